Context: an optimization exercise on an open-source flow, tuned for small area. The choices shown serve that exercise and are no tape-out recipe. Only simulation tests tie the RTL to the original design; equivalence was not proved. Runs are listed by start time; runs that overlapped did not see each other's results, and the first one shown may already differ from the original design. Not every run is shown, and edits may drop behaviour that the tests do not exercise.

==> design/flow/run.sh <==
#!/bin/bash
# synth_recipe.tcl (not shown) runs the flow's synth.tcl, then flattens the netlist and writes it again
# the make line also repeats each setting of config.mk as NAME=value (left out here)
make -C /OpenROAD-flow-scripts/flow DESIGN_CONFIG=/design/flow/config.mk WORK_HOME=/design/flow/orfs CLKGATE_MAP_FILE= SYNTH_SCRIPT=/design/flow/synth_recipe.tcl finish
==> design/flow/config.mk <==
export PLATFORM = sky130hd
export DESIGN_NAME = CC
export DESIGN_NICKNAME = CC
export VERILOG_FILES = /design/flow/design.v
export SDC_FILE = /design/flow/constraint.sdc
export NUM_CORES = 4
export LEC_CHECK = 0
export CAP_MARGIN = 20
export CORE_MARGIN = 2
export CORE_UTILIZATION = 40
export PLACE_DENSITY = 0.6
export SLEW_MARGIN = 20
==> design/flow/constraint.sdc <==
create_clock -name core_clock -period 50.0 [get_ports {clk}]
set_input_delay 10.0000 -clock core_clock [delete_from_list [all_inputs] [get_ports {clk}]]
set_output_delay 10.0000 -clock core_clock [all_outputs]
set_load 0.01 [all_outputs]
==> design/flow/design.v <==
module CC(
           clk,
           rst_n,
           in_valid,
           mode,
           xi,
           yi,
           out_valid,
           xo,
           yo
       );
input               clk, rst_n, in_valid;
input       [1:0]   mode;
input       [7:0]   xi, yi;
output reg          out_valid;
output reg  [7:0]   xo, yo;
localparam  DIV_LENGTH   = 8;
localparam  DATA_WIDTH   = 8;
localparam  DIV_IN   = 18;
parameter   MULTS_INPUT = 9;
parameter   MULTS_OUT = 17;
localparam R_SQR_BITS = 13;
localparam D_SQR_BITS = 24;
localparam ABS_RESULT_BITS = 17;
localparam CROSS_ADD_BITS = 18;
localparam AB_SQR_BITS = 13;
reg[2:0] currentState, nextState;
localparam IDLE                     = 3'd0;
localparam RD_DATA                  = 3'd1;
localparam OUT_FIRST_POINT          = 3'd2;
localparam MODE0                    = 3'd3;
localparam MODE1                    = 3'd4;
localparam MODE2                    = 3'd5;
wire state_IDLE                      = currentState == IDLE;
wire state_RD_DATA                   = currentState == RD_DATA;
wire state_OUTPUT_FIRST_POINT        = currentState == OUT_FIRST_POINT;
wire state_MODE0                     = currentState == MODE0;
wire state_MODE1                     = currentState == MODE1;
wire state_MODE2                     = currentState == MODE2;
reg signed[DATA_WIDTH-1:0] a1,a2,b1,b2,c1,c2,d1,d2;
reg signed[5:0] a1_m1,a2_m1,b1_m1,b2_m1,c1_m1,c2_m1,d1_m1,d2_m1;
reg signed[DATA_WIDTH-1:0] xul,xur,xdl,xdr;
reg signed[DATA_WIDTH-1:0] xr,xl,xr_ff;
reg signed[DATA_WIDTH-1:0] yu,yd;
reg signed[DATA_WIDTH-1:0] x_ff[0:3];
reg signed[DATA_WIDTH-1:0] y_ff[0:3];
reg signed[7:0] x_ptr,y_ptr;
reg rd_data_done_d;
reg[1:0] mode1_result;
reg[DATA_WIDTH*2-1:0] mode2_result;
reg[1:0] mode_ff;
localparam MODE0_DIV_IN0 = 16;
localparam MODE0_DIV_IN1 = 8;
localparam MODE0_DIV_LENGTH = 8;
localparam MODE0_MULT0_IN0 = 9;
localparam MODE0_MULT0_IN1 = 9;
localparam MODE0_MULT0_LENGTH = 17;
localparam MODE1_MULT0_IN0 = 9;
localparam MODE1_MULT0_IN1 = 9;
localparam MODE1_MULT0_LENGTH = 17;
reg signed[MODE0_MULT0_IN0-1:0]   mode0_mult0_in0;
reg signed[MODE0_MULT0_IN1-1:0]   mode0_mult0_in1;
wire signed[MODE0_MULT0_LENGTH-1:0] mode0_mult0_out;
reg signed[MODE1_MULT0_IN0-1:0]   mode1_mult0_in0;
reg signed[MODE1_MULT0_IN1-1:0]   mode1_mult0_in1;
wire signed[MODE1_MULT0_LENGTH-1:0] mode1_mult0_out;
reg xul_gt_xdl;
reg xur_gt_xdr;
reg signed[DATA_WIDTH:0] xul_xdl_sub;
reg signed[DATA_WIDTH:0] xdr_xur_sub;
reg signed[DATA_WIDTH:0] yu_sub_yd;
reg signed[DATA_WIDTH:0] xdl_sub_xul;
reg signed[DATA_WIDTH:0] xur_sub_xdr;
reg[AB_SQR_BITS-1:0] ab_sqr;
reg signed[AB_SQR_BITS-1:0] ab_sqr_ff;
reg signed[12:0]  d_sqr_first_term_ff;
reg [R_SQR_BITS-1:0] r_square;
reg [D_SQR_BITS-1:0] d_square;
reg [ABS_RESULT_BITS-1:0] abs_result;
reg signed[CROSS_ADD_BITS-1:0] cross_add;
reg [MODE0_DIV_IN0-1:0]   mode0_div0_in0;
reg [MODE0_DIV_IN1-1:0]   mode0_div0_in1;
wire [MODE0_DIV_LENGTH-1:0] mode0_div0_out;
wire read_done_f                = y_ptr == 3;
wire rendering_done_f           = y_ptr == yu & x_ptr == xur;
reg  right_bound_reach_d;
wire right_bound_reach_f        =  ~right_bound_reach_d && x_ptr == xr_ff;
always @(posedge clk or negedge rst_n)
begin
    if(~rst_n)
    begin
        right_bound_reach_d <= 0 ;
    end
    else
    begin
        right_bound_reach_d <= state_MODE0 ? right_bound_reach_f : 1'b0;
    end
end
always @(posedge clk or negedge rst_n)
begin
    if(~rst_n)
    begin
        currentState <= IDLE;
    end
    else
    begin
        currentState <= nextState;
    end
end
always @(*)
begin: NXT_STATE
    nextState = currentState;
    case (currentState)
        IDLE:
        begin
            nextState            = in_valid ? RD_DATA : IDLE;
        end
        RD_DATA :
        begin
            if(read_done_f)
            begin
                case(mode_ff)
                    'd0:
                    begin
                        nextState = (mode_ff == 0) ? OUT_FIRST_POINT: currentState;
                    end
                    'd1:
                    begin
                        nextState = (mode_ff == 1) ? MODE1: currentState;
                    end
                    'd2:
                    begin
                        nextState = (mode_ff == 2) ? MODE2: currentState;
                    end
                endcase
            end
        end
        OUT_FIRST_POINT:
        begin
            nextState = MODE0;
        end
        MODE0:
        begin
            if(rendering_done_f)
            begin
                nextState = IDLE;
            end
        end
        MODE1:
        begin
            nextState            = IDLE;
        end
        MODE2:
        begin
            nextState            = IDLE;
        end
    endcase
end
wire read_data = state_RD_DATA || state_IDLE;
always @(posedge clk)
begin
    if(read_data)
    begin
        if(in_valid)
        begin
            mode_ff <= mode;
            x_ff[y_ptr] <= xi;
            y_ff[y_ptr] <= yi;
        end
    end
end
always @(*)
begin
    xul = x_ff[0];
    xur = x_ff[1];
    xdl = x_ff[2];
    xdr = x_ff[3];
    yu = y_ff[0];
    yd = y_ff[2];
    a1 = x_ff[0];
    a2 = y_ff[0];
    b1 = x_ff[1];
    b2 = y_ff[1];
    c1 = x_ff[2];
    c2 = y_ff[2];
    d1 = x_ff[3];
    d2 = y_ff[3];
    a1_m1 = x_ff[0];
    a2_m1 = y_ff[0];
    b1_m1 = x_ff[1];
    b2_m1 = y_ff[1];
    c1_m1 = x_ff[2];
    c2_m1 = y_ff[2];
    d1_m1 = x_ff[3];
    d2_m1 = y_ff[3];
end
always @(posedge clk or negedge rst_n)
begin
    if(~rst_n)
    begin
        x_ptr <= 0;
        y_ptr <= 0;
        xr_ff <= 0;
    end
    else if(state_RD_DATA || state_IDLE)
    begin
        if(read_done_f)
        begin
            y_ptr <= 0;
        end
        else if(in_valid)
        begin
            y_ptr <= y_ptr + 1;
        end
        case(y_ptr)
            'd2:
                ab_sqr_ff           <= mode0_mult0_out - mode1_mult0_out;
            'd3:
                d_sqr_first_term_ff <= mode0_mult0_out - mode1_mult0_out;
        endcase
    end
    else
    begin
        case({state_OUTPUT_FIRST_POINT,state_MODE0})
            2'b10:
            begin
                x_ptr <= xdl + 1;
                y_ptr <= yd;
                xr_ff <= xdr;
            end
            2'b01:
            begin
                x_ptr <= ~right_bound_reach_d & right_bound_reach_f ? xl        : x_ptr + 1;
                y_ptr <= rendering_done_f ? 0 : (right_bound_reach_f ? y_ptr + 1 : y_ptr);
                xr_ff <= right_bound_reach_d ? xr        : xr_ff;
            end
            default:
            begin
                x_ptr <= x_ptr;
                y_ptr <= y_ptr;
            end
        endcase
    end
end
assign mode0_div0_out  = mode0_div0_in0 / mode0_div0_in1;
assign mode0_mult0_out = mode0_mult0_in0 * mode0_mult0_in1;
assign mode1_mult0_out = mode1_mult0_in0 * mode1_mult0_in1;
always @(*)
begin
    d_square     = 0;
    r_square     = 0;
    mode1_result = 0;
    cross_add    = 0;
    abs_result   = 0;
    mode2_result = 0;
    xl           = 0;
    xr           = 0;
    ab_sqr       = 0;
    mode0_div0_in0 = 0;
    mode0_div0_in1 = 1;
    mode0_mult0_in0 = 0;
    mode0_mult0_in1 = 0;
    mode1_mult0_in0 = 0;
    mode1_mult0_in1 = 0;
    xul_gt_xdl  = 0;
    xur_gt_xdr  = 0;
    yu_sub_yd   = 0;
    xul_xdl_sub = 0;
    xdr_xur_sub = 0;
    xdl_sub_xul    = 0;
    xur_sub_xdr    = 0;
    if(state_RD_DATA)
    begin
        case(y_ptr)
            'd2:
            begin
                mode0_mult0_in0 = a2_m1 - b2_m1;
                mode0_mult0_in1 = a2_m1 - b2_m1;
                mode1_mult0_in0 = a1_m1 - b1_m1;
                mode1_mult0_in1 = b1_m1 - a1_m1;
            end
            'd3:
            begin
                mode0_mult0_in0 = a2_m1 - b2_m1;
                mode0_mult0_in1 = c1_m1 - a1_m1;
                mode1_mult0_in0 = b1_m1 - a1_m1;
                mode1_mult0_in1 = a2_m1 - c2_m1;
            end
        endcase
    end
    else
    begin
        case({state_MODE0,state_MODE1,state_MODE2})
            3'b100:
            begin
                xul_gt_xdl  = (xul >= xdl);
                xur_gt_xdr  = (xur >= xdr);
                yu_sub_yd   = yu - yd;
                xul_xdl_sub = xul-xdl;
                xdr_xur_sub = xdr-xur;
                xdl_sub_xul    = xdl-xul;
                xur_sub_xdr    = xur-xdr;
                mode0_div0_in1 = yu_sub_yd;
                if(~right_bound_reach_d)
                begin
                    if(xul_gt_xdl == 1)
                    begin
                        mode0_mult0_in1 = xul_xdl_sub;
                        if(right_bound_reach_f)
                        begin
                            mode0_mult0_in0 = (y_ptr-yd)+1;
                            mode0_div0_in0 = $unsigned(mode0_mult0_out);
                            xl = xdl + $signed(mode0_div0_out);
                        end
                        else
                        begin
                            mode0_mult0_in0 = y_ptr-yd;
                            mode0_div0_in0 = $unsigned(mode0_mult0_out);
                            xl = xdl + $signed(mode0_div0_out);
                        end
                    end
                    else
                    begin
                        mode0_mult0_in1 = xdl_sub_xul;
                        if(right_bound_reach_f)
                        begin
                            mode0_mult0_in0 = (yu-y_ptr)-1 ;
                            mode0_div0_in0 = $unsigned(mode0_mult0_out);
                            xl = xul + $signed(mode0_div0_out);
                        end
                        else
                        begin
                            mode0_mult0_in0 = (yu-y_ptr);
                            mode0_div0_in0 = $unsigned(mode0_mult0_out);
                            xl = xul + $signed(mode0_div0_out);
                        end
                    end
                end
                else
                begin
                    if(xur_gt_xdr == 1)
                    begin
                        mode0_mult0_in1 = xur_sub_xdr;
                        if(right_bound_reach_f)
                        begin
                            mode0_mult0_in0 = (y_ptr-yd)+1;
                            mode0_div0_in0 = $unsigned(mode0_mult0_out);
                            xr = xdr + $signed(mode0_div0_out);
                        end
                        else
                        begin
                            mode0_mult0_in0 = (y_ptr-yd);
                            mode0_div0_in0 = $unsigned(mode0_mult0_out);
                            xr = xdr + $signed(mode0_div0_out);
                        end
                    end
                    else
                    begin
                        mode0_mult0_in1 = xdr_xur_sub;
                        if(right_bound_reach_f)
                        begin
                            mode0_mult0_in0 = (yu-y_ptr)-1;
                            mode0_div0_in0 = $unsigned(mode0_mult0_out);
                            xr = xur + $signed(mode0_div0_out);
                        end
                        else
                        begin
                            mode0_mult0_in0 = (yu-y_ptr);
                            mode0_div0_in0 = $unsigned(mode0_mult0_out);
                            xr = xur + $signed(mode0_div0_out);
                        end
                    end
                end
            end
            3'b010:
            begin
                mode0_mult0_in0 = d1_m1-c1_m1;
                mode0_mult0_in1 = d1_m1-c1_m1;
                mode1_mult0_in0 = c2_m1-d2_m1;
                mode1_mult0_in1 = d2_m1-c2_m1;
                d_square = (d_sqr_first_term_ff) * (d_sqr_first_term_ff);
                r_square = (mode0_mult0_out) - (mode1_mult0_out);
                ab_sqr = ab_sqr_ff;
                if (d_square > $unsigned(r_square) * $unsigned(ab_sqr))
                begin
                    mode1_result = 0;
                end
                else if(d_square < $unsigned(r_square) * $unsigned(ab_sqr))
                begin
                    mode1_result = 1;
                end
                else
                begin
                    mode1_result = 2;
                end
            end
            3'b001:
            begin
                mode0_mult0_in0 = c1-a1;
                mode0_mult0_in1 = d2-b2;
                mode1_mult0_in0 = c2-a2;
                mode1_mult0_in1 = b1-d1;
                cross_add =  (mode0_mult0_out) + (mode1_mult0_out);
                if( cross_add >= 0)
                begin
                    abs_result = cross_add;
                end
                else
                begin
                    abs_result = ~cross_add + 1;
                end
                mode2_result = abs_result/2;
            end
        endcase
    end
end
always @(posedge clk or negedge rst_n)
begin
    if(~rst_n)
    begin
        out_valid <= 0;
        xo        <= 0;
        yo        <= 0;
    end
    else if(state_IDLE || state_RD_DATA)
    begin
        out_valid <= 0;
        xo        <= 0;
        yo        <= 0;
    end
    else if(state_MODE0 || state_OUTPUT_FIRST_POINT)
    begin
        out_valid <= 1;
        case({state_OUTPUT_FIRST_POINT,state_MODE0})
            2'b10:
            begin
                xo <= xdl;
                yo <= yd;
            end
            2'b01:
            begin
                xo <= x_ptr;
                yo <= y_ptr;
            end
            default:
            begin
                xo <= xo;
                yo <= yo;
            end
        endcase
    end
    else if(state_MODE1 || state_MODE2)
    begin
        if(state_MODE1)
        begin
            out_valid <= 1;
            xo <= 0;
            yo <= mode1_result;
        end
        else
        begin
            out_valid <= 1;
            xo <= mode2_result[15:8];
            yo <= mode2_result[7:0];
        end
    end
    else
    begin
        out_valid <= 0;
        xo        <= 0;
        yo        <= 0;
    end
end
endmodule
==> reports/summary.txt, run 1 <==
status: no timing/DRC/antenna violations
share of flip-flops with an asynchronous set or reset: 0.328
routability-driven placement congestion ratio: 0.992
maximum clock frequency: 22.4 MHz
Synth top area share: 0.233
vias in the first global route: 28913
type of the worst min-delay path: flop to flop
DR iter-0 viols: 1917
starting density of the core: 0.403
ys flop type: sky130_fd_sc_hd__edfxtp_1
largest net degree at the start of global routing: 48
synthesized flop and latch total: 137
count of synthesis-stage warnings from yosys: 1
WS Path Type: flop to flop
fraction of layout cells with a size suffix above 1: 0.0364
share of the clock period used by the worst path after layout: 0.893
Slowest Stage Delay on Critical Path: 0.76 ns
fin area: 37800 um^2
Chip Width: 302 um
depth of the CTS H-tree: 4
DPL Wire Length: 84.0 mm
data arrival time of the critical path: 45.00 ns
gate count of the mapped netlist: 4176
count of clock tree sinks: 137
number of distinct library cell variants in the gate-level netlist after synthesis: 98
placed standard-cell area: 37200 um^2
I/O pin count: 38
clock root buffer: sky130_fd_sc_hd__clkbuf_16
Total Routing Usage GR: 0.226
total setup violations reported at the end of the flow: 0
Die Span Y: 302 um
biggest area contributors in the synthesized netlist: sky130_fd_sc_hd__fa_1 (23%), sky130_fd_sc_hd__ha_1 (17%), sky130_fd_sc_hd__edfxtp_1 (7.8%)
post-layout net count: 5070
port bufs: 37
count of standard-cell rows: 109
vias per std cell: 5.37
maximum fanout along the worst path: 28
initial antenna violation count: 1
clock transition at the registers of the reported paths: 0.08 ns
number of search-and-repair iterations in the first detailed-routing pass: 5
FF-to-FF setup slack: 5.36 ns
required time reported for the critical path endpoint: 50.35 ns
destination of the worst hold path: xr_ff[1]
relative slew slack: 0.232
setup skew after layout: 0.0328 ns
# DRC: 0
most used standard cell by instance count after synthesis: sky130_fd_sc_hd__inv_1
synthesized area per cell: 8.52 um^2
synth cell count leaders: sky130_fd_sc_hd__inv_1 (652), sky130_fd_sc_hd__ha_1 (495), sky130_fd_sc_hd__fa_1 (414)
area growth from synthesis to layout: 6.25%
number of cells traversed by the worst register-to-register path: 204
count of instances resized after the clock tree is built: 0
Critical Path Most Common Cell: sky130_fd_sc_hd__o21a_1
capturing point of the worst reg2reg path: x_ptr[7]
WL final: 101 mm
post-synthesis net count: 5106
number of stages on the worst hold path: 1
per-cell routed wire length: 19.0 um
number of max-cap violations: 0
number of vias in the routed layout: 28567
post-synth top area cell: sky130_fd_sc_hd__fa_1
time the final worst path needs with I/O delays and setup: 44.64 ns
buffer count from post-CTS setup fixing: 0
final slew viol count: 0
startpoint kind of the worst setup timing path: flop
TritonCTS buffer count: 17
count of hold-fix buffers inserted at cts: 0
Crit Reg-Reg Startpoint: x_ff[1][1]
crit path max-delay cell type: sky130_fd_sc_hd__a2111oi_1
post-place setup slack: 5.75 ns
insertion delay to the later sink of the worst-skew pair: 0.49 ns
core box area: 88200 um^2
number of synthesized flops with an enable pin: 92
clk buf depth: 2
RSZ-0062 raised after global routing: false
wire length of the first global-routing pass: 161 mm
Worst-Margin Slew: 1.14 ns
cell area after technology mapping: 35600 um^2
type of destination of the critical path: flop
hold violation count in the final report: 0
CTS tree: built
Setup TNS Final: 0 ns
source of the worst hold timing path: xr_ff[1]
Die Outline Area: 91300 um^2
post-route setup slack: 5.36 ns
remaining global-route overflow: 0
sequential fraction of the synthesis area: 0.109
number of nets with antenna violations after routing: 0
-- how the worst max path moves through the flow --
| stage | startpoint | end | cells past startpoint |
|---|---|---|---|
| 6_report | x_ff[1][1] | x_ptr[7] | 204 |
| 3_3_place_gp | x_ff[1][1] | x_ptr[7] | 204 |
| 4_1_cts | x_ff[1][1] | x_ptr[7] | 204 |
| 5_1_grt | x_ff[1][1] | x_ptr[7] | 203 |
| 3_5_place_dp | x_ff[1][1] | x_ptr[7] | 204 |
| 2_1_floorplan | x_ff[1][1] | x_ptr[7] | 214 |
-- cells by family after synthesis --
group / Yosys count / synth area share
other: 1 / 0.000105
AND/OR/NAND/NOR: 1141 / 0.154
flip-flops: 137 / 0.109
multiplexers: 71 / 0.0217
adder cells (fa/ha/maj): 909 / 0.407
XOR/XNOR: 287 / 0.0707
AO/OA/AOI/OAI: 847 / 0.153
buffers and inverters: 783 / 0.0835
-- layer usage --
layer | part of all wire | vias up | global-route usage
met3 | 0.051 | 155 | 0.0274
li1 | - | 13806 | -
met5 | 0.00015 | - | 0
met1 | 0.45 | 13841 | 0.300
met2 | 0.46 | 763 | 0.374
met4 | 0.041 | 2 | 0.0896
-- layout make-up --
class / instances / area [um^2]
tap: 1165 / 1460
sequential: 137 / 3890
antenna: 1 / 2.50
clock inverter: 15 / 178
inverter: 653 / 2450
timing repair buffer: 75 / 651
fill: 8831 / 50500
multi-input combinational: 3256 / 28700
clock buffer: 17 / 425
-- worst max-delay path: cells and delay by family, from the launching register on --
| family | cells | cell delay, ns |
|---|---|---|
| compound gates | 111 | 22.25 |
| simple gates | 46 | 9.70 |
| fa+ha+maj | 24 | 8.03 |
| mux | 7 | 2.14 |
| buf+inv | 13 | 1.46 |
| flops | 1 | 0.55 |
| xor+xnor | 3 | 0.38 |
-- state kept, by name (all words and copies together), names as in the netlist, 8 cells and up --
| name | cells |
|---|---|
| ab_sqr_ff | 13 |
| xr_ff | 8 |
| x_ff | 32 |
| x_ptr | 8 |
| y_ptr | 8 |
| yo | 8 |
| d_sqr_first_term_ff | 13 |
| y_ff | 32 |
| xo | 8 |
-- per-stage QoR --
step                std cells  hold slack, ns  utilization
floorplan                4176           0.501            -
global placement         5286           0.512        0.421
detailed placement       5286           0.525        0.421
CTS                      5318           0.540        0.428
global route             5318           0.570        0.428
finish                   5319           0.536        0.428
-- cell usage in the layout, fill, tap and decap left out, types with 40 or more instances in the layout --
master	Yosys	layout
sky130_fd_sc_hd__nor3_1	72	72
sky130_fd_sc_hd__and2_1	137	137
sky130_fd_sc_hd__nor2b_1	51	51
sky130_fd_sc_hd__nand2b_1	59	59
sky130_fd_sc_hd__mux2i_1	40	40
sky130_fd_sc_hd__inv_1	652	652
sky130_fd_sc_hd__a21o_1	88	88
sky130_fd_sc_hd__xor2_1	74	74
sky130_fd_sc_hd__nand3_1	41	41
sky130_fd_sc_hd__fa_1	414	414
sky130_fd_sc_hd__ha_1	495	493
sky130_fd_sc_hd__xnor2_1	213	213
sky130_fd_sc_hd__nand2_1	407	407
sky130_fd_sc_hd__o21ai_0	176	176
sky130_fd_sc_hd__nor2_1	241	240
sky130_fd_sc_hd__o21bai_1	50	50
sky130_fd_sc_hd__a21oi_1	245	245
sky130_fd_sc_hd__o21a_1	54	54
sky130_fd_sc_hd__dfrtp_1	45	45
sky130_fd_sc_hd__edfxtp_1	92	92
Power of run 1 is left out: the tool's default activity adds up to more than one toggle a clock period on the data nets, which glitch-free logic cannot reach.
==> inputs of run 2 (changes only) <==
==> design/flow/design.v (replaced) <==
module CC(
           clk,
           rst_n,
           in_valid,
           mode,
           xi,
           yi,
           out_valid,
           xo,
           yo
       );
input               clk, rst_n, in_valid;
input       [1:0]   mode;
input       [7:0]   xi, yi;
output              out_valid;
output      [7:0]   xo, yo;
localparam S_IDLE = 3'd0;
localparam S_CAP  = 3'd1;
localparam S_DIV  = 3'd2;
localparam S_RUN  = 3'd3;
localparam S_MUL  = 3'd4;
localparam S_LOAD = 3'd5;
localparam OP_H  = 3'd0;    
localparam OP_C  = 3'd1;    
localparam OP_R  = 3'd2;    
localparam OP_D  = 3'd3;    
localparam OP_S1 = 3'd4;    
localparam OP_S2 = 3'd5;    
reg [2:0] st;
reg [2:0] op;
reg [3:0] cnt;
reg       ph;
reg [1:0] md;
reg       valid;
reg       gneg;
reg       first;
reg [7:0] X, Y, YU, XL, XR, EL, ER, RL;
reg [8:0] DYm, QL, QR, RR;
reg signed [13:0] MA, MB, SA, SB;
reg signed [15:0] ACC;
assign out_valid = valid;
assign xo = X & {8{valid}};
assign yo = Y & {8{valid}};
wire m0 = md == 2'd0;
wire m1 = md == 2'd1;
wire m2 = md == 2'd2;
wire [1:0] pidx = (st == S_IDLE) ? 2'd0 : cnt[1:0];
wire cmode1 = (st == S_IDLE) ? (mode == 2'd1) : m1;
wire [7:0] xprev = (pidx == 2'd3) ? (cmode1 ? X : XR) : XL;
wire [7:0] yprev = (pidx == 2'd3) ? (cmode1 ? Y : ER) : YU;
wire [8:0] xsub = {xprev[7], xprev} - {xi[7], xi};
wire ycin = ~(pidx == 2'd2 && md == 2'd0);
wire [8:0] ysub = {yprev[7], yprev} + {~yi[7], ~yi} + {8'd0, ycin};
wire [8:0] dtL = {RL, QL[7]};
wire [9:0] duL = {1'b0, dtL} + {2'b11, ~DYm[7:0]};      
wire       dqL = ~duL[9];
wire [8:0] dtR = {RR[7:0], QR[7]};
wire [9:0] duR = {1'b0, dtR} + {2'b11, ~DYm[7:0]};
wire       dqR = ~duR[9];
wire [8:0] etL = EL + RL;
wire [9:0] euL = {1'b0, etL} + {2'b11, ~DYm[7:0]};
wire       ecL = ~euL[9];
wire [7:0] enL = ecL ? euL[7:0] : etL[7:0];
wire [7:0] xnL = XL + QL[7:0] + {7'd0, ecL};
wire [8:0] etR = ER + RR[7:0];
wire [9:0] euR = {1'b0, etR} + {2'b11, ~DYm[7:0]};
wire       ecR = ~euR[9];
wire [7:0] enR = ecR ? euR[7:0] : etR[7:0];
wire [7:0] xnR = XR + QR[7:0] + {7'd0, ecR};
wire row_end  = X == XR;
wire last_row = Y == YU;
wire [3:0] nsteps = (op == OP_D) ? 4'd13 : (op[2] ? 4'd8 : 4'd6);
wire last = cnt == nsteps;
wire mbit = ph ? SB[0] : SA[0];
wire addB = (op == OP_H) || (op == OP_R);
wire mneg = (ph ? ~addB : 1'b0) ^ last ^ gneg;
wire signed [15:0] mc = ph ? MB : MA;
wire signed [15:0] pp = mbit ? (mneg ? -mc : mc) : 16'sd0;
wire signed [15:0] asum = ACC + pp;
wire [13:0] res14 = {ACC[6:0], SA[13:7]};
wire d_zero = (asum == 16'sd0) && (SA[13:1] == 13'd0);
always @(posedge clk or negedge rst_n) begin
    if (!rst_n) begin
        st    <= S_IDLE;
        valid <= 1'b0;
        cnt   <= 4'd0;
    end else begin
        case (st)
            S_IDLE: begin
                valid <= 1'b0;
                if (in_valid) begin
                    st  <= S_CAP;
                    cnt <= 4'd1;
                end
            end
            S_CAP: begin
                cnt <= cnt + 4'd1;
                if (cnt[1:0] == 2'd3) begin
                    cnt <= 4'd0;
                    st  <= m0 ? S_DIV : S_MUL;
                end
            end
            S_DIV: begin
                cnt <= cnt + 4'd1;
                if (cnt == 4'd7) begin
                    st    <= S_RUN;
                    valid <= 1'b1;
                end
            end
            S_RUN: begin
                if (row_end && last_row) begin
                    st    <= S_IDLE;
                    valid <= 1'b0;
                end
            end
            S_MUL: begin
                if (ph) begin
                    cnt <= cnt + 4'd1;
                    if (last) begin
                        cnt <= 4'd0;
                        if (op == OP_D || op == OP_S2) begin
                            st    <= S_IDLE;
                            valid <= 1'b1;
                        end else
                            st <= S_LOAD;
                    end
                end
            end
            S_LOAD: st <= S_MUL;
            default: st <= S_IDLE;
        endcase
    end
end
always @(posedge clk) begin
    if ((st == S_IDLE && in_valid) || st == S_CAP) begin
        case (pidx)
            2'd0: begin
                md <= mode;
                XL <= xi;
                YU <= yi;
                ph <= 1'b0;
                gneg <= 1'b0;
                op <= (mode == 2'd1) ? OP_H : OP_S1;
            end
            2'd1: begin
                XR <= xi;
                ER <= yi;
                MA <= {{5{xsub[8]}}, xsub};
                SA <= {{5{xsub[8]}}, xsub};
                MB <= {{5{ysub[8]}}, ysub};
                SB <= {{5{ysub[8]}}, ysub};
            end
            2'd2: begin
                X  <= xi;
                Y  <= yi;
                XL <= xi;
                QL <= xsub;
                DYm <= ysub;
                if (m2) begin
                    MA <= {{5{xsub[8]}}, xsub};
                    MB <= {{5{ysub[8]}}, ysub};
                end
            end
            2'd3: begin
                XR <= xi;
                QR <= xsub;
                RR <= ysub;
                RL <= QL[8] ? DYm[7:0] : 8'd0;
                ACC <= 16'sd0;
                if (m2) begin
                    SA <= {{5{ysub[8]}}, ysub};
                    SB <= {{5{xsub[8]}}, xsub};
                end
            end
        endcase
        if (pidx == 2'd3 && m0)
            RR <= xsub[8] ? {1'b0, DYm[7:0]} : 9'd0;
    end
    if (st == S_DIV) begin
        RL <= dqL ? duL[7:0] : dtL[7:0];
        QL <= {QL[8], QL[6:0], dqL};
        RR <= {1'b0, dqR ? duR[7:0] : dtR[7:0]};
        QR <= {QR[8], QR[6:0], dqR};
        EL <= 8'd0;
        ER <= 8'd0;
        first <= 1'b1;
    end
    if (st == S_RUN) begin
        if (row_end) begin
            X  <= XL;
            Y  <= Y + 8'd1;
            XR <= xnR;
            ER <= enR;
            first <= 1'b1;
        end else begin
            X <= X + 8'd1;
            if (first) begin
                XL <= xnL;
                EL <= enL;
                first <= 1'b0;
            end
        end
    end
    if (st == S_MUL) begin
        if (ph) begin
            ACC <= asum >>> 1;
            SA  <= {asum[0], SA[13:1]};
            SB  <= SB >>> 1;
        end else begin
            ACC <= asum;
        end
        ph <= ~ph;
    end
    if (st == S_LOAD) begin
        ACC <= 16'sd0;
        case (op)
            OP_H: begin
                {X, Y} <= {{2{res14[13]}}, res14};
                SA <= {{5{DYm[8]}}, DYm};
                SB <= {{5{QL[8]}}, QL};
                op <= OP_C;
            end
            OP_C: begin
                {XL, XR} <= {{2{res14[13]}}, res14};
                MA <= {{5{QR[8]}}, QR};
                SA <= {{5{QR[8]}}, QR};
                MB <= {{5{RR[8]}}, RR};
                SB <= {{5{RR[8]}}, RR};
                op <= OP_R;
            end
            OP_R: begin
                MA <= res14;
                MB <= {XL[5:0], XR};
                SA <= {X[5:0], Y};
                SB <= {XL[5:0], XR};
                op <= OP_D;
            end
            default: begin
                gneg <= ACC[15];
                SA <= {{5{RR[8]}}, RR};
                SB <= {{5{QR[8]}}, QR};
                op <= OP_S2;
            end
        endcase
    end
    if (st == S_MUL && ph && last && op == OP_D) begin
        X <= 8'd0;
        Y <= {6'd0, d_zero, ~asum[15] & ~d_zero};
    end
    if (st == S_MUL && ph && last && op == OP_S2) begin
        X <= asum[8:1];
        Y <= {asum[0], SA[13:7]};
    end
end
endmodule
==> reports/summary.txt, run 2 <==
number of nets with antenna violations after routing: 0 (unchanged)
insertion delay to the later sink of the worst-skew pair: 0.47 ns (-0.02 ns)
time the final worst path needs with I/O delays and setup: 14.18 ns (-30.46 ns)
fin area: 16500 um^2 (-56%)
post-place setup slack: 35.39 ns (+29.64 ns)
core box area: 37400 um^2 (-58%)
number of vias in the routed layout: 15155 (-47%)
post-synth top area cell: sky130_fd_sc_hd__dfxtp_1
type of destination of the critical path: flop
clk buf depth: 2 (unchanged)
Slowest Stage Delay on Critical Path: 0.53 ns (-0.23 ns)
filler cell count in the final layout: 3700 (-58%)
share of the clock period used by the worst path after layout: 0.284 (-0.609)
I/O pin count: 38 (unchanged)
clock root buffer: sky130_fd_sc_hd__clkbuf_16
fraction of layout cells with a size suffix above 1: 0.0456 (+0.00926)
gate count of the mapped netlist: 1895 (-55%)
biggest area contributors in the synthesized netlist: sky130_fd_sc_hd__dfxtp_1 (16%), sky130_fd_sc_hd__edfxtp_1 (12%), sky130_fd_sc_hd__ha_1 (8.3%)
register name with the most flops: ACC
Chip Width: 198 um (-34%)
most used standard cell by instance count after synthesis: sky130_fd_sc_hd__a21oi_1
sequential fraction of the synthesis area: 0.290 (+0.181)
DPL Wire Length: 43.1 mm (-49%)
relative slew slack: 0.190 (-0.0419)
type of the worst min-delay path: flop to flop
post-route setup slack: 35.82 ns (+30.46 ns)
count of hold-fix buffers inserted at cts: 0 (unchanged)
count of instances resized after the clock tree is built: 0 (unchanged)
vias per std cell: 6.33 (+18%)
setup skew after layout: 0.0166 ns (-0.0162 ns)
crit path max-delay cell type: sky130_fd_sc_hd__o21ai_0
Die Outline Area: 39300 um^2 (-57%)
total setup violations reported at the end of the flow: 0 (unchanged)
post-synthesis net count: 2030 (-60%)
port bufs: 37 (unchanged)
maximum fanout along the worst path: 18 (-36%)
cells along the critical path: clkdlybuf4s50_1 > nand2b_1 > o21ai_2 > buf_4 > mux2i_1 > nand2_1 > o21ai_0 > fa_1 > fa_1 > nor2b_1 > o21ai_0 > a21boi_1 > o21ai_0 > a221o_1 > and2_1 > o21ai_0 > o211ai_1
most frequent cells in the layout: sky130_fd_sc_hd__a21oi_1 (196), sky130_fd_sc_hd__nand2_1 (176), sky130_fd_sc_hd__nor2_1 (166)
CTS tree: built
startpoint kind of the worst setup timing path: input port
area occupied by multi-input gates: 10000 um^2 (-65%)
Core Util, Final: 0.441 (+0.0129)
count of clock tree sinks: 188 (+37%)
initial antenna violation count: 0 (-1)
required time reported for the critical path endpoint: 50.18 ns (-0.17 ns)
depth of the CTS H-tree: 4 (unchanged)
number of max-cap violations: 0 (unchanged)
wire length of the first global-routing pass: 87.9 mm (-45%)
Setup TNS Final: 0 ns (unchanged)
number of synthesized flops with an enable pin: 58 (-37%)
post-layout net count: 2007 (-60%)
DR iter-0 viols: 1900 (-0.89%)
number of cells traversed by the worst register-to-register path: 17 (-92%)
hold violation count in the final report: 0 (unchanged)
Synth top area share: 0.162 (-0.0713)
number of stages on the worst hold path: 2 (+1)
WS Path Type: input port to flop
worst setup path startpoint: mode[1]
number of distinct library cell variants in the gate-level netlist after synthesis: 81 (-17%)
data arrival time of the critical path: 14.36 ns (-30.64 ns)
WL final: 58.4 mm (-42%)
Total Routing Usage GR: 0.298 (+0.0724)
area growth from synthesis to layout: 9.24%
placed standard-cell area: 15900 um^2 (-57%)
synthesized flop and latch total: 188 (+37%)
RSZ-0062 raised after global routing: false
Die Span Y: 198 um (-34%)
Crit Reg-Reg Startpoint: st[0]
cell area after technology mapping: 15100 um^2 (-58%)
area taken by flip-flops and latches: 4380 um^2 (+13%)
largest net degree at the start of global routing: 47 (-2.1%)
final slew viol count: 0 (unchanged)
remaining global-route overflow: 0 (unchanged)
status: no timing/DRC/antenna violations
starting density of the core: 0.404 (+0.000735)
count of synthesis-stage warnings from yosys: 1 (unchanged)
number of search-and-repair iterations in the first detailed-routing pass: 9 (+4)
buffer count from post-CTS setup fixing: 0 (unchanged)
synth cell count leaders: sky130_fd_sc_hd__a21oi_1 (196), sky130_fd_sc_hd__nand2_1 (176), sky130_fd_sc_hd__nor2_1 (167)
vias in the first global route: 14088 (-51%)
TritonCTS buffer count: 17 (unchanged)
source of the worst hold timing path: ACC[7]
per-cell routed wire length: 24.4 um (+29%)
maximum clock frequency: 70.5 MHz (+210%)
number of inserted diodes: 0 (-1)
# DRC: 0 (unchanged)
clock transition at the registers of the reported paths: 0.08 ns (about the same)
number of flip-flops in the largest register: 16
synthesized area per cell: 7.97 um^2 (-6.4%)
share of flip-flops with an asynchronous set or reset: 0.0426 (-0.286)
Critical Path Most Common Cell: sky130_fd_sc_hd__o21ai_0
Worst-Margin Slew: 1.21 ns (+0.0630 ns)
routability-driven placement congestion ratio: 1.03 (+3.9%)
most common library cell in the layout ignoring fill and taps: sky130_fd_sc_hd__a21oi_1
FF-to-FF setup slack: 44.13 ns (+38.77 ns)
count of standard-cell rows: 71 (-35%)
ys flop type: sky130_fd_sc_hd__dfxtp_1
run 2: stage by stage:
| step | hold WS [ns] | cells |
|---|---|---|
| detailed placement | 0.452 | 2363 |
| floorplan | 0.436 | 1895 |
| global placement | 0.447 | 2363 |
| CTS | 0.462 | 2395 |
| global route | 0.497 | 2396 |
| finish | 0.462 | 2396 |
run 2: worst paths after layout:
check                          to
max                        SB[13]
min                        ACC[7]
max reg2reg                SB[13]
min reg2reg                ACC[7]
max in group asynchronous   valid
min in group asynchronous   st[1]
run 2: layout make-up:
type	instances	share of cell area
repair buffers	62	0.0337
inverters	87	0.0198
flip-flops and latches	188	0.266
clock inverters	15	0.00918
multi-input cells	1516	0.607
clock buffers	17	0.0258
well taps	511	0.0388
run 2: critical path: cells and delay by family:
family,cells,cell delay (ns)
muxes,1,0.14
AOI/OAI and AO/OA,8,1.95
adders and majority gates,2,0.90
and+or+nand+nor,4,0.61
buffers and inverters,2,0.74
run 2: kinds of logic after synthesis:
family / synth area share
compound gates: 0.267
xor+xnor: 0.0568
fa+ha+maj: 0.101
buf+inv: 0.0481
flops: 0.290
mux: 0.0497
simple gates: 0.187
run 2: routing by layer:
metal	GRT usage	wire, um	vias up
met5	0.0128	62	-
met4	0.0872	1800	2
met3	0.0705	6280	143
met2	0.459	25400	814
li1	-	-	6916
met1	0.413	24900	7280
Power of run 2 is not shown: the default activity estimate is doubtful for this run.
==> inputs of run 3 (changes only) <==
==> design/flow/design.v (replaced) <==
module CC(
           clk,
           rst_n,
           in_valid,
           mode,
           xi,
           yi,
           out_valid,
           xo,
           yo
       );
input               clk, rst_n, in_valid;
input       [1:0]   mode;
input       [7:0]   xi, yi;
output              out_valid;
output      [7:0]   xo, yo;
localparam S_IDLE = 3'd0;
localparam S_CAP  = 3'd1;
localparam S_DIV  = 3'd2;
localparam S_RUN  = 3'd3;
localparam S_MUL  = 3'd4;
localparam S_LD   = 3'd5;
localparam OP_C  = 3'd0;    
localparam OP_H  = 3'd1;    
localparam OP_R0 = 3'd2;    
localparam OP_R  = 3'd3;    
localparam OP_D  = 3'd4;    
localparam OP_S1 = 3'd5;    
localparam OP_S2 = 3'd6;    
reg [2:0] st;
reg [2:0] op;
reg [3:0] cnt;
reg       ph;
reg [1:0] md;
reg       valid;
reg       gneg;
reg       first;
reg [7:0] X, Y, YU;
reg [8:0] DY;
reg [7:0] AX, AR, AE, BX, BR, BE;
reg [8:0] AQ, BQ;
reg signed [13:0] MA, MB, SA, SB;
reg signed [15:0] ACC;
assign out_valid = valid;
assign xo = X & {8{valid}};
assign yo = Y & {8{valid}};
wire m0 = md == 2'd0;
wire m1 = md == 2'd1;
wire m2 = md == 2'd2;
wire cap = (st == S_IDLE && in_valid) || st == S_CAP;
wire [1:0] pidx = (st == S_IDLE) ? 2'd0 : cnt[1:0];
wire p3 = pidx == 2'd3;
wire [7:0] xprev = p3 ? (m1 ? X : BX) : AX;
wire [7:0] yprev = p3 ? (m1 ? Y : BE) : YU;
wire [8:0] xsub = {xprev[7], xprev} + {~xi[7], ~xi} + 9'd1;
wire ycin = ~(pidx == 2'd2 && m0);
wire [8:0] ysub = {yprev[7], yprev} + {~yi[7], ~yi} + {8'd0, ycin};
wire div    = st == S_DIV;
wire render = st == S_RUN;
wire [8:0] et = AE + AR + {7'd0, div & AQ[7]};
wire [9:0] eu = {1'b0, et} + {2'b11, ~DY[7:0]};       
wire       ec = ~eu[9];
wire [7:0] rem_new = ec ? eu[7:0] : et[7:0];
wire div_final = div && cnt[2:0] == 3'd7;
wire [8:0] fQ = div ? {AQ[8], AQ[6:0], ec} : AQ;
wire [7:0] fR = div ? rem_new : AR;
wire [7:0] fE = div_final ? 8'd0 : rem_new;
wire [7:0] fX = AX + (AQ[7:0] & {8{render}}) + {7'd0, render & ec};
wire row_end  = ~first && X == AX;
wire last_row = Y == YU;
wire swap = div_final || (render && (first || row_end));
wire [3:0] nlast = (op == OP_D) ? 4'd13 : (op[2] ? 4'd8 : 4'd7);
wire last = cnt == nlast;
wire mbit = ph ? SB[0] : SA[0];
reg  psign;
always @(*) begin
    case (op)
        OP_C, OP_D: psign = ph;
        OP_H, OP_R: psign = 1'b0;
        default:    psign = ~ph ^ gneg;
    endcase
end
wire mneg = psign ^ last;
wire signed [15:0] mc = ph ? MB : MA;
wire [15:0] ppx = (mc ^ {16{mneg}}) & {16{mbit}};
wire signed [15:0] asum = ACC + ppx + {15'd0, mbit & mneg};
wire [15:0] res = {ACC[7:0], SA[13:6]};
wire d_zero = (ACC == 16'd0) && (SA == 14'd0);
always @(posedge clk or negedge rst_n) begin
    if (!rst_n) begin
        st    <= S_IDLE;
        valid <= 1'b0;
    end else begin
        case (st)
            S_IDLE: begin
                valid <= 1'b0;
                if (in_valid) st <= S_CAP;
            end
            S_CAP:
                if (p3) st <= m0 ? S_DIV : S_MUL;
            S_DIV:
                if (cnt == 4'd15) begin
                    st    <= S_RUN;
                    valid <= 1'b1;
                end
            S_RUN:
                if (row_end && last_row) begin
                    st    <= S_IDLE;
                    valid <= 1'b0;
                end
            S_MUL:
                if (ph && last) st <= S_LD;
            S_LD:
                if (op == OP_D || op == OP_S2) begin
                    st    <= S_IDLE;
                    valid <= 1'b1;
                end else if (op != OP_H)
                    st <= S_MUL;
            default: st <= S_IDLE;
        endcase
    end
end
always @(posedge clk) begin
    if (st == S_IDLE)
        cnt <= 4'd1;
    else if (st == S_CAP && p3)
        cnt <= 4'd0;
    else if (st == S_LD)
        cnt <= 4'd0;
    else if (st != S_MUL || ph)
        cnt <= cnt + 4'd1;
    if (st == S_DIV && cnt == 4'd15)
        first <= 1'b1;
    else if (render)
        first <= row_end;
    if (cap) begin
        case (pidx)
            2'd0: begin
                md   <= mode;
                AX   <= xi;
                YU   <= yi;
                ph   <= 1'b0;
                gneg <= 1'b0;
            end
            2'd1: begin
                BX <= xi;
                BE <= yi;
                MA <= {{5{xsub[8]}}, xsub};
                MB <= {{5{ysub[8]}}, ysub};
            end
            2'd2: begin
                X  <= xi;
                Y  <= yi;
                AX <= xi;
                AQ <= xsub;
                DY <= ysub;
            end
            2'd3: begin
                BX <= xi;
                BQ <= xsub;
                AR <= AQ[8] ? DY[7:0] : 8'd0;
                AE <= AQ[8] ? DY[7:0] : 8'd0;
                BE <= xsub[8] ? DY[7:0] : 8'd0;
                BR <= m0 ? (xsub[8] ? DY[7:0] : 8'd0) : ysub[7:0];
                SA <= {{5{DY[8]}}, DY};
                SB <= {{5{AQ[8]}}, AQ};
                ACC <= 16'sd0;
                op  <= m1 ? OP_C : OP_S1;
                if (m2) begin
                    MA <= {{5{xsub[8]}}, xsub};
                    MB <= {{5{ysub[8]}}, ysub};
                end
            end
        endcase
    end
    if (swap) begin
        AX <= BX; AQ <= BQ; AR <= BR; AE <= BE;
        BX <= fX; BQ <= fQ; BR <= fR; BE <= fE;
    end else if (div) begin
        AQ <= fQ; AR <= fR; AE <= fE;
    end
    if (render) begin
        if (row_end) begin
            X <= BX;
            Y <= Y + 8'd1;
        end else
            X <= X + 8'd1;
    end
    if (st == S_MUL) begin
        if (ph) begin
            ACC <= asum >>> 1;
            SA  <= {asum[0], SA[13:1]};
            SB  <= SB >>> 1;
        end else
            ACC <= asum;
        ph <= ~ph;
    end
    if (st == S_LD) begin
        ACC <= 16'sd0;
        case (op)
            OP_C: begin
                {YU, DY[7:0]} <= res;
                SA <= MA;
                SB <= MB;
                op <= OP_H;
            end
            OP_H: begin
                {X, Y} <= res;
                MA <= {{5{BQ[8]}}, BQ};
                MB <= {{6{BR[7]}}, BR};
                op <= OP_R0;
            end
            OP_R0: begin
                SA <= MA;
                SB <= MB;
                op <= OP_R;
            end
            OP_R: begin
                MA <= res[13:0];
                MB <= {YU[5:0], DY[7:0]};
                SB <= {YU[5:0], DY[7:0]};
                SA <= {X[5:0], Y};
                op <= OP_D;
            end
            OP_D: begin
                X <= 8'd0;
                Y <= {6'd0, d_zero, ~ACC[15] & ~d_zero};
            end
            OP_S1: begin
                gneg <= ACC[15];
                SA <= {{5{DY[8]}}, DY};
                SB <= {{5{AQ[8]}}, AQ};
                op <= OP_S2;
            end
            default:
                {X, Y} <= res;
        endcase
    end
end
endmodule
==> reports/summary.txt, run 3 <==
time the final worst path needs with I/O delays and setup: 12.44 ns (-1.74 ns)
depth of the CTS H-tree: 4 (unchanged)
filler cell count in the final layout: 3271 (-12%)
sequential fraction of the synthesis area: 0.336 (+0.0459)
biggest area contributors in the synthesized netlist: sky130_fd_sc_hd__dfxtp_1 (17%), sky130_fd_sc_hd__edfxtp_1 (16%), sky130_fd_sc_hd__nand2_1 (6.4%)
number of nets with antenna violations after routing: 0 (unchanged)
share of the clock period used by the worst path after layout: 0.249 (-0.0349)
DR iter-0 viols: 1494 (-21%)
most used standard cell by instance count after synthesis: sky130_fd_sc_hd__nand2_1
data arrival time of the critical path: 12.75 ns (-1.61 ns)
synthesized flop and latch total: 187 (-0.53%)
fraction of layout cells with a size suffix above 1: 0.0482 (+0.00260)
count of clock tree sinks: 187 (-0.53%)
most common library cell in the layout ignoring fill and taps: sky130_fd_sc_hd__nand2_1
number of synthesized flops with an enable pin: 70 (+21%)
relative slew slack: 0.337 (+0.147)
startpoint kind of the worst setup timing path: input port
Total Routing Usage GR: 0.273 (-0.0257)
I/O pin count: 38 (unchanged)
cell area after technology mapping: 13300 um^2 (-12%)
hold violation count in the final report: 0 (unchanged)
remaining global-route overflow: 0 (unchanged)
final slew viol count: 0 (unchanged)
wire length of the first global-routing pass: 70.7 mm (-20%)
largest net degree at the start of global routing: 55 (+17%)
number of search-and-repair iterations in the first detailed-routing pass: 6 (-3)
share of flip-flops with an asynchronous set or reset: 0.0214 (-0.0212)
count of standard-cell rows: 66 (-7.0%)
most frequent cells in the layout: sky130_fd_sc_hd__nand2_1 (225), sky130_fd_sc_hd__a21oi_1 (163), sky130_fd_sc_hd__nor2_1 (159)
port bufs: 37 (unchanged)
WS Path Type: input port to flop
count of instances resized after the clock tree is built: 0 (unchanged)
CTS tree: built
count of hold-fix buffers inserted at cts: 0 (unchanged)
post-synthesis net count: 1772 (-13%)
Synth top area share: 0.170 (+0.00864)
area occupied by multi-input gates: 8140 um^2 (-19%)
synth cell count leaders: sky130_fd_sc_hd__nand2_1 (226), sky130_fd_sc_hd__a21oi_1 (163), sky130_fd_sc_hd__nor2_1 (161)
number of max-cap violations: 0 (unchanged)
vias in the first global route: 11920 (-15%)
count of synthesis-stage warnings from yosys: 1 (unchanged)
routability-driven placement congestion ratio: 0.924 (-10%)
# DRC: 0 (unchanged)
Die Span Y: 186 um (-6.1%)
type of the worst min-delay path: flop to flop
clock transition at the registers of the reported paths: 0.08 ns (about the same)
maximum clock frequency: 80.4 MHz (+14%)
synthesized area per cell: 7.87 um^2 (-1.2%)
type of destination of the critical path: flop
Die Outline Area: 34700 um^2 (-12%)
area taken by flip-flops and latches: 4460 um^2 (+1.8%)
insertion delay to the later sink of the worst-skew pair: 0.47 ns (about the same)
maximum fanout along the worst path: 6 (-12)
Worst-Margin Slew: 0.992 ns (-0.214 ns)
number of flip-flops in the largest register: 16 (unchanged)
WL final: 46.8 mm (-20%)
RSZ-0062 raised after global routing: false
starting density of the core: 0.407 (+0.00329)
area growth from synthesis to layout: 9.54%
clk buf depth: 2 (unchanged)
total setup violations reported at the end of the flow: 0 (unchanged)
post-layout net count: 1731 (-14%)
initial antenna violation count: 0 (unchanged)
Chip Width: 186 um (-6.1%)
ys flop type: sky130_fd_sc_hd__dfxtp_1
Setup TNS Final: 0 ns (unchanged)
buffer count from post-CTS setup fixing: 0 (unchanged)
number of vias in the routed layout: 12675 (-16%)
setup skew after layout: 0.0173 ns (+0.000740 ns)
core box area: 32600 um^2 (-13%)
gate count of the mapped netlist: 1687 (-11%)
number of distinct library cell variants in the gate-level netlist after synthesis: 74 (-8.6%)
register name with the most flops: ACC
per-cell routed wire length: 22.3 um (-8.7%)
clock root buffer: sky130_fd_sc_hd__clkbuf_16
TritonCTS buffer count: 17 (unchanged)
required time reported for the critical path endpoint: 50.31 ns (+0.13 ns)
status: no timing/DRC/antenna violations
vias per std cell: 6.03 (-4.7%)
post-synth top area cell: sky130_fd_sc_hd__dfxtp_1
DPL Wire Length: 34.4 mm (-20%)
## run 3: cell count changes after synthesis, moves of 15 or more
cell / delta
sky130_fd_sc_hd__o21ai_1: +70
sky130_fd_sc_hd__o21ai_0: -69
sky130_fd_sc_hd__nand2_1: +50
sky130_fd_sc_hd__ha_1: -46
sky130_fd_sc_hd__a22oi_1: -36
sky130_fd_sc_hd__inv_1: -36
sky130_fd_sc_hd__a21oi_1: -33
sky130_fd_sc_hd__o21a_1: +25
sky130_fd_sc_hd__nor2b_1: +24
sky130_fd_sc_hd__o221ai_1: -18
sky130_fd_sc_hd__xnor2_1: -18
sky130_fd_sc_hd__nand3_1: -17
sky130_fd_sc_hd__mux2i_1: -16
sky130_fd_sc_hd__a311o_1: +15
## run 3: final timing paths
check | slack, ns | start | cells past startpoint | to
max | 37.56 | yi[0] | 11 | MB[10]
max reg2reg | 43.93 | st[2] | 26 | BX[6]
min in group asynchronous | 9.74 | rst_n | 1 | st[0]
max in group asynchronous | 40.09 | rst_n | 1 | st[1]
min | 0.50 | SB[13] | 2 | SB[13]
min reg2reg | 0.50 | SB[13] | 2 | SB[13]
## run 3: area by class of cell
type / count / area share
multi-input cells: 1325 / 0.560
flip-flops and latches: 187 / 0.307
repair buffers: 63 / 0.0389
well taps: 442 / 0.0380
clock buffers: 17 / 0.0292
clock inverters: 15 / 0.0136
inverters: 52 / 0.0136
diodes: 1 / 0.000172
## run 3: cells by family (layout without fill, tap and decap cells)
| group | after synthesis | in the layout | share of synthesized area |
|---|---|---|---|
| other | 0 | 1 | 0 |
| muxes | 54 | 54 | 0.0411 |
| DFF | 187 | 187 | 0.336 |
| AOI/OAI and AO/OA | 522 | 522 | 0.243 |
| xor gates and xnor gates | 78 | 78 | 0.0525 |
| buffers and inverters | 175 | 147 | 0.0519 |
| and+or+nand+nor | 607 | 607 | 0.210 |
| adders and majority gates | 64 | 64 | 0.0660 |
## run 3: worst max-delay path, stage by stage
cell and delay, ns:
sky130_fd_sc_hd__clkdlybuf4s50_1 0.51, sky130_fd_sc_hd__fa_1 0.50, sky130_fd_sc_hd__fa_1 0.45, sky130_fd_sc_hd__nor2b_1 0.13, sky130_fd_sc_hd__o21a_1 0.15, sky130_fd_sc_hd__o21ai_1 0.09
sky130_fd_sc_hd__a21oi_1 0.21, sky130_fd_sc_hd__o22ai_1 0.16, sky130_fd_sc_hd__nor2_1 0.31, sky130_fd_sc_hd__or3_1 0.16, sky130_fd_sc_hd__o21ai_0 0.07
## run 3: stage by stage
stage	utilization	setup slack, ns	hold slack, ns	instances	cell area [um^2]
after floorplan	-	37.98	0.454	1687	13300
after global placement	0.427	37.17	0.478	2069	13900
after detailed placement	0.427	37.16	0.487	2069	13900
after CTS	0.446	37.61	0.505	2101	14500
after global routing	0.446	37.35	0.550	2101	14500
final	0.446	37.56	0.497	2102	14500
## run 3: layer usage
metal | vias to the layer above | part of all wire | track usage
li1 | 5926 | - | -
met1 | 5996 | 0.41 | 0.357
met2 | 639 | 0.46 | 0.432
met3 | 114 | 0.089 | 0.0574
met4 | 0 | 0.041 | 0.125
met5 | - | 0 | 0
Power of run 3 is not shown: the default activity estimate is doubtful for this run.
==> inputs of run 4 (changes only) <==
==> design/flow/design.v (replaced) <==
module CC(
           clk,
           rst_n,
           in_valid,
           mode,
           xi,
           yi,
           out_valid,
           xo,
           yo
       );
input               clk, rst_n, in_valid;
input       [1:0]   mode;
input       [7:0]   xi, yi;
output              out_valid;
output      [7:0]   xo, yo;
localparam S_IDLE = 3'd0;
localparam S_CAP  = 3'd1;
localparam S_DIV  = 3'd2;
localparam S_RUN  = 3'd3;
localparam S_MUL  = 3'd4;
localparam S_OUT  = 3'd5;
reg [2:0] st;
reg [1:0] op;
reg [3:0] cnt;
reg [1:0] md;
reg       valid;
reg       gneg;
reg       first;
reg       ph;
reg [7:0] X, Y, YU;
reg [7:0] AX, AR, AE, BX, BR;
reg [8:0] BE;    
reg [13:0] AQ, BQ, DY;
reg [13:0] T1;
reg [15:0] ACC;
assign out_valid = valid;
assign xo = X & {8{valid}};
assign yo = Y & {8{valid}};
wire m0 = md == 2'd0;
wire m1 = md == 2'd1;
wire cap = (st == S_IDLE && in_valid) || st == S_CAP;
wire [1:0] pidx = (st == S_IDLE) ? 2'd0 : cnt[1:0];
wire p1 = cap && pidx == 2'd1;
wire p2 = cap && pidx == 2'd2;
wire p3 = cap && pidx == 2'd3;
wire [7:0] xprev = p3 ? (m1 ? X : BX) : AX;
wire [7:0] yprev = p3 ? (m1 ? Y : BE[7:0]) : YU;
wire [8:0] xsub = {xprev[7], xprev} + {~xi[7], ~xi} + 9'd1;
wire ycin = ~(pidx == 2'd2 && m0);
wire [8:0] ysub = {yprev[7], yprev} + {~yi[7], ~yi} + {8'd0, ycin};
wire [13:0] xsub14 = {{5{xsub[8]}}, xsub};
wire [13:0] ysub14 = {{5{ysub[8]}}, ysub};
wire div    = st == S_DIV;
wire render = st == S_RUN;
wire [8:0] et = AE + AR + {7'd0, div & AQ[7]};
wire [9:0] eu = {1'b0, et} + {2'b11, ~DY[7:0]};       
wire       ec = ~eu[9];
wire [7:0] rem_new = ec ? eu[7:0] : et[7:0];
wire div_final = div && cnt[2:0] == 3'd7;
wire [8:0] fQ = div ? {AQ[8], AQ[6:0], ec} : AQ[8:0];
wire [7:0] fR = div ? rem_new : AR;
wire [7:0] fE = div_final ? 8'd0 : rem_new;
wire [7:0] fX = AX + (AQ[7:0] & {8{render}}) + {7'd0, render & ec};
wire row_end  = ~first && X == AX;
wire last_row = Y == YU;
wire swap = div_final || (render && (first || row_end));
wire mul  = st == S_MUL;
wire smallop = m1 && op != 2'd3;
wire mstep = ~(smallop && cnt > 4'd6);
wire sh    = mul && (ph || !mstep);           
wire last  = sh && cnt == 4'd13;
wire sstep = cnt == (smallop ? 4'd6 : 4'd13);   
wire o0 = op == 2'd0, o1 = op == 2'd1, o2 = op == 2'd2, o3 = op == 2'd3;
reg        bitA, bitB;
reg [13:0] PA, PB;
always @(*) begin
    if (!m1) begin
        bitA = DY[0];  bitB = AQ[0];
        PA = BQ;  PB = {{5{BE[8]}}, BE};
    end else begin
        case (op)
            2'd0: begin bitA = T1[0]; bitB = BX[0]; end
            2'd1: begin bitA = DY[0]; bitB = AQ[0]; end
            2'd2: begin bitA = BQ[0]; bitB = BR[0]; end
            default: begin bitA = T1[0]; bitB = DY[0]; end
        endcase
        case (op)
            2'd0, 2'd1: begin PA = {{6{AR[7]}}, AR}; PB = {{6{AE[7]}}, AE}; end
            2'd2:       begin PA = {{6{AX[7]}}, AX}; PB = {{6{BE[7]}}, BE[7:0]}; end
            default:    begin PA = BQ;               PB = AQ;               end
        endcase
    end
end
wire neg  = (ph ? (m1 ? op[0] : gneg) : (m1 ? 1'b0 : ~gneg)) ^ sstep;
wire mbit = mstep & (ph ? bitB : bitA);
wire [13:0] PM = ph ? PB : PA;
wire [15:0] pp = ({{2{PM[13]}}, PM} ^ {16{neg}}) & {16{mbit}};
wire [15:0] accin = ACC & {16{cnt != 4'd0 || ph}};
wire [15:0] asum = accin + pp + {15'd0, mbit & neg};
wire drop = asum[0];
wire d_zero = (ACC == 16'd0) && (T1 == 14'd0);
always @(posedge clk or negedge rst_n) begin
    if (!rst_n) begin
        st    <= S_IDLE;
        valid <= 1'b0;
    end else begin
        case (st)
            S_IDLE: begin
                valid <= 1'b0;
                if (in_valid) st <= S_CAP;
            end
            S_CAP:
                if (pidx == 2'd3) st <= m0 ? S_DIV : S_MUL;
            S_DIV:
                if (cnt == 4'd15) begin
                    st    <= S_RUN;
                    valid <= 1'b1;
                end
            S_RUN:
                if (row_end && last_row) begin
                    st    <= S_IDLE;
                    valid <= 1'b0;
                end
            S_MUL:
                if (last && (m1 ? o3 : o1)) st <= S_OUT;
            S_OUT: begin
                st    <= S_IDLE;
                valid <= 1'b1;
            end
            default: st <= S_IDLE;
        endcase
    end
end
always @(posedge clk) begin
    if (st == S_IDLE)
        cnt <= 4'd1;
    else if (st == S_CAP && pidx == 2'd3)
        cnt <= 4'd0;
    else if (last)
        cnt <= 4'd0;
    else if (!mul || sh)
        cnt <= cnt + 4'd1;
    ph <= mul && mstep && !ph;
    if (cap)
        op <= 2'd0;
    else if (last)
        op <= op + 2'd1;
    if (div && cnt == 4'd15)
        first <= 1'b1;
    else if (render)
        first <= row_end;
    if (last && o0)
        gneg <= asum[15];
    else if (cap)
        gneg <= 1'b0;
    if (cap && pidx == 2'd0) begin
        md <= mode;
        YU <= yi;
    end
    if (cap && (pidx == 2'd0 || pidx == 2'd2))
        AX <= xi;
    else if (p3 && m1)
        AX <= xsub[7:0];                        
    else if (swap)
        AX <= BX;
    if (p1) begin
        AR <= xsub[7:0];                        
        AE <= ysub[7:0];                        
        T1 <= xsub14;                           
        BE[7:0] <= yi;
    end
    if (p1 || (p3 && !m1))
        BX <= (p1 && m1) ? ysub[7:0] : xi;      
    else if (swap)
        BX <= fX;
    else if (sh && m1 && o0)
        BX <= {BX[7], BX[7:1]};
    if (p2) begin
        X  <= xi;
        Y  <= yi;
        DY <= ysub14;
    end
    if (p2)
        AQ <= xsub14;
    else if (swap)
        AQ[8:0] <= BQ[8:0];
    else if (div)
        AQ[8:0] <= fQ;
    else if (sh && (m1 ? o1 : 1'b1))
        AQ <= {m1 ? drop : AQ[0], AQ[13:1]};
    if (p3)
        BQ <= xsub14;
    else if (swap)
        BQ[8:0] <= fQ;
    else if (sh && m1 && o2)
        BQ <= {drop, BQ[13:1]};
    if (sh && (m1 ? (o1 || o3) : 1'b1))
        DY <= {(m1 || o1) ? drop : DY[0], DY[13:1]};
    if (p3) begin
        if (m0) begin
            AR <= AQ[8] ? DY[7:0] : 8'd0;
            AE <= AQ[8] ? DY[7:0] : 8'd0;
        end
        BR <= m0 ? (xsub[8] ? DY[7:0] : 8'd0) : ysub[7:0];
        BE <= m0 ? {1'b0, xsub[8] ? DY[7:0] : 8'd0} : ysub;
    end else if (swap) begin
        AR <= BR; AE <= BE[7:0];
        BR <= fR; BE[7:0] <= fE;
    end else if (div) begin
        AR <= fR; AE <= fE;
    end else if (sh && m1 && o2)
        BR <= {BR[7], BR[7:1]};
    if (sh && m1 && (o0 || o3))
        T1 <= {drop, T1[13:1]};
    if (sh)
        ACC <= {asum[15], asum[15:1]};
    else if (mul)
        ACC <= asum;
    if (render) begin
        if (row_end) begin
            X <= BX;
            Y <= Y + 8'd1;
        end else
            X <= X + 8'd1;
    end
    if (st == S_OUT) begin
        X <= m1 ? 8'd0 : {ACC[2:0], DY[13:9]};
        Y <= m1 ? {6'd0, d_zero, ~ACC[15] & ~d_zero} : DY[8:1];
    end
end
endmodule
==> reports/summary.txt, run 4 <==
CTS tree: built
grt met1 use: 0.393 (+0.0361)
filler cell count in the final layout: 2957 (-9.6%)
number of flip-flops in the largest register: 16 (unchanged)
vias in the first global route: 10745 (-9.9%)
remaining global-route overflow: 0 (unchanged)
Synth top area share: 0.306 (+0.136)
number of search-and-repair iterations in the first detailed-routing pass: 6 (unchanged)
WL final: 44.3 mm (-5.3%)
count of clock tree sinks: 160 (-14%)
type of the worst min-delay path: flop to flop
count of standard-cell rows: 63 (-4.5%)
DR iter-0 viols: 1649 (+10%)
time the final worst path needs with I/O delays and setup: 12.82 ns (+0.387 ns)
number of nets with antenna violations after routing: 0 (unchanged)
most used routing layer: met2
insertion delay to the later sink of the worst-skew pair: 0.45 ns (-0.02 ns)
most frequent cells in the layout: sky130_fd_sc_hd__nand2_1 (174), sky130_fd_sc_hd__nor2_1 (148), sky130_fd_sc_hd__edfxtp_1 (124)
total setup violations reported at the end of the flow: 0 (unchanged)
Total Routing Usage GR: 0.281 (+0.00891)
most common library cell in the layout ignoring fill and taps: sky130_fd_sc_hd__nand2_1
Die Outline Area: 31800 um^2 (-8.1%)
share of the clock period used by the worst path after layout: 0.256 (+0.00775)
sequential fraction of the synthesis area: 0.367 (+0.0305)
per-cell routed wire length: 24.4 um (+9.4%)
cell area after technology mapping: 12200 um^2 (-8.3%)
number of vias in the routed layout: 11709 (-7.6%)
count of instances resized after the clock tree is built: 0 (unchanged)
relative slew slack: 0.216 (-0.121)
total buffers and inverters traversed by the critical path: 2 (+1)
synth cell count leaders: sky130_fd_sc_hd__nand2_1 (174), sky130_fd_sc_hd__nor2_1 (149), sky130_fd_sc_hd__edfxtp_1 (124)
largest net degree at the start of global routing: 46 (-16%)
Worst-Margin Slew: 1.16 ns (+0.173 ns)
dominant delay contributor by cell family on the critical path: compound AO/OA/AOI/OAI gates
required time reported for the critical path endpoint: 50.35 ns (+0.04 ns)
buffer count from post-CTS setup fixing: 0 (unchanged)
Chip Width: 178 um (-4.2%)
wire length of the first global-routing pass: 66.7 mm (-5.7%)
crit path max-delay cell type: sky130_fd_sc_hd__a21boi_1
port bufs: 37 (unchanged)
WS Path Type: input port to flop
data arrival time of the critical path: 13.17 ns (+0.42 ns)
number of inserted diodes: 0 (-1)
final slew viol count: 0 (unchanged)
initial antenna violation count: 1 (+1)
count of hold-fix buffers inserted at cts: 0 (unchanged)
hold violation count in the final report: 0 (unchanged)
startpoint kind of the worst setup timing path: input port
depth of the CTS H-tree: 4 (unchanged)
routability-driven placement congestion ratio: 0.989 (+7.0%)
share of flip-flops with an asynchronous set or reset: 0.0250 (+0.00361)
number of max-cap violations: 0 (unchanged)
Core Util, Final: 0.452 (+0.00655)
core box area: 29800 um^2 (-8.7%)
Setup TNS Final: 0 ns (unchanged)
met2 Usage GRT: 0.417 (-0.0156)
number of distinct library cell variants in the gate-level netlist after synthesis: 76 (+2.7%)
Slowest Stage Delay on Critical Path: 0.60 ns (+0.09 ns)
starting density of the core: 0.409 (+0.00148)
register name with the most flops: ACC
# DRC: 0 (unchanged)
post-synth top area cell: sky130_fd_sc_hd__edfxtp_1
post-synthesis net count: 1507 (-15%)
most used standard cell by instance count after synthesis: sky130_fd_sc_hd__nand2_1
RSZ-0062 raised after global routing: false
cells along the critical path: clkdlybuf4s50_1 > ha_1 > inv_2 > fa_1 > a21o_1 > a21oi_1 > nor2b_1 > o31ai_1 > a21boi_1 > mux2_2 > o21ai_1 > o211ai_1
synthesized area per cell: 8.60 um^2 (+9.3%)
maximum clock frequency: 78.0 MHz (-3.0%)
clock transition at the registers of the reported paths: 0.07 ns (about the same)
gate count of the mapped netlist: 1415 (-16%)
TritonCTS buffer count: 17 (unchanged)
setup skew after layout: 0.0181 ns (+0.000805 ns)
I/O pin count: 38 (unchanged)
count of synthesis-stage warnings from yosys: 1 (unchanged)
synthesized flop and latch total: 160 (-14%)
maximum fanout along the worst path: 5 (-1)
ys flop type: sky130_fd_sc_hd__edfxtp_1
post-layout net count: 1508 (-13%)
number of synthesized flops with an enable pin: 124 (+77%)
DPL Wire Length: 33.0 mm (-4.1%)
area growth from synthesis to layout: 10.7%
biggest area contributors in the synthesized netlist: sky130_fd_sc_hd__edfxtp_1 (31%), sky130_fd_sc_hd__ha_1 (6.3%), sky130_fd_sc_hd__nand2_1 (5.4%)
type of destination of the critical path: flop
GRT met3 Usage: 0.0543 (-0.00309)
clock root buffer: sky130_fd_sc_hd__clkbuf_16
clk buf depth: 2 (unchanged)
status: no timing/DRC/antenna violations
Die Span Y: 178 um (-4.2%)
vias per std cell: 6.44 (+6.8%)
fraction of layout cells with a size suffix above 1: 0.0623 (+0.0141)
[run 4: layout make-up]
| type | instances | area [um^2] | share of cell area |
|---|---|---|---|
| sequential | 160 | 4460 | 0.331 |
| multi-input combinational | 1123 | 7220 | 0.536 |
| tap | 390 | 488 | 0.0362 |
| timing repair buffer | 60 | 543 | 0.0403 |
| clock buffer | 18 | 429 | 0.0318 |
| inverter | 54 | 203 | 0.0150 |
| clock inverter | 14 | 130 | 0.00965 |
[run 4: metrics by stage]
step	hold slack [ns]	setup slack, ns	cell area, um^2	instances
floorplan	0.465	37.73	12200	1415
global placement	0.507	36.84	12900	1787
detailed placement	0.506	36.80	12900	1787
CTS	0.524	37.25	13500	1819
global route	0.551	36.99	13500	1819
finish	0.531	37.18	13500	1819
[run 4: kinds of logic after synthesis]
kind of cell,synth area share
compound gates,0.236
buf+inv,0.0414
mux,0.0296
flops,0.367
xor+xnor,0.0594
fa+ha+maj,0.0791
simple gates,0.187
[run 4: final timing paths]
kind | from | end | slack [ns] | cells past startpoint
setup reg to reg | st[2] | BX[6] | 43.93 | 27
max in group asynchronous | rst_n | st[1] | 40.01 | 1
hold / removal | BR[2] | AR[2] | 0.53 | 2
min in group asynchronous | rst_n | st[2] | 9.79 | 1
setup / recovery | xi[0] | AR[6] | 37.18 | 12
hold reg to reg | BR[2] | AR[2] | 0.53 | 2
[run 4: layer usage]
metal,wire length [um],share of wire,vias up
li1,-,-,5217
met1,18800,0.42,5636
met2,19000,0.43,744
met3,4380,0.099,112
met4,2170,0.049,0
met5,0,0,-
[run 4: worst register-to-register path, stage by stage (launching register included)]
cell,delay [ns]
sky130_fd_sc_hd__dfrtp_1,0.50
sky130_fd_sc_hd__nand2b_1,0.25
sky130_fd_sc_hd__nor2_2,0.19
sky130_fd_sc_hd__nand2_1,0.13
sky130_fd_sc_hd__fa_1,0.46
sky130_fd_sc_hd__fa_1,0.42
sky130_fd_sc_hd__nor2b_1,0.15
sky130_fd_sc_hd__o21ai_1,0.10
sky130_fd_sc_hd__a21oi_1,0.21
sky130_fd_sc_hd__a211oi_1,0.09
sky130_fd_sc_hd__xnor2_1,0.22
sky130_fd_sc_hd__ha_1,0.31
sky130_fd_sc_hd__a21oi_1,0.18
sky130_fd_sc_hd__o21ai_1,0.10
sky130_fd_sc_hd__or3_1,0.31
sky130_fd_sc_hd__a211oi_1,0.32
sky130_fd_sc_hd__o32ai_2,0.14
sky130_fd_sc_hd__buf_4,0.22
sky130_fd_sc_hd__nand2_1,0.12
sky130_fd_sc_hd__fa_1,0.21
sky130_fd_sc_hd__fa_1,0.22
sky130_fd_sc_hd__inv_1,0.05
sky130_fd_sc_hd__a21oi_1,0.13
sky130_fd_sc_hd__o21bai_1,0.11
sky130_fd_sc_hd__a21o_1,0.19
sky130_fd_sc_hd__a21oi_1,0.17
sky130_fd_sc_hd__xor2_1,0.18
sky130_fd_sc_hd__o221ai_1,0.13
Power of run 4 is not shown: the default activity estimate is doubtful for this run.
==> inputs of run 5 (changes only) <==
--- a/design/flow/config.mk
+++ b/design/flow/config.mk
@@ -8,5 +8,6 @@
 export CAP_MARGIN = 20
 export CORE_MARGIN = 2
 export CORE_UTILIZATION = 40
+export CTS_BUF_LIST = sky130_fd_sc_hd__clkbuf_8
 export PLACE_DENSITY = 0.6
 export SLEW_MARGIN = 20
==> reports/summary.txt, run 5 <==
status: no timing/DRC/antenna violations
TritonCTS buffer count: 17 (unchanged)
relative slew slack: 0.249 (+0.0325)
capturing point of the worst reg2reg path: BX[6]
vias per std cell: 6.39 (-0.67%)
share of the clock period used by the worst path after layout: 0.256 (-0.000670)
RSZ-0062 raised after global routing: false
starting density of the core: 0.409 (unchanged)
count of hold-fix buffers inserted at cts: 0 (unchanged)
cell area after technology mapping: 12200 um^2 (unchanged)
vias in the first global route: 10763 (+0.17%)
Synth top area share: 0.306 (unchanged)
type of destination of the critical path: flop
wire length of the first global-routing pass: 66.5 mm (-0.21%)
biggest area contributors in the synthesized netlist: sky130_fd_sc_hd__edfxtp_1 (31%), sky130_fd_sc_hd__ha_1 (6.3%), sky130_fd_sc_hd__nand2_1 (5.4%)
number of max-cap violations: 0 (unchanged)
count of standard-cell rows: 63 (unchanged)
count of synthesis-stage warnings from yosys: 1 (unchanged)
placed standard-cell area: 12900 um^2 (unchanged)
gate count of the mapped netlist: 1415 (unchanged)
fin area: 13300 um^2 (-1.4%)
Setup TNS Final: 0 ns (unchanged)
synth cell count leaders: sky130_fd_sc_hd__nand2_1 (174), sky130_fd_sc_hd__nor2_1 (149), sky130_fd_sc_hd__edfxtp_1 (124)
ys flop type: sky130_fd_sc_hd__edfxtp_1
WS Path Type: input port to flop
most frequent cells in the layout: sky130_fd_sc_hd__nand2_1 (174), sky130_fd_sc_hd__nor2_1 (148), sky130_fd_sc_hd__edfxtp_1 (124)
Chip Width: 178 um (unchanged)
buffer count from post-CTS setup fixing: 0 (unchanged)
DR iter-0 viols: 1500 (-9.0%)
insertion delay to the later sink of the worst-skew pair: 0.50 ns (+0.05 ns)
data arrival time of the critical path: 13.18 ns (about the same)
Post-Route Hold Slack: 0.532 ns (+0.000916 ns)
final slew viol count: 0 (unchanged)
hold violation count in the final report: 0 (unchanged)
post-synthesis net count: 1507 (unchanged)
I/O pin count: 38 (unchanged)
Die Span Y: 178 um (unchanged)
most used routing layer: met2
clock transition at the registers of the reported paths: 0.10 ns (+0.03 ns)
post-layout net count: 1509 (+0.066%)
register name with the most flops: ACC
required time reported for the critical path endpoint: 50.39 ns (+0.04 ns)
count of instances resized after the clock tree is built: 0 (unchanged)
most used standard cell by instance count after synthesis: sky130_fd_sc_hd__nand2_1
DPL Wire Length: 33.0 mm (unchanged)
grt met1 use: 0.392 (-0.000936)
startpoint kind of the worst setup timing path: input port
area growth from synthesis to layout: 9.21%
depth of the CTS H-tree: 4 (unchanged)
port bufs: 37 (unchanged)
time the final worst path needs with I/O delays and setup: 12.79 ns (-0.0335 ns)
sequential fraction of the synthesis area: 0.367 (unchanged)
share of flip-flops with an asynchronous set or reset: 0.0250 (unchanged)
setup skew after layout: 0.0221 ns (+0.00401 ns)
post-synth top area cell: sky130_fd_sc_hd__edfxtp_1
worst setup path startpoint: xi[0]
maximum clock frequency: 78.2 MHz (+0.26%)
met2 Usage GRT: 0.416 (-0.000483)
number of synthesized flops with an enable pin: 124 (unchanged)
initial antenna violation count: 0 (-1)
WL final: 44.3 mm (-0.18%)
number of distinct library cell variants in the gate-level netlist after synthesis: 76 (unchanged)
number of vias in the routed layout: 11637 (-0.61%)
Crit Reg-Reg Startpoint: st[2]
Layout Cells excl Fill: 1820 (+0.055%)
CTS tree: built
total setup violations reported at the end of the flow: 0 (unchanged)
largest net degree at the start of global routing: 46 (unchanged)
FF-to-FF setup slack: 43.89 ns (-0.04 ns)
Die Outline Area: 31800 um^2 (unchanged)
synthesized area per cell: 8.60 um^2 (unchanged)
GRT met3 Usage: 0.0531 (-0.00128)
maximum fanout along the worst path: 5 (unchanged)
count of clock tree sinks: 160 (unchanged)
remaining global-route overflow: 0 (unchanged)
Worst setup endpoint: AR[6]
synthesized flop and latch total: 160 (unchanged)
core box area: 29800 um^2 (unchanged)
number of nets with antenna violations after routing: 0 (unchanged)
number of cells traversed by the worst register-to-register path: 27 (unchanged)
number of flip-flops in the largest register: 16 (unchanged)
number of search-and-repair iterations in the first detailed-routing pass: 6 (unchanged)
type of the worst min-delay path: flop to flop
most common library cell in the layout ignoring fill and taps: sky130_fd_sc_hd__nand2_1
clock root buffer: sky130_fd_sc_hd__clkbuf_8
number of inserted diodes: 0 (unchanged)
Total Routing Usage GR: 0.281 (-0.000455)
# DRC: 0 (unchanged)
clk buf depth: 2 (unchanged)
routability-driven placement congestion ratio: 0.989 (unchanged)
Placed Instances: 1787 (unchanged)
Worst-Margin Slew: 1.13 ns (-0.0380 ns)
per-cell routed wire length: 24.3 um (-0.24%)
fraction of layout cells with a size suffix above 1: 0.0629 (+0.000656)
[run 5: cell counts after synthesis]
Identical to the previous run, type by type.
[run 5: worst min-delay path by stage]
stage | start | end | slack [ns] | cells after the start
floorplan | BR[7] | AR[7] | 0.46 | 2
global placement | first | first | 0.51 | 1
detailed placement | BR[2] | AR[2] | 0.51 | 2
CTS | BR[2] | AR[2] | 0.53 | 2
global route | first | first | 0.56 | 1
finish | BR[2] | AR[2] | 0.53 | 2
[run 5: area by class of cell]
type                    instances  area, um^2
fillers                      2978       16500
multi-input cells            1123        7220
flip-flops and latches        160        4460
repair buffers                 61         548
well taps                     390         488
clock buffers                  17         234
inverters                      54         203
clock inverters                15         134
[run 5: critical path: stages]
cell                              delay [ns]
sky130_fd_sc_hd__clkdlybuf4s50_1        0.55
sky130_fd_sc_hd__ha_1                   0.19
sky130_fd_sc_hd__inv_2                  0.05
sky130_fd_sc_hd__fa_1                   0.39
sky130_fd_sc_hd__a21o_1                 0.18
sky130_fd_sc_hd__a21oi_1                0.29
sky130_fd_sc_hd__nor2b_1                0.10
sky130_fd_sc_hd__o31ai_1                0.35
sky130_fd_sc_hd__a21boi_1               0.61
sky130_fd_sc_hd__mux2_2                 0.28
sky130_fd_sc_hd__o21ai_1                0.06
sky130_fd_sc_hd__o211ai_1               0.11
[run 5: cell families after synthesis]
kind of cell / Yosys count / synth area share
AND/OR/NAND/NOR: 502 / 0.187
flip-flops: 160 / 0.367
buffers and inverters: 132 / 0.0414
AO/OA/AOI/OAI: 437 / 0.236
XOR/XNOR: 80 / 0.0594
adder cells (fa/ha/maj): 71 / 0.0791
multiplexers: 33 / 0.0296
[run 5: metrics by stage]
step            util  setup slack [ns]
3_5_place_dp   0.434             36.80
2_1_floorplan      -             37.73
3_3_place_gp   0.434             36.84
4_1_cts        0.446             37.30
5_1_grt        0.446             37.04
6_report       0.446             37.21
[run 5: routing by layer]
layer | part of all wire | vias up
li1 | - | 5219
met1 | 0.43 | 5628
met2 | 0.43 | 678
met3 | 0.095 | 112
met4 | 0.050 | 0
met5 | 0 | -
Power of run 5 is not shown: the default activity estimate is doubtful for this run.
==> inputs of run 6 (changes only) <==
==> design/flow/design.v (replaced) <==
module CC(
           clk,
           rst_n,
           in_valid,
           mode,
           xi,
           yi,
           out_valid,
           xo,
           yo
       );
input               clk, rst_n, in_valid;
input       [1:0]   mode;
input       [7:0]   xi, yi;
output              out_valid;
output      [7:0]   xo, yo;
localparam S_IDLE = 3'd0;
localparam S_CAP  = 3'd1;
localparam S_DIV  = 3'd2;
localparam S_RUN  = 3'd3;
localparam S_MUL  = 3'd4;
localparam S_OUT  = 3'd5;
reg [2:0] st;
reg [1:0] op;
reg [4:0] cnt;
reg [1:0] md;
reg       valid;
reg       gneg;
reg       first;
reg       ph;
reg [7:0] X, Y, YU;
reg [7:0] AX, AR, AE, BX, BR;
reg [8:0] BE;           
reg [13:0] AQ, BQ, DY;
reg [13:0] T1;
reg [15:0] ACC;
assign out_valid = valid;
assign xo = X;
assign yo = Y & {8{valid}};
wire m0 = md == 2'd0;
wire m1 = md == 2'd1;
wire cap = (st == S_IDLE && in_valid) || st == S_CAP;
wire [1:0] pidx = (st == S_IDLE) ? 2'd0 : cnt[1:0];
wire p0 = cap && pidx == 2'd0;
wire p1 = cap && pidx == 2'd1;
wire p2 = cap && pidx == 2'd2;
wire p3 = cap && pidx == 2'd3;
wire lastm = p3 && !m1;
wire [7:0] xprev = lastm ? BX : AX;
wire [7:0] yprev = lastm ? BE[7:0] : YU;
wire [8:0] xsub = {xprev[7], xprev} + {~xi[7], ~xi} + 9'd1;
wire ycin = ~(pidx == 2'd2 && m0);
wire [8:0] ysub = {yprev[7], yprev} + {~yi[7], ~yi} + {8'd0, ycin};
wire [13:0] xsub14 = {{5{xsub[8]}}, xsub};
wire [13:0] ysub14 = {{5{ysub[8]}}, ysub};
wire div    = st == S_DIV;
wire render = st == S_RUN;
wire dinit  = div && cnt[4:1] == 4'd0;            
wire dlast  = div && cnt[4:1] == 4'd8;            
wire [7:0] initv = DY[7:0] & {8{AQ[8]}};          
wire [8:0] et = AE + AR + {7'd0, div & AQ[7]};
wire [9:0] eu = {1'b0, et} + {2'b11, ~DY[7:0]};   
wire       ec = ~eu[9];
wire [7:0] rem_new = ec ? eu[7:0] : et[7:0];
wire [8:0] fQ = (div && !dinit) ? {AQ[8], AQ[6:0], ec} : AQ[8:0];
wire [7:0] fR = render ? AR : (dinit ? initv : rem_new);
wire [7:0] fE = dinit ? initv : (dlast ? 8'd0 : rem_new);
wire [7:0] fX = AX + (AQ[7:0] & {8{render}}) + {7'd0, render & ec};
wire row_end  = ~first && X == AX;
wire last_row = Y == YU;
wire swap = div || (render && (first || row_end));
wire div_end = div && cnt == 5'd17;
wire mul  = st == S_MUL;
wire o0 = op == 2'd0, o1 = op == 2'd1, o2 = op == 2'd2, o3 = op == 2'd3;
wire smallop = m1 && !o3;
wire mstep = ~(smallop && cnt > 5'd6);
wire sh    = mul && (ph || !mstep);               
wire last  = sh && cnt == 5'd13;
wire sstep = cnt == (smallop ? 5'd6 : 5'd13);     
reg        bitA, bitB;
reg [13:0] PA, PB;
always @(*) begin
    if (!m1) begin
        bitA = DY[0];  bitB = AQ[0];
        PA = BQ;  PB = {{5{BE[8]}}, BE};
    end else begin
        case (op)
            2'd0: begin bitA = T1[0]; bitB = BX[0]; end
            2'd1: begin bitA = DY[0]; bitB = AQ[0]; end
            2'd2: begin bitA = BQ[0]; bitB = BR[0]; end
            default: begin bitA = T1[0]; bitB = DY[0]; end
        endcase
        case (op)
            2'd0, 2'd1: begin PA = {{6{AR[7]}}, AR}; PB = {{6{AE[7]}}, AE}; end
            2'd2:       begin PA = {{6{AX[7]}}, AX}; PB = {{6{BE[7]}}, BE[7:0]}; end
            default:    begin PA = BQ;               PB = AQ;               end
        endcase
    end
end
wire neg  = (ph ? (m1 ? op[0] : gneg) : (m1 ? 1'b0 : ~gneg)) ^ sstep;
wire mbit = mstep & (ph ? bitB : bitA);
wire [13:0] PM = ph ? PB : PA;
wire [15:0] pp = ({{2{PM[13]}}, PM} ^ {16{neg}}) & {16{mbit}};
wire [15:0] accin = ACC & {16{cnt != 5'd0 || ph}};
wire [15:0] asum = accin + pp + {15'd0, mbit & neg};
wire drop = asum[0];
wire d_zero = (ACC == 16'd0) && (T1 == 14'd0);
always @(posedge clk or negedge rst_n) begin
    if (!rst_n)
        X <= 8'd0;
    else if (st == S_OUT)
        X <= m1 ? 8'd0 : {ACC[2:0], DY[13:9]};
    else if (div_end || (render && row_end && !last_row))
        X <= BX;
    else if (render && !row_end)
        X <= X + 8'd1;
    else
        X <= 8'd0;
end
always @(posedge clk or negedge rst_n) begin
    if (!rst_n) begin
        st    <= S_IDLE;
        valid <= 1'b0;
    end else begin
        case (st)
            S_IDLE: begin
                valid <= 1'b0;
                if (in_valid) st <= S_CAP;
            end
            S_CAP:
                if (pidx == 2'd3) st <= m0 ? S_DIV : S_MUL;
            S_DIV:
                if (div_end) begin
                    st    <= S_RUN;
                    valid <= 1'b1;
                end
            S_RUN:
                if (row_end && last_row) begin
                    st    <= S_IDLE;
                    valid <= 1'b0;
                end
            S_MUL:
                if (last && (m1 ? o3 : o1)) st <= S_OUT;
            S_OUT: begin
                st    <= S_IDLE;
                valid <= 1'b1;
            end
            default: st <= S_IDLE;
        endcase
    end
end
always @(posedge clk) begin
    if (st == S_IDLE)
        cnt <= 5'd1;
    else if (p3 || last)
        cnt <= 5'd0;
    else if (!mul || sh)
        cnt <= cnt + 5'd1;
    ph <= mul && mstep && !ph;
    if (cap)
        op <= 2'd0;
    else if (last)
        op <= op + 2'd1;
    if (div_end)
        first <= 1'b1;
    else if (render)
        first <= row_end;
    if (last && o0)
        gneg <= asum[15];
    else if (cap)
        gneg <= 1'b0;
    if (p0)
        md <= mode;
    if (p0 || (p2 && m1))
        YU <= yi;                                 
    if (p2)
        Y <= yi;
    if (p0 || p2)
        AX <= xi;                                 
    else if (p3 && m1)
        AX <= xsub[7:0];                          
    else if (swap)
        AX <= BX;
    if (p1) begin
        AR <= xsub[7:0];                          
        AE <= ysub[7:0];                          
    end else if (swap) begin
        AR <= BR;
        AE <= BE[7:0];
    end
    if (p2)
        AQ <= xsub14;                             
    else if (swap)
        AQ[8:0] <= BQ[8:0];
    else if (sh && (m1 ? o1 : 1'b1))
        AQ <= {m1 ? drop : AQ[0], AQ[13:1]};
    if (p1 || (p3 && !m1))
        BX <= (p1 && m1) ? ysub[7:0] : xi;        
    else if (swap)
        BX <= fX;
    else if (sh && m1 && o0)
        BX <= {BX[7], BX[7:1]};
    if (p3)
        BQ <= xsub14;                             
    else if (swap)
        BQ[8:0] <= fQ;
    else if (sh && m1 && o2)
        BQ <= {drop, BQ[13:1]};
    if (p3)
        BR <= ysub[7:0];                          
    else if (swap)
        BR <= fR;
    else if (sh && m1 && o2)
        BR <= {BR[7], BR[7:1]};
    if (p1)
        BE[7:0] <= yi;                            
    else if (p3)
        BE <= ysub;                               
    else if (swap)
        BE[7:0] <= fE;
    if (p2)
        DY <= ysub14;                             
    else if (sh && (m1 ? (o1 || o3) : 1'b1))
        DY <= {(m1 || o1) ? drop : DY[0], DY[13:1]};
    if (p1)
        T1 <= xsub14;                             
    else if (sh && m1 && (o0 || o3))
        T1 <= {drop, T1[13:1]};
    ACC <= sh ? {asum[15], asum[15:1]} : asum;
    if (st == S_OUT)
        Y <= m1 ? {6'd0, d_zero, ~ACC[15] & ~d_zero} : DY[8:1];
    if (render && row_end)
        Y <= Y + 8'd1;
end
endmodule
--- a/design/flow/config.mk
+++ b/design/flow/config.mk
@@ -8,6 +8,5 @@
 export CAP_MARGIN = 20
 export CORE_MARGIN = 2
 export CORE_UTILIZATION = 40
-export CTS_BUF_LIST = sky130_fd_sc_hd__clkbuf_8
 export PLACE_DENSITY = 0.6
 export SLEW_MARGIN = 20
==> reports/summary.txt, run 6 <==
number of max-cap violations: 0 (unchanged)
biggest area contributors in the synthesized netlist: sky130_fd_sc_hd__edfxtp_1 (32%), sky130_fd_sc_hd__ha_1 (6.5%), sky130_fd_sc_hd__dfxtp_1 (4.3%)
number of distinct library cell variants in the gate-level netlist after synthesis: 74 (-2.6%)
DPL Wire Length: 29.0 mm (-12%)
number of cells traversed by the worst register-to-register path: 29 (+7.4%)
area occupied by multi-input gates: 6590 um^2 (-8.8%)
initial antenna violation count: 0 (unchanged)
wire length of the first global-routing pass: 59.3 mm (-11%)
Total Routing Usage GR: 0.258 (-0.0228)
vias in the first global route: 9573 (-11%)
WL final: 39.1 mm (-12%)
insertion delay to the later sink of the worst-skew pair: 0.45 ns (-0.05 ns)
number of synthesized flops with an enable pin: 124 (unchanged)
cell area after technology mapping: 11600 um^2 (-4.6%)
required time reported for the critical path endpoint: 50.18 ns (-0.21 ns)
I/O pin count: 38 (unchanged)
hold violation count in the final report: 0 (unchanged)
share of the clock period used by the worst path after layout: 0.255 (-0.00111)
Synth top area share: 0.321 (+0.0149)
time the final worst path needs with I/O delays and setup: 12.74 ns (-0.0555 ns)
data arrival time of the critical path: 12.92 ns (-0.26 ns)
register name with the most flops: ACC
share of flip-flops with an asynchronous set or reset: 0.0745 (+0.0495)
count of instances resized after the clock tree is built: 0 (unchanged)
per-cell routed wire length: 23.4 um (-3.9%)
gate count of the mapped netlist: 1268 (-10%)
maximum clock frequency: 78.5 MHz (+0.44%)
WS Path Type: input port to flop
clock transition at the registers of the reported paths: 0.07 ns (-0.03 ns)
clk buf depth: 2 (unchanged)
number of vias in the routed layout: 10254 (-12%)
depth of the CTS H-tree: 4 (unchanged)
setup skew after layout: 0.0149 ns (-0.00724 ns)
filler cell count in the final layout: 2728 (-8.4%)
core box area: 28600 um^2 (-3.9%)
number of flip-flops in the largest register: 16 (unchanged)
worst setup path startpoint: yi[0]
number of nets with antenna violations after routing: 0 (unchanged)
startpoint kind of the worst setup timing path: input port
most frequent cells in the layout: sky130_fd_sc_hd__edfxtp_1 (124), sky130_fd_sc_hd__nor2_1 (123), sky130_fd_sc_hd__nand2_1 (117)
post-synthesis net count: 1359 (-9.8%)
number of search-and-repair iterations in the first detailed-routing pass: 6 (unchanged)
count of clock tree sinks: 161 (+0.63%)
post-synth top area cell: sky130_fd_sc_hd__edfxtp_1
synth cell count leaders: sky130_fd_sc_hd__edfxtp_1 (124), sky130_fd_sc_hd__nor2_1 (124), sky130_fd_sc_hd__nand2_1 (117)
synthesized flop and latch total: 161 (+0.63%)
count of standard-cell rows: 62 (-1.6%)
most common library cell in the layout ignoring fill and taps: sky130_fd_sc_hd__edfxtp_1
TritonCTS buffer count: 17 (unchanged)
final slew viol count: 0 (unchanged)
area taken by flip-flops and latches: 4520 um^2 (+1.3%)
synthesized area per cell: 9.15 um^2 (+6.4%)
post-layout net count: 1365 (-9.5%)
Crit Reg-Reg Startpoint: AX[5]
ys flop type: sky130_fd_sc_hd__edfxtp_1
capturing point of the worst reg2reg path: BX[6]
RSZ-0062 raised after global routing: false
Chip Width: 174 um (-2.3%)
starting density of the core: 0.405 (-0.00304)
buffer count from post-CTS setup fixing: 0 (unchanged)
Die Outline Area: 30400 um^2 (-4.5%)
count of hold-fix buffers inserted at cts: 0 (unchanged)
count of synthesis-stage warnings from yosys: 1 (unchanged)
# DRC: 0 (unchanged)
FF-to-FF setup slack: 42.73 ns (-1.16 ns)
relative slew slack: 0.287 (+0.0383)
vias per std cell: 6.14 (-4.0%)
clock root buffer: sky130_fd_sc_hd__clkbuf_16
total setup violations reported at the end of the flow: 0 (unchanged)
fraction of layout cells with a size suffix above 1: 0.0738 (+0.0109)
Worst setup endpoint: BX[6]
remaining global-route overflow: 0 (unchanged)
CTS tree: built
Die Span Y: 174 um (-2.3%)
sequential fraction of the synthesis area: 0.390 (+0.0230)
number of inserted diodes: 0 (unchanged)
DR iter-0 viols: 1371 (-8.6%)
maximum fanout along the worst path: 4 (-1)
port bufs: 37 (unchanged)
type of destination of the critical path: flop
type of the worst min-delay path: flop to flop
Worst-Margin Slew: 1.07 ns (-0.0614 ns)
Setup TNS Final: 0 ns (unchanged)
area growth from synthesis to layout: 11.4%
routability-driven placement congestion ratio: 0.927 (-6.2%)
status: no timing/DRC/antenna violations
largest net degree at the start of global routing: 39 (-15%)
## run 6: cell types whose count changed after synthesis, moves of 12 or more
cell                       change
sky130_fd_sc_hd__a211oi_1     +12
sky130_fd_sc_hd__a21oi_1      -49
sky130_fd_sc_hd__a22oi_1      +15
sky130_fd_sc_hd__a31oi_1      -18
sky130_fd_sc_hd__inv_1        +25
sky130_fd_sc_hd__mux2_2       +17
sky130_fd_sc_hd__nand2_1      -57
sky130_fd_sc_hd__nand3_1      -23
sky130_fd_sc_hd__nor2_1       -25
sky130_fd_sc_hd__o211ai_1     -26
sky130_fd_sc_hd__o21ai_0      +37
sky130_fd_sc_hd__o21ai_1      -37
## run 6: worst min path at each step
stage          cells past startpoint  slack (ns)  endpoint   start
6_report                           1        0.53      X[0]   DY[9]
5_1_grt                            2        0.57     T1[1]   T1[2]
4_1_cts                            1        0.54      X[3]  DY[12]
3_5_place_dp                       1        0.52      X[3]  DY[12]
3_3_place_gp                       1        0.52      X[1]  DY[10]
2_1_floorplan                      1        0.48      X[6]  ACC[1]
## run 6: layout make-up
type	count	area share
Sequential cell	161	0.350
Inverter	71	0.0206
Timing Repair Buffer	53	0.0379
Clock inverter	15	0.0124
Clock buffer	17	0.0329
Tap cell	384	0.0372
Multi-Input combinational cell	970	0.509
## run 6: cells by family after synthesis
kind of cell / share of synthesized area
AO/OA/AOI/OAI: 0.209
XOR/XNOR: 0.0634
adder cells (fa/ha/maj): 0.0819
buffers and inverters: 0.0452
flip-flops: 0.390
multiplexers: 0.0389
AND/OR/NAND/NOR: 0.172
## run 6: layer usage
metal / wire, um / vias up / share of wire / track usage
met4: 1480 / 0 / 0.038 / 0.108
met3: 4480 / 89 / 0.11 / 0.0566
li1: - / 4652 / - / -
met2: 16600 / 611 / 0.42 / 0.377
met1: 16500 / 4902 / 0.42 / 0.368
met5: 0 / - / 0 / 0
## run 6: stage by stage
step / utilization / instance area [um^2] / instances / worst slack (ns) / hold WS, ns
floorplan: - / 11600 / 1268 / 37.65 / 0.478
global placement: 0.431 / 12300 / 1639 / 36.89 / 0.518
detailed placement: 0.431 / 12300 / 1639 / 36.85 / 0.520
CTS: 0.452 / 12900 / 1671 / 37.30 / 0.536
global route: 0.452 / 12900 / 1671 / 37.03 / 0.568
finish: 0.452 / 12900 / 1671 / 37.26 / 0.530
## run 6: critical path, cell delays in order
cell and delay [ns]:
sky130_fd_sc_hd__clkdlybuf4s50_1 0.49, sky130_fd_sc_hd__inv_1 0.10, sky130_fd_sc_hd__fa_1 0.47, sky130_fd_sc_hd__fa_1 0.41, sky130_fd_sc_hd__a21o_1 0.17, sky130_fd_sc_hd__a21oi_1 0.24
sky130_fd_sc_hd__o21bai_1 0.10, sky130_fd_sc_hd__a21oi_1 0.20, sky130_fd_sc_hd__xor2_1 0.33, sky130_fd_sc_hd__nor3_1 0.10, sky130_fd_sc_hd__a211oi_1 0.19, sky130_fd_sc_hd__o31ai_1 0.10
Power of run 6 is not shown: the default activity estimate is doubtful for this run.
==> inputs of run 7 (changes only) <==
--- a/design/flow/design.v
+++ b/design/flow/design.v
@@ -77,32 +77,23 @@
 wire sh    = mul && (ph || !mstep);               
 wire last  = sh && cnt == 5'd13;
 wire sstep = cnt == (smallop ? 5'd6 : 5'd13);     
-reg        bitA, bitB;
-reg [13:0] PA, PB;
-always @(*) begin
-    if (!m1) begin
-        bitA = DY[0];  bitB = AQ[0];
-        PA = BQ;  PB = {{5{BE[8]}}, BE};
-    end else begin
-        case (op)
-            2'd0: begin bitA = T1[0]; bitB = BX[0]; end
-            2'd1: begin bitA = DY[0]; bitB = AQ[0]; end
-            2'd2: begin bitA = BQ[0]; bitB = BR[0]; end
-            default: begin bitA = T1[0]; bitB = DY[0]; end
-        endcase
-        case (op)
-            2'd0, 2'd1: begin PA = {{6{AR[7]}}, AR}; PB = {{6{AE[7]}}, AE}; end
-            2'd2:       begin PA = {{6{AX[7]}}, AX}; PB = {{6{BE[7]}}, BE[7:0]}; end
-            default:    begin PA = BQ;               PB = AQ;               end
-        endcase
-    end
-end
+wire oab = o0 || o1;
+wire sA_T1 = m1 && (o0 || o3), sA_DY = !m1 || o1, sA_BQ = m1 && o2;
+wire sB_BX = m1 && o0, sB_AQ = !m1 || o1, sB_BR = m1 && o2, sB_DY = m1 && o3;
+wire bitA = (sA_T1 & T1[0]) | (sA_DY & DY[0]) | (sA_BQ & BQ[0]);
+wire bitB = (sB_BX & BX[0]) | (sB_AQ & AQ[0]) | (sB_BR & BR[0]) | (sB_DY & DY[0]);
+wire mbit = mstep & (ph ? bitB : bitA);
+wire g0 = mbit & ~ph, g1 = mbit & ph;
+wire pAR = g0 & m1 & oab, pAX = g0 & m1 & o2, pBQ = g0 & (!m1 || o3);
+wire pAE = g1 & m1 & oab, pBE = g1 & (!m1 || o2), pAQ = g1 & m1 & o3;
+wire [15:0] PM = ({16{pAR}} & {{8{AR[7]}}, AR}) | ({16{pAX}} & {{8{AX[7]}}, AX})
+               | ({16{pBQ}} & {{2{BQ[13]}}, BQ}) | ({16{pAE}} & {{8{AE[7]}}, AE})
+               | ({16{pBE}} & {{7{BE[8]}}, BE}) | ({16{pAQ}} & {{2{AQ[13]}}, AQ});
 wire neg  = (ph ? (m1 ? op[0] : gneg) : (m1 ? 1'b0 : ~gneg)) ^ sstep;
-wire mbit = mstep & (ph ? bitB : bitA);
-wire [13:0] PM = ph ? PB : PA;
-wire [15:0] pp = ({{2{PM[13]}}, PM} ^ {16{neg}}) & {16{mbit}};
+wire mneg = mbit & neg;
+wire [15:0] pp = PM ^ {16{mneg}};
 wire [15:0] accin = ACC & {16{cnt != 5'd0 || ph}};
-wire [15:0] asum = accin + pp + {15'd0, mbit & neg};
+wire [15:0] asum = accin + pp + {15'd0, mneg};
 wire drop = asum[0];
 wire d_zero = (ACC == 16'd0) && (T1 == 14'd0);
 always @(posedge clk or negedge rst_n) begin
@@ -149,87 +140,57 @@
         endcase
     end
 end
+wire idle    = st == S_IDLE;
+wire cnt_clr = p3 || last;
+wire cnt_inc = !idle && !cnt_clr && (!mul || sh);
+wire cnt_hld = !idle && !cnt_clr && !cnt_inc;
+wire op_inc  = !cap && last;
+wire fst_set = div_end;
+wire fst_upd = !div_end && render;
+wire gn_set  = last && o0;
+wire gn_clr  = !gn_set && cap;
+wire yu_ld   = p0 || (p2 && m1);
+wire out     = st == S_OUT;
+wire y_inc   = render && row_end;
+wire ax_xi   = p0 || p2;
+wire ax_sub  = p3 && m1;
+wire ax_sw   = swap;
+wire aq_sh   = sh && (m1 ? o1 : 1'b1);
+wire bx_ld   = p1 || (p3 && !m1);
+wire bx_sh   = sh && m1 && o0;
+wire bq_sh   = sh && m1 && o2;
+wire dy_sh   = sh && (m1 ? (o1 || o3) : 1'b1);
+wire t1_sh   = sh && m1 && (o0 || o3);
+wire [7:0] bx_in = (p1 && m1) ? ysub[7:0] : xi;
 always @(posedge clk) begin
-    if (st == S_IDLE)
-        cnt <= 5'd1;
-    else if (p3 || last)
-        cnt <= 5'd0;
-    else if (!mul || sh)
-        cnt <= cnt + 5'd1;
-    ph <= mul && mstep && !ph;
-    if (cap)
-        op <= 2'd0;
-    else if (last)
-        op <= op + 2'd1;
-    if (div_end)
-        first <= 1'b1;
-    else if (render)
-        first <= row_end;
-    if (last && o0)
-        gneg <= asum[15];
-    else if (cap)
-        gneg <= 1'b0;
-    if (p0)
-        md <= mode;
-    if (p0 || (p2 && m1))
-        YU <= yi;                                 
-    if (p2)
-        Y <= yi;
-    if (p0 || p2)
-        AX <= xi;                                 
-    else if (p3 && m1)
-        AX <= xsub[7:0];                          
-    else if (swap)
-        AX <= BX;
-    if (p1) begin
-        AR <= xsub[7:0];                          
-        AE <= ysub[7:0];                          
-    end else if (swap) begin
-        AR <= BR;
-        AE <= BE[7:0];
-    end
-    if (p2)
-        AQ <= xsub14;                             
-    else if (swap)
-        AQ[8:0] <= BQ[8:0];
-    else if (sh && (m1 ? o1 : 1'b1))
-        AQ <= {m1 ? drop : AQ[0], AQ[13:1]};
-    if (p1 || (p3 && !m1))
-        BX <= (p1 && m1) ? ysub[7:0] : xi;        
-    else if (swap)
-        BX <= fX;
-    else if (sh && m1 && o0)
-        BX <= {BX[7], BX[7:1]};
-    if (p3)
-        BQ <= xsub14;                             
-    else if (swap)
-        BQ[8:0] <= fQ;
-    else if (sh && m1 && o2)
-        BQ <= {drop, BQ[13:1]};
-    if (p3)
-        BR <= ysub[7:0];                          
-    else if (swap)
-        BR <= fR;
-    else if (sh && m1 && o2)
-        BR <= {BR[7], BR[7:1]};
-    if (p1)
-        BE[7:0] <= yi;                            
-    else if (p3)
-        BE <= ysub;                               
-    else if (swap)
-        BE[7:0] <= fE;
-    if (p2)
-        DY <= ysub14;                             
-    else if (sh && (m1 ? (o1 || o3) : 1'b1))
-        DY <= {(m1 || o1) ? drop : DY[0], DY[13:1]};
-    if (p1)
-        T1 <= xsub14;                             
-    else if (sh && m1 && (o0 || o3))
-        T1 <= {drop, T1[13:1]};
+    cnt   <= ({5{idle}} & (5'd1)) | ({5{cnt_inc}} & (cnt + 5'd1)) | ({5{cnt_hld}} & (cnt));
+    ph    <= mul && mstep && !ph;
+    op    <= ({2{op_inc}} & (op + 2'd1)) | ({2{!cap && !last}} & (op));
+    first <= fst_set | (fst_upd & row_end) | (!fst_set && !fst_upd && first);
+    gneg  <= (gn_set & asum[15]) | (!gn_set && !gn_clr && gneg);
+    md    <= ({2{p0}} & (mode)) | ({2{!p0}} & (md));
+    YU    <= ({8{yu_ld}} & (yi)) | ({8{!yu_ld}} & (YU));
+    Y     <= ({8{p2}} & (yi)) | ({8{y_inc}} & (Y + 8'd1))
+           | ({8{out}} & (m1 ? {6'd0, d_zero, ~ACC[15] & ~d_zero} : DY[8:1]))
+           | ({8{!p2 && !y_inc && !out}} & (Y));
+    AX <= ({8{ax_xi}} & (xi)) | ({8{ax_sub}} & (xsub[7:0])) | ({8{ax_sw}} & (BX))
+        | ({8{!ax_xi && !ax_sub && !ax_sw}} & (AX));
+    AR <= ({8{p1}} & (xsub[7:0])) | ({8{swap}} & (BR)) | ({8{!p1 && !swap}} & (AR));
+    AE <= ({8{p1}} & (ysub[7:0])) | ({8{swap}} & (BE[7:0])) | ({8{!p1 && !swap}} & (AE));
+    AQ <= ({14{p2}} & (xsub14)) | ({14{swap}} & ({AQ[13:9], BQ[8:0]}))
+        | ({14{aq_sh}} & ({m1 ? drop : AQ[0], AQ[13:1]}))
+        | ({14{!p2 && !swap && !aq_sh}} & (AQ));
+    BX <= ({8{bx_ld}} & (bx_in)) | ({8{swap}} & (fX)) | ({8{bx_sh}} & ({BX[7], BX[7:1]}))
+        | ({8{!bx_ld && !swap && !bx_sh}} & (BX));
+    BQ <= ({14{p3}} & (xsub14)) | ({14{swap}} & ({BQ[13:9], fQ}))
+        | ({14{bq_sh}} & ({drop, BQ[13:1]})) | ({14{!p3 && !swap && !bq_sh}} & (BQ));
+    BR <= ({8{p3}} & (ysub[7:0])) | ({8{swap}} & (fR)) | ({8{bq_sh}} & ({BR[7], BR[7:1]}))
+        | ({8{!p3 && !swap && !bq_sh}} & (BR));
+    BE <= ({9{p1}} & ({BE[8], yi})) | ({9{p3}} & (ysub)) | ({9{swap}} & ({BE[8], fE}))
+        | ({9{!p1 && !p3 && !swap}} & (BE));
+    DY <= ({14{p2}} & (ysub14)) | ({14{dy_sh}} & ({(m1 || o1) ? drop : DY[0], DY[13:1]}))
+        | ({14{!p2 && !dy_sh}} & (DY));
+    T1 <= ({14{p1}} & (xsub14)) | ({14{t1_sh}} & ({drop, T1[13:1]})) | ({14{!p1 && !t1_sh}} & (T1));
     ACC <= sh ? {asum[15], asum[15:1]} : asum;
-    if (st == S_OUT)
-        Y <= m1 ? {6'd0, d_zero, ~ACC[15] & ~d_zero} : DY[8:1];
-    if (render && row_end)
-        Y <= Y + 8'd1;
 end
 endmodule
--- a/design/flow/config.mk
+++ b/design/flow/config.mk
@@ -8,5 +8,6 @@
 export CAP_MARGIN = 20
 export CORE_MARGIN = 2
 export CORE_UTILIZATION = 40
+export CTS_BUF_LIST = sky130_fd_sc_hd__clkbuf_8
 export PLACE_DENSITY = 0.6
 export SLEW_MARGIN = 20
==> reports/summary.txt, run 7 <==
routability-driven placement congestion ratio: 0.955 (+3.0%)
Synth top area share: 0.257 (-0.0637)
wire length of the first global-routing pass: 57.7 mm (-2.7%)
most frequent cells in the layout: sky130_fd_sc_hd__dfxtp_1 (139), sky130_fd_sc_hd__nand2_1 (107), sky130_fd_sc_hd__nor2_1 (99)
number of inserted diodes: 0 (unchanged)
sequential fraction of the synthesis area: 0.313 (-0.0773)
core box area: 26700 um^2 (-6.6%)
largest net degree at the start of global routing: 52 (+33%)
fin area: 11900 um^2 (-7.7%)
total setup violations reported at the end of the flow: 0 (unchanged)
hold violation count in the final report: 0 (unchanged)
fraction of layout cells with a size suffix above 1: 0.0724 (-0.00140)
most common library cell in the layout ignoring fill and taps: sky130_fd_sc_hd__dfxtp_1
Post-Route Hold Slack: 0.501 ns (-0.0288 ns)
clock root buffer: sky130_fd_sc_hd__clkbuf_8
count of clock tree sinks: 161 (unchanged)
per-cell routed wire length: 22.9 um (-2.3%)
synth cell count leaders: sky130_fd_sc_hd__dfxtp_1 (139), sky130_fd_sc_hd__nand2_1 (107), sky130_fd_sc_hd__nor2_1 (101)
CTS tree: built
count of instances resized after the clock tree is built: 0 (unchanged)
placed standard-cell area: 11600 um^2 (-6.4%)
Die Outline Area: 28400 um^2 (-6.6%)
Setup TNS Final: 0 ns (unchanged)
area taken by flip-flops and latches: 3380 um^2 (-25%)
ys flop type: sky130_fd_sc_hd__dfxtp_1
share of the clock period used by the worst path after layout: 0.253 (-0.00176)
required time reported for the critical path endpoint: 50.39 ns (+0.21 ns)
Worst-Margin Slew: 1.14 ns (+0.0749 ns)
Die Span Y: 169 um (-3.3%)
WS Path Type: input port to flop
count of synthesis-stage warnings from yosys: 1 (unchanged)
number of synthesized flops with an enable pin: 10 (-92%)
area occupied by multi-input gates: 6990 um^2 (+6.1%)
vias in the first global route: 9703 (+1.4%)
Critical Path Most Common Cell: sky130_fd_sc_hd__o21ai_0
Core Util, Final: 0.447 (-0.00511)
dominant delay contributor by cell family on the critical path: compound AO/OA/AOI/OAI gates
startpoint kind of the worst setup timing path: input port
RSZ-0062 raised after global routing: false
synthesized area per cell: 8.50 um^2 (-7.1%)
buffer count from post-CTS setup fixing: 0 (unchanged)
initial antenna violation count: 0 (unchanged)
status: no timing/DRC/antenna violations
setup skew after layout: 0.0181 ns (+0.00326 ns)
post-layout net count: 1375 (+0.73%)
Chip Width: 169 um (-3.3%)
cell area after technology mapping: 10800 um^2 (-6.7%)
data arrival time of the critical path: 13.04 ns (+0.12 ns)
number of nets with antenna violations after routing: 0 (unchanged)
number of vias in the routed layout: 10450 (+1.9%)
gate count of the mapped netlist: 1273 (+0.39%)
time the final worst path needs with I/O delays and setup: 12.65 ns (-0.0878 ns)
maximum fanout along the worst path: 6 (+2)
Total Routing Usage GR: 0.263 (+0.00436)
Slowest Stage Delay on Critical Path: 0.63 ns (+0.14 ns)
total buffers and inverters traversed by the critical path: 1 (-1)
# DRC: 0 (unchanged)
most used standard cell by instance count after synthesis: sky130_fd_sc_hd__dfxtp_1
type of destination of the critical path: flop
number of search-and-repair iterations in the first detailed-routing pass: 7 (+1)
post-synthesis net count: 1363 (+0.29%)
share of flip-flops with an asynchronous set or reset: 0.0745 (unchanged)
biggest area contributors in the synthesized netlist: sky130_fd_sc_hd__dfxtp_1 (26%), sky130_fd_sc_hd__ha_1 (6.9%), sky130_fd_sc_hd__a221o_1 (5.5%)
filler cell count in the final layout: 2692 (-1.3%)
maximum clock frequency: 79.1 MHz (+0.69%)
I/O pin count: 38 (unchanged)
register name with the most flops: ACC
type of the worst min-delay path: flop to flop
depth of the CTS H-tree: 4 (unchanged)
synthesized flop and latch total: 161 (unchanged)
count of hold-fix buffers inserted at cts: 0 (unchanged)
cells along the critical path: clkdlybuf4s50_1 > ha_1 > fa_1 > nor2b_1 > o21ai_0 > a21boi_0 > o21a_1 > o21ai_0 > a31oi_1 > nor2_1 > a221o_1
clock transition at the registers of the reported paths: 0.10 ns (+0.03 ns)
number of max-cap violations: 0 (unchanged)
final slew viol count: 0 (unchanged)
relative slew slack: 0.237 (-0.0501)
post-synth top area cell: sky130_fd_sc_hd__dfxtp_1
insertion delay to the later sink of the worst-skew pair: 0.50 ns (+0.05 ns)
clk buf depth: 2 (unchanged)
FF-to-FF setup slack: 43.48 ns (+0.75 ns)
vias per std cell: 6.38 (+3.9%)
DPL Wire Length: 27.9 mm (-3.9%)
WL final: 37.5 mm (-4.1%)
starting density of the core: 0.405 (-0.000443)
TritonCTS buffer count: 17 (unchanged)
port bufs: 37 (unchanged)
DR iter-0 viols: 1376 (+0.36%)
remaining global-route overflow: 0 (unchanged)
area growth from synthesis to layout: 10.3%
number of flip-flops in the largest register: 16 (unchanged)
crit path max-delay cell type: sky130_fd_sc_hd__a31oi_1
count of standard-cell rows: 60 (-3.2%)
number of distinct library cell variants in the gate-level netlist after synthesis: 76 (+2.7%)
## run 7: cell families after synthesis
logic type               share of synthesized area
AO/OA/AOI/OAI                                0.272
XOR/XNOR                                    0.0663
adder cells (fa/ha/maj)                     0.0860
buffers and inverters                       0.0457
flip-flops                                   0.313
multiplexers                                0.0333
AND/OR/NAND/NOR                              0.184
## run 7: worst register-to-register path, cell delays in order, from the launching register on
cell and delay (ns):
sky130_fd_sc_hd__dfrtp_1 0.50, sky130_fd_sc_hd__nand2b_1 0.27, sky130_fd_sc_hd__nor2_1 0.47, sky130_fd_sc_hd__nand2_1 0.14, sky130_fd_sc_hd__fa_1 0.45, sky130_fd_sc_hd__inv_1 0.10
sky130_fd_sc_hd__fa_1 0.20, sky130_fd_sc_hd__a21o_1 0.12, sky130_fd_sc_hd__a21oi_1 0.09, sky130_fd_sc_hd__o21bai_1 0.19, sky130_fd_sc_hd__a21oi_1 0.11, sky130_fd_sc_hd__xnor2_1 0.26
sky130_fd_sc_hd__ha_1 0.26, sky130_fd_sc_hd__nor2_1 0.05, sky130_fd_sc_hd__nor2_1 0.22, sky130_fd_sc_hd__nand3_1 0.35, sky130_fd_sc_hd__nand2_1 0.26, sky130_fd_sc_hd__nand2_1 0.17
sky130_fd_sc_hd__fa_1 0.43, sky130_fd_sc_hd__fa_1 0.42, sky130_fd_sc_hd__nor2b_1 0.12, sky130_fd_sc_hd__o21ai_0 0.09, sky130_fd_sc_hd__nand2b_1 0.12, sky130_fd_sc_hd__a21o_1 0.13
sky130_fd_sc_hd__a21oi_1 0.07, sky130_fd_sc_hd__xnor2_1 0.14, sky130_fd_sc_hd__a222oi_1 0.47, sky130_fd_sc_hd__o21ai_0 0.15
## run 7: area by class of cell
class / instances / share of cell area
clock buffers: 17 / 0.0196
multi-input cells: 983 / 0.585
inverters: 65 / 0.0204
clock inverters: 15 / 0.0121
repair buffers: 57 / 0.0436
flip-flops and latches: 161 / 0.283
well taps: 341 / 0.0357
## run 7: path summary, 6_finish.rpt
path	cells past startpoint	to	startpoint
worst min-delay path	2	gneg	gneg
worst max register to register	27	BX[6]	st[2]
min in group asynchronous	1	X[3]	rst_n
max in group asynchronous	1	st[0]	rst_n
worst max-delay path	11	BQ[10]	xi[0]
worst min register to register	2	gneg	gneg
## run 7: layer usage
metal | part of all wire | wire length [um] | global-route usage | vias up
met4 | 0.030 | 1110 | 0.0926 | 0
met2 | 0.44 | 16500 | 0.405 | 491
met5 | 0 | 0 | 0 | -
met3 | 0.082 | 3080 | 0.0496 | 64
met1 | 0.45 | 16800 | 0.367 | 5058
li1 | - | - | - | 4837
## run 7: stage by stage
| step | cells | worst slack, ns |
|---|---|---|
| detailed placement | 1607 | 36.85 |
| global placement | 1607 | 36.89 |
| finish | 1639 | 37.35 |
| floorplan | 1273 | 37.80 |
| CTS | 1639 | 37.38 |
| global route | 1639 | 37.18 |
Power of run 7 is not shown: the default activity estimate is doubtful for this run.
==> inputs of run 8 (changes only) <==
--- a/design/flow/config.mk
+++ b/design/flow/config.mk
@@ -9,5 +9,6 @@
 export CORE_MARGIN = 2
 export CORE_UTILIZATION = 40
 export CTS_BUF_LIST = sky130_fd_sc_hd__clkbuf_8
+export GPL_TIMING_DRIVEN = 0
 export PLACE_DENSITY = 0.6
 export SLEW_MARGIN = 20
==> reports/summary.txt, run 8 <==
clk buf depth: 2 (unchanged)
dominant combinational cell family by area after synthesis: compound AO/OA/AOI/OAI gates
count of hold-fix buffers inserted at cts: 0 (unchanged)
maximum fanout along the worst path: 6 (unchanged)
DR iter-0 viols: 1661 (+21%)
wire length of the first global-routing pass: 60.5 mm (+4.9%)
port bufs: 37 (unchanged)
share of the clock period used by the worst path after layout: 0.261 (+0.00818)
count of instances resized after the clock tree is built: 0 (unchanged)
XOR/XNOR Fraction of Synth Area: 0.0663 (unchanged)
CTS tree: built
type of the worst min-delay path: flop to flop
synthesized area per cell: 8.50 um^2 (unchanged)
fraction of layout cells with a size suffix above 1: 0.0544 (-0.0180)
maximum clock frequency: 76.6 MHz (-3.1%)
required time reported for the critical path endpoint: 50.39 ns (about the same)
Die Outline Area: 28400 um^2 (unchanged)
total setup violations reported at the end of the flow: 0 (unchanged)
mux cell area share after synthesis: 0.0333 (unchanged)
Die Span Y: 169 um (unchanged)
count of standard-cell rows: 60 (unchanged)
sequential fraction of the synthesis area: 0.313 (unchanged)
Setup TNS Final: 0 ns (unchanged)
number of synthesized flops with an enable pin: 10 (unchanged)
Crit Reg-Reg Startpoint: st[1]
source of the worst hold timing path: BE[8]
synthesized flop and latch total: 161 (unchanged)
per-cell routed wire length: 23.5 um (+3.0%)
remaining global-route overflow: 0 (unchanged)
synth cell count leaders: sky130_fd_sc_hd__dfxtp_1 (139), sky130_fd_sc_hd__nand2_1 (107), sky130_fd_sc_hd__nor2_1 (101)
most common library cell in the layout ignoring fill and taps: sky130_fd_sc_hd__dfxtp_1
number of flip-flops in the largest register: 16 (unchanged)
# DRC: 0 (unchanged)
Total Routing Usage GR: 0.279 (+0.0166)
status: no timing/DRC/antenna violations
gate count of the mapped netlist: 1273 (unchanged)
RSZ-0062 raised after global routing: false
number of nets with antenna violations after routing: 0 (unchanged)
clock root buffer: sky130_fd_sc_hd__clkbuf_8
simple-gate portion of the synthesized area: 0.184 (unchanged)
number of search-and-repair iterations in the first detailed-routing pass: 9 (+2)
number of distinct library cell variants in the gate-level netlist after synthesis: 76 (unchanged)
WS Path Type: input port to flop
post-layout net count: 1419 (+3.2%)
insertion delay to the later sink of the worst-skew pair: 0.51 ns (about the same)
startpoint kind of the worst setup timing path: input port
number of vias in the routed layout: 10720 (+2.6%)
ys flop type: sky130_fd_sc_hd__dfxtp_1
filler cell count in the final layout: 2704 (+0.45%)
Synth Area in Compound Gates: 0.272 (unchanged)
hold violation count in the final report: 0 (unchanged)
setup skew after layout: 0.0299 ns (+0.0118 ns)
count of clock tree sinks: 161 (unchanged)
depth of the CTS H-tree: 4 (unchanged)
biggest area contributors in the synthesized netlist: sky130_fd_sc_hd__dfxtp_1 (26%), sky130_fd_sc_hd__ha_1 (6.9%), sky130_fd_sc_hd__a221o_1 (5.5%)
initial antenna violation count: 0 (unchanged)
worst setup path startpoint: yi[0]
vias per std cell: 6.37 (about the same)
routability-driven placement congestion ratio: 0.934 (-2.2%)
number of inserted diodes: 0 (unchanged)
Worst-Margin Slew: 1.17 ns (+0.0258 ns)
most used standard cell by instance count after synthesis: sky130_fd_sc_hd__dfxtp_1
core box area: 26700 um^2 (unchanged)
area growth from synthesis to layout: 11.1%
vias in the first global route: 10041 (+3.5%)
Synth top area share: 0.257 (unchanged)
DPL Wire Length: 30.9 mm (+11%)
cell area after technology mapping: 10800 um^2 (unchanged)
most frequent cells in the layout: sky130_fd_sc_hd__dfxtp_1 (139), sky130_fd_sc_hd__nand2_1 (107), sky130_fd_sc_hd__nor2_1 (101)
number of max-cap violations: 0 (unchanged)
final slew viol count: 0 (unchanged)
post-synthesis net count: 1363 (unchanged)
I/O pin count: 38 (unchanged)
largest net degree at the start of global routing: 19 (-63%)
WL final: 39.6 mm (+5.8%)
time the final worst path needs with I/O delays and setup: 13.06 ns (+0.409 ns)
starting density of the core: 0.405 (unchanged)
register name with the most flops: ACC
TritonCTS buffer count: 17 (unchanged)
post-synth top area cell: sky130_fd_sc_hd__dfxtp_1
relative slew slack: 0.217 (-0.0204)
Chip Width: 169 um (unchanged)
buffer count from post-CTS setup fixing: 0 (unchanged)
type of destination of the critical path: flop
clock transition at the registers of the reported paths: 0.12 ns (+0.02 ns)
data arrival time of the critical path: 13.45 ns (+0.41 ns)
share of flip-flops with an asynchronous set or reset: 0.0745 (unchanged)
adder-cell share of the synthesized area: 0.0860 (unchanged)
count of synthesis-stage warnings from yosys: 1 (unchanged)
[run 8: cell types whose count changed in the layout (fill, tap and decap cells not counted), sizes merged]
cell      before  now
inv           76   72
clkbuf        17   72
buf           20    9
clkinvlp       1    0
clkinv         3    8
[run 8: worst paths after layout]
kind	end	slack, ns	cells after the start
min in group asynchronous	X[5]	9.86	1
worst min-delay path	BE[8]	0.51	2
worst max-delay path	DY[8]	36.94	11
worst max register to register	BX[6]	43.75	26
worst min register to register	BE[8]	0.51	2
max in group asynchronous	X[3]	39.74	1
[run 8: area by class of cell]
class	instances	area, um^2	share of cell area
multi-input combinational	983	6950	0.578
sequential	161	3380	0.281
tap	341	427	0.0355
timing repair buffer	37	370	0.0308
buffer	64	250	0.0208
inverter	65	244	0.0203
clock buffer	17	234	0.0194
clock inverter	15	169	0.0140
[run 8: stage by stage]
step | utilization | worst slack (ns) | area [um^2] | cells | hold WS [ns]
final | 0.450 | 36.94 | 12000 | 1683 | 0.510
after detailed placement | 0.435 | 36.51 | 11600 | 1651 | 0.492
after global routing | 0.450 | 36.72 | 12000 | 1683 | 0.544
after floorplan | - | 37.80 | 10800 | 1273 | 0.439
after global placement | 0.435 | 36.54 | 11600 | 1651 | 0.488
after CTS | 0.450 | 37.02 | 12000 | 1683 | 0.511
[run 8: worst max-delay path, stage by stage]
cell and delay [ns]:
sky130_fd_sc_hd__clkdlybuf4s50_1 0.51, sky130_fd_sc_hd__fa_1 0.50, sky130_fd_sc_hd__fa_1 0.47, sky130_fd_sc_hd__nor2b_1 0.14, sky130_fd_sc_hd__o21ai_0 0.13, sky130_fd_sc_hd__a21boi_0 0.31
sky130_fd_sc_hd__o21a_1 0.17, sky130_fd_sc_hd__o21ai_0 0.07, sky130_fd_sc_hd__a31oi_1 0.60, sky130_fd_sc_hd__nor2_1 0.23, sky130_fd_sc_hd__a221o_1 0.32
[run 8: kinds of logic after synthesis]
logic type	count (synthesis)
buf+inv	129
compound gates	394
flops	161
mux	34
fa+ha+maj	69
simple gates	404
xor+xnor	82
[run 8: routing by layer]
| metal | track usage | vias up | wire length, um |
|---|---|---|---|
| met2 | 0.425 | 514 | 17000 |
| met3 | 0.0505 | 96 | 3250 |
| met1 | 0.393 | 5180 | 17900 |
| met4 | 0.107 | 0 | 1520 |
| li1 | - | 4930 | - |
| met5 | 0 | - | 0 |
Power of run 8 is not shown: the default activity estimate is doubtful for this run.
==> inputs of run 9 (changes only) <==
--- a/design/flow/design.v
+++ b/design/flow/design.v
@@ -32,8 +32,7 @@
 reg [7:0] AX, AR, AE, BX, BR;
 reg [8:0] BE;           
 reg [13:0] AQ, BQ, DY;
-reg [13:0] T1;
-reg [15:0] ACC;
+wire [15:0] ACC = {YU, Y};
 assign out_valid = valid;
 assign xo = X;
 assign yo = Y & {8{valid}};
@@ -46,8 +45,8 @@
 wire p2 = cap && pidx == 2'd2;
 wire p3 = cap && pidx == 2'd3;
 wire lastm = p3 && !m1;
-wire [7:0] xprev = lastm ? BX : AX;
-wire [7:0] yprev = lastm ? BE[7:0] : YU;
+wire [7:0] xprev = ({8{lastm}} & BX) | ({8{~lastm}} & AX);
+wire [7:0] yprev = ({8{lastm}} & BE[7:0]) | ({8{~lastm}} & YU);
 wire [8:0] xsub = {xprev[7], xprev} + {~xi[7], ~xi} + 9'd1;
 wire ycin = ~(pidx == 2'd2 && m0);
 wire [8:0] ysub = {yprev[7], yprev} + {~yi[7], ~yi} + {8'd0, ycin};
@@ -61,10 +60,13 @@
 wire [8:0] et = AE + AR + {7'd0, div & AQ[7]};
 wire [9:0] eu = {1'b0, et} + {2'b11, ~DY[7:0]};   
 wire       ec = ~eu[9];
-wire [7:0] rem_new = ec ? eu[7:0] : et[7:0];
-wire [8:0] fQ = (div && !dinit) ? {AQ[8], AQ[6:0], ec} : AQ[8:0];
-wire [7:0] fR = render ? AR : (dinit ? initv : rem_new);
-wire [7:0] fE = dinit ? initv : (dlast ? 8'd0 : rem_new);
+wire [7:0] rem_new = ({8{ec}} & eu[7:0]) | ({8{~ec}} & et[7:0]);
+wire qsh = div && !dinit;
+wire [8:0] fQ = ({9{qsh}} & {AQ[8], AQ[6:0], ec}) | ({9{~qsh}} & AQ[8:0]);
+wire r_new = !render && !dinit;
+wire e_new = !dinit && !dlast;
+wire [7:0] fR = ({8{render}} & AR) | ({8{dinit}} & initv) | ({8{r_new}} & rem_new);
+wire [7:0] fE = ({8{dinit}} & initv) | ({8{e_new}} & rem_new);
 wire [7:0] fX = AX + (AQ[7:0] & {8{render}}) + {7'd0, render & ec};
 wire row_end  = ~first && X == AX;
 wire last_row = Y == YU;
@@ -78,10 +80,11 @@
 wire last  = sh && cnt == 5'd13;
 wire sstep = cnt == (smallop ? 5'd6 : 5'd13);     
 wire oab = o0 || o1;
-wire sA_T1 = m1 && (o0 || o3), sA_DY = !m1 || o1, sA_BQ = m1 && o2;
-wire sB_BX = m1 && o0, sB_AQ = !m1 || o1, sB_BR = m1 && o2, sB_DY = m1 && o3;
-wire bitA = (sA_T1 & T1[0]) | (sA_DY & DY[0]) | (sA_BQ & BQ[0]);
-wire bitB = (sB_BX & BX[0]) | (sB_AQ & AQ[0]) | (sB_BR & BR[0]) | (sB_DY & DY[0]);
+wire [2:0] bi = cnt[2:0];
+wire sA_AR = m1 && o0, sA_DY = !m1 || o1, sA_AX = m1 && o2, sA_BX = m1 && o3;
+wire sB_AE = m1 && o0, sB_AQ = !m1 || o1, sB_BE = m1 && o2, sB_DY = m1 && o3;
+wire bitA = (sA_AR & AR[bi]) | (sA_DY & DY[0]) | (sA_AX & AX[bi]) | (sA_BX & BX[0]);
+wire bitB = (sB_AE & AE[bi]) | (sB_AQ & AQ[0]) | (sB_BE & BE[bi]) | (sB_DY & DY[0]);
 wire mbit = mstep & (ph ? bitB : bitA);
 wire g0 = mbit & ~ph, g1 = mbit & ph;
 wire pAR = g0 & m1 & oab, pAX = g0 & m1 & o2, pBQ = g0 & (!m1 || o3);
@@ -95,18 +98,16 @@
 wire [15:0] accin = ACC & {16{cnt != 5'd0 || ph}};
 wire [15:0] asum = accin + pp + {15'd0, mneg};
 wire drop = asum[0];
-wire d_zero = (ACC == 16'd0) && (T1 == 14'd0);
+wire [15:0] acc_nx = ({16{sh}} & {asum[15], asum[15:1]}) | ({16{~sh}} & asum);
+wire d_zero = (ACC == 16'd0) && ({BR[5:0], BX} == 14'd0);
+wire x_res = st == S_OUT && !m1;
+wire x_bx  = div_end || (render && row_end && !last_row);
+wire x_inc = render && !row_end;
 always @(posedge clk or negedge rst_n) begin
     if (!rst_n)
         X <= 8'd0;
-    else if (st == S_OUT)
-        X <= m1 ? 8'd0 : {ACC[2:0], DY[13:9]};
-    else if (div_end || (render && row_end && !last_row))
-        X <= BX;
-    else if (render && !row_end)
-        X <= X + 8'd1;
     else
-        X <= 8'd0;
+        X <= ({8{x_res}} & {ACC[2:0], DY[13:9]}) | ({8{x_bx}} & BX) | ({8{x_inc}} & (X + 8'd1));
 end
 always @(posedge clk or negedge rst_n) begin
     if (!rst_n) begin
@@ -156,12 +157,10 @@
 wire ax_sub  = p3 && m1;
 wire ax_sw   = swap;
 wire aq_sh   = sh && (m1 ? o1 : 1'b1);
-wire bx_ld   = p1 || (p3 && !m1);
-wire bx_sh   = sh && m1 && o0;
+wire bx_ld   = p1 || p3;
+wire ch_sh   = sh && m1 && (o0 || o3);
 wire bq_sh   = sh && m1 && o2;
 wire dy_sh   = sh && (m1 ? (o1 || o3) : 1'b1);
-wire t1_sh   = sh && m1 && (o0 || o3);
-wire [7:0] bx_in = (p1 && m1) ? ysub[7:0] : xi;
 always @(posedge clk) begin
     cnt   <= ({5{idle}} & (5'd1)) | ({5{cnt_inc}} & (cnt + 5'd1)) | ({5{cnt_hld}} & (cnt));
     ph    <= mul && mstep && !ph;
@@ -169,10 +168,10 @@
     first <= fst_set | (fst_upd & row_end) | (!fst_set && !fst_upd && first);
     gneg  <= (gn_set & asum[15]) | (!gn_set && !gn_clr && gneg);
     md    <= ({2{p0}} & (mode)) | ({2{!p0}} & (md));
-    YU    <= ({8{yu_ld}} & (yi)) | ({8{!yu_ld}} & (YU));
-    Y     <= ({8{p2}} & (yi)) | ({8{y_inc}} & (Y + 8'd1))
-           | ({8{out}} & (m1 ? {6'd0, d_zero, ~ACC[15] & ~d_zero} : DY[8:1]))
-           | ({8{!p2 && !y_inc && !out}} & (Y));
+    YU    <= ({8{yu_ld}} & (yi)) | ({8{mul}} & (acc_nx[15:8])) | ({8{!yu_ld && !mul}} & (YU));
+    Y     <= ({8{p2}} & (yi)) | ({8{y_inc}} & (Y + 8'd1)) | ({8{mul}} & (acc_nx[7:0]))
+           | ({8{out & m1}} & ({6'd0, d_zero, ~ACC[15] & ~d_zero})) | ({8{out & ~m1}} & (DY[8:1]))
+           | ({8{!p2 && !y_inc && !out && !mul}} & (Y));
     AX <= ({8{ax_xi}} & (xi)) | ({8{ax_sub}} & (xsub[7:0])) | ({8{ax_sw}} & (BX))
         | ({8{!ax_xi && !ax_sub && !ax_sw}} & (AX));
     AR <= ({8{p1}} & (xsub[7:0])) | ({8{swap}} & (BR)) | ({8{!p1 && !swap}} & (AR));
@@ -180,17 +179,15 @@
     AQ <= ({14{p2}} & (xsub14)) | ({14{swap}} & ({AQ[13:9], BQ[8:0]}))
         | ({14{aq_sh}} & ({m1 ? drop : AQ[0], AQ[13:1]}))
         | ({14{!p2 && !swap && !aq_sh}} & (AQ));
-    BX <= ({8{bx_ld}} & (bx_in)) | ({8{swap}} & (fX)) | ({8{bx_sh}} & ({BX[7], BX[7:1]}))
-        | ({8{!bx_ld && !swap && !bx_sh}} & (BX));
+    BX <= ({8{bx_ld}} & (xi)) | ({8{swap}} & (fX)) | ({8{ch_sh}} & ({BR[0], BX[7:1]}))
+        | ({8{!bx_ld && !swap && !ch_sh}} & (BX));
     BQ <= ({14{p3}} & (xsub14)) | ({14{swap}} & ({BQ[13:9], fQ}))
         | ({14{bq_sh}} & ({drop, BQ[13:1]})) | ({14{!p3 && !swap && !bq_sh}} & (BQ));
-    BR <= ({8{p3}} & (ysub[7:0])) | ({8{swap}} & (fR)) | ({8{bq_sh}} & ({BR[7], BR[7:1]}))
-        | ({8{!p3 && !swap && !bq_sh}} & (BR));
+    BR <= ({8{swap}} & (fR)) | ({8{ch_sh}} & ({BR[7:6], drop, BR[5:1]}))
+        | ({8{!swap && !ch_sh}} & (BR));
     BE <= ({9{p1}} & ({BE[8], yi})) | ({9{p3}} & (ysub)) | ({9{swap}} & ({BE[8], fE}))
         | ({9{!p1 && !p3 && !swap}} & (BE));
     DY <= ({14{p2}} & (ysub14)) | ({14{dy_sh}} & ({(m1 || o1) ? drop : DY[0], DY[13:1]}))
         | ({14{!p2 && !dy_sh}} & (DY));
-    T1 <= ({14{p1}} & (xsub14)) | ({14{t1_sh}} & ({drop, T1[13:1]})) | ({14{!p1 && !t1_sh}} & (T1));
-    ACC <= sh ? {asum[15], asum[15:1]} : asum;
 end
 endmodule
--- a/design/flow/config.mk
+++ b/design/flow/config.mk
@@ -9,6 +9,5 @@
 export CORE_MARGIN = 2
 export CORE_UTILIZATION = 40
 export CTS_BUF_LIST = sky130_fd_sc_hd__clkbuf_8
-export GPL_TIMING_DRIVEN = 0
 export PLACE_DENSITY = 0.6
 export SLEW_MARGIN = 20
==> reports/summary.txt, run 9 <==
final slew viol count: 0 (unchanged)
post-synth top area cell: sky130_fd_sc_hd__dfxtp_1
type of destination of the critical path: flop
WS Path Type: input port to flop
port bufs: 37 (unchanged)
CTS tree: built
most used standard cell by instance count after synthesis: sky130_fd_sc_hd__dfxtp_1
I/O pin count: 38 (unchanged)
Chip Width: 161 um (-4.3%)
WL final: 36.1 mm (-8.8%)
most common library cell in the layout ignoring fill and taps: sky130_fd_sc_hd__dfxtp_1
number of stages on the worst hold path: 2 (unchanged)
number of nets with antenna violations after routing: 0 (unchanged)
source of the worst hold timing path: BE[8]
data arrival time of the critical path: 13.07 ns (-0.38 ns)
count of standard-cell rows: 57 (-5.0%)
depth of the CTS H-tree: 4 (unchanged)
count of synthesis-stage warnings from yosys: 1 (unchanged)
maximum clock frequency: 78.6 MHz (+2.6%)
status: no timing/DRC/antenna violations
gate count of the mapped netlist: 1183 (-7.1%)
core box area: 24300 um^2 (-9.0%)
cell area after technology mapping: 9900 um^2 (-8.6%)
most used routing layer: met2
Die Outline Area: 26000 um^2 (-8.4%)
met2 Usage GRT: 0.416 (-0.00883)
destination of the worst hold path: BE[8]
# DRC: 0 (unchanged)
ys flop type: sky130_fd_sc_hd__dfxtp_1
most frequent cells in the layout: sky130_fd_sc_hd__dfxtp_1 (117), sky130_fd_sc_hd__nor2_1 (107), sky130_fd_sc_hd__o21ai_0 (97)
DPL Wire Length: 27.2 mm (-12%)
type of the worst min-delay path: flop to flop
count of instances resized after the clock tree is built: 0 (unchanged)
per-cell routed wire length: 23.5 um (about the same)
maximum fanout along the worst path: 6 (unchanged)
required time reported for the critical path endpoint: 50.35 ns (-0.04 ns)
count of clock tree sinks: 131 (-19%)
initial antenna violation count: 0 (unchanged)
post-route setup slack: 37.28 ns (+0.336 ns)
GRT met3 Usage: 0.0542 (+0.00368)
remaining global-route overflow: 0 (unchanged)
vias per std cell: 6.41 (+0.62%)
grt met1 use: 0.384 (-0.00873)
Worst-Margin Slew: 1.29 ns (+0.119 ns)
count of hold-fix buffers inserted at cts: 0 (unchanged)
wire length of the first global-routing pass: 55.1 mm (-8.9%)
vias in the first global route: 9088 (-9.5%)
Total Routing Usage GR: 0.276 (-0.00319)
clock transition at the registers of the reported paths: 0.09 ns (-0.03 ns)
insertion delay to the later sink of the worst-skew pair: 0.46 ns (-0.05 ns)
FF-to-FF setup slack: 43.38 ns (-0.37 ns)
routability-driven placement congestion ratio: 0.979 (+4.9%)
post-layout net count: 1289 (-9.2%)
largest net degree at the start of global routing: 54 (+35)
setup skew after layout: 0.0124 ns (-0.0175 ns)
filler cell count in the final layout: 2422 (-10%)
DR iter-0 viols: 1572 (-5.4%)
post-place setup slack: 36.87 ns (+0.359 ns)
hold violation count in the final report: 0 (unchanged)
share of the clock period used by the worst path after layout: 0.254 (-0.00673)
Crit Reg-Reg Startpoint: cnt[0]
share of flip-flops with an asynchronous set or reset: 0.0916 (+0.0171)
capturing point of the worst reg2reg path: YU[6]
starting density of the core: 0.407 (+0.00195)
synthesized flop and latch total: 131 (-19%)
area growth from synthesis to layout: 11.0%
number of synthesized flops with an enable pin: 2 (-8)
number of distinct library cell variants in the gate-level netlist after synthesis: 78 (+2.6%)
buffer count from post-CTS setup fixing: 0 (unchanged)
biggest registers after layout: AQ (14), BQ (14), DY (14)
number of inserted diodes: 0 (unchanged)
fraction of layout cells with a size suffix above 1: 0.0694 (+0.0150)
relative slew slack: 0.137 (-0.0799)
sequential fraction of the synthesis area: 0.273 (-0.0395)
TritonCTS buffer count: 17 (unchanged)
Setup TNS Final: 0 ns (unchanged)
startpoint kind of the worst setup timing path: input port
clk buf depth: 2 (unchanged)
number of cells traversed by the worst register-to-register path: 20 (-23%)
post-synthesis net count: 1274 (-6.5%)
clock root buffer: sky130_fd_sc_hd__clkbuf_8
synthesized area per cell: 8.37 um^2 (-1.6%)
number of search-and-repair iterations in the first detailed-routing pass: 9 (unchanged)
biggest area contributors in the synthesized netlist: sky130_fd_sc_hd__dfxtp_1 (24%), sky130_fd_sc_hd__ha_1 (7.7%), sky130_fd_sc_hd__o21ai_0 (4.9%)
time the final worst path needs with I/O delays and setup: 12.72 ns (-0.336 ns)
Die Span Y: 161 um (-4.3%)
synth cell count leaders: sky130_fd_sc_hd__dfxtp_1 (117), sky130_fd_sc_hd__nor2_1 (107), sky130_fd_sc_hd__o21ai_0 (97)
RSZ-0062 raised after global routing: false
number of max-cap violations: 0 (unchanged)
total setup violations reported at the end of the flow: 0 (unchanged)
number of vias in the routed layout: 9838 (-8.2%)
worst setup path startpoint: yi[0]
Synth top area share: 0.237 (-0.0204)
==> run 9: layout make-up <==
| cell class | instances | area [um^2] | share of cell area |
|---|---|---|---|
| multi-input cells | 934 | 6750 | 0.614 |
| clock buffers | 18 | 248 | 0.0225 |
| inverters | 61 | 229 | 0.0208 |
| clock inverters | 14 | 163 | 0.0148 |
| repair buffers | 53 | 490 | 0.0446 |
| flip-flops and latches | 131 | 2700 | 0.246 |
| well taps | 324 | 405 | 0.0369 |
==> run 9: cell families (layout without fill, tap and decap cells) <==
| logic type | after synthesis | count (layout) | synth area share |
|---|---|---|---|
| XOR/XNOR | 82 | 82 | 0.0733 |
| adder cells (fa/ha/maj) | 70 | 70 | 0.0953 |
| AND/OR/NAND/NOR | 360 | 360 | 0.174 |
| AO/OA/AOI/OAI | 375 | 375 | 0.278 |
| buffers and inverters | 118 | 146 | 0.0464 |
| flip-flops | 131 | 131 | 0.273 |
| multiplexers | 47 | 47 | 0.0598 |
==> run 9: worst max-delay path, cell delays in order <==
cell and delay (ns):
sky130_fd_sc_hd__clkdlybuf4s50_1 0.58, sky130_fd_sc_hd__fa_1 0.53, sky130_fd_sc_hd__fa_1 0.44, sky130_fd_sc_hd__nor2b_1 0.12, sky130_fd_sc_hd__o21ai_0 0.09, sky130_fd_sc_hd__nand2b_1 0.11
sky130_fd_sc_hd__a21o_1 0.12, sky130_fd_sc_hd__a21o_1 0.14, sky130_fd_sc_hd__nand2_1 0.06, sky130_fd_sc_hd__a31oi_1 0.39, sky130_fd_sc_hd__nor2_1 0.19, sky130_fd_sc_hd__a221o_1 0.30
==> run 9: worst max path at each step <==
stage,depth (start not counted),endpoint
3_3_place_gp,12,DY[10]
5_1_grt,8,YU[0]
4_1_cts,12,DY[9]
2_1_floorplan,11,BE[6]
3_5_place_dp,12,DY[9]
6_report,12,DY[9]
==> run 9: metal layers <==
layer / vias to the layer above / part of all wire
met4: 0 / 0.039
met5: - / 0
met1: 4723 / 0.44
met3: 94 / 0.091
met2: 537 / 0.43
li1: 4484 / -
==> run 9: through the flow <==
| step | utilization | cells | area (um^2) | hold slack (ns) |
|---|---|---|---|---|
| after floorplan | - | 1183 | 9900 | 0.425 |
| after global placement | 0.435 | 1503 | 10600 | 0.447 |
| after detailed placement | 0.435 | 1503 | 10600 | 0.460 |
| after CTS | 0.452 | 1535 | 11000 | 0.479 |
| after global routing | 0.452 | 1535 | 11000 | 0.502 |
| final | 0.452 | 1535 | 11000 | 0.478 |
Power of run 9 is not shown: the default activity estimate is doubtful for this run.
==> inputs of run 10 (changes only) <==
--- a/design/flow/design.v
+++ b/design/flow/design.v
@@ -36,6 +36,24 @@
 assign out_valid = valid;
 assign xo = X;
 assign yo = Y & {8{valid}};
+function [16:0] rca;
+    input [15:0] a, b;
+    input        cin;
+    integer k;
+    reg c;
+    begin
+        c = cin;
+        for (k = 0; k < 16; k = k + 1) begin
+            rca[k] = a[k] ^ b[k] ^ c;
+            c = (a[k] & b[k]) | (c & (a[k] ^ b[k]));
+        end
+        rca[16] = c;
+    end
+endfunction
+wire [16:0] xinc = rca({8'd0, X}, 16'd0, 1'b1);
+wire [16:0] yinc = rca({8'd0, Y}, 16'd0, 1'b1);
+wire [16:0] cinc = rca({11'd0, cnt}, 16'd0, 1'b1);
+wire [16:0] oinc = rca({14'd0, op}, 16'd0, 1'b1);
 wire m0 = md == 2'd0;
 wire m1 = md == 2'd1;
 wire cap = (st == S_IDLE && in_valid) || st == S_CAP;
@@ -47,9 +65,11 @@
 wire lastm = p3 && !m1;
 wire [7:0] xprev = ({8{lastm}} & BX) | ({8{~lastm}} & AX);
 wire [7:0] yprev = ({8{lastm}} & BE[7:0]) | ({8{~lastm}} & YU);
-wire [8:0] xsub = {xprev[7], xprev} + {~xi[7], ~xi} + 9'd1;
+wire [16:0] xsub_w = rca({{8{xprev[7]}}, xprev}, {{8{~xi[7]}}, ~xi}, 1'b1);
+wire [8:0] xsub = xsub_w[8:0];
 wire ycin = ~(pidx == 2'd2 && m0);
-wire [8:0] ysub = {yprev[7], yprev} + {~yi[7], ~yi} + {8'd0, ycin};
+wire [16:0] ysub_w = rca({{8{yprev[7]}}, yprev}, {{8{~yi[7]}}, ~yi}, ycin);
+wire [8:0] ysub = ysub_w[8:0];
 wire [13:0] xsub14 = {{5{xsub[8]}}, xsub};
 wire [13:0] ysub14 = {{5{ysub[8]}}, ysub};
 wire div    = st == S_DIV;
@@ -57,8 +77,10 @@
 wire dinit  = div && cnt[4:1] == 4'd0;            
 wire dlast  = div && cnt[4:1] == 4'd8;            
 wire [7:0] initv = DY[7:0] & {8{AQ[8]}};          
-wire [8:0] et = AE + AR + {7'd0, div & AQ[7]};
-wire [9:0] eu = {1'b0, et} + {2'b11, ~DY[7:0]};   
+wire [16:0] et_w = rca({8'd0, AE}, {8'd0, AR}, div & AQ[7]);
+wire [8:0] et = et_w[8:0];
+wire [16:0] eu_w = rca({7'd0, et}, {8'hff, ~DY[7:0]}, 1'b0);   
+wire [9:0] eu = eu_w[9:0];
 wire       ec = ~eu[9];
 wire [7:0] rem_new = ({8{ec}} & eu[7:0]) | ({8{~ec}} & et[7:0]);
 wire qsh = div && !dinit;
@@ -67,7 +89,8 @@
 wire e_new = !dinit && !dlast;
 wire [7:0] fR = ({8{render}} & AR) | ({8{dinit}} & initv) | ({8{r_new}} & rem_new);
 wire [7:0] fE = ({8{dinit}} & initv) | ({8{e_new}} & rem_new);
-wire [7:0] fX = AX + (AQ[7:0] & {8{render}}) + {7'd0, render & ec};
+wire [16:0] fX_w = rca({8'd0, AX}, {8'd0, AQ[7:0] & {8{render}}}, render & ec);
+wire [7:0] fX = fX_w[7:0];
 wire row_end  = ~first && X == AX;
 wire last_row = Y == YU;
 wire swap = div || (render && (first || row_end));
@@ -96,7 +119,8 @@
 wire mneg = mbit & neg;
 wire [15:0] pp = PM ^ {16{mneg}};
 wire [15:0] accin = ACC & {16{cnt != 5'd0 || ph}};
-wire [15:0] asum = accin + pp + {15'd0, mneg};
+wire [16:0] asum_w = rca(accin, pp, mneg);
+wire [15:0] asum = asum_w[15:0];
 wire drop = asum[0];
 wire [15:0] acc_nx = ({16{sh}} & {asum[15], asum[15:1]}) | ({16{~sh}} & asum);
 wire d_zero = (ACC == 16'd0) && ({BR[5:0], BX} == 14'd0);
@@ -107,7 +131,7 @@
     if (!rst_n)
         X <= 8'd0;
     else
-        X <= ({8{x_res}} & {ACC[2:0], DY[13:9]}) | ({8{x_bx}} & BX) | ({8{x_inc}} & (X + 8'd1));
+        X <= ({8{x_res}} & {ACC[2:0], DY[13:9]}) | ({8{x_bx}} & BX) | ({8{x_inc}} & xinc[7:0]);
 end
 always @(posedge clk or negedge rst_n) begin
     if (!rst_n) begin
@@ -162,14 +186,14 @@
 wire bq_sh   = sh && m1 && o2;
 wire dy_sh   = sh && (m1 ? (o1 || o3) : 1'b1);
 always @(posedge clk) begin
-    cnt   <= ({5{idle}} & (5'd1)) | ({5{cnt_inc}} & (cnt + 5'd1)) | ({5{cnt_hld}} & (cnt));
+    cnt   <= ({5{idle}} & (5'd1)) | ({5{cnt_inc}} & (cinc[4:0])) | ({5{cnt_hld}} & (cnt));
     ph    <= mul && mstep && !ph;
-    op    <= ({2{op_inc}} & (op + 2'd1)) | ({2{!cap && !last}} & (op));
+    op    <= ({2{op_inc}} & (oinc[1:0])) | ({2{!cap && !last}} & (op));
     first <= fst_set | (fst_upd & row_end) | (!fst_set && !fst_upd && first);
     gneg  <= (gn_set & asum[15]) | (!gn_set && !gn_clr && gneg);
     md    <= ({2{p0}} & (mode)) | ({2{!p0}} & (md));
     YU    <= ({8{yu_ld}} & (yi)) | ({8{mul}} & (acc_nx[15:8])) | ({8{!yu_ld && !mul}} & (YU));
-    Y     <= ({8{p2}} & (yi)) | ({8{y_inc}} & (Y + 8'd1)) | ({8{mul}} & (acc_nx[7:0]))
+    Y     <= ({8{p2}} & (yi)) | ({8{y_inc}} & (yinc[7:0])) | ({8{mul}} & (acc_nx[7:0]))
            | ({8{out & m1}} & ({6'd0, d_zero, ~ACC[15] & ~d_zero})) | ({8{out & ~m1}} & (DY[8:1]))
            | ({8{!p2 && !y_inc && !out && !mul}} & (Y));
     AX <= ({8{ax_xi}} & (xi)) | ({8{ax_sub}} & (xsub[7:0])) | ({8{ax_sw}} & (BX))
==> reports/summary.txt, run 10 <==
Post-Route Hold Slack: 0.489 ns (+0.0118 ns)
starting density of the core: 0.404 (-0.00305)
final slew viol count: 0 (unchanged)
number of search-and-repair iterations in the first detailed-routing pass: 8 (-1)
# DRC: 0 (unchanged)
most used standard cell by instance count after synthesis: sky130_fd_sc_hd__nand2_1
most frequent cells in the layout: sky130_fd_sc_hd__nand2_1 (125), sky130_fd_sc_hd__dfxtp_1 (117), sky130_fd_sc_hd__inv_1 (65)
clk buf depth: 2 (unchanged)
Critical Path Most Common Cell: sky130_fd_sc_hd__fa_1
Chip Width: 155 um (-4.2%)
time the final worst path needs with I/O delays and setup: 13.90 ns (+1.18 ns)
insertion delay to the later sink of the worst-skew pair: 0.47 ns (about the same)
wire length of the first global-routing pass: 51.8 mm (-6.0%)
ys flop type: sky130_fd_sc_hd__dfxtp_1
share of flip-flops with an asynchronous set or reset: 0.0916 (unchanged)
number of synthesized flops with an enable pin: 2 (unchanged)
remaining global-route overflow: 0 (unchanged)
Core Util, Final: 0.454 (+0.00272)
number of distinct library cell variants in the gate-level netlist after synthesis: 71 (-9.0%)
count of instances resized after the clock tree is built: 0 (unchanged)
area taken by flip-flops and latches: 2700 um^2 (unchanged)
synth cell count leaders: sky130_fd_sc_hd__nand2_1 (125), sky130_fd_sc_hd__dfxtp_1 (117), sky130_fd_sc_hd__inv_1 (64)
TritonCTS buffer count: 17 (unchanged)
synthesized area per cell: 9.01 um^2 (+7.7%)
type of destination of the critical path: flop
post-layout net count: 1116 (-13%)
hold violation count in the final report: 0 (unchanged)
area growth from synthesis to layout: 12.5%
Die Outline Area: 23900 um^2 (-8.2%)
status: no timing/DRC/antenna violations
startpoint kind of the worst setup timing path: input port
post-synthesis net count: 1102 (-14%)
maximum clock frequency: 71.9 MHz (-8.5%)
vias in the first global route: 8213 (-9.6%)
count of synthesis-stage warnings from yosys: 1 (unchanged)
area occupied by multi-input gates: 5910 um^2 (-12%)
total setup violations reported at the end of the flow: 0 (unchanged)
number of nets with antenna violations after routing: 0 (unchanged)
post-synth top area cell: sky130_fd_sc_hd__dfxtp_1
depth of the CTS H-tree: 4 (unchanged)
core box area: 22400 um^2 (-7.8%)
DPL Wire Length: 25.8 mm (-5.2%)
Synth top area share: 0.258 (+0.0218)
routability-driven placement congestion ratio: 1.01 (+2.7%)
synthesized flop and latch total: 131 (unchanged)
WL final: 34.0 mm (-6.0%)
clock root buffer: sky130_fd_sc_hd__clkbuf_8
number of vias in the routed layout: 8625 (-12%)
type of the worst min-delay path: flop to flop
crit path max-delay cell type: sky130_fd_sc_hd__clkdlybuf4s50_1
filler cell count in the final layout: 2198 (-9.2%)
most common library cell in the layout ignoring fill and taps: sky130_fd_sc_hd__nand2_1
Total Routing Usage GR: 0.288 (+0.0119)
biggest area contributors in the synthesized netlist: sky130_fd_sc_hd__dfxtp_1 (26%), sky130_fd_sc_hd__fa_1 (11%), sky130_fd_sc_hd__a221o_1 (6.5%)
cell area after technology mapping: 9060 um^2 (-8.4%)
maximum fanout along the worst path: 6 (unchanged)
biggest registers after layout: AQ (14), BQ (14), DY (14)
largest net degree at the start of global routing: 47 (-13%)
count of hold-fix buffers inserted at cts: 0 (unchanged)
Die Span Y: 155 um (-4.2%)
I/O pin count: 38 (unchanged)
cells along the critical path: clkdlybuf4s50_1 > fa_1 > fa_1 > fa_1 > fa_1 > fa_1 > fa_1 > inv_1 > fa_1 > fa_1 > nor2_1 > a31oi_1 > o311ai_2
count of clock tree sinks: 131 (unchanged)
Worst-Margin Slew: 1.10 ns (-0.185 ns)
setup skew after layout: 0.0143 ns (+0.00184 ns)
number of max-cap violations: 0 (unchanged)
per-cell routed wire length: 25.8 um (+9.5%)
FF-to-FF setup slack: 40.50 ns (-2.88 ns)
relative slew slack: 0.264 (+0.127)
vias per std cell: 6.54 (+2.1%)
WS Path Type: input port to flop
count of standard-cell rows: 55 (-3.5%)
number of inserted diodes: 0 (unchanged)
share of the clock period used by the worst path after layout: 0.278 (+0.0237)
Slowest Stage Delay on Critical Path: 0.51 ns (-0.07 ns)
data arrival time of the critical path: 14.24 ns (+1.17 ns)
gate count of the mapped netlist: 1006 (-15%)
DR iter-0 viols: 1221 (-22%)
CTS tree: built
port bufs: 37 (unchanged)
required time reported for the critical path endpoint: 50.34 ns (about the same)
fraction of layout cells with a size suffix above 1: 0.0707 (+0.00130)
RSZ-0062 raised after global routing: false
sequential fraction of the synthesis area: 0.298 (+0.0252)
post-route setup slack: 36.10 ns (-1.18 ns)
initial antenna violation count: 0 (unchanged)
Setup TNS Final: 0 ns (unchanged)
buffer count from post-CTS setup fixing: 0 (unchanged)
clock transition at the registers of the reported paths: 0.08 ns (about the same)
post-place setup slack: 35.63 ns (-1.24 ns)
==> run 10: cell count changes after synthesis, sizes merged, moves of 20 or more <==
| cell | before | now |
|---|---|---|
| nor2 | 108 | 62 |
| xnor2 | 36 | 9 |
| fa | 9 | 51 |
| a21oi | 52 | 31 |
| nand2 | 96 | 125 |
| ha | 61 | 24 |
| a22oi | 21 | 44 |
| o21ai | 98 | 37 |
| xor2 | 46 | 26 |
==> run 10: worst max-delay path, delay by kind of cell <==
kind / cells / cell delay [ns]
AND/OR/NAND/NOR: 1 / 0.15
AO/OA/AOI/OAI: 2 / 0.37
buffers and inverters: 2 / 0.59
adder cells (fa/ha/maj): 8 / 3.12
==> run 10: worst paths after layout <==
| kind | startpoint | to | cells past startpoint |
|---|---|---|---|
| setup / recovery | yi[0] | DY[13] | 13 |
| hold / removal | AE[6] | AE[6] | 2 |
| setup reg to reg | ph | YU[6] | 27 |
| hold reg to reg | AE[6] | AE[6] | 2 |
| max in group asynchronous | rst_n | st[2] | 1 |
| min in group asynchronous | rst_n | st[0] | 1 |
==> run 10: logic make-up (layout without fill, tap and decap cells) <==
kind of cell	Yosys count	after routing	share of synthesized area
AO/OA/AOI/OAI	299	299	0.265
AND/OR/NAND/NOR	299	299	0.155
flip-flops	131	131	0.298
buffers and inverters	124	151	0.0525
adder cells (fa/ha/maj)	75	75	0.146
multiplexers	43	43	0.0490
XOR/XNOR	35	35	0.0347
==> run 10: final cells by class <==
| class | count | area share |
|---|---|---|
| multi-input combinational | 751 | 0.580 |
| sequential | 131 | 0.265 |
| timing repair buffer | 55 | 0.0493 |
| tap | 285 | 0.0350 |
| clock buffer | 22 | 0.0297 |
| inverter | 64 | 0.0236 |
| clock inverter | 10 | 0.0173 |
==> run 10: through the flow <==
stage	instance area (um^2)	instances
finish	10200	1318
global route	10200	1318
CTS	10200	1316
detailed placement	9700	1284
global placement	9700	1284
floorplan	9060	1006
==> run 10: per-layer routing <==
layer | vias to the layer above | GRT usage | share of wire
met4 | 0 | 0.126 | 0.040
met5 | - | 0 | 0
li1 | 3798 | - | -
met3 | 80 | 0.0569 | 0.094
met2 | 509 | 0.446 | 0.44
met1 | 4238 | 0.391 | 0.42
Power of run 10 is not shown: the default activity estimate is doubtful for this run.
==> inputs of run 11 (changes only) <==
--- a/design/flow/config.mk
+++ b/design/flow/config.mk
@@ -9,5 +9,7 @@
 export CORE_MARGIN = 2
 export CORE_UTILIZATION = 40
 export CTS_BUF_LIST = sky130_fd_sc_hd__clkbuf_8
+export CTS_CLUSTER_DIAMETER = 100
+export CTS_CLUSTER_SIZE = 30
 export PLACE_DENSITY = 0.6
 export SLEW_MARGIN = 20
==> reports/summary.txt, run 11 <==
port bufs: 37 (unchanged)
per-cell routed wire length: 25.8 um (unchanged)
ys flop type: sky130_fd_sc_hd__dfxtp_1
largest net degree at the start of global routing: 47 (unchanged)
initial antenna violation count: 0 (unchanged)
DPL Wire Length: 25.8 mm (unchanged)
share of flip-flops with an asynchronous set or reset: 0.0916 (unchanged)
Total Routing Usage GR: 0.288 (unchanged)
WL final: 34.0 mm (unchanged)
hold violation count in the final report: 0 (unchanged)
number of nets with antenna violations after routing: 0 (unchanged)
starting density of the core: 0.404 (unchanged)
biggest registers after layout: AQ (14), BQ (14), DY (14)
count of clock tree sinks: 131 (unchanged)
gate count of the mapped netlist: 1006 (unchanged)
cell area after technology mapping: 9060 um^2 (unchanged)
count of synthesis-stage warnings from yosys: 1 (unchanged)
Die Outline Area: 23900 um^2 (unchanged)
data arrival time of the critical path: 14.24 ns (about the same)
core box area: 22400 um^2 (unchanged)
Layout Cells excl Fill: 1318 (unchanged)
area growth from synthesis to layout: 12.5% (unchanged)
type of the worst min-delay path: flop to flop
share of the clock period used by the worst path after layout: 0.278 (unchanged)
total setup violations reported at the end of the flow: 0 (unchanged)
final slew viol count: 0 (unchanged)
depth of the CTS H-tree: 4 (unchanged)
status: no timing/DRC/antenna violations
synth cell count leaders: sky130_fd_sc_hd__nand2_1 (125), sky130_fd_sc_hd__dfxtp_1 (117), sky130_fd_sc_hd__inv_1 (64)
Chip Width: 155 um (unchanged)
Die Span Y: 155 um (unchanged)
Worst-Margin Slew: 1.10 ns (unchanged)
RSZ-0062 raised after global routing: false
Setup TNS Final: 0 ns (unchanged)
# DRC: 0 (unchanged)
time the final worst path needs with I/O delays and setup: 13.90 ns (unchanged)
relative slew slack: 0.264 (unchanged)
Synth top area share: 0.258 (unchanged)
number of distinct library cell variants in the gate-level netlist after synthesis: 71 (unchanged)
number of inserted diodes: 0 (unchanged)
maximum clock frequency: 71.9 MHz (unchanged)
fin area: 10200 um^2 (unchanged)
most frequent cells in the layout: sky130_fd_sc_hd__nand2_1 (125), sky130_fd_sc_hd__dfxtp_1 (117), sky130_fd_sc_hd__inv_1 (65)
number of max-cap violations: 0 (unchanged)
crit path max-delay cell type: sky130_fd_sc_hd__clkdlybuf4s50_1
clock transition at the registers of the reported paths: 0.08 ns (about the same)
post-synth top area cell: sky130_fd_sc_hd__dfxtp_1
biggest area contributors in the synthesized netlist: sky130_fd_sc_hd__dfxtp_1 (26%), sky130_fd_sc_hd__fa_1 (11%), sky130_fd_sc_hd__a221o_1 (6.5%)
insertion delay to the later sink of the worst-skew pair: 0.47 ns (about the same)
most used standard cell by instance count after synthesis: sky130_fd_sc_hd__nand2_1
synthesized flop and latch total: 131 (unchanged)
remaining global-route overflow: 0 (unchanged)
buffer count from post-CTS setup fixing: 0 (unchanged)
placed standard-cell area: 9700 um^2 (unchanged)
most common library cell in the layout ignoring fill and taps: sky130_fd_sc_hd__nand2_1
Placed Instances: 1284 (unchanged)
cells along the critical path: clkdlybuf4s50_1 > fa_1 > fa_1 > fa_1 > fa_1 > fa_1 > fa_1 > inv_1 > fa_1 > fa_1 > nor2_1 > a31oi_1 > o311ai_2
type of destination of the critical path: flop
required time reported for the critical path endpoint: 50.34 ns (about the same)
TritonCTS buffer count: 17 (unchanged)
maximum fanout along the worst path: 6 (unchanged)
WS Path Type: input port to flop
CTS tree: built
total buffers and inverters traversed by the critical path: 2 (unchanged)
startpoint kind of the worst setup timing path: input port
post-synthesis net count: 1102 (unchanged)
number of search-and-repair iterations in the first detailed-routing pass: 8 (unchanged)
number of synthesized flops with an enable pin: 2 (unchanged)
routability-driven placement congestion ratio: 1.01 (unchanged)
vias per std cell: 6.54 (unchanged)
count of hold-fix buffers inserted at cts: 0 (unchanged)
sequential fraction of the synthesis area: 0.298 (unchanged)
post-layout net count: 1116 (unchanged)
filler cell count in the final layout: 2198 (unchanged)
clock root buffer: sky130_fd_sc_hd__clkbuf_8
vias in the first global route: 8213 (unchanged)
wire length of the first global-routing pass: 51.8 mm (unchanged)
setup skew after layout: 0.0143 ns (unchanged)
Critical Path Most Common Cell: sky130_fd_sc_hd__fa_1
count of standard-cell rows: 55 (unchanged)
fraction of layout cells with a size suffix above 1: 0.0707 (unchanged)
clk buf depth: 2 (unchanged)
number of vias in the routed layout: 8625 (unchanged)
dominant delay contributor by cell family on the critical path: adder cells
Slowest Stage Delay on Critical Path: 0.51 ns (about the same)
synthesized area per cell: 9.01 um^2 (unchanged)
count of instances resized after the clock tree is built: 0 (unchanged)
I/O pin count: 38 (unchanged)
Core Util, Final: 0.454 (unchanged)
DR iter-0 viols: 1221 (unchanged)
==> run 11: final cells by class <==
class / count / area, um^2 / share of cell area
Timing Repair Buffer: 55 / 503 / 0.0493
Multi-Input combinational cell: 751 / 5910 / 0.580
Sequential cell: 131 / 2700 / 0.265
Tap cell: 285 / 357 / 0.0350
Clock inverter: 10 / 176 / 0.0173
Inverter: 64 / 240 / 0.0236
Clock buffer: 22 / 303 / 0.0297
==> run 11: stage by stage <==
step | worst slack [ns] | hold WS [ns]
finish | 36.10 | 0.489
floorplan | 36.37 | 0.426
global placement | 35.67 | 0.454
CTS | 36.08 | 0.480
detailed placement | 35.63 | 0.462
global route | 35.88 | 0.506
==> run 11: worst paths after layout <==
check / startpoint / endpoint / slack [ns] / depth (start not counted)
hold / removal: AE[6] / AE[6] / 0.49 / 2
max in group asynchronous: rst_n / st[2] / 39.77 / 1
hold reg to reg: AE[6] / AE[6] / 0.49 / 2
setup / recovery: yi[0] / DY[13] / 36.10 / 13
min in group asynchronous: rst_n / st[0] / 9.87 / 1
setup reg to reg: ph / YU[6] / 40.50 / 27
==> run 11: cells by family (layout without fill, tap and decap cells) <==
| family | count (synthesis) | count (layout) | share of synthesized area |
|---|---|---|---|
| AOI/OAI and AO/OA | 299 | 299 | 0.265 |
| xor gates and xnor gates | 35 | 35 | 0.0347 |
| adders and majority gates | 75 | 75 | 0.146 |
| buffers and inverters | 124 | 151 | 0.0525 |
| DFF | 131 | 131 | 0.298 |
| muxes | 43 | 43 | 0.0490 |
| and+or+nand+nor | 299 | 299 | 0.155 |
==> run 11: per-layer routing <==
metal	vias to the layer above	routed length [um]	part of all wire	global-route usage
met3	80	3210	0.094	0.0569
met1	4238	14400	0.42	0.391
li1	3798	-	-	-
met5	-	0	0	0
met2	509	15000	0.44	0.446
met4	0	1370	0.040	0.126
==> run 11: worst min-delay path: cells and delay by family, from the launching register on <==
kind | cells | cell delay, ns
DFF | 1 | 0.34
and+or+nand+nor | 2 | 0.10
Power of run 11 is not shown: the default activity estimate is doubtful for this run.
==> inputs of run 12 (changes only) <==
==> design/flow/flow/run.sh (new file) <==
#!/bin/bash
cp standard.sh standard.sh.txt
export CTS_ARGS="-sink_clustering_enable -repair_clock_nets -dont_use_dummy_load -buf_list sky130_fd_sc_hd__clkbuf_8"
bash standard.sh > standard.log 2>&1
==> design/flow/standard.sh (new file) <==
#!/bin/bash
# synth_recipe.tcl (not shown) runs the flow's synth.tcl, then flattens the netlist and writes it again
# the make line also repeats each setting of config.mk as NAME=value (left out here)
make -C /OpenROAD-flow-scripts/flow DESIGN_CONFIG=/design/flow/config.mk WORK_HOME=/design/flow/orfs CLKGATE_MAP_FILE= SYNTH_SCRIPT=/design/flow/synth_recipe.tcl "${@:-finish}"
--- a/design/flow/config.mk
+++ b/design/flow/config.mk
@@ -9,7 +9,5 @@
 export CORE_MARGIN = 2
 export CORE_UTILIZATION = 40
 export CTS_BUF_LIST = sky130_fd_sc_hd__clkbuf_8
-export CTS_CLUSTER_DIAMETER = 100
-export CTS_CLUSTER_SIZE = 30
 export PLACE_DENSITY = 0.6
 export SLEW_MARGIN = 20
removed: design/flow/run.sh
==> reports/summary.txt, run 12 <==
relative slew slack: 0.285 (+0.0211)
number of stages on the worst hold path: 2 (unchanged)
required time reported for the critical path endpoint: 50.33 ns (about the same)
RSZ-0062 raised after global routing: false
Die Span Y: 155 um (unchanged)
vias in the first global route: 8165 (-0.58%)
buffer count from post-CTS setup fixing: 0 (unchanged)
type of destination of the critical path: flop
largest net degree at the start of global routing: 47 (unchanged)
vias per std cell: 6.60 (+0.83%)
final slew viol count: 0 (unchanged)
Crit Reg-Reg Startpoint: st[0]
number of cells traversed by the worst register-to-register path: 26 (-3.7%)
wire length of the first global-routing pass: 51.5 mm (-0.69%)
FF-to-FF setup slack: 40.55 ns (+0.05 ns)
dominant delay contributor by cell family on the critical path: adder cells
filler cell count in the final layout: 2223 (+1.1%)
DR iter-0 viols: 1062 (-13%)
Slowest Stage Delay on Critical Path: 0.51 ns (about the same)
most frequent cells in the layout: sky130_fd_sc_hd__nand2_1 (125), sky130_fd_sc_hd__dfxtp_1 (117), sky130_fd_sc_hd__inv_1 (64)
source of the worst hold timing path: BE[8]
DPL Wire Length: 25.8 mm (unchanged)
WS Path Type: input port to flop
Layout Cells excl Fill: 1303 (-1.1%)
number of synthesized flops with an enable pin: 2 (unchanged)
I/O pin count: 38 (unchanged)
area growth from synthesis to layout: 9.80%
synth cell count leaders: sky130_fd_sc_hd__nand2_1 (125), sky130_fd_sc_hd__dfxtp_1 (117), sky130_fd_sc_hd__inv_1 (64)
count of clock tree sinks: 131 (unchanged)
starting density of the core: 0.404 (unchanged)
crit path max-delay cell type: sky130_fd_sc_hd__clkdlybuf4s50_1
synthesized area per cell: 9.01 um^2 (unchanged)
destination of the worst hold path: BE[8]
initial antenna violation count: 0 (unchanged)
Total Routing Usage GR: 0.287 (-0.00126)
WL final: 33.8 mm (-0.48%)
cell area after technology mapping: 9060 um^2 (unchanged)
Placed Instances: 1284 (unchanged)
cells along the critical path: clkdlybuf4s50_1 > fa_1 > fa_1 > fa_1 > fa_1 > fa_1 > fa_1 > inv_1 > fa_1 > fa_1 > nor2_1 > a31oi_1 > o311ai_2
remaining global-route overflow: 0 (unchanged)
data arrival time of the critical path: 14.26 ns (+0.02 ns)
count of instances resized after the clock tree is built: 0 (unchanged)
fraction of layout cells with a size suffix above 1: 0.0580 (-0.0127)
post-synth top area cell: sky130_fd_sc_hd__dfxtp_1
ys flop type: sky130_fd_sc_hd__dfxtp_1
total setup violations reported at the end of the flow: 0 (unchanged)
maximum fanout along the worst path: 6 (unchanged)
CTS tree: built
per-cell routed wire length: 26.0 um (+0.67%)
area taken by flip-flops and latches: 2700 um^2 (unchanged)
Critical Path Most Common Cell: sky130_fd_sc_hd__fa_1
Die Outline Area: 23900 um^2 (unchanged)
insertion delay to the later sink of the worst-skew pair: 0.47 ns (about the same)
startpoint kind of the worst setup timing path: input port
share of flip-flops with an asynchronous set or reset: 0.0916 (unchanged)
Post-Route Hold Slack: 0.485 ns (-0.00485 ns)
capturing point of the worst reg2reg path: BX[7]
core box area: 22400 um^2 (unchanged)
most used standard cell by instance count after synthesis: sky130_fd_sc_hd__nand2_1
number of distinct library cell variants in the gate-level netlist after synthesis: 71 (unchanged)
clk buf depth: 2 (unchanged)
number of max-cap violations: 0 (unchanged)
Chip Width: 155 um (unchanged)
maximum clock frequency: 71.8 MHz (-0.13%)
area occupied by multi-input gates: 5910 um^2 (unchanged)
# DRC: 0 (unchanged)
count of synthesis-stage warnings from yosys: 1 (unchanged)
depth of the CTS H-tree: 4 (unchanged)
type of the worst min-delay path: flop to flop
TritonCTS buffer count: 17 (unchanged)
number of nets with antenna violations after routing: 0 (unchanged)
biggest registers after layout: AQ (14), BQ (14), DY (14)
setup skew after layout: 0.0191 ns (+0.00477 ns)
clock root buffer: sky130_fd_sc_hd__clkbuf_8
number of search-and-repair iterations in the first detailed-routing pass: 9 (+1)
Synth top area share: 0.258 (unchanged)
count of standard-cell rows: 55 (unchanged)
port bufs: 37 (unchanged)
sequential fraction of the synthesis area: 0.298 (unchanged)
post-route setup slack: 36.08 ns (-0.0181 ns)
count of hold-fix buffers inserted at cts: 0 (unchanged)
Setup TNS Final: 0 ns (unchanged)
post-layout net count: 1116 (unchanged)
biggest area contributors in the synthesized netlist: sky130_fd_sc_hd__dfxtp_1 (26%), sky130_fd_sc_hd__fa_1 (11%), sky130_fd_sc_hd__a221o_1 (6.5%)
hold violation count in the final report: 0 (unchanged)
time the final worst path needs with I/O delays and setup: 13.92 ns (+0.0181 ns)
Worst-Margin Slew: 1.07 ns (-0.0315 ns)
post-synthesis net count: 1102 (unchanged)
number of inserted diodes: 0 (unchanged)
routability-driven placement congestion ratio: 1.01 (unchanged)
total buffers and inverters traversed by the critical path: 2 (unchanged)
number of vias in the routed layout: 8598 (-0.31%)
post-place setup slack: 35.63 ns (unchanged)
gate count of the mapped netlist: 1006 (unchanged)
share of the clock period used by the worst path after layout: 0.278 (+0.000362)
synthesized flop and latch total: 131 (unchanged)
status: no timing/DRC/antenna violations
clock transition at the registers of the reported paths: 0.07 ns (about the same)
most common library cell in the layout ignoring fill and taps: sky130_fd_sc_hd__nand2_1
[run 12: cell types whose count changed in the layout (fill, tap and decap cells not counted), sizes merged]
cell and delta:
clkinvlp -1, inv -1, clkinv -3, bufinv -5
clkbuf -5
[run 12: how the worst max path moves through the flow]
stage | from | slack [ns] | depth (start not counted) | to
floorplan | yi[0] | 36.37 | 10 | BE[7]
global placement | yi[0] | 35.67 | 13 | DY[13]
detailed placement | yi[0] | 35.63 | 13 | DY[13]
CTS | yi[0] | 36.07 | 13 | DY[13]
global route | yi[0] | 35.88 | 13 | DY[13]
finish | yi[0] | 36.08 | 13 | DY[13]
[run 12: routing by layer]
layer / track usage / routed length (um) / up-vias / share of wire
met4: 0.133 / 1390 / 0 / 0.041
li1: - / - / 3787 / -
met5: 0 / 0 / - / 0
met2: 0.441 / 15000 / 459 / 0.44
met1: 0.389 / 14300 / 4274 / 0.42
met3: 0.0563 / 3090 / 78 / 0.091
[run 12: cell type report]
type                            count  area share
Inverter                           64      0.0241
Multi-Input combinational cell    751       0.594
Tap cell                          285      0.0358
Sequential cell                   131       0.272
Timing Repair Buffer               55      0.0505
Clock buffer                       17      0.0235
[run 12: worst min-delay path, delay by kind of cell, from the launching register on]
family,cells,cell delay [ns]
flip-flops,1,0.32
AND/OR/NAND/NOR,1,0.05
AO/OA/AOI/OAI,1,0.06
[run 12: per-stage QoR]
stage	cell area (um^2)	util
after floorplan	9060	-
after global placement	9700	0.432
after detailed placement	9700	0.432
after CTS	9930	0.443
after global routing	9950	0.444
final	9950	0.444
[run 12: logic make-up (layout without fill, tap and decap cells)]
family / Yosys count / in the layout / share of synthesized area
simple gates: 299 / 299 / 0.155
xor+xnor: 35 / 35 / 0.0347
flops: 131 / 131 / 0.298
mux: 43 / 43 / 0.0490
buf+inv: 124 / 136 / 0.0525
fa+ha+maj: 75 / 75 / 0.146
compound gates: 299 / 299 / 0.265
Power of run 12 is not shown: the default activity estimate is doubtful for this run.
==> inputs of run 13 (changes only) <==
--- a/design/flow/design.v
+++ b/design/flow/design.v
@@ -65,11 +65,9 @@
 wire lastm = p3 && !m1;
 wire [7:0] xprev = ({8{lastm}} & BX) | ({8{~lastm}} & AX);
 wire [7:0] yprev = ({8{lastm}} & BE[7:0]) | ({8{~lastm}} & YU);
-wire [16:0] xsub_w = rca({{8{xprev[7]}}, xprev}, {{8{~xi[7]}}, ~xi}, 1'b1);
-wire [8:0] xsub = xsub_w[8:0];
+wire [8:0] xsub;
 wire ycin = ~(pidx == 2'd2 && m0);
-wire [16:0] ysub_w = rca({{8{yprev[7]}}, yprev}, {{8{~yi[7]}}, ~yi}, ycin);
-wire [8:0] ysub = ysub_w[8:0];
+wire [8:0] ysub;
 wire [13:0] xsub14 = {{5{xsub[8]}}, xsub};
 wire [13:0] ysub14 = {{5{ysub[8]}}, ysub};
 wire div    = st == S_DIV;
@@ -77,8 +75,11 @@
 wire dinit  = div && cnt[4:1] == 4'd0;            
 wire dlast  = div && cnt[4:1] == 4'd8;            
 wire [7:0] initv = DY[7:0] & {8{AQ[8]}};          
-wire [16:0] et_w = rca({8'd0, AE}, {8'd0, AR}, div & AQ[7]);
+wire [8:0] etA = ({9{cap}} & {yprev[7], yprev}) | ({9{~cap}} & {1'b0, AE});
+wire [8:0] etB = ({9{cap}} & {~yi[7], ~yi}) | ({9{~cap}} & {1'b0, AR});
+wire [16:0] et_w = rca({{7{etA[8]}}, etA}, {{7{etB[8]}}, etB}, (div & AQ[7]) | (cap & ycin));
 wire [8:0] et = et_w[8:0];
+assign ysub = et;
 wire [16:0] eu_w = rca({7'd0, et}, {8'hff, ~DY[7:0]}, 1'b0);   
 wire [9:0] eu = eu_w[9:0];
 wire       ec = ~eu[9];
@@ -89,8 +90,10 @@
 wire e_new = !dinit && !dlast;
 wire [7:0] fR = ({8{render}} & AR) | ({8{dinit}} & initv) | ({8{r_new}} & rem_new);
 wire [7:0] fE = ({8{dinit}} & initv) | ({8{e_new}} & rem_new);
-wire [16:0] fX_w = rca({8'd0, AX}, {8'd0, AQ[7:0] & {8{render}}}, render & ec);
+wire [7:0] fXb = ({8{render}} & AQ[7:0]) | ({8{cap}} & ~xi);
+wire [16:0] fX_w = rca({{8{xprev[7]}}, xprev}, {{8{fXb[7]}}, fXb}, (render & ec) | cap);
 wire [7:0] fX = fX_w[7:0];
+assign xsub = fX_w[8:0];
 wire row_end  = ~first && X == AX;
 wire last_row = Y == YU;
 wire swap = div || (render && (first || row_end));
==> design/flow/run.sh (new file) <==
#!/bin/bash
# synth_recipe.tcl (not shown) runs the flow's synth.tcl, then flattens the netlist and writes it again
# the make line also repeats each setting of config.mk as NAME=value (left out here)
make -C /OpenROAD-flow-scripts/flow DESIGN_CONFIG=/design/flow/config.mk WORK_HOME=/design/flow/orfs CLKGATE_MAP_FILE= SYNTH_SCRIPT=/design/flow/synth_recipe.tcl finish
removed: design/flow/flow/run.sh
removed: design/flow/standard.sh
==> reports/summary.txt, run 13 <==
core box area: 21800 um^2 (-2.7%)
biggest area contributors in the synthesized netlist: sky130_fd_sc_hd__dfxtp_1 (26%), sky130_fd_sc_hd__fa_1 (8.3%), sky130_fd_sc_hd__nand2_1 (7.2%)
vias per std cell: 6.57 (-0.40%)
simple-gate portion of the synthesized area: 0.179 (+0.0243)
Crit Reg-Reg Startpoint: cnt[1]
ys flop type: sky130_fd_sc_hd__dfxtp_1
most frequent cells in the layout: sky130_fd_sc_hd__nand2_1 (170), sky130_fd_sc_hd__dfxtp_1 (117), sky130_fd_sc_hd__o21ai_0 (70)
clk buf depth: 2 (unchanged)
DPL Wire Length: 25.4 mm (-1.2%)
depth of the CTS H-tree: 4 (unchanged)
clock transition at the registers of the reported paths: 0.08 ns (about the same)
capturing point of the worst reg2reg path: AQ[7]
synthesized area per cell: 8.60 um^2 (-4.5%)
count of standard-cell rows: 54 (-1.8%)
share of the clock period used by the worst path after layout: 0.394 (+0.115)
FF-to-FF setup slack: 38.71 ns (-1.84 ns)
destination of the worst hold path: gneg
post-synth top area cell: sky130_fd_sc_hd__dfxtp_1
count of clock tree sinks: 131 (unchanged)
post-layout net count: 1130 (+1.3%)
Post-Route Hold Slack: 0.489 ns (+0.00446 ns)
sequential fraction of the synthesis area: 0.304 (+0.00532)
count of instances resized after the clock tree is built: 0 (unchanged)
Layout Cells excl Fill: 1342 (+3.0%)
WL final: 34.6 mm (+2.3%)
count of synthesis-stage warnings from yosys: 1 (unchanged)
met3 wirelength from detailed routing: 3.92 mm (+27%)
starting density of the core: 0.408 (+0.00402)
XOR/XNOR Fraction of Synth Area: 0.0344 (-0.000225)
filler cell count in the final layout: 2148 (-3.4%)
source of the worst hold timing path: gneg
type of destination of the critical path: flop
most common library cell in the layout ignoring fill and taps: sky130_fd_sc_hd__nand2_1
mux cell area share after synthesis: 0.0516 (+0.00256)
per-cell routed wire length: 25.8 um (-0.72%)
clock root buffer: sky130_fd_sc_hd__clkbuf_8
post-synthesis net count: 1116 (+1.3%)
TritonCTS buffer count: 17 (unchanged)
number of synthesized flops with an enable pin: 2 (unchanged)
biggest registers after layout: AQ (14), BQ (14), DY (14)
insertion delay to the later sink of the worst-skew pair: 0.48 ns (about the same)
Die Span Y: 153 um (-0.86%)
final slew viol count: 0 (unchanged)
# DRC: 0 (unchanged)
gate count of the mapped netlist: 1035 (+2.9%)
share of flip-flops with an asynchronous set or reset: 0.0916 (unchanged)
Placed Instances: 1310 (+2.0%)
metal2 WL: 14.7 mm (-2.0%)
number of stages on the worst hold path: 2 (unchanged)
number of distinct library cell variants in the gate-level netlist after synthesis: 71 (unchanged)
Total Routing Usage GR: 0.291 (+0.00407)
wire length of the first global-routing pass: 51.8 mm (+0.59%)
data arrival time of the critical path: 20.11 ns (+5.85 ns)
count of hold-fix buffers inserted at cts: 0 (unchanged)
area growth from synthesis to layout: 11.4%
hold violation count in the final report: 0 (unchanged)
number of search-and-repair iterations in the first detailed-routing pass: 13 (+4)
port bufs: 37 (unchanged)
maximum fanout along the worst path: 48 (+42)
Worst-Margin Slew: 1.17 ns (+0.105 ns)
type of the worst min-delay path: flop to flop
required time reported for the critical path endpoint: 50.41 ns (+0.08 ns)
setup skew after layout: 0.0211 ns (+0.00209 ns)
Core Util, Final: 0.455 (+0.0110)
relative slew slack: 0.212 (-0.0737)
adder-cell share of the synthesized area: 0.116 (-0.0303)
CTS tree: built
Synth Area in Compound Gates: 0.267 (+0.00191)
WS Path Type: input port to flop
largest net degree at the start of global routing: 49 (+4.3%)
time the final worst path needs with I/O delays and setup: 19.70 ns (+5.77 ns)
total setup violations reported at the end of the flow: 0 (unchanged)
most used standard cell by instance count after synthesis: sky130_fd_sc_hd__nand2_1
status: no timing/DRC/antenna violations
number of max-cap violations: 0 (unchanged)
Die Outline Area: 23500 um^2 (-1.7%)
routability-driven placement congestion ratio: 0.995 (-1.0%)
Synth top area share: 0.263 (+0.00461)
Setup TNS Final: 0 ns (unchanged)
synthesized flop and latch total: 131 (unchanged)
number of cells traversed by the worst register-to-register path: 30 (+15%)
maximum clock frequency: 50.8 MHz (-29%)
dominant combinational cell family by area after synthesis: compound AO/OA/AOI/OAI gates
number of inserted diodes: 0 (unchanged)
buffer count from post-CTS setup fixing: 0 (unchanged)
Chip Width: 153 um (-0.86%)
fraction of layout cells with a size suffix above 1: 0.0744 (+0.0164)
cell area after technology mapping: 8900 um^2 (-1.8%)
number of nets with antenna violations after routing: 0 (unchanged)
vias in the first global route: 8182 (+0.21%)
startpoint kind of the worst setup timing path: input port
remaining global-route overflow: 0 (unchanged)
DR iter-0 viols: 1552 (+46%)
RSZ-0062 raised after global routing: false
highest metal layer with signal wires: met5
initial antenna violation count: 0 (unchanged)
I/O pin count: 38 (unchanged)
synth cell count leaders: sky130_fd_sc_hd__nand2_1 (170), sky130_fd_sc_hd__dfxtp_1 (117), sky130_fd_sc_hd__o21ai_0 (71)
number of vias in the routed layout: 8820 (+2.6%)
total routed wire length on the met1 layer: 14.1 mm (-1.2%)
-- run 13: cell count changes after synthesis, sizes merged, moves of 8 or more --
cell    change
o21ai      +39
a221oi      -8
nor2       -11
inv        -19
o211ai      -8
buf         +8
nand2      +47
mux2i       -9
mux2        +9
a221o       -9
fa         -14
-- run 13: worst max-delay path by stage --
stage                     startpoint  endpoint  slack, ns  cells after the start
after floorplan             in_valid     AQ[7]      30.85                     29
after global placement      in_valid     AQ[7]      29.98                     28
after detailed placement    in_valid     AQ[7]      29.89                     28
after CTS                   in_valid     AQ[7]      30.34                     28
after global routing        in_valid     AQ[7]      29.66                     28
final                       in_valid     AQ[7]      30.30                     28
-- run 13: cell families (layout without fill, tap and decap cells) --
kind of cell,after synthesis,in the layout
simple gates,344,344
fa+ha+maj,60,60
xor+xnor,35,35
compound gates,315,315
buf+inv,107,134
flops,131,131
mux,43,43
-- run 13: layer usage --
metal	global-route usage	vias up
met5	0.0166	-
met4	0.128	2
met3	0.0819	115
met2	0.422	579
met1	0.401	4222
li1	-	3902
-- run 13: worst max-delay path: stages --
cell and delay (ns):
sky130_fd_sc_hd__clkdlybuf4s50_1 0.48, sky130_fd_sc_hd__o21ai_4 0.14, sky130_fd_sc_hd__buf_4 0.41, sky130_fd_sc_hd__o21ai_0 0.22
sky130_fd_sc_hd__fa_1 0.49, sky130_fd_sc_hd__fa_1 0.46, sky130_fd_sc_hd__fa_1 0.46, sky130_fd_sc_hd__fa_1 0.46
sky130_fd_sc_hd__fa_1 0.47, sky130_fd_sc_hd__fa_1 0.47, sky130_fd_sc_hd__fa_1 0.56, sky130_fd_sc_hd__inv_1 0.11
sky130_fd_sc_hd__fa_1 0.20, sky130_fd_sc_hd__fa_1 0.20, sky130_fd_sc_hd__nand2b_1 0.07, sky130_fd_sc_hd__mux2i_2 0.75
sky130_fd_sc_hd__o21ai_0 0.26, sky130_fd_sc_hd__fa_1 0.49, sky130_fd_sc_hd__fa_1 0.46, sky130_fd_sc_hd__fa_1 0.46
sky130_fd_sc_hd__fa_1 0.46, sky130_fd_sc_hd__fa_1 0.46, sky130_fd_sc_hd__fa_1 0.43, sky130_fd_sc_hd__inv_1 0.08
sky130_fd_sc_hd__fa_1 0.23, sky130_fd_sc_hd__fa_1 0.48, sky130_fd_sc_hd__o21ai_0 0.19, sky130_fd_sc_hd__a221o_1 0.14
-- run 13: cell type report --
type | instances | area [um^2] | area share
Timing Repair Buffer | 57 | 520 | 0.0525
Multi-Input combinational cell | 797 | 5810 | 0.586
Sequential cell | 131 | 2700 | 0.272
Inverter | 45 | 169 | 0.0170
Clock buffer | 17 | 234 | 0.0236
Tap cell | 280 | 350 | 0.0353
Clock inverter | 15 | 133 | 0.0134
-- run 13: stage by stage --
step	setup WS, ns	instance area [um^2]
global route	29.66	9920
finish	30.30	9920
CTS	30.34	9920
detailed placement	29.89	9550
global placement	29.98	9550
floorplan	30.85	8900
Power of run 13 is not shown: the default activity estimate is doubtful for this run.
==> inputs of run 14 (changes only) <==
--- a/design/flow/design.v
+++ b/design/flow/design.v
@@ -51,7 +51,6 @@
     end
 endfunction
 wire [16:0] xinc = rca({8'd0, X}, 16'd0, 1'b1);
-wire [16:0] yinc = rca({8'd0, Y}, 16'd0, 1'b1);
 wire [16:0] cinc = rca({11'd0, cnt}, 16'd0, 1'b1);
 wire [16:0] oinc = rca({14'd0, op}, 16'd0, 1'b1);
 wire m0 = md == 2'd0;
@@ -111,7 +110,7 @@
 wire sB_AE = m1 && o0, sB_AQ = !m1 || o1, sB_BE = m1 && o2, sB_DY = m1 && o3;
 wire bitA = (sA_AR & AR[bi]) | (sA_DY & DY[0]) | (sA_AX & AX[bi]) | (sA_BX & BX[0]);
 wire bitB = (sB_AE & AE[bi]) | (sB_AQ & AQ[0]) | (sB_BE & BE[bi]) | (sB_DY & DY[0]);
-wire mbit = mstep & (ph ? bitB : bitA);
+wire mbit = mul & mstep & (ph ? bitB : bitA);
 wire g0 = mbit & ~ph, g1 = mbit & ph;
 wire pAR = g0 & m1 & oab, pAX = g0 & m1 & o2, pBQ = g0 & (!m1 || o3);
 wire pAE = g1 & m1 & oab, pBE = g1 & (!m1 || o2), pAQ = g1 & m1 & o3;
@@ -121,8 +120,8 @@
 wire neg  = (ph ? (m1 ? op[0] : gneg) : (m1 ? 1'b0 : ~gneg)) ^ sstep;
 wire mneg = mbit & neg;
 wire [15:0] pp = PM ^ {16{mneg}};
-wire [15:0] accin = ACC & {16{cnt != 5'd0 || ph}};
-wire [16:0] asum_w = rca(accin, pp, mneg);
+wire [15:0] accin = ACC & {16{cnt != 5'd0 || ph || !mul}};
+wire [16:0] asum_w = rca(accin, pp, mneg | render);
 wire [15:0] asum = asum_w[15:0];
 wire drop = asum[0];
 wire [15:0] acc_nx = ({16{sh}} & {asum[15], asum[15:1]}) | ({16{~sh}} & asum);
@@ -196,7 +195,7 @@
     gneg  <= (gn_set & asum[15]) | (!gn_set && !gn_clr && gneg);
     md    <= ({2{p0}} & (mode)) | ({2{!p0}} & (md));
     YU    <= ({8{yu_ld}} & (yi)) | ({8{mul}} & (acc_nx[15:8])) | ({8{!yu_ld && !mul}} & (YU));
-    Y     <= ({8{p2}} & (yi)) | ({8{y_inc}} & (yinc[7:0])) | ({8{mul}} & (acc_nx[7:0]))
+    Y     <= ({8{p2}} & (yi)) | ({8{y_inc}} & (asum[7:0])) | ({8{mul}} & (acc_nx[7:0]))
            | ({8{out & m1}} & ({6'd0, d_zero, ~ACC[15] & ~d_zero})) | ({8{out & ~m1}} & (DY[8:1]))
            | ({8{!p2 && !y_inc && !out && !mul}} & (Y));
     AX <= ({8{ax_xi}} & (xi)) | ({8{ax_sub}} & (xsub[7:0])) | ({8{ax_sw}} & (BX))
==> design/flow/flow/run.sh (new file) <==
#!/bin/bash
export CTS_ARGS="-sink_clustering_enable -repair_clock_nets -dont_use_dummy_load -buf_list sky130_fd_sc_hd__clkbuf_8"
export BUFFER_PORTS_ARGS="-buffer_cell sky130_fd_sc_hd__buf_1"
bash standard.sh > standard.log 2>&1
==> design/flow/standard.sh (new file) <==
#!/bin/bash
# synth_recipe.tcl (not shown) runs the flow's synth.tcl, then flattens the netlist and writes it again
# the make line also repeats each setting of config.mk as NAME=value (left out here)
make -C /OpenROAD-flow-scripts/flow DESIGN_CONFIG=/design/flow/config.mk WORK_HOME=/design/flow/orfs CLKGATE_MAP_FILE= SYNTH_SCRIPT=/design/flow/synth_recipe.tcl "${@:-finish}"
==> design/flow/config.mk (replaced) <==
export PLATFORM = sky130hd
export DESIGN_NAME = CC
export DESIGN_NICKNAME = CC
export VERILOG_FILES = /design/flow/design.v
export SDC_FILE = /design/flow/constraint.sdc
export NUM_CORES = 4
export LEC_CHECK = 0
export CAP_MARGIN = 0
export CORE_MARGIN = 2
export CORE_UTILIZATION = 40
export CTS_BUF_LIST = sky130_fd_sc_hd__clkbuf_8
export PLACE_DENSITY = 0.6
export SLEW_MARGIN = 0
removed: design/flow/run.sh
==> reports/summary.txt, run 14 <==
maximum fanout along the worst path: 46 (-4.2%)
Setup TNS Final: 0 ns (unchanged)
Total Routing Usage GR: 0.283 (-0.00749)
hold violation count in the final report: 0 (unchanged)
# DRC: 0 (unchanged)
number of distinct library cell variants in the gate-level netlist after synthesis: 65 (-8.5%)
Die Outline Area: 23300 um^2 (-0.61%)
count of clock tree sinks: 131 (unchanged)
post-synthesis net count: 1103 (-1.2%)
Chip Width: 153 um (-0.30%)
time the final worst path needs with I/O delays and setup: 19.18 ns (-0.519 ns)
TritonCTS buffer count: 17 (unchanged)
post-layout net count: 1122 (-0.71%)
most common library cell in the layout ignoring fill and taps: sky130_fd_sc_hd__nand2_1
number of vias in the routed layout: 8711 (-1.2%)
total buffers and inverters traversed by the critical path: 4 (unchanged)
synthesized area per cell: 8.61 um^2 (about the same)
WS Path Type: input port to flop
count of synthesis-stage warnings from yosys: 1 (unchanged)
DR iter-0 viols: 1451 (-6.5%)
Slowest Stage Delay on Critical Path: 0.54 ns (-0.21 ns)
largest net degree at the start of global routing: 57 (+16%)
status: no timing/DRC/antenna violations
number of inserted diodes: 0 (unchanged)
startpoint kind of the worst setup timing path: input port
count of hold-fix buffers inserted at cts: 0 (unchanged)
post-synth top area cell: sky130_fd_sc_hd__dfxtp_1
initial antenna violation count: 2 (+2)
insertion delay to the later sink of the worst-skew pair: 0.46 ns (-0.02 ns)
biggest registers after layout: AQ (14), BQ (14), DY (14)
number of nets with antenna violations after routing: 0 (unchanged)
vias per std cell: 6.57 (about the same)
ys flop type: sky130_fd_sc_hd__dfxtp_1
most used standard cell by instance count after synthesis: sky130_fd_sc_hd__nand2_1
type of destination of the critical path: flop
buffer count from post-CTS setup fixing: 0 (unchanged)
Worst-Margin Slew: 1.20 ns (+0.0256 ns)
total setup violations reported at the end of the flow: 0 (unchanged)
WL final: 33.7 mm (-2.7%)
remaining global-route overflow: 0 (unchanged)
clock root buffer: sky130_fd_sc_hd__clkbuf_8
dominant delay contributor by cell family on the critical path: adder cells
wire length of the first global-routing pass: 50.6 mm (-2.3%)
count of standard-cell rows: 54 (unchanged)
biggest area contributors in the synthesized netlist: sky130_fd_sc_hd__dfxtp_1 (26%), sky130_fd_sc_hd__fa_1 (8.6%), sky130_fd_sc_hd__a221o_1 (7.4%)
depth of the CTS H-tree: 4 (unchanged)
starting density of the core: 0.407 (-0.00126)
Die Span Y: 153 um (-0.30%)
routability-driven placement congestion ratio: 0.968 (-2.7%)
share of flip-flops with an asynchronous set or reset: 0.0916 (unchanged)
Synth top area share: 0.265 (+0.00164)
I/O pin count: 38 (unchanged)
sequential fraction of the synthesis area: 0.305 (+0.00189)
share of the clock period used by the worst path after layout: 0.384 (-0.0104)
most frequent cells in the layout: sky130_fd_sc_hd__nand2_1 (167), sky130_fd_sc_hd__dfxtp_1 (117), sky130_fd_sc_hd__o21ai_0 (69)
clk buf depth: 2 (unchanged)
vias in the first global route: 8010 (-2.1%)
count of instances resized after the clock tree is built: 0 (unchanged)
synth cell count leaders: sky130_fd_sc_hd__nand2_1 (167), sky130_fd_sc_hd__dfxtp_1 (117), sky130_fd_sc_hd__o21ai_0 (69)
fraction of layout cells with a size suffix above 1: 0.0660 (-0.00836)
core box area: 21800 um^2 (-0.31%)
gate count of the mapped netlist: 1028 (-0.68%)
number of synthesized flops with an enable pin: 2 (unchanged)
cell area after technology mapping: 8850 um^2 (-0.62%)
synthesized flop and latch total: 131 (unchanged)
port bufs: 37 (unchanged)
setup skew after layout: 0.0265 ns (+0.00532 ns)
relative slew slack: 0.194 (-0.0172)
RSZ-0062 raised after global routing: false
clock transition at the registers of the reported paths: 0.07 ns (about the same)
crit path max-delay cell type: sky130_fd_sc_hd__fa_1
area growth from synthesis to layout: 7.75%
DPL Wire Length: 24.9 mm (-2.3%)
Critical Path Most Common Cell: sky130_fd_sc_hd__fa_1
data arrival time of the critical path: 19.56 ns (-0.55 ns)
type of the worst min-delay path: flop to flop
CTS tree: built
per-cell routed wire length: 25.4 um (-1.5%)
number of max-cap violations: 0 (unchanged)
required time reported for the critical path endpoint: 50.39 ns (-0.02 ns)
number of search-and-repair iterations in the first detailed-routing pass: 8 (-5)
maximum clock frequency: 52.1 MHz (+2.7%)
final slew viol count: 0 (unchanged)
-- run 14: final cells by class --
| class | instances | area [um^2] |
|---|---|---|
| Clock buffer | 17 | 234 |
| Fill cell | 2226 | 12200 |
| Inverter | 41 | 154 |
| Multi-Input combinational cell | 796 | 5780 |
| Sequential cell | 131 | 2700 |
| Tap cell | 280 | 350 |
| Timing Repair Buffer | 60 | 312 |
-- run 14: path summary, 6_finish.rpt --
check	start	slack, ns	to	cells past startpoint
worst max-delay path	in_valid	30.82	AQ[7]	29
worst min-delay path	BE[8]	0.48	BE[8]	2
worst max register to register	st[0]	38.90	AQ[7]	31
worst min register to register	BE[8]	0.48	BE[8]	2
max in group asynchronous	rst_n	39.75	st[2]	1
min in group asynchronous	rst_n	9.65	X[1]	1
-- run 14: per-stage QoR --
stage               hold slack (ns)  cell area (um^2)  cells   util  setup slack (ns)
detailed placement            0.456              9300   1308  0.427             30.47
finish                        0.482              9530   1325  0.438             30.82
floorplan                     0.425              8850   1028      -             31.28
global route                  0.496              9530   1325  0.438             30.38
CTS                           0.478              9530   1325  0.438             30.87
global placement              0.447              9300   1308  0.427             30.53
-- run 14: worst reg2reg max path: cells and delay by family, from the launching register on --
kind	cells	cell delay, ns
AOI/OAI and AO/OA	4	0.70
buffers and inverters	4	0.73
muxes	2	0.71
DFF	1	0.72
and+or+nand+nor	4	0.99
adders and majority gates	17	7.18
-- run 14: logic make-up after synthesis --
kind of cell	count (synthesis)	share of synthesized area
AO/OA/AOI/OAI	310	0.264
XOR/XNOR	29	0.0287
adder cells (fa/ha/maj)	54	0.109
buffers and inverters	101	0.0448
flip-flops	131	0.305
multiplexers	48	0.0622
AND/OR/NAND/NOR	355	0.186
-- run 14: routing by layer --
layer / track usage / part of all wire / wire length, um
met4: 0.116 / 0.044 / 1460
met1: 0.398 / 0.42 / 14100
met2: 0.413 / 0.43 / 14400
met3: 0.0739 / 0.11 / 3690
met5: 0 / 0 / 0
Power of run 14 is not shown: the default activity estimate is doubtful for this run.
==> inputs of run 15 (changes only) <==
==> design/flow/config.mk (replaced) <==
export PLATFORM = sky130hd
export DESIGN_NAME = CC
export DESIGN_NICKNAME = CC
export VERILOG_FILES = /design/flow/design.v
export SDC_FILE = /design/flow/constraint.sdc
export NUM_CORES = 4
export LEC_CHECK = 0
export CAP_MARGIN = 20
export CORE_MARGIN = 2
export CORE_UTILIZATION = 40
export CTS_BUF_LIST = sky130_fd_sc_hd__clkbuf_8
export PLACE_DENSITY = 0.6
export SLEW_MARGIN = 20
==> reports/summary.txt, run 15 <==
post-synth top area cell: sky130_fd_sc_hd__dfxtp_1
post-synthesis net count: 1103 (unchanged)
post-place setup slack: 30.47 ns (unchanged)
Worst-Margin Slew: 1.08 ns (-0.115 ns)
fraction of layout cells with a size suffix above 1: 0.0679 (+0.00185)
maximum clock frequency: 52.1 MHz (about the same)
crit path max-delay cell type: sky130_fd_sc_hd__fa_1
remaining global-route overflow: 0 (unchanged)
per-cell routed wire length: 25.4 um (about the same)
time the final worst path needs with I/O delays and setup: 19.18 ns (+0.000200 ns)
count of clock tree sinks: 131 (unchanged)
cell area after technology mapping: 8850 um^2 (unchanged)
TritonCTS buffer count: 17 (unchanged)
synthesized area per cell: 8.61 um^2 (unchanged)
Slowest Stage Delay on Critical Path: 0.54 ns (about the same)
maximum fanout along the worst path: 46 (unchanged)
number of vias in the routed layout: 8716 (+0.057%)
sequential fraction of the synthesis area: 0.305 (unchanged)
vias in the first global route: 8010 (unchanged)
Die Span Y: 153 um (unchanged)
RSZ-0062 raised after global routing: false
starting density of the core: 0.407 (unchanged)
synth cell count leaders: sky130_fd_sc_hd__nand2_1 (167), sky130_fd_sc_hd__dfxtp_1 (117), sky130_fd_sc_hd__o21ai_0 (69)
DPL Wire Length: 24.9 mm (unchanged)
Layout Cells excl Fill: 1327 (+0.15%)
routability-driven placement congestion ratio: 0.968 (unchanged)
number of synthesized flops with an enable pin: 2 (unchanged)
synthesized flop and latch total: 131 (unchanged)
area growth from synthesis to layout: 7.89%
startpoint kind of the worst setup timing path: input port
Total Routing Usage GR: 0.283 (unchanged)
required time reported for the critical path endpoint: 50.39 ns (about the same)
total setup violations reported at the end of the flow: 0 (unchanged)
most used standard cell by instance count after synthesis: sky130_fd_sc_hd__nand2_1
wire length of the first global-routing pass: 50.6 mm (unchanged)
share of the clock period used by the worst path after layout: 0.384 (about the same)
count of standard-cell rows: 54 (unchanged)
WL final: 33.7 mm (+0.13%)
ys flop type: sky130_fd_sc_hd__dfxtp_1
clk buf depth: 2 (unchanged)
setup skew after layout: 0.0288 ns (+0.00239 ns)
Synth top area share: 0.265 (unchanged)
count of synthesis-stage warnings from yosys: 1 (unchanged)
number of distinct library cell variants in the gate-level netlist after synthesis: 65 (unchanged)
vias per std cell: 6.57 (about the same)
most frequent cells in the layout: sky130_fd_sc_hd__nand2_1 (167), sky130_fd_sc_hd__dfxtp_1 (117), sky130_fd_sc_hd__o21ai_0 (69)
Critical Path Most Common Cell: sky130_fd_sc_hd__fa_1
WS Path Type: input port to flop
port bufs: 37 (unchanged)
dominant delay contributor by cell family on the critical path: adder cells
share of flip-flops with an asynchronous set or reset: 0.0916 (unchanged)
Die Outline Area: 23300 um^2 (unchanged)
gate count of the mapped netlist: 1028 (unchanged)
DR iter-0 viols: 1422 (-2.0%)
status: no timing/DRC/antenna violations
type of the worst min-delay path: flop to flop
initial antenna violation count: 2 (unchanged)
Placed Instances: 1308 (unchanged)
biggest registers after layout: AQ (14), BQ (14), DY (14)
hold violation count in the final report: 0 (unchanged)
WP depth: 29 (unchanged)
biggest area contributors in the synthesized netlist: sky130_fd_sc_hd__dfxtp_1 (26%), sky130_fd_sc_hd__fa_1 (8.6%), sky130_fd_sc_hd__a221o_1 (7.4%)
data arrival time of the critical path: 19.56 ns (about the same)
clock transition at the registers of the reported paths: 0.06 ns (about the same)
total buffers and inverters traversed by the critical path: 4 (unchanged)
final slew viol count: 0 (unchanged)
type of destination of the critical path: flop
filler cell count in the final layout: 2226 (unchanged)
number of search-and-repair iterations in the first detailed-routing pass: 9 (+1)
count of instances resized after the clock tree is built: 0 (unchanged)
buffer count from post-CTS setup fixing: 0 (unchanged)
relative slew slack: 0.272 (+0.0773)
core box area: 21800 um^2 (unchanged)
most common library cell in the layout ignoring fill and taps: sky130_fd_sc_hd__nand2_1
# DRC: 0 (unchanged)
number of max-cap violations: 0 (unchanged)
CTS tree: built
post-route setup slack: 30.82 ns (-0.000200 ns)
depth of the CTS H-tree: 4 (unchanged)
largest net degree at the start of global routing: 57 (unchanged)
I/O pin count: 38 (unchanged)
insertion delay to the later sink of the worst-skew pair: 0.46 ns (about the same)
Chip Width: 153 um (unchanged)
post-layout net count: 1123 (+0.089%)
number of stages on the worst hold path: 2 (unchanged)
number of cells traversed by the worst register-to-register path: 31 (unchanged)
count of hold-fix buffers inserted at cts: 0 (unchanged)
clock root buffer: sky130_fd_sc_hd__clkbuf_8
number of nets with antenna violations after routing: 0 (unchanged)
Setup TNS Final: 0 ns (unchanged)
## run 15: cell type report
type                       count  area, um^2  area share
antenna                        1        2.50    0.000262
clock buffer                  17         234      0.0245
inverter                      41         154      0.0161
multi-input combinational    796        5790       0.606
sequential                   131        2700       0.283
tap                          280         350      0.0367
timing repair buffer          61         317      0.0332
## run 15: metrics by stage
step	hold WS, ns	cell area [um^2]	util
after floorplan	0.425	8850	-
after global placement	0.447	9300	0.427
after detailed placement	0.456	9300	0.427
after CTS	0.478	9530	0.438
after global routing	0.496	9540	0.439
final	0.490	9550	0.439
## run 15: worst reg2reg max path: cells and delay by family, from the launching register on
kind,cells,cell delay [ns]
AOI/OAI and AO/OA,4,0.68
adders and majority gates,17,7.18
buffers and inverters,4,0.73
DFF,1,0.73
muxes,2,0.72
and+or+nand+nor,4,1.00
## run 15: kinds of logic (layout without fill, tap and decap cells)
family | count (synthesis) | in the layout | synth area share
compound gates | 310 | 310 | 0.264
other cells | 0 | 1 | 0
simple gates | 355 | 355 | 0.186
flops | 131 | 131 | 0.305
fa+ha+maj | 54 | 54 | 0.109
buf+inv | 101 | 119 | 0.0448
xor+xnor | 29 | 29 | 0.0287
mux | 48 | 48 | 0.0622
## run 15: worst paths after layout
kind / from / end / slack [ns]
setup / recovery: in_valid / AQ[7] / 30.82
hold / removal: BE[8] / BE[8] / 0.49
setup reg to reg: st[0] / AQ[7] / 38.88
hold reg to reg: BE[8] / BE[8] / 0.49
max in group asynchronous: rst_n / st[2] / 39.75
min in group asynchronous: rst_n / X[1] / 9.65
## run 15: layer usage
layer,vias to the layer above,track usage,part of all wire
li1,3882,-,-
met1,4208,0.398,0.42
met2,556,0.413,0.43
met3,70,0.0739,0.11
met4,0,0.116,0.039
met5,-,0,0
Power of run 15 is not shown: the default activity estimate is doubtful for this run.
==> inputs of run 16 (changes only) <==
--- a/design/flow/design.v
+++ b/design/flow/design.v
@@ -31,7 +31,7 @@
 reg [7:0] X, Y, YU;
 reg [7:0] AX, AR, AE, BX, BR;
 reg [8:0] BE;           
-reg [13:0] AQ, BQ, DY;
+reg [12:0] AQ, BQ, DY;
 wire [15:0] ACC = {YU, Y};
 assign out_valid = valid;
 assign xo = X;
@@ -67,8 +67,8 @@
 wire [8:0] xsub;
 wire ycin = ~(pidx == 2'd2 && m0);
 wire [8:0] ysub;
-wire [13:0] xsub14 = {{5{xsub[8]}}, xsub};
-wire [13:0] ysub14 = {{5{ysub[8]}}, ysub};
+wire [12:0] xsub13 = {{4{xsub[8]}}, xsub};
+wire [12:0] ysub13 = {{4{ysub[8]}}, ysub};
 wire div    = st == S_DIV;
 wire render = st == S_RUN;
 wire dinit  = div && cnt[4:1] == 4'd0;            
@@ -102,8 +102,8 @@
 wire smallop = m1 && !o3;
 wire mstep = ~(smallop && cnt > 5'd6);
 wire sh    = mul && (ph || !mstep);               
-wire last  = sh && cnt == 5'd13;
-wire sstep = cnt == (smallop ? 5'd6 : 5'd13);     
+wire last  = sh && cnt == 5'd12;
+wire sstep = cnt == (smallop ? 5'd6 : 5'd12) && !(m1 && o3 && !ph);
 wire oab = o0 || o1;
 wire [2:0] bi = cnt[2:0];
 wire sA_AR = m1 && o0, sA_DY = !m1 || o1, sA_AX = m1 && o2, sA_BX = m1 && o3;
@@ -115,8 +115,8 @@
 wire pAR = g0 & m1 & oab, pAX = g0 & m1 & o2, pBQ = g0 & (!m1 || o3);
 wire pAE = g1 & m1 & oab, pBE = g1 & (!m1 || o2), pAQ = g1 & m1 & o3;
 wire [15:0] PM = ({16{pAR}} & {{8{AR[7]}}, AR}) | ({16{pAX}} & {{8{AX[7]}}, AX})
-               | ({16{pBQ}} & {{2{BQ[13]}}, BQ}) | ({16{pAE}} & {{8{AE[7]}}, AE})
-               | ({16{pBE}} & {{7{BE[8]}}, BE}) | ({16{pAQ}} & {{2{AQ[13]}}, AQ});
+               | ({16{pBQ}} & {{3{BQ[12] & !m1}}, BQ}) | ({16{pAE}} & {{8{AE[7]}}, AE})
+               | ({16{pBE}} & {{7{BE[8]}}, BE}) | ({16{pAQ}} & {{3{AQ[12]}}, AQ});
 wire neg  = (ph ? (m1 ? op[0] : gneg) : (m1 ? 1'b0 : ~gneg)) ^ sstep;
 wire mneg = mbit & neg;
 wire [15:0] pp = PM ^ {16{mneg}};
@@ -125,7 +125,7 @@
 wire [15:0] asum = asum_w[15:0];
 wire drop = asum[0];
 wire [15:0] acc_nx = ({16{sh}} & {asum[15], asum[15:1]}) | ({16{~sh}} & asum);
-wire d_zero = (ACC == 16'd0) && ({BR[5:0], BX} == 14'd0);
+wire d_zero = (ACC == 16'd0) && ({BR[4:0], BX} == 13'd0);
 wire x_res = st == S_OUT && !m1;
 wire x_bx  = div_end || (render && row_end && !last_row);
 wire x_inc = render && !row_end;
@@ -133,7 +133,7 @@
     if (!rst_n)
         X <= 8'd0;
     else
-        X <= ({8{x_res}} & {ACC[2:0], DY[13:9]}) | ({8{x_bx}} & BX) | ({8{x_inc}} & xinc[7:0]);
+        X <= ({8{x_res}} & {ACC[3:0], DY[12:9]}) | ({8{x_bx}} & BX) | ({8{x_inc}} & xinc[7:0]);
 end
 always @(posedge clk or negedge rst_n) begin
     if (!rst_n) begin
@@ -202,18 +202,18 @@
         | ({8{!ax_xi && !ax_sub && !ax_sw}} & (AX));
     AR <= ({8{p1}} & (xsub[7:0])) | ({8{swap}} & (BR)) | ({8{!p1 && !swap}} & (AR));
     AE <= ({8{p1}} & (ysub[7:0])) | ({8{swap}} & (BE[7:0])) | ({8{!p1 && !swap}} & (AE));
-    AQ <= ({14{p2}} & (xsub14)) | ({14{swap}} & ({AQ[13:9], BQ[8:0]}))
-        | ({14{aq_sh}} & ({m1 ? drop : AQ[0], AQ[13:1]}))
-        | ({14{!p2 && !swap && !aq_sh}} & (AQ));
+    AQ <= ({13{p2}} & (xsub13)) | ({13{swap}} & ({AQ[12:9], BQ[8:0]}))
+        | ({13{aq_sh}} & ({m1 ? drop : AQ[0], AQ[12:1]}))
+        | ({13{!p2 && !swap && !aq_sh}} & (AQ));
     BX <= ({8{bx_ld}} & (xi)) | ({8{swap}} & (fX)) | ({8{ch_sh}} & ({BR[0], BX[7:1]}))
         | ({8{!bx_ld && !swap && !ch_sh}} & (BX));
-    BQ <= ({14{p3}} & (xsub14)) | ({14{swap}} & ({BQ[13:9], fQ}))
-        | ({14{bq_sh}} & ({drop, BQ[13:1]})) | ({14{!p3 && !swap && !bq_sh}} & (BQ));
-    BR <= ({8{swap}} & (fR)) | ({8{ch_sh}} & ({BR[7:6], drop, BR[5:1]}))
+    BQ <= ({13{p3}} & (xsub13)) | ({13{swap}} & ({BQ[12:9], fQ}))
+        | ({13{bq_sh}} & ({drop, BQ[12:1]})) | ({13{!p3 && !swap && !bq_sh}} & (BQ));
+    BR <= ({8{swap}} & (fR)) | ({8{ch_sh}} & ({BR[7:5], drop, BR[4:1]}))
         | ({8{!swap && !ch_sh}} & (BR));
     BE <= ({9{p1}} & ({BE[8], yi})) | ({9{p3}} & (ysub)) | ({9{swap}} & ({BE[8], fE}))
         | ({9{!p1 && !p3 && !swap}} & (BE));
-    DY <= ({14{p2}} & (ysub14)) | ({14{dy_sh}} & ({(m1 || o1) ? drop : DY[0], DY[13:1]}))
-        | ({14{!p2 && !dy_sh}} & (DY));
+    DY <= ({13{p2}} & (ysub13)) | ({13{dy_sh}} & ({(m1 || o1) ? drop : DY[0], DY[12:1]}))
+        | ({13{!p2 && !dy_sh}} & (DY));
 end
 endmodule
==> design/flow/flow/run.sh (replaced) <==
#!/bin/bash
export CTS_ARGS="-sink_clustering_enable -repair_clock_nets -dont_use_dummy_load -buf_list sky130_fd_sc_hd__clkbuf_8 -sink_clustering_size 24 -sink_clustering_max_diameter 80 -sink_clustering_levels 1"
export BUFFER_PORTS_ARGS="-buffer_cell sky130_fd_sc_hd__buf_1"
bash standard.sh > standard.log 2>&1
==> reports/summary.txt, run 16 <==
most used standard cell by instance count after synthesis: sky130_fd_sc_hd__nand2_1
remaining global-route overflow: 0 (unchanged)
crit path max-delay cell type: sky130_fd_sc_hd__fa_1
hold violation count in the final report: 0 (unchanged)
type of destination of the critical path: flop
RSZ-0062 raised after global routing: false
Die Outline Area: 22800 um^2 (-2.3%)
number of synthesized flops with an enable pin: 2 (unchanged)
area occupied by multi-input gates: 5640 um^2 (-2.6%)
number of nets with antenna violations after routing: 0 (unchanged)
number of vias in the routed layout: 8502 (-2.5%)
maximum clock frequency: 53.2 MHz (+2.1%)
relative slew slack: 0.221 (-0.0502)
vias per std cell: 6.66 (+1.4%)
final slew viol count: 0 (unchanged)
routability-driven placement congestion ratio: 0.940 (-2.9%)
time the final worst path needs with I/O delays and setup: 18.78 ns (-0.393 ns)
synth cell count leaders: sky130_fd_sc_hd__nand2_1 (144), sky130_fd_sc_hd__dfxtp_1 (114), sky130_fd_sc_hd__nor2_1 (65)
maximum fanout along the worst path: 48 (+4.3%)
WL final: 33.6 mm (-0.42%)
post-synthesis net count: 1061 (-3.8%)
Slowest Stage Delay on Critical Path: 0.55 ns (about the same)
wire length of the first global-routing pass: 50.4 mm (-0.45%)
fraction of layout cells with a size suffix above 1: 0.0739 (+0.00597)
vias in the first global route: 8057 (+0.59%)
number of search-and-repair iterations in the first detailed-routing pass: 10 (+1)
Total Routing Usage GR: 0.301 (+0.0177)
cell area after technology mapping: 8640 um^2 (-2.3%)
biggest area contributors in the synthesized netlist: sky130_fd_sc_hd__dfxtp_1 (26%), sky130_fd_sc_hd__fa_1 (8.8%), sky130_fd_sc_hd__nand2_1 (6.3%)
count of clock tree sinks: 128 (-2.3%)
share of the clock period used by the worst path after layout: 0.376 (-0.00786)
startpoint kind of the worst setup timing path: input port
clock root buffer: sky130_fd_sc_hd__clkbuf_8
Setup TNS Final: 0 ns (unchanged)
type of the worst min-delay path: flop to flop
TritonCTS buffer count: 17 (unchanged)
initial antenna violation count: 1 (-1)
buffer count from post-CTS setup fixing: 0 (unchanged)
number of inserted diodes: 0 (-1)
Worst-Margin Slew: 1.17 ns (+0.0837 ns)
most common library cell in the layout ignoring fill and taps: sky130_fd_sc_hd__nand2_1
count of hold-fix buffers inserted at cts: 0 (unchanged)
most frequent cells in the layout: sky130_fd_sc_hd__nand2_1 (144), sky130_fd_sc_hd__dfxtp_1 (114), sky130_fd_sc_hd__nor2_1 (64)
post-layout net count: 1079 (-3.9%)
setup skew after layout: 0.0290 ns (+0.000141 ns)
data arrival time of the critical path: 19.18 ns (-0.38 ns)
post-synth top area cell: sky130_fd_sc_hd__dfxtp_1
sequential fraction of the synthesis area: 0.306 (about the same)
number of distinct library cell variants in the gate-level netlist after synthesis: 72 (+11%)
depth of the CTS H-tree: 4 (unchanged)
synthesized flop and latch total: 128 (-2.3%)
count of standard-cell rows: 53 (-1.9%)
core box area: 21100 um^2 (-3.1%)
required time reported for the critical path endpoint: 50.39 ns (about the same)
CTS tree: built
synthesized area per cell: 8.77 um^2 (+1.8%)
biggest registers after layout: AQ (13), BQ (13), DY (13)
count of synthesis-stage warnings from yosys: 1 (unchanged)
I/O pin count: 38 (unchanged)
Critical Path Most Common Cell: sky130_fd_sc_hd__fa_1
DPL Wire Length: 24.3 mm (-2.4%)
share of flip-flops with an asynchronous set or reset: 0.0938 (+0.00215)
port bufs: 37 (unchanged)
clock transition at the registers of the reported paths: 0.07 ns (about the same)
# DRC: 0 (unchanged)
largest net degree at the start of global routing: 53 (-7.0%)
clk buf depth: 2 (unchanged)
total setup violations reported at the end of the flow: 0 (unchanged)
Synth top area share: 0.264 (-0.000664)
Chip Width: 151 um (-1.1%)
status: no timing/DRC/antenna violations
number of max-cap violations: 0 (unchanged)
insertion delay to the later sink of the worst-skew pair: 0.47 ns (about the same)
count of instances resized after the clock tree is built: 0 (unchanged)
Die Span Y: 151 um (-1.1%)
WS Path Type: input port to flop
per-cell routed wire length: 26.3 um (+3.5%)
starting density of the core: 0.410 (+0.00316)
DR iter-0 viols: 1387 (-2.5%)
gate count of the mapped netlist: 986 (-4.1%)
ys flop type: sky130_fd_sc_hd__dfxtp_1
filler cell count in the final layout: 2171 (-2.5%)
area growth from synthesis to layout: 7.87% (about the same)
area taken by flip-flops and latches: 2640 um^2 (-2.2%)
[run 16: cell count changes after synthesis, sizes merged, moves of 9 or more]
cell    delta
nand2     -23
nand3      -9
a221o     -18
buf        +9
a222oi    +14
[run 16: cell families after synthesis]
logic type	share of synthesized area
and+or+nand+nor	0.165
AOI/OAI and AO/OA	0.269
buffers and inverters	0.0470
xor gates and xnor gates	0.0371
adders and majority gates	0.111
muxes	0.0643
DFF	0.306
[run 16: layer usage]
metal | share of wire | track usage
met2 | 0.43 | 0.450
met5 | 0.00048 | 0
met4 | 0.045 | 0.135
met3 | 0.12 | 0.0873
met1 | 0.40 | 0.403
[run 16: critical path, delay by kind of cell]
family                   cells  cell delay, ns
adder cells (fa/ha/maj)     17            7.27
multiplexers                 1            0.17
buffers and inverters        4            0.75
AND/OR/NAND/NOR              2            0.20
AO/OA/AOI/OAI                6            0.77
[run 16: stage by stage]
step / util / std cells / cell area (um^2) / hold WS (ns) / setup WS (ns)
global route: 0.442 / 1277 / 9320 / 0.505 / 30.79
CTS: 0.442 / 1277 / 9320 / 0.462 / 31.25
detailed placement: 0.431 / 1260 / 9090 / 0.449 / 30.81
global placement: 0.431 / 1260 / 9090 / 0.436 / 30.92
floorplan: - / 986 / 8640 / 0.426 / 30.82
finish: 0.442 / 1277 / 9320 / 0.461 / 31.22
[run 16: path summary, 6_finish.rpt]
check,start,end,slack [ns],cells past startpoint
min in group asynchronous,rst_n,X[4],9.54,1
max reg2reg,st[2],BQ[7],39.04,31
min,BE[8],BE[8],0.46,2
max,in_valid,BQ[7],31.22,30
max in group asynchronous,rst_n,st[0],40.00,1
min reg2reg,BE[8],BE[8],0.46,2
[run 16: final cells by class]
class | count | share of cell area
Multi-Input combinational cell | 756 | 0.605
Tap cell | 275 | 0.0369
Sequential cell | 128 | 0.283
Timing Repair Buffer | 60 | 0.0334
Clock buffer | 17 | 0.0251
Inverter | 41 | 0.0165
Power of run 16 is not shown: the default activity estimate is doubtful for this run.
==> inputs of run 17 (changes only) <==
==> design/flow/flow/run.sh (replaced) <==
#!/bin/bash
export CTS_ARGS="-sink_clustering_enable -repair_clock_nets -dont_use_dummy_load -buf_list sky130_fd_sc_hd__clkbuf_8"
export BUFFER_PORTS_ARGS="-buffer_cell sky130_fd_sc_hd__buf_1"
bash standard.sh > standard.log 2>&1
==> reports/summary.txt, run 17 <==
biggest registers after layout: AQ (13), BQ (13), DY (13)
mux cell area share after synthesis: 0.0643 (unchanged)
initial antenna violation count: 1 (unchanged)
relative slew slack: 0.221 (unchanged)
per-cell routed wire length: 26.3 um (unchanged)
simple-gate portion of the synthesized area: 0.165 (unchanged)
Synth top area share: 0.264 (unchanged)
Layout Cells excl Fill: 1277 (unchanged)
crit path max-delay cell type: sky130_fd_sc_hd__fa_1
fraction of layout cells with a size suffix above 1: 0.0739 (unchanged)
final slew viol count: 0 (unchanged)
Chip Width: 151 um (unchanged)
WS Path Type: input port to flop
startpoint kind of the worst setup timing path: input port
Slowest Stage Delay on Critical Path: 0.55 ns (about the same)
count of synthesis-stage warnings from yosys: 1 (unchanged)
insertion delay to the later sink of the worst-skew pair: 0.47 ns (about the same)
largest net degree at the start of global routing: 53 (unchanged)
gate count of the mapped netlist: 986 (unchanged)
vias per std cell: 6.66 (unchanged)
number of nets with antenna violations after routing: 0 (unchanged)
maximum fanout along the worst path: 48 (unchanged)
count of standard-cell rows: 53 (unchanged)
count of hold-fix buffers inserted at cts: 0 (unchanged)
most common library cell in the layout ignoring fill and taps: sky130_fd_sc_hd__nand2_1
adder-cell share of the synthesized area: 0.111 (unchanged)
number of distinct library cell variants in the gate-level netlist after synthesis: 72 (unchanged)
hold violation count in the final report: 0 (unchanged)
most frequent cells in the layout: sky130_fd_sc_hd__nand2_1 (144), sky130_fd_sc_hd__dfxtp_1 (114), sky130_fd_sc_hd__nor2_1 (64)
XOR/XNOR Fraction of Synth Area: 0.0371 (unchanged)
synthesized area per cell: 8.77 um^2 (unchanged)
routability-driven placement congestion ratio: 0.940 (unchanged)
core box area: 21100 um^2 (unchanged)
Worst-Margin Slew: 1.17 ns (unchanged)
buffer count from post-CTS setup fixing: 0 (unchanged)
dominant combinational cell family by area after synthesis: compound AO/OA/AOI/OAI gates
clk buf depth: 2 (unchanged)
synth cell count leaders: sky130_fd_sc_hd__nand2_1 (144), sky130_fd_sc_hd__dfxtp_1 (114), sky130_fd_sc_hd__nor2_1 (65)
starting density of the core: 0.410 (unchanged)
most used standard cell by instance count after synthesis: sky130_fd_sc_hd__nand2_1
# DRC: 0 (unchanged)
sequential fraction of the synthesis area: 0.306 (unchanged)
Placed Instances: 1260 (unchanged)
area growth from synthesis to layout: 7.87% (unchanged)
Critical Path Most Common Cell: sky130_fd_sc_hd__fa_1
port bufs: 37 (unchanged)
area occupied by multi-input gates: 5640 um^2 (unchanged)
number of synthesized flops with an enable pin: 2 (unchanged)
DR iter-0 viols: 1387 (unchanged)
ys flop type: sky130_fd_sc_hd__dfxtp_1
Total Routing Usage GR: 0.301 (unchanged)
number of vias in the routed layout: 8502 (unchanged)
count of clock tree sinks: 128 (unchanged)
post-synth top area cell: sky130_fd_sc_hd__dfxtp_1
RSZ-0062 raised after global routing: false
CTS tree: built
clock transition at the registers of the reported paths: 0.07 ns (about the same)
share of flip-flops with an asynchronous set or reset: 0.0938 (unchanged)
cell area after technology mapping: 8640 um^2 (unchanged)
number of search-and-repair iterations in the first detailed-routing pass: 10 (unchanged)
wire length of the first global-routing pass: 50.4 mm (unchanged)
area taken by flip-flops and latches: 2640 um^2 (unchanged)
DPL Wire Length: 24.3 mm (unchanged)
count of instances resized after the clock tree is built: 0 (unchanged)
Die Outline Area: 22800 um^2 (unchanged)
number of inserted diodes: 0 (unchanged)
required time reported for the critical path endpoint: 50.39 ns (about the same)
number of max-cap violations: 0 (unchanged)
type of destination of the critical path: flop
post-layout net count: 1079 (unchanged)
TritonCTS buffer count: 17 (unchanged)
filler cell count in the final layout: 2171 (unchanged)
total setup violations reported at the end of the flow: 0 (unchanged)
Synth Area in Compound Gates: 0.269 (unchanged)
I/O pin count: 38 (unchanged)
biggest area contributors in the synthesized netlist: sky130_fd_sc_hd__dfxtp_1 (26%), sky130_fd_sc_hd__fa_1 (8.8%), sky130_fd_sc_hd__nand2_1 (6.3%)
Die Span Y: 151 um (unchanged)
setup skew after layout: 0.0290 ns (unchanged)
clock root buffer: sky130_fd_sc_hd__clkbuf_8
depth of the CTS H-tree: 4 (unchanged)
data arrival time of the critical path: 19.18 ns (about the same)
remaining global-route overflow: 0 (unchanged)
type of the worst min-delay path: flop to flop
synthesized flop and latch total: 128 (unchanged)
maximum clock frequency: 53.2 MHz (unchanged)
time the final worst path needs with I/O delays and setup: 18.78 ns (unchanged)
status: no timing/DRC/antenna violations
vias in the first global route: 8057 (unchanged)
WL final: 33.6 mm (unchanged)
post-synthesis net count: 1061 (unchanged)
share of the clock period used by the worst path after layout: 0.376 (unchanged)
Setup TNS Final: 0 ns (unchanged)
run 17: cell counts after synthesis:
Identical to the previous run, type by type.
run 17: critical path, delay by kind of cell:
family,cells,cell delay (ns)
AO/OA/AOI/OAI,6,0.77
adder cells (fa/ha/maj),17,7.27
buffers and inverters,4,0.75
multiplexers,1,0.17
AND/OR/NAND/NOR,2,0.20
run 17: through the flow:
stage | utilization | hold slack, ns | cell area (um^2) | worst slack, ns
final | 0.442 | 0.461 | 9320 | 31.22
after global routing | 0.442 | 0.505 | 9320 | 30.79
after CTS | 0.442 | 0.462 | 9320 | 31.25
after detailed placement | 0.431 | 0.449 | 9090 | 30.81
after global placement | 0.431 | 0.436 | 9090 | 30.92
after floorplan | - | 0.426 | 8640 | 30.82
run 17: final cells by class:
cell class	instances	share of cell area
clock buffers	17	0.0251
inverters	41	0.0165
multi-input cells	756	0.605
flip-flops and latches	128	0.283
well taps	275	0.0369
repair buffers	60	0.0334
run 17: path summary, 6_finish.rpt:
kind / from / endpoint / slack (ns) / depth (start not counted)
max in group asynchronous: rst_n / st[0] / 40.00 / 1
max reg2reg: st[2] / BQ[7] / 39.04 / 31
min: BE[8] / BE[8] / 0.46 / 2
max: in_valid / BQ[7] / 31.22 / 30
min in group asynchronous: rst_n / X[4] / 9.54 / 1
min reg2reg: BE[8] / BE[8] / 0.46 / 2
run 17: cell families after synthesis:
family,Yosys count
AOI/OAI and AO/OA,306
xor gates and xnor gates,35
adders and majority gates,54
buffers and inverters,102
DFF,128
muxes,46
and+or+nand+nor,315
run 17: layer usage:
metal,GRT usage,wire length (um),vias to the layer above
met1,0.403,13600,4071
met5,0,16,-
met2,0.450,14400,592
met3,0.0873,3990,115
met4,0.135,1520,2
li1,-,-,3722
Power of run 17 is not shown: the default activity estimate is doubtful for this run.
==> inputs of run 18 (changes only) <==
==> design/flow/flow/run.sh (replaced) <==
#!/bin/bash
export CTS_ARGS="-repair_clock_nets -dont_use_dummy_load -buf_list sky130_fd_sc_hd__clkbuf_8"
export BUFFER_PORTS_ARGS="-buffer_cell sky130_fd_sc_hd__buf_1"
bash standard.sh > standard.log 2>&1
==> reports/summary.txt, run 18 <==
biggest registers after layout: AQ (13), BQ (13), DY (13)
number of cells traversed by the worst register-to-register path: 31 (unchanged)
time the final worst path needs with I/O delays and setup: 18.78 ns (unchanged)
type of the worst min-delay path: flop to flop
hold violation count in the final report: 0 (unchanged)
vias per std cell: 6.66 (unchanged)
count of hold-fix buffers inserted at cts: 0 (unchanged)
total setup violations reported at the end of the flow: 0 (unchanged)
most used standard cell by instance count after synthesis: sky130_fd_sc_hd__nand2_1
number of inserted diodes: 0 (unchanged)
Slowest Stage Delay on Critical Path: 0.55 ns (about the same)
dominant delay contributor by cell family on the critical path: adder cells
WL final: 33.6 mm (unchanged)
TritonCTS buffer count: 17 (unchanged)
number of nets with antenna violations after routing: 0 (unchanged)
share of the clock period used by the worst path after layout: 0.376 (unchanged)
CTS tree: built
depth of the CTS H-tree: 4 (unchanged)
data arrival time of the critical path: 19.18 ns (about the same)
routability-driven placement congestion ratio: 0.940 (unchanged)
number of distinct library cell variants in the gate-level netlist after synthesis: 72 (unchanged)
gate count of the mapped netlist: 986 (unchanged)
most common library cell in the layout ignoring fill and taps: sky130_fd_sc_hd__nand2_1
total buffers and inverters traversed by the critical path: 4 (unchanged)
final slew viol count: 0 (unchanged)
share of flip-flops with an asynchronous set or reset: 0.0938 (unchanged)
WS Path Type: input port to flop
type of destination of the critical path: flop
I/O pin count: 38 (unchanged)
startpoint kind of the worst setup timing path: input port
vias in the first global route: 8057 (unchanged)
fraction of layout cells with a size suffix above 1: 0.0739 (unchanged)
buffer count from post-CTS setup fixing: 0 (unchanged)
post-layout net count: 1079 (unchanged)
fin area: 9320 um^2 (unchanged)
starting density of the core: 0.410 (unchanged)
maximum clock frequency: 53.2 MHz (unchanged)
largest net degree at the start of global routing: 53 (unchanged)
clock root buffer: sky130_fd_sc_hd__clkbuf_8
Setup TNS Final: 0 ns (unchanged)
post-synth top area cell: sky130_fd_sc_hd__dfxtp_1
Total Routing Usage GR: 0.301 (unchanged)
initial antenna violation count: 1 (unchanged)
number of vias in the routed layout: 8502 (unchanged)
count of synthesis-stage warnings from yosys: 1 (unchanged)
most frequent cells in the layout: sky130_fd_sc_hd__nand2_1 (144), sky130_fd_sc_hd__dfxtp_1 (114), sky130_fd_sc_hd__nor2_1 (64)
Critical Path Most Common Cell: sky130_fd_sc_hd__fa_1
FF-to-FF setup slack: 39.04 ns (about the same)
capturing point of the worst reg2reg path: BQ[7]
sequential fraction of the synthesis area: 0.306 (unchanged)
ys flop type: sky130_fd_sc_hd__dfxtp_1
Worst setup endpoint: BQ[7]
remaining global-route overflow: 0 (unchanged)
area growth from synthesis to layout: 7.87% (unchanged)
synthesized area per cell: 8.77 um^2 (unchanged)
per-cell routed wire length: 26.3 um (unchanged)
number of max-cap violations: 0 (unchanged)
count of standard-cell rows: 53 (unchanged)
synth cell count leaders: sky130_fd_sc_hd__nand2_1 (144), sky130_fd_sc_hd__dfxtp_1 (114), sky130_fd_sc_hd__nor2_1 (65)
RSZ-0062 raised after global routing: false
number of synthesized flops with an enable pin: 2 (unchanged)
DR iter-0 viols: 1387 (unchanged)
biggest area contributors in the synthesized netlist: sky130_fd_sc_hd__dfxtp_1 (26%), sky130_fd_sc_hd__fa_1 (8.8%), sky130_fd_sc_hd__nand2_1 (6.3%)
Die Span Y: 151 um (unchanged)
Die Outline Area: 22800 um^2 (unchanged)
worst setup path startpoint: in_valid
count of clock tree sinks: 128 (unchanged)
synthesized flop and latch total: 128 (unchanged)
count of instances resized after the clock tree is built: 0 (unchanged)
port bufs: 37 (unchanged)
required time reported for the critical path endpoint: 50.39 ns (about the same)
core box area: 21100 um^2 (unchanged)
cell area after technology mapping: 8640 um^2 (unchanged)
setup skew after layout: 0.0290 ns (unchanged)
post-synthesis net count: 1061 (unchanged)
placed standard-cell area: 9090 um^2 (unchanged)
Chip Width: 151 um (unchanged)
Worst-Margin Slew: 1.17 ns (unchanged)
Crit Reg-Reg Startpoint: st[2]
status: no timing/DRC/antenna violations
relative slew slack: 0.221 (unchanged)
clock transition at the registers of the reported paths: 0.07 ns (about the same)
number of search-and-repair iterations in the first detailed-routing pass: 10 (unchanged)
DPL Wire Length: 24.3 mm (unchanged)
insertion delay to the later sink of the worst-skew pair: 0.47 ns (about the same)
maximum fanout along the worst path: 48 (unchanged)
wire length of the first global-routing pass: 50.4 mm (unchanged)
clk buf depth: 2 (unchanged)
Synth top area share: 0.264 (unchanged)
# DRC: 0 (unchanged)
crit path max-delay cell type: sky130_fd_sc_hd__fa_1
WP depth: 30 (unchanged)
-- run 18: per-stage QoR --
step	util	hold slack (ns)	setup WS [ns]	cells
2_1_floorplan	-	0.426	30.82	986
3_3_place_gp	0.431	0.436	30.92	1260
3_5_place_dp	0.431	0.449	30.81	1260
4_1_cts	0.442	0.462	31.25	1277
5_1_grt	0.442	0.505	30.79	1277
6_report	0.442	0.461	31.22	1277
-- run 18: cell families (layout without fill, tap and decap cells) --
kind of cell    count (synthesis)  count (layout)  share of synthesized area
fa+ha+maj                      54              54                      0.111
compound gates                306             306                      0.269
xor+xnor                       35              35                     0.0371
buf+inv                       102             118                     0.0470
simple gates                  315             315                      0.165
mux                            46              46                     0.0643
flops                         128             128                      0.306
-- run 18: worst min-delay path: stages, from the launching register on --
cell and delay (ns):
sky130_fd_sc_hd__dfxtp_1 0.33, sky130_fd_sc_hd__nand2_1 0.05, sky130_fd_sc_hd__o21ai_0 0.06
-- run 18: how the worst min path moves through the flow --
| stage | startpoint | to | slack (ns) | depth (start not counted) |
|---|---|---|---|---|
| after global placement | BE[8] | BE[8] | 0.44 | 2 |
| after floorplan | BE[8] | BE[8] | 0.43 | 2 |
| after global routing | BE[8] | BE[8] | 0.50 | 2 |
| after CTS | BE[8] | BE[8] | 0.46 | 2 |
| after detailed placement | BE[8] | BE[8] | 0.45 | 2 |
| final | BE[8] | BE[8] | 0.46 | 2 |
-- run 18: final cells by class --
type / count / area, um^2
Sequential cell: 128 / 2640
Tap cell: 275 / 344
Clock buffer: 17 / 234
Fill cell: 2171 / 11800
Timing Repair Buffer: 60 / 312
Inverter: 41 / 154
Multi-Input combinational cell: 756 / 5640
-- run 18: routing by layer --
metal / wire length (um) / up-vias / global-route usage
met1: 13600 / 4071 / 0.403
li1: - / 3722 / -
met2: 14400 / 592 / 0.450
met3: 3990 / 115 / 0.0873
met5: 16 / - / 0
met4: 1520 / 2 / 0.135
Power of run 18 is not shown: the default activity estimate is doubtful for this run.
==> inputs of run 19 (changes only) <==
==> design/flow/run.sh (new file) <==
#!/bin/bash
# synth_recipe.tcl (not shown) runs the flow's synth.tcl, then flattens the netlist and writes it again
# the make line also repeats each setting of config.mk as NAME=value (left out here)
make -C /OpenROAD-flow-scripts/flow DESIGN_CONFIG=/design/flow/config.mk WORK_HOME=/design/flow/orfs CLKGATE_MAP_FILE= SYNTH_SCRIPT=/design/flow/synth_recipe.tcl finish
removed: design/flow/flow/run.sh
removed: design/flow/standard.sh
==> reports/summary.txt, run 19 <==
number of inserted diodes: 0 (unchanged)
most frequent cells in the layout: sky130_fd_sc_hd__nand2_1 (144), sky130_fd_sc_hd__dfxtp_1 (114), sky130_fd_sc_hd__nor2_1 (64)
Setup TNS Final: 0 ns (unchanged)
CTS tree: built
port bufs: 37 (unchanged)
count of hold-fix buffers inserted at cts: 0 (unchanged)
DPL Wire Length: 24.2 mm (-0.20%)
initial antenna violation count: 0 (-1)
DR iter-0 viols: 1151 (-17%)
count of synthesis-stage warnings from yosys: 1 (unchanged)
post-synthesis net count: 1061 (unchanged)
core box area: 21100 um^2 (unchanged)
ys flop type: sky130_fd_sc_hd__dfxtp_1
remaining global-route overflow: 0 (unchanged)
most used routing layer: met2
largest net degree at the start of global routing: 53 (unchanged)
relative slew slack: 0.305 (+0.0837)
fraction of layout cells with a size suffix above 1: 0.0809 (+0.00702)
biggest registers after layout: AQ (13), BQ (13), DY (13)
most used standard cell by instance count after synthesis: sky130_fd_sc_hd__nand2_1
per-cell routed wire length: 25.9 um (-1.3%)
Die Span Y: 151 um (unchanged)
dominant delay contributor by cell family on the critical path: adder cells
clock transition at the registers of the reported paths: 0.08 ns (about the same)
Critical Path Most Common Cell: sky130_fd_sc_hd__fa_1
hold violation count in the final report: 0 (unchanged)
Worst-Margin Slew: 1.04 ns (-0.128 ns)
met2 Usage GRT: 0.445 (-0.00568)
Layout Cells excl Fill: 1289 (+0.94%)
final slew viol count: 0 (unchanged)
Placed Instances: 1257 (-0.24%)
synth cell count leaders: sky130_fd_sc_hd__nand2_1 (144), sky130_fd_sc_hd__dfxtp_1 (114), sky130_fd_sc_hd__nor2_1 (65)
number of vias in the routed layout: 8549 (+0.55%)
gate count of the mapped netlist: 986 (unchanged)
post-layout net count: 1076 (-0.28%)
maximum clock frequency: 52.3 MHz (-1.7%)
status: no timing/DRC/antenna violations
post-synth top area cell: sky130_fd_sc_hd__dfxtp_1
data arrival time of the critical path: 19.54 ns (+0.36 ns)
setup skew after layout: 0.0134 ns (-0.0156 ns)
area taken by flip-flops and latches: 2640 um^2 (unchanged)
share of flip-flops with an asynchronous set or reset: 0.0938 (unchanged)
TritonCTS buffer count: 17 (unchanged)
number of distinct library cell variants in the gate-level netlist after synthesis: 72 (unchanged)
maximum fanout along the worst path: 48 (unchanged)
number of synthesized flops with an enable pin: 2 (unchanged)
Chip Width: 151 um (unchanged)
filler cell count in the final layout: 2076 (-4.4%)
number of search-and-repair iterations in the first detailed-routing pass: 8 (-2)
depth of the CTS H-tree: 4 (unchanged)
area growth from synthesis to layout: 12.4%
crit path max-delay cell type: sky130_fd_sc_hd__fa_1
number of nets with antenna violations after routing: 0 (unchanged)
WS Path Type: input port to flop
count of instances resized after the clock tree is built: 0 (unchanged)
clk buf depth: 2 (unchanged)
synthesized area per cell: 8.77 um^2 (unchanged)
wire length of the first global-routing pass: 50.3 mm (-0.14%)
cell area after technology mapping: 8640 um^2 (unchanged)
Slowest Stage Delay on Critical Path: 0.50 ns (-0.05 ns)
most common library cell in the layout ignoring fill and taps: sky130_fd_sc_hd__nand2_1
total setup violations reported at the end of the flow: 0 (unchanged)
RSZ-0062 raised after global routing: false
total buffers and inverters traversed by the critical path: 4 (unchanged)
buffer count from post-CTS setup fixing: 0 (unchanged)
synthesized flop and latch total: 128 (unchanged)
Synth top area share: 0.264 (unchanged)
number of max-cap violations: 0 (unchanged)
I/O pin count: 38 (unchanged)
routability-driven placement congestion ratio: 0.957 (+1.8%)
startpoint kind of the worst setup timing path: input port
vias per std cell: 6.63 (-0.38%)
starting density of the core: 0.410 (unchanged)
type of destination of the critical path: flop
WL final: 33.4 mm (-0.41%)
share of the clock period used by the worst path after layout: 0.382 (+0.00666)
required time reported for the critical path endpoint: 50.42 ns (+0.03 ns)
insertion delay to the later sink of the worst-skew pair: 0.48 ns (about the same)
grt met1 use: 0.403 (about the same)
vias in the first global route: 8017 (-0.50%)
area occupied by multi-input gates: 5640 um^2 (unchanged)
# DRC: 0 (unchanged)
sequential fraction of the synthesis area: 0.306 (unchanged)
biggest area contributors in the synthesized netlist: sky130_fd_sc_hd__dfxtp_1 (26%), sky130_fd_sc_hd__fa_1 (8.8%), sky130_fd_sc_hd__nand2_1 (6.3%)
Total Routing Usage GR: 0.300 (-0.00128)
clock root buffer: sky130_fd_sc_hd__clkbuf_8
GRT met3 Usage: 0.0822 (-0.00512)
time the final worst path needs with I/O delays and setup: 19.12 ns (+0.333 ns)
count of standard-cell rows: 53 (unchanged)
type of the worst min-delay path: flop to flop
count of clock tree sinks: 128 (unchanged)
Die Outline Area: 22800 um^2 (unchanged)
## run 19: kinds of logic after synthesis
logic type | synth area share
AO/OA/AOI/OAI | 0.269
adder cells (fa/ha/maj) | 0.111
multiplexers | 0.0643
flip-flops | 0.306
AND/OR/NAND/NOR | 0.165
buffers and inverters | 0.0470
XOR/XNOR | 0.0371
## run 19: layer usage
layer,part of all wire,up-vias
met5,0,-
met4,0.042,0
met3,0.12,96
met2,0.44,585
met1,0.40,4126
li1,-,3742
## run 19: through the flow
stage                     hold WS [ns]  area (um^2)  setup slack [ns]  utilization
after floorplan                  0.426         8640             30.82            -
after global placement           0.436         9300             30.56        0.441
after detailed placement         0.448         9300             30.44        0.441
after CTS                        0.466         9720             30.93        0.461
after global routing             0.487         9720             30.42        0.461
final                            0.466         9720             30.88        0.461
## run 19: layout make-up
class,count,area share
tap,275,0.0354
clock inverter,12,0.0148
sequential,128,0.272
timing repair buffer,57,0.0536
multi-input combinational,756,0.580
inverter,41,0.0158
clock buffer,20,0.0283
## run 19: worst paths after layout
path                       depth (start not counted)  slack [ns]     start  endpoint
min reg2reg                                        2        0.47     BE[8]     BE[8]
max in group asynchronous                          1       39.70     rst_n     valid
min                                                2        0.47     BE[8]     BE[8]
min in group asynchronous                          1        9.90     rst_n      X[2]
max reg2reg                                       30       38.98     st[0]     AQ[7]
max                                               29       30.88  in_valid     AQ[7]
## run 19: worst register-to-register path, delay by kind of cell (launching register included)
kind	cells	cell delay, ns
buf+inv	3	0.51
fa+ha+maj	17	7.21
flops	1	0.80
mux	2	0.39
simple gates	4	1.45
compound gates	4	0.61
Power of run 19 is not shown: the default activity estimate is doubtful for this run.
==> inputs of run 20 (changes only) <==
==> design/flow/flow/run.sh (new file) <==
#!/bin/bash
export CTS_ARGS="-sink_clustering_enable -repair_clock_nets -dont_use_dummy_load -buf_list {sky130_fd_sc_hd__clkbuf_4 sky130_fd_sc_hd__clkbuf_8}"
export BUFFER_PORTS_ARGS="-buffer_cell sky130_fd_sc_hd__buf_1"
bash standard.sh > standard.log 2>&1
==> design/flow/standard.sh (new file) <==
#!/bin/bash
# synth_recipe.tcl (not shown) runs the flow's synth.tcl, then flattens the netlist and writes it again
# the make line also repeats each setting of config.mk as NAME=value (left out here)
make -C /OpenROAD-flow-scripts/flow DESIGN_CONFIG=/design/flow/config.mk WORK_HOME=/design/flow/orfs CLKGATE_MAP_FILE= SYNTH_SCRIPT=/design/flow/synth_recipe.tcl "${@:-finish}"
removed: design/flow/run.sh
==> reports/summary.txt, run 20 <==
status: no timing/DRC/antenna violations
required time reported for the critical path endpoint: 50.39 ns (-0.03 ns)
per-cell routed wire length: 26.3 um (+1.4%)
number of nets with antenna violations after routing: 0 (unchanged)
gate count of the mapped netlist: 986 (unchanged)
Chip Width: 151 um (unchanged)
synth cell count leaders: sky130_fd_sc_hd__nand2_1 (144), sky130_fd_sc_hd__dfxtp_1 (114), sky130_fd_sc_hd__nor2_1 (65)
count of instances resized after the clock tree is built: 0 (unchanged)
clock transition at the registers of the reported paths: 0.07 ns (about the same)
area taken by flip-flops and latches: 2640 um^2 (unchanged)
vias in the first global route: 8057 (+0.50%)
area growth from synthesis to layout: 7.87%
relative slew slack: 0.221 (-0.0837)
biggest area contributors in the synthesized netlist: sky130_fd_sc_hd__dfxtp_1 (26%), sky130_fd_sc_hd__fa_1 (8.8%), sky130_fd_sc_hd__nand2_1 (6.3%)
WL final: 33.6 mm (+0.41%)
type of the worst min-delay path: flop to flop
fin area: 9320 um^2 (-4.1%)
post-layout net count: 1079 (+0.28%)
core box area: 21100 um^2 (unchanged)
synthesized flop and latch total: 128 (unchanged)
TritonCTS buffer count: 17 (unchanged)
starting density of the core: 0.410 (unchanged)
FF-to-FF setup slack: 39.04 ns (+0.06 ns)
Slowest Stage Delay on Critical Path: 0.55 ns (+0.05 ns)
Worst-Margin Slew: 1.17 ns (+0.128 ns)
I/O pin count: 38 (unchanged)
vias per std cell: 6.66 (+0.38%)
total setup violations reported at the end of the flow: 0 (unchanged)
DR iter-0 viols: 1387 (+21%)
clock root buffer: sky130_fd_sc_hd__clkbuf_8
number of synthesized flops with an enable pin: 2 (unchanged)
cell area after technology mapping: 8640 um^2 (unchanged)
count of standard-cell rows: 53 (unchanged)
source of the worst hold timing path: BE[8]
type of destination of the critical path: flop
number of cells traversed by the worst register-to-register path: 31 (+3.3%)
Synth top area share: 0.264 (unchanged)
count of hold-fix buffers inserted at cts: 0 (unchanged)
WS Path Type: input port to flop
Die Span Y: 151 um (unchanged)
CTS tree: built
most frequent cells in the layout: sky130_fd_sc_hd__nand2_1 (144), sky130_fd_sc_hd__dfxtp_1 (114), sky130_fd_sc_hd__nor2_1 (64)
number of inserted diodes: 0 (unchanged)
sequential fraction of the synthesis area: 0.306 (unchanged)
final slew viol count: 0 (unchanged)
number of search-and-repair iterations in the first detailed-routing pass: 10 (+2)
maximum clock frequency: 53.2 MHz (+1.8%)
share of flip-flops with an asynchronous set or reset: 0.0938 (unchanged)
number of distinct library cell variants in the gate-level netlist after synthesis: 72 (unchanged)
worst setup path startpoint: in_valid
Die Outline Area: 22800 um^2 (unchanged)
insertion delay to the later sink of the worst-skew pair: 0.47 ns (about the same)
largest net degree at the start of global routing: 53 (unchanged)
count of clock tree sinks: 128 (unchanged)
# DRC: 0 (unchanged)
biggest registers after layout: AQ (13), BQ (13), DY (13)
routability-driven placement congestion ratio: 0.940 (-1.7%)
startpoint kind of the worst setup timing path: input port
fraction of layout cells with a size suffix above 1: 0.0739 (-0.00702)
Crit Reg-Reg Startpoint: st[2]
filler cell count in the final layout: 2171 (+4.6%)
destination of the worst hold path: BE[8]
hold violation count in the final report: 0 (unchanged)
share of the clock period used by the worst path after layout: 0.376 (-0.00666)
most common library cell in the layout ignoring fill and taps: sky130_fd_sc_hd__nand2_1
crit path max-delay cell type: sky130_fd_sc_hd__fa_1
post-synthesis net count: 1061 (unchanged)
buffer count from post-CTS setup fixing: 0 (unchanged)
remaining global-route overflow: 0 (unchanged)
ys flop type: sky130_fd_sc_hd__dfxtp_1
Setup TNS Final: 0 ns (unchanged)
capturing point of the worst reg2reg path: BQ[7]
area occupied by multi-input gates: 5640 um^2 (unchanged)
Critical Path Most Common Cell: sky130_fd_sc_hd__fa_1
depth of the CTS H-tree: 4 (unchanged)
post-synth top area cell: sky130_fd_sc_hd__dfxtp_1
port bufs: 37 (unchanged)
clk buf depth: 2 (unchanged)
placed standard-cell area: 9090 um^2 (-2.2%)
count of synthesis-stage warnings from yosys: 1 (unchanged)
data arrival time of the critical path: 19.18 ns (-0.36 ns)
most used standard cell by instance count after synthesis: sky130_fd_sc_hd__nand2_1
number of stages on the worst hold path: 2 (unchanged)
maximum fanout along the worst path: 48 (unchanged)
number of max-cap violations: 0 (unchanged)
setup skew after layout: 0.0290 ns (+0.0156 ns)
number of vias in the routed layout: 8502 (-0.55%)
RSZ-0062 raised after global routing: false
Total Routing Usage GR: 0.301 (+0.00128)
synthesized area per cell: 8.77 um^2 (unchanged)
time the final worst path needs with I/O delays and setup: 18.78 ns (-0.333 ns)
Core Util, Final: 0.442 (-0.0187)
initial antenna violation count: 1 (+1)
DPL Wire Length: 24.3 mm (+0.20%)
wire length of the first global-routing pass: 50.4 mm (+0.14%)
## run 20: cell counts after synthesis
Identical to the previous run, type by type.
## run 20: per-stage QoR
| stage | hold slack [ns] | setup WS [ns] | cells |
|---|---|---|---|
| floorplan | 0.426 | 30.82 | 986 |
| global placement | 0.436 | 30.92 | 1260 |
| detailed placement | 0.449 | 30.81 | 1260 |
| CTS | 0.462 | 31.25 | 1277 |
| global route | 0.505 | 30.79 | 1277 |
| finish | 0.461 | 31.22 | 1277 |
## run 20: how the worst max path moves through the flow
stage | end | slack, ns | cells after the start
6_report | BQ[7] | 31.22 | 30
5_1_grt | AQ[7] | 30.79 | 29
4_1_cts | BQ[7] | 31.25 | 30
3_5_place_dp | BQ[7] | 30.81 | 30
3_3_place_gp | BQ[7] | 30.92 | 30
2_1_floorplan | AQ[7] | 30.82 | 29
## run 20: kinds of logic (layout without fill, tap and decap cells)
group	after synthesis	count (layout)	synth area share
compound gates	306	306	0.269
xor+xnor	35	35	0.0371
fa+ha+maj	54	54	0.111
buf+inv	102	118	0.0470
flops	128	128	0.306
mux	46	46	0.0643
simple gates	315	315	0.165
## run 20: area by class of cell
| class | count | share of cell area |
|---|---|---|
| inverter | 41 | 0.0165 |
| sequential | 128 | 0.283 |
| multi-input combinational | 756 | 0.605 |
| tap | 275 | 0.0369 |
| timing repair buffer | 60 | 0.0334 |
| clock buffer | 17 | 0.0251 |
## run 20: metal layers
| metal | global-route usage | wire [um] | up-vias |
|---|---|---|---|
| met5 | 0 | 16 | - |
| met4 | 0.135 | 1520 | 2 |
| met3 | 0.0873 | 3990 | 115 |
| met2 | 0.450 | 14400 | 592 |
| met1 | 0.403 | 13600 | 4071 |
| li1 | - | - | 3722 |
## run 20: critical path: cells and delay by family
kind / cells / cell delay (ns)
adder cells (fa/ha/maj): 17 / 7.27
multiplexers: 1 / 0.17
buffers and inverters: 4 / 0.75
AND/OR/NAND/NOR: 2 / 0.20
AO/OA/AOI/OAI: 6 / 0.77
Power of run 20 is not shown: the default activity estimate is doubtful for this run.
==> inputs of run 21 (changes only) <==
==> design/flow/flow/run.sh (replaced) <==
#!/bin/bash
export CTS_ARGS="-sink_clustering_enable -repair_clock_nets -dont_use_dummy_load -buf_list sky130_fd_sc_hd__clkbuf_8"
export BUFFER_PORTS_ARGS="-buffer_cell sky130_fd_sc_hd__buf_1"
bash standard.sh > standard.log 2>&1
--- a/design/flow/config.mk
+++ b/design/flow/config.mk
@@ -9,5 +9,6 @@
 export CORE_MARGIN = 2
 export CORE_UTILIZATION = 40
 export CTS_BUF_LIST = sky130_fd_sc_hd__clkbuf_8
+export GPL_ROUTABILITY_DRIVEN = 0
 export PLACE_DENSITY = 0.6
 export SLEW_MARGIN = 20
==> reports/summary.txt, run 21 <==
WL final: 33.4 mm (-0.58%)
synthesized flop and latch total: 128 (unchanged)
starting density of the core: 0.410 (unchanged)
clk buf depth: 2 (unchanged)
maximum fanout along the worst path: 48 (unchanged)
count of clock tree sinks: 128 (unchanged)
DR iter-0 viols: 1535 (+11%)
required time reported for the critical path endpoint: 50.40 ns (about the same)
Synth Area in Compound Gates: 0.269 (unchanged)
WS Path Type: input port to flop
remaining global-route overflow: 0 (unchanged)
number of distinct library cell variants in the gate-level netlist after synthesis: 72 (unchanged)
# DRC: 0 (unchanged)
TritonCTS buffer count: 17 (unchanged)
number of inserted diodes: 0 (unchanged)
most common library cell in the layout ignoring fill and taps: sky130_fd_sc_hd__nand2_1
data arrival time of the critical path: 20.03 ns (+0.85 ns)
share of the clock period used by the worst path after layout: 0.393 (+0.0169)
clock transition at the registers of the reported paths: 0.07 ns (about the same)
share of flip-flops with an asynchronous set or reset: 0.0938 (unchanged)
number of vias in the routed layout: 8538 (+0.42%)
maximum clock frequency: 50.9 MHz (-4.3%)
clock root buffer: sky130_fd_sc_hd__clkbuf_8
port bufs: 37 (unchanged)
count of standard-cell rows: 53 (unchanged)
insertion delay to the later sink of the worst-skew pair: 0.48 ns (about the same)
number of synthesized flops with an enable pin: 2 (unchanged)
type of destination of the critical path: flop
number of search-and-repair iterations in the first detailed-routing pass: 6 (-4)
simple-gate portion of the synthesized area: 0.165 (unchanged)
Setup TNS Final: 0 ns (unchanged)
vias per std cell: 6.70 (+0.66%)
hold violation count in the final report: 0 (unchanged)
core box area: 21100 um^2 (unchanged)
count of hold-fix buffers inserted at cts: 0 (unchanged)
largest net degree at the start of global routing: 53 (unchanged)
Chip Width: 151 um (unchanged)
most frequent cells in the layout: sky130_fd_sc_hd__nand2_1 (144), sky130_fd_sc_hd__dfxtp_1 (114), sky130_fd_sc_hd__nor2_1 (64)
area growth from synthesis to layout: 7.59%
initial antenna violation count: 0 (-1)
biggest registers after layout: AQ (13), BQ (13), DY (13)
vias in the first global route: 7902 (-1.9%)
type of the worst min-delay path: flop to flop
per-cell routed wire length: 26.2 um (-0.35%)
CTS tree: built
dominant combinational cell family by area after synthesis: compound AO/OA/AOI/OAI gates
I/O pin count: 38 (unchanged)
Die Outline Area: 22800 um^2 (unchanged)
startpoint kind of the worst setup timing path: input port
status: no timing/DRC/antenna violations
XOR/XNOR Fraction of Synth Area: 0.0371 (unchanged)
Post-Route Hold Slack: 0.457 ns (-0.00492 ns)
DPL Wire Length: 24.2 mm (-0.34%)
Worst-Margin Slew: 1.08 ns (-0.0923 ns)
RSZ-0062 raised after global routing: false
fraction of layout cells with a size suffix above 1: 0.0711 (-0.00278)
number of nets with antenna violations after routing: 0 (unchanged)
synth cell count leaders: sky130_fd_sc_hd__nand2_1 (144), sky130_fd_sc_hd__dfxtp_1 (114), sky130_fd_sc_hd__nor2_1 (65)
gate count of the mapped netlist: 986 (unchanged)
post-synthesis net count: 1061 (unchanged)
number of max-cap violations: 0 (unchanged)
total setup violations reported at the end of the flow: 0 (unchanged)
cell area after technology mapping: 8640 um^2 (unchanged)
depth of the CTS H-tree: 4 (unchanged)
synthesized area per cell: 8.77 um^2 (unchanged)
mux cell area share after synthesis: 0.0643 (unchanged)
biggest area contributors in the synthesized netlist: sky130_fd_sc_hd__dfxtp_1 (26%), sky130_fd_sc_hd__fa_1 (8.8%), sky130_fd_sc_hd__nand2_1 (6.3%)
setup skew after layout: 0.0245 ns (-0.00453 ns)
relative slew slack: 0.269 (+0.0473)
ys flop type: sky130_fd_sc_hd__dfxtp_1
buffer count from post-CTS setup fixing: 0 (unchanged)
Slowest Stage Delay on Critical Path: 0.84 ns (+0.29 ns)
time the final worst path needs with I/O delays and setup: 19.63 ns (+0.846 ns)
most used standard cell by instance count after synthesis: sky130_fd_sc_hd__nand2_1
count of instances resized after the clock tree is built: 0 (unchanged)
Die Span Y: 151 um (unchanged)
crit path max-delay cell type: sky130_fd_sc_hd__mux2i_2
Synth top area share: 0.264 (unchanged)
Critical Path Most Common Cell: sky130_fd_sc_hd__fa_1
adder-cell share of the synthesized area: 0.111 (unchanged)
post-synth top area cell: sky130_fd_sc_hd__dfxtp_1
sequential fraction of the synthesis area: 0.306 (unchanged)
Total Routing Usage GR: 0.298 (-0.00260)
final slew viol count: 0 (unchanged)
count of synthesis-stage warnings from yosys: 1 (unchanged)
post-layout net count: 1076 (-0.28%)
Core Util, Final: 0.441 (-0.00119)
wire length of the first global-routing pass: 50.2 mm (-0.39%)
-- run 21: cell counts after synthesis --
Identical to the previous run, type by type.
-- run 21: logic make-up after synthesis --
family | count (synthesis)
xor+xnor | 35
compound gates | 306
mux | 46
buf+inv | 102
fa+ha+maj | 54
flops | 128
simple gates | 315
-- run 21: area by class of cell --
cell class                      instances  area [um^2]
Fill cell                            2111        11800
Multi-Input combinational cell        756         5640
Sequential cell                       128         2640
Tap cell                              275          344
Timing Repair Buffer                   57          287
Clock buffer                           17          234
Inverter                               41          154
-- run 21: layer usage --
| layer | global-route usage | vias to the layer above | part of all wire |
|---|---|---|---|
| met5 | 0 | - | 0 |
| met4 | 0.110 | 0 | 0.041 |
| met3 | 0.0654 | 109 | 0.11 |
| met2 | 0.459 | 618 | 0.44 |
| met1 | 0.411 | 4091 | 0.41 |
| li1 | - | 3720 | - |
-- run 21: critical path, delay by kind of cell --
family | cells | cell delay [ns]
AOI/OAI and AO/OA | 6 | 0.88
adders and majority gates | 17 | 7.29
muxes | 1 | 0.84
and+or+nand+nor | 2 | 0.22
buffers and inverters | 4 | 0.77
-- run 21: final timing paths --
check                         start     to  slack, ns  cells past startpoint
setup / recovery           in_valid  BQ[7]      30.37                     30
hold / removal                BE[8]  BE[8]       0.46                      2
setup reg to reg              st[0]  BQ[7]      37.96                     31
hold reg to reg               BE[8]  BE[8]       0.46                      2
max in group asynchronous     rst_n  st[2]      40.02                      1
min in group asynchronous     rst_n   X[3]       9.53                      1
-- run 21: metrics by stage --
step,instance area [um^2],setup slack (ns),cells
after floorplan,8640,30.82,986
after global placement,9060,30.18,1256
after detailed placement,9060,29.97,1256
after CTS,9290,30.45,1273
after global routing,9300,29.87,1274
final,9300,30.37,1274
Power of run 21 is not shown: the default activity estimate is doubtful for this run.
==> inputs of run 22 (changes only) <==
--- a/design/flow/config.mk
+++ b/design/flow/config.mk
@@ -7,8 +7,7 @@
 export LEC_CHECK = 0
 export CAP_MARGIN = 20
 export CORE_MARGIN = 2
-export CORE_UTILIZATION = 40
+export CORE_UTILIZATION = 65
 export CTS_BUF_LIST = sky130_fd_sc_hd__clkbuf_8
-export GPL_ROUTABILITY_DRIVEN = 0
-export PLACE_DENSITY = 0.6
+export PLACE_DENSITY = 0.8
 export SLEW_MARGIN = 20
==> reports/summary.txt, run 22 <==
status: no timing/DRC/antenna violations
synthesized flop and latch total: 128 (unchanged)
number of max-cap violations: 0 (unchanged)
core box area: 13100 um^2 (-38%)
post-layout net count: 1072 (-0.37%)
most frequent cells in the layout: sky130_fd_sc_hd__nand2_1 (144), sky130_fd_sc_hd__dfxtp_1 (114), sky130_fd_sc_hd__nor2_1 (64)
maximum fanout along the worst path: 48 (unchanged)
CTS tree: built
insertion delay to the later sink of the worst-skew pair: 0.47 ns (about the same)
count of hold-fix buffers inserted at cts: 0 (unchanged)
number of inserted diodes: 0 (unchanged)
maximum clock frequency: 51.2 MHz (+0.44%)
crit path max-delay cell type: sky130_fd_sc_hd__mux2i_2
number of search-and-repair iterations in the first detailed-routing pass: 8 (+2)
Slowest Stage Delay on Critical Path: 0.81 ns (-0.03 ns)
post-synthesis net count: 1061 (unchanged)
clk buf depth: 2 (unchanged)
ys flop type: sky130_fd_sc_hd__dfxtp_1
vias in the first global route: 7872 (-0.38%)
setup skew after layout: 0.0288 ns (+0.00431 ns)
relative slew slack: 0.291 (+0.0227)
most used standard cell by instance count after synthesis: sky130_fd_sc_hd__nand2_1
routability-driven placement congestion ratio: 1.03
required time reported for the critical path endpoint: 50.42 ns (+0.02 ns)
number of nets with antenna violations after routing: 0 (unchanged)
Crit Reg-Reg Startpoint: st[0]
startpoint kind of the worst setup timing path: input port
count of synthesis-stage warnings from yosys: 1 (unchanged)
source of the worst hold timing path: BE[8]
Total Routing Usage GR: 0.443 (+0.145)
port bufs: 37 (unchanged)
Chip Width: 119 um (-21%)
data arrival time of the critical path: 19.97 ns (-0.06 ns)
per-cell routed wire length: 26.7 um (+1.8%)
biggest registers after layout: AQ (13), BQ (13), DY (13)
Worst-Margin Slew: 1.04 ns (-0.0334 ns)
Setup TNS Final: 0 ns (unchanged)
starting density of the core: 0.658 (+0.248)
post-synth top area cell: sky130_fd_sc_hd__dfxtp_1
clock transition at the registers of the reported paths: 0.08 ns (about the same)
DPL Wire Length: 22.7 mm (-6.0%)
sequential fraction of the synthesis area: 0.306 (unchanged)
synthesized area per cell: 8.77 um^2 (unchanged)
gate count of the mapped netlist: 986 (unchanged)
post-place setup slack: 30.05 ns (+0.0779 ns)
share of the clock period used by the worst path after layout: 0.391 (-0.00173)
WS Path Type: input port to flop
worst setup path startpoint: in_valid
Die Span Y: 119 um (-21%)
final slew viol count: 0 (unchanged)
type of the worst min-delay path: flop to flop
FF-to-FF setup slack: 38.10 ns (+0.14 ns)
depth of the CTS H-tree: 4 (unchanged)
count of instances resized after the clock tree is built: 0 (unchanged)
count of standard-cell rows: 42 (-21%)
WL final: 31.2 mm (-6.4%)
most common library cell in the layout ignoring fill and taps: sky130_fd_sc_hd__nand2_1
post-route setup slack: 30.46 ns (+0.0865 ns)
Die Outline Area: 14200 um^2 (-38%)
fraction of layout cells with a size suffix above 1: 0.0704 (-0.000719)
number of vias in the routed layout: 8676 (+1.6%)
cell area after technology mapping: 8640 um^2 (unchanged)
largest net degree at the start of global routing: 53 (unchanged)
Critical Path Most Common Cell: sky130_fd_sc_hd__fa_1
number of synthesized flops with an enable pin: 2 (unchanged)
total setup violations reported at the end of the flow: 0 (unchanged)
synth cell count leaders: sky130_fd_sc_hd__nand2_1 (144), sky130_fd_sc_hd__dfxtp_1 (114), sky130_fd_sc_hd__nor2_1 (65)
# DRC: 0 (unchanged)
time the final worst path needs with I/O delays and setup: 19.54 ns (-0.0865 ns)
vias per std cell: 7.41 (+11%)
clock root buffer: sky130_fd_sc_hd__clkbuf_8
hold violation count in the final report: 0 (unchanged)
number of distinct library cell variants in the gate-level netlist after synthesis: 72 (unchanged)
RSZ-0062 raised after global routing: false
wire length of the first global-routing pass: 47.4 mm (-5.6%)
Synth top area share: 0.264 (unchanged)
initial antenna violation count: 0 (unchanged)
remaining global-route overflow: 0 (unchanged)
share of flip-flops with an asynchronous set or reset: 0.0938 (unchanged)
TritonCTS buffer count: 17 (unchanged)
count of clock tree sinks: 128 (unchanged)
I/O pin count: 38 (unchanged)
biggest area contributors in the synthesized netlist: sky130_fd_sc_hd__dfxtp_1 (26%), sky130_fd_sc_hd__fa_1 (8.8%), sky130_fd_sc_hd__nand2_1 (6.3%)
type of destination of the critical path: flop
buffer count from post-CTS setup fixing: 0 (unchanged)
area growth from synthesis to layout: 6.08%
DR iter-0 viols: 1845 (+20%)
## run 22: kinds of logic after synthesis
kind of cell             share of synthesized area
multiplexers                                0.0643
AO/OA/AOI/OAI                                0.269
adder cells (fa/ha/maj)                      0.111
AND/OR/NAND/NOR                              0.165
XOR/XNOR                                    0.0371
flip-flops                                   0.306
buffers and inverters                       0.0470
## run 22: layout make-up
class,instances,area (um^2)
timing repair buffer,53,259
sequential,128,2640
multi-input combinational,756,5660
clock buffer,17,234
tap,176,220
fill,1079,3970
inverter,41,154
## run 22: final timing paths
kind | to | cells after the start
worst max-delay path | AQ[7] | 29
worst max register to register | AQ[7] | 29
min in group asynchronous | X[3] | 1
max in group asynchronous | X[1] | 1
worst min register to register | BE[8] | 2
worst min-delay path | BE[8] | 2
## run 22: metal layers
metal	GRT usage	vias up	wire length, um
li1	-	3714	-
met1	0.612	4068	11600
met2	0.649	763	13300
met3	0.125	131	4730
met4	0.196	0	1620
met5	0	-	0
## run 22: metrics by stage
| step | std cells | area [um^2] | hold slack [ns] | util |
|---|---|---|---|---|
| after floorplan | 986 | 8640 | 0.426 | - |
| after global placement | 1154 | 8910 | 0.434 | 0.678 |
| after detailed placement | 1154 | 8910 | 0.446 | 0.678 |
| after CTS | 1171 | 9150 | 0.459 | 0.696 |
| after global routing | 1171 | 9170 | 0.488 | 0.698 |
| final | 1171 | 9170 | 0.460 | 0.698 |
## run 22: critical path: cells and delay by family
family          cells  cell delay [ns]
fa+ha+maj          17             7.22
compound gates      6             1.04
simple gates        1             0.07
mux                 1             0.81
buf+inv             4             0.80
Power of run 22 is not shown: the default activity estimate is doubtful for this run.
==> inputs of run 23 (changes only) <==
==> design/flow/flow/run.sh (replaced) <==
#!/bin/bash
export CTS_ARGS="-sink_clustering_enable -repair_clock_nets -dont_use_dummy_load -buf_list sky130_fd_sc_hd__clkbuf_16 -sink_buffer_max_cap_derate 2.0"
export BUFFER_PORTS_ARGS="-buffer_cell sky130_fd_sc_hd__buf_1"
bash standard.sh > standard.log 2>&1
--- a/design/flow/config.mk
+++ b/design/flow/config.mk
@@ -7,7 +7,7 @@
 export LEC_CHECK = 0
 export CAP_MARGIN = 20
 export CORE_MARGIN = 2
-export CORE_UTILIZATION = 65
+export CORE_UTILIZATION = 40
 export CTS_BUF_LIST = sky130_fd_sc_hd__clkbuf_8
-export PLACE_DENSITY = 0.8
+export PLACE_DENSITY = 0.6
 export SLEW_MARGIN = 20
==> reports/summary.txt, run 23 <==
status: did not finish
Halt Stage: clock tree synthesis
first error in the log: [ERROR CTS-0109] sink_buffer_max_cap_derate needs to be between 0 and 1.0.
DPL Wire Length: 24.3 mm (+6.8%)
count of standard-cell rows: 53 (+26%)
synth cell count leaders: sky130_fd_sc_hd__nand2_1 (144), sky130_fd_sc_hd__dfxtp_1 (114), sky130_fd_sc_hd__nor2_1 (65)
synthesized area per cell: 8.77 um^2 (unchanged)
number of distinct library cell variants in the gate-level netlist after synthesis: 72 (unchanged)
sequential fraction of the synthesis area: 0.306 (unchanged)
post-synthesis net count: 1061 (unchanged)
starting density of the core: 0.410 (-0.248)
post-synth top area cell: sky130_fd_sc_hd__dfxtp_1
count of synthesis-stage warnings from yosys: 1 (unchanged)
I/O pin count: 38 (unchanged)
port bufs: 37 (unchanged)
share of flip-flops with an asynchronous set or reset: 0.0938 (unchanged)
Chip Width: 151 um (+27%)
biggest area contributors in the synthesized netlist: sky130_fd_sc_hd__dfxtp_1 (26%), sky130_fd_sc_hd__fa_1 (8.8%), sky130_fd_sc_hd__nand2_1 (6.3%)
number of synthesized flops with an enable pin: 2 (unchanged)
Synth top area share: 0.264 (unchanged)
routability-driven placement congestion ratio: 0.940 (-8.4%)
most used standard cell by instance count after synthesis: sky130_fd_sc_hd__nand2_1
Placed Instances: 1260 (+9.2%)
synthesized flop and latch total: 128 (unchanged)
gate count of the mapped netlist: 986 (unchanged)
cell area after technology mapping: 8640 um^2 (unchanged)
ys flop type: sky130_fd_sc_hd__dfxtp_1
Die Span Y: 151 um (+27%)
[run 23: cell counts after synthesis]
Identical to the previous run, type by type.
[run 23: how the worst min path moves through the flow]
stage	startpoint	to	slack [ns]	depth (start not counted)
detailed placement	BE[8]	BE[8]	0.45	2
floorplan	BE[8]	BE[8]	0.43	2
global placement	BE[8]	BE[8]	0.44	2
[run 23: through the flow]
stage	area, um^2	setup WS, ns
floorplan	8640	30.82
global placement	9090	30.92
detailed placement	9090	30.81
[run 23: cells by family after synthesis]
logic type | Yosys count | share of synthesized area
AOI/OAI and AO/OA | 306 | 0.269
xor gates and xnor gates | 35 | 0.0371
adders and majority gates | 54 | 0.111
buffers and inverters | 102 | 0.0470
DFF | 128 | 0.306
muxes | 46 | 0.0643
and+or+nand+nor | 315 | 0.165
==> inputs of run 24 (changes only) <==
==> design/flow/flow/run.sh (replaced) <==
#!/bin/bash
export CTS_ARGS="-sink_clustering_enable -repair_clock_nets -dont_use_dummy_load -buf_list sky130_fd_sc_hd__clkbuf_8 -sink_buffer_max_cap_derate 2.0"
export BUFFER_PORTS_ARGS="-buffer_cell sky130_fd_sc_hd__buf_1"
bash standard.sh > standard.log 2>&1
==> reports/summary.txt, run 24 <==
number of synthesized flops with an enable pin: 2 (unchanged)
ys flop type: sky130_fd_sc_hd__dfxtp_1
synth cell count leaders: sky130_fd_sc_hd__nand2_1 (144), sky130_fd_sc_hd__dfxtp_1 (114), sky130_fd_sc_hd__nor2_1 (65)
gate count of the mapped netlist: 986 (unchanged)
first error in the log: [ERROR CTS-0109] sink_buffer_max_cap_derate needs to be between 0 and 1.0.
count of standard-cell rows: 53 (unchanged)
cell area after technology mapping: 8640 um^2 (unchanged)
most used standard cell by instance count after synthesis: sky130_fd_sc_hd__nand2_1
biggest area contributors in the synthesized netlist: sky130_fd_sc_hd__dfxtp_1 (26%), sky130_fd_sc_hd__fa_1 (8.8%), sky130_fd_sc_hd__nand2_1 (6.3%)
status: did not finish
Chip Width: 151 um (unchanged)
share of flip-flops with an asynchronous set or reset: 0.0938 (unchanged)
DPL Wire Length: 24.3 mm (unchanged)
synthesized flop and latch total: 128 (unchanged)
sequential fraction of the synthesis area: 0.306 (unchanged)
count of synthesis-stage warnings from yosys: 1 (unchanged)
Halt Stage: clock tree synthesis
post-synthesis net count: 1061 (unchanged)
port bufs: 37 (unchanged)
Synth top area share: 0.264 (unchanged)
routability-driven placement congestion ratio: 0.940 (unchanged)
starting density of the core: 0.410 (unchanged)
I/O pin count: 38 (unchanged)
synthesized area per cell: 8.77 um^2 (unchanged)
number of distinct library cell variants in the gate-level netlist after synthesis: 72 (unchanged)
post-synth top area cell: sky130_fd_sc_hd__dfxtp_1
Die Span Y: 151 um (unchanged)
==> run 24: cell counts after synthesis <==
Identical to the previous run, type by type.
==> run 24: cell families after synthesis <==
logic type | Yosys count | share of synthesized area
simple gates | 315 | 0.165
xor+xnor | 35 | 0.0371
buf+inv | 102 | 0.0470
fa+ha+maj | 54 | 0.111
flops | 128 | 0.306
compound gates | 306 | 0.269
mux | 46 | 0.0643
==> run 24: worst min-delay path by stage <==
stage                from  endpoint  slack (ns)  depth (start not counted)
detailed placement  BE[8]     BE[8]        0.45                          2
global placement    BE[8]     BE[8]        0.44                          2
floorplan           BE[8]     BE[8]        0.43                          2
==> run 24: per-stage QoR <==
stage	std cells	setup slack (ns)	utilization	cell area (um^2)	hold WS (ns)
after floorplan	986	30.82	-	8640	0.426
after detailed placement	1260	30.81	0.431	9090	0.449
after global placement	1260	30.92	0.431	9090	0.436

## port drivers added, routing unchanged
How much do the figures lean on ideal ports? The routed layouts below were timed once more, with nothing changed but the port constraints.
Step 1 (the two cells are an assumption about what drives the block):
set clk [get_ports {clk}]
set_driving_cell -lib_cell sky130_fd_sc_hd__clkbuf_16 $clk
set_driving_cell -lib_cell sky130_fd_sc_hd__buf_2 [delete_from_list [all_inputs] $clk]
Step 2 also shifts input and output timing later by t, the mid clock arrival at the registers, as if the neighbouring blocks saw the same clock.
Three values: ideal, step 1, step 2; two values: the first two.
run | shift t [ns] | setup WS [ns] | hold slack, ns | slew at the worst register clock pin (ns)
run 1 | 0.542 | 5.358 / 5.358 / 5.358 | 0.536 / 0.536 / 0.536 | 0.08 / 0.08
run 2 | 0.514 | 35.819 / 35.855 / 35.341 | 0.462 / 0.462 / 0.462 | 0.09 / 0.09
run 3 | 0.510 | 37.563 / 37.592 / 37.082 | 0.497 / 0.497 / 0.497 | 0.09 / 0.09
run 4 | 0.494 | 37.175 / 37.201 / 36.707 | 0.531 / 0.531 / 0.531 | 0.08 / 0.08
run 5 | 0.536 | 37.209 / 37.230 / 36.694 | 0.532 / 0.532 / 0.532 | 0.11 / 0.11
run 6 | 0.492 | 37.264 / 37.291 / 36.798 | 0.530 / 0.530 / 0.530 | 0.08 / 0.08
run 7 | 0.542 | 37.352 / 37.383 / 36.841 | 0.501 / 0.501 / 0.501 | 0.11 / 0.11
run 8 | 0.541 | 36.943 / 36.968 / 36.427 | 0.510 / 0.510 / 0.510 | 0.12 / 0.12
run 9 | 0.499 | 37.279 / 37.296 / 36.796 | 0.478 / 0.478 / 0.478 | 0.09 / 0.09
run 10 | 0.510 | 36.096 / 36.115 / 35.605 | 0.489 / 0.489 / 0.489 | 0.08 / 0.08
run 11 | 0.510 | 36.096 / 36.115 / 35.605 | 0.489 / 0.489 / 0.489 | 0.08 / 0.08
run 12 | 0.500 | 36.078 / 36.096 / 35.595 | 0.485 / 0.485 / 0.485 | 0.08 / 0.08
run 13 | 0.510 | 30.304 / 30.321 / 29.812 | 0.489 / 0.489 / 0.489 | 0.09 / 0.09
run 14 | 0.488 | 30.823 / 30.836 / 30.348 | 0.482 / 0.482 / 0.482 | 0.09 / 0.09
run 15 | 0.486 | 30.823 / 30.835 / 30.348 | 0.490 / 0.490 / 0.490 | 0.09 / 0.09
run 16 | 0.495 | 31.216 / 31.240 / 30.744 | 0.461 / 0.461 / 0.461 | 0.08 / 0.08
run 17 | 0.495 | 31.216 / 31.240 / 30.744 | 0.461 / 0.461 / 0.461 | 0.08 / 0.08
run 18 | 0.495 | 31.216 / 31.240 / 30.744 | 0.461 / 0.461 / 0.461 | 0.08 / 0.08
run 19 | 0.513 | 30.882 / 30.904 / 30.391 | 0.466 / 0.466 / 0.466 | 0.08 / 0.08
run 20 | 0.495 | 31.216 / 31.240 / 30.744 | 0.461 / 0.461 / 0.461 | 0.08 / 0.08
run 21 | 0.506 | 30.369 / 30.391 / 29.885 | 0.457 / 0.457 / 0.457 | 0.08 / 0.08
run 22 | 0.498 | 30.456 / 30.475 / 29.977 | 0.460 / 0.460 / 0.460 | 0.08 / 0.08
After both steps every run listed still meets setup and hold. For run 8, which loses most, drivers alone change the setup slack by +0.025 ns; drivers and shift together by -0.516 ns.
